What follows belongs to an exercise in optimizing a design on an open flow for small area; a production flow would make more cautious choices. Function was checked by simulation only, so behaviour that the tests miss may differ from the original. The runs stand in the order in which they began. Some may have run side by side, so a run need not build on the results above it, and the first need not be the original design. Not every run is shown, and edits may drop behaviour that the tests do not exercise. Power figures rest on the tool's default switching activity, not on a simulated workload.

`run.sh`:
```
#!/bin/bash
# synth_recipe.tcl (not shown) runs the flow's synth.tcl, then flattens the netlist and writes it again
# the make line also repeats each setting of config.mk as NAME=value (left out here)
make -C /OpenROAD-flow-scripts/flow DESIGN_CONFIG=/design/flow/config.mk WORK_HOME=/design/flow/orfs CLKGATE_MAP_FILE= SYNTH_SCRIPT=/design/flow/synth_recipe.tcl finish
```
`config.mk`:
```
export PLATFORM = sky130hd
export DESIGN_NAME = profir
export DESIGN_NICKNAME = profir
export VERILOG_FILES = /design/flow/design.v
export SDC_FILE = /design/flow/constraint.sdc
export NUM_CORES = 4
export LEC_CHECK = 0
export CAP_MARGIN = 20
export CORE_MARGIN = 2
export CORE_UTILIZATION = 40
export SLEW_MARGIN = 20
```
`constraint.sdc`:
```
create_clock -name core_clock -period 13.0 [get_ports {clock}]
set_input_delay 2.6000 -clock core_clock [delete_from_list [all_inputs] [get_ports {clock}]]
set_output_delay 2.6000 -clock core_clock [all_outputs]
set_load 0.01 [all_outputs]
```
`design.v`:
```
`timescale 1ns/1ps
module profir(
	input 			clock,
	input 			reset,
	input signed  [15:0] 	datain,
	input			din_enable,
	output         [5:0] 	coeffaddress,
	input signed  [35:0]	coeff0,
	input signed  [35:0]	coeff1,
	input signed  [35:0]	coeff2,
	input signed  [35:0]	coeff3,
	input signed  [35:0]	coeff4,
	input signed  [35:0]	coeff5,
	input signed  [35:0]	coeff6,
	input signed  [35:0]	coeff7,
	output signed [15:0]  dataout0,
	output signed [15:0]  dataout1,
	output signed [15:0]  dataout2,
	output signed [15:0]  dataout3,
	output signed [15:0]  dataout4,
	output signed [15:0]  dataout5,
	output signed [15:0]  dataout6,
	output signed [15:0]  dataout7
);
reg [15:0] ring [0:127];
reg [15:0] newx;
reg [6:0] tapidx;
reg [7:0] nvalid;
reg [6:0] remain;
reg [31:0] acc0, acc1, acc2, acc3, acc4, acc5, acc6, acc7;
wire [6:0] j = tapidx + {6'd0, din_enable};
wire [7:0] nv = nvalid + {7'd0, din_enable};
wire jzero = (j == 7'd0);
wire [15:0] xnew = din_enable ? datain : newx;
wire [15:0] xm = jzero ? xnew : ring[127];
wire active = din_enable | (remain != 7'd0);
wire use_x = active & ({1'b0, j} < nv);
wire signed [15:0] x = use_x ? xm : 16'd0;
wire busy_next = din_enable | (remain > 7'd1);
wire [6:0] jm1 = j - 7'd1;
wire [6:0] jnext = busy_next ? jm1 : j;
assign coeffaddress = jnext[6:1];
wire hi = j[0];
wire signed [17:0] c0 = hi ? coeff0[35:18] : coeff0[17:0];
wire signed [17:0] c1 = hi ? coeff1[35:18] : coeff1[17:0];
wire signed [17:0] c2 = hi ? coeff2[35:18] : coeff2[17:0];
wire signed [17:0] c3 = hi ? coeff3[35:18] : coeff3[17:0];
wire signed [17:0] c4 = hi ? coeff4[35:18] : coeff4[17:0];
wire signed [17:0] c5 = hi ? coeff5[35:18] : coeff5[17:0];
wire signed [17:0] c6 = hi ? coeff6[35:18] : coeff6[17:0];
wire signed [17:0] c7 = hi ? coeff7[35:18] : coeff7[17:0];
wire signed [33:0] p0 = x * c0;
wire signed [33:0] p1 = x * c1;
wire signed [33:0] p2 = x * c2;
wire signed [33:0] p3 = x * c3;
wire signed [33:0] p4 = x * c4;
wire signed [33:0] p5 = x * c5;
wire signed [33:0] p6 = x * c6;
wire signed [33:0] p7 = x * c7;
wire keep = ~din_enable;
integer i;
always @(posedge clock)
begin
	for (i = 127; i > 0; i = i - 1)
		ring[i] <= ring[i-1];
	ring[0] <= xm;
	if (din_enable)
		newx <= datain;
	acc0 <= (keep ? acc0 : 32'd0) + p0[31:0];
	acc1 <= (keep ? acc1 : 32'd0) + p1[31:0];
	acc2 <= (keep ? acc2 : 32'd0) + p2[31:0];
	acc3 <= (keep ? acc3 : 32'd0) + p3[31:0];
	acc4 <= (keep ? acc4 : 32'd0) + p4[31:0];
	acc5 <= (keep ? acc5 : 32'd0) + p5[31:0];
	acc6 <= (keep ? acc6 : 32'd0) + p6[31:0];
	acc7 <= (keep ? acc7 : 32'd0) + p7[31:0];
	if (reset) begin
		tapidx <= 7'd64;
		nvalid <= 8'd0;
		remain <= 7'd0;
	end else begin
		tapidx <= jm1;
		if (din_enable) begin
			if (!nvalid[7])
				nvalid <= nvalid + 8'd1;
			remain <= 7'd127;
		end else if (remain != 7'd0)
			remain <= remain - 7'd1;
	end
end
assign dataout0 = acc0[31:16];
assign dataout1 = acc1[31:16];
assign dataout2 = acc2[31:16];
assign dataout3 = acc3[31:16];
assign dataout4 = acc4[31:16];
assign dataout5 = acc5[31:16];
assign dataout6 = acc6[31:16];
assign dataout7 = acc7[31:16];
endmodule
```
==> impl_metrics.toml, run 1 <==
[run_status]
run_status = "complete, no violations"

[power]
ir_drop_uv = 157.0
powerDensity_nw_per_um2 = 105.8
p_int_w = 0.01232
switching_power_w = 0.004605
clock_power_share_pct = 40.0
static_leakage_nw = 77.91
switching_share_pct = 27.20
power_frac_seq_pct = 44.8
share_comb_of_total_power_pct = 15.2

[setup_path]
crit_buf_inv = 8
crit_path_slowest_cell = "fa_1"
max_stage_delay_ps = 520
crit_cells = 35
arrival_ps = 12120
critical_path.startpoint = "din_enable"
worst_path_dominant_cell_family = "adder cells"
worstReg2RegStart = "tapidx[0]"
required_ps = 13780
worstSetupEndpointType = "flop"
worstSetupStartpointType = "input pin"
path_max_fanout = 44
ff2ff_path_depth = 34
worst-setup-path-type = "input pin to flop"

[final_layout]
most_common_cell_after_layout_fill_and_taps_aside = "inv_1"
final_util_pct = 45.39
final-instance-count-excl-fill = 18556
stdcell_area_um2 = 160000
syn2layout_area_growth_pct = 13.10
fin_nets = 17153
layout.cells.most_common_list = "2794 x inv_1, 2448 x fa_1, 2342 x dfxtp_1, 1320 x nor2_1, 1172 x nand2_1"
drive_above_1_share_pct = 6.248

[sta]
period_minus_slack_ps = 11340
final.setup.tns_ps = 0
final.setup_skew_ps = 116.5
setup_violations = 0
worst-slew-pin-transition_ps = 1148
slew_viol_final = 0
layout_worst_path_cycle_share_pct = 87.23
setup_repair_after_global_routing_missed_its_margin = "no"
setup_ws_ps = 1660
fmaxAchievable_mhz = 88.18
report.final.hold_viol_count = 0
timing.max_slew.rel_slack_pct = 21.26

[die]
floorplan.rows = 218
io_pins = 441
die-area_um2 = 358400
die_height_um = 598.7
floorplan.initialDensity_pct = 40.14
die_w_um = 598.7
core_region_area_um2 = 352400

[hold_path]
launch_instance_of_the_worst_min_delay_path = "ring[49][15]"
hold_class = "flop to flop"
hold_depth = 0

[drt]
route.detailed.vias_per_inst = 4.698
detail_route.first_pass.iterations = 6
post_drt_wl_per_cell_um = 19.79
detail-route-antenna-nets = 0
routed-via-count = 87167
first_iter_violations = 5311
drc = 0
route.final.wire_length_mm = 367.2

[placement]
dpl.hpwl_mm = 287.9
placed_cells_incl_taps = 18105
detailed_place.area_um2 = 152100
port-buffer-count = 440
dp_worst_setup_slack_ps = 795.9
gpl_wtd_cong = 0.8845

[cts]
cts_buffers = 231
cts.htree.levels = 4
cts-root-buf = "clkbuf_16"
clkSinkCount = 2342
clkTransAtPathRegs_ps = 60
tritoncts_clock_tree = "done"
cts_resized = 0
ctsHoldBuffers = 0
cts_max_path_buffers = 4
clk-insertion-delay-late_ps = 960
post-cts-setup-buffer-count = 0

[yosys]
yosysTopAreaCellShare_pct = 34.65
ys_warn_count = 2
syn_inst = 13119
synth-edff-count = 0
ys.flop_type = "dfxtp_1"
ys_seq_elements = 2342
synth.area.top_cells = "fa_1 35%, dfxtp_1 33%, inv_1 7.4%, ha_1 7.0%, nor2_1 3.5%"
synth_area_leader_cell = "fa_1"
seq_area_frac_synth_pct = 33.15
yosysUniqueCellTypes = 72
async_reset_ff_share_pct = 0
syn_area_per_cell_um2 = 10.78
synth.cell_area_um2 = 141400

[grt]
antenna_found_initial = 56
grt_pass1_vias = 93608
grt_remaining_overflow = 0
globalRouteTotalUtil_pct = 21.02
grt_first_pass_wirelength_mm = 566.8
grt_start_max_net_pins = 106

[job]
max_cap_viol_count = 0
## cell usage after synthesis (56+ instances only)
cell / number
buf_4: 129
nor2_1: 1320
a21o_1: 92
nand2_1: 1188
fa_1: 2448
xnor2_1: 285
o21ai_0: 101
mux2_2: 111
xor2_1: 78
inv_1: 2795
nor2b_1: 288
mux2_1: 56
ha_1: 790
clkbuf_1: 250
a21oi_1: 182
dfxtp_1: 2342
mux2i_1: 146
## path summary, 6_finish.rpt
check	to	slack, ps
max	acc0[30]	1660
min	ring[50][15]	260
max reg2reg	acc0[30]	3190
min reg2reg	ring[50][15]	260
## registers in the layout, indices dropped and copies added (netlist names)
register and cells:
acc3 32, acc7 32, remain 7, acc5 32, acc2 32, nvalid 8, acc0 32, ring 2048
acc1 32, tapidx 7, acc4 32, acc6 32, newx 16
## layout make-up
type                       instances  area [µm²]
fill                           33137      192400
timing repair buffer             721        6807
inverter                        2795       10490
clock inverter                   104        1219
clock buffer                     317        6545
tap                             4730        5918
multi-input combinational       7517       82030
antenna                           30       75.07
sequential                      2342       46890
## layer usage
layer  wire (µm)  vias to the layer above  part of all wire, %  GRT usage (%)
li1            -                    39531                    -              -
met1      154500                    44086                   42          27.54
met2      168200                     2770                   46          34.04
met3       25370                      758                  6.9          3.883
met4       19020                       22                  5.2          9.151
met5         108                        -                0.029              0
## per-stage QoR
stage	total power, W	hold WS, ps
after floorplan	0.009231	309.6
after global placement	0.01032	309.6
after detailed placement	0.01033	312.1
after CTS	0.01719	256.4
after global routing	0.01770	254.3
final	0.01693	262.8
## power groups by stage
| stage | Clock (W) | Sequential, W | Combinational [W] |
|---|---|---|---|
| 2_1_floorplan | 0 | 0.00768 | 0.00155 |
| 3_3_place_gp | 0 | 0.00775 | 0.00257 |
| 3_5_place_dp | 0 | 0.00775 | 0.00258 |
| 4_1_cts | 0.00700 | 0.00760 | 0.00260 |
| 5_1_grt | 0.00728 | 0.00762 | 0.00281 |
| 6_report | 0.00677 | 0.00759 | 0.00257 |
## worst register-to-register path: cells and delay by family, from the launching register on
| kind | cells | cell delay (ps) |
|---|---|---|
| adders and majority gates | 10 | 3760 |
| AOI/OAI and AO/OA | 10 | 3050 |
| buffers and inverters | 7 | 1240 |
| xor gates and xnor gates | 2 | 320 |
| DFF | 1 | 350 |
| and+or+nand+nor | 5 | 1040 |
## cells by family after synthesis
group / count (synthesis) / synth area share [%]
adder cells (fa/ha/maj): 3238 / 41.64
multiplexers: 313 / 2.363
buffers and inverters: 3260 / 9.039
AND/OR/NAND/NOR: 3027 / 8.941
AO/OA/AOI/OAI: 576 / 2.626
flip-flops: 2342 / 33.15
XOR/XNOR: 363 / 2.248
==> inputs of run 2 (changes only) <==
--- a/design.v
+++ b/design.v
@@ -43,19 +43,20 @@
 wire hi = j[0];
-wire signed [17:0] c0 = hi ? coeff0[35:18] : coeff0[17:0];
-wire signed [17:0] c1 = hi ? coeff1[35:18] : coeff1[17:0];
-wire signed [17:0] c2 = hi ? coeff2[35:18] : coeff2[17:0];
-wire signed [17:0] c3 = hi ? coeff3[35:18] : coeff3[17:0];
-wire signed [17:0] c4 = hi ? coeff4[35:18] : coeff4[17:0];
-wire signed [17:0] c5 = hi ? coeff5[35:18] : coeff5[17:0];
-wire signed [17:0] c6 = hi ? coeff6[35:18] : coeff6[17:0];
-wire signed [17:0] c7 = hi ? coeff7[35:18] : coeff7[17:0];
-wire signed [33:0] p0 = x * c0;
-wire signed [33:0] p1 = x * c1;
-wire signed [33:0] p2 = x * c2;
-wire signed [33:0] p3 = x * c3;
-wire signed [33:0] p4 = x * c4;
-wire signed [33:0] p5 = x * c5;
-wire signed [33:0] p6 = x * c6;
-wire signed [33:0] p7 = x * c7;
+wire [16:0] xe = {x, 1'b0};
+wire [7:0] one, two, neg;
+genvar g;
+generate for (g = 0; g < 8; g = g + 1) begin : bd
+	assign one[g] = xe[2*g+1] ^ xe[2*g];
+	assign two[g] = (xe[2*g+2] & ~xe[2*g+1] & ~xe[2*g]) | (~xe[2*g+2] & xe[2*g+1] & xe[2*g]);
+	assign neg[g] = xe[2*g+2];
+end endgenerate
 wire keep = ~din_enable;
+wire [31:0] s0, s1, s2, s3, s4, s5, s6, s7;
+profir_mac m0(.one(one), .two(two), .neg(neg), .c(hi ? coeff0[35:18] : coeff0[17:0]), .a(keep ? acc0 : 32'd0), .y(s0));
+profir_mac m1(.one(one), .two(two), .neg(neg), .c(hi ? coeff1[35:18] : coeff1[17:0]), .a(keep ? acc1 : 32'd0), .y(s1));
+profir_mac m2(.one(one), .two(two), .neg(neg), .c(hi ? coeff2[35:18] : coeff2[17:0]), .a(keep ? acc2 : 32'd0), .y(s2));
+profir_mac m3(.one(one), .two(two), .neg(neg), .c(hi ? coeff3[35:18] : coeff3[17:0]), .a(keep ? acc3 : 32'd0), .y(s3));
+profir_mac m4(.one(one), .two(two), .neg(neg), .c(hi ? coeff4[35:18] : coeff4[17:0]), .a(keep ? acc4 : 32'd0), .y(s4));
+profir_mac m5(.one(one), .two(two), .neg(neg), .c(hi ? coeff5[35:18] : coeff5[17:0]), .a(keep ? acc5 : 32'd0), .y(s5));
+profir_mac m6(.one(one), .two(two), .neg(neg), .c(hi ? coeff6[35:18] : coeff6[17:0]), .a(keep ? acc6 : 32'd0), .y(s6));
+profir_mac m7(.one(one), .two(two), .neg(neg), .c(hi ? coeff7[35:18] : coeff7[17:0]), .a(keep ? acc7 : 32'd0), .y(s7));
 integer i;
@@ -68,10 +69,10 @@
 		newx <= datain;
-	acc0 <= (keep ? acc0 : 32'd0) + p0[31:0];
-	acc1 <= (keep ? acc1 : 32'd0) + p1[31:0];
-	acc2 <= (keep ? acc2 : 32'd0) + p2[31:0];
-	acc3 <= (keep ? acc3 : 32'd0) + p3[31:0];
-	acc4 <= (keep ? acc4 : 32'd0) + p4[31:0];
-	acc5 <= (keep ? acc5 : 32'd0) + p5[31:0];
-	acc6 <= (keep ? acc6 : 32'd0) + p6[31:0];
-	acc7 <= (keep ? acc7 : 32'd0) + p7[31:0];
+	acc0 <= s0;
+	acc1 <= s1;
+	acc2 <= s2;
+	acc3 <= s3;
+	acc4 <= s4;
+	acc5 <= s5;
+	acc6 <= s6;
+	acc7 <= s7;
 	if (reset) begin
@@ -99 +100,483 @@
 endmodule
+module profir_mac(
+	input  [7:0]  one,
+	input  [7:0]  two,
+	input  [7:0]  neg,
+	input  [17:0] c,
+	input  [31:0] a,
+	output [31:0] y
+);
+	wire pp0_0 = ((one[0] & c[0]) | (two[0] & 1'b0)) ^ neg[0];
+	wire pp0_1 = ((one[0] & c[1]) | (two[0] & c[0])) ^ neg[0];
+	wire pp0_2 = ((one[0] & c[2]) | (two[0] & c[1])) ^ neg[0];
+	wire pp0_3 = ((one[0] & c[3]) | (two[0] & c[2])) ^ neg[0];
+	wire pp0_4 = ((one[0] & c[4]) | (two[0] & c[3])) ^ neg[0];
+	wire pp0_5 = ((one[0] & c[5]) | (two[0] & c[4])) ^ neg[0];
+	wire pp0_6 = ((one[0] & c[6]) | (two[0] & c[5])) ^ neg[0];
+	wire pp0_7 = ((one[0] & c[7]) | (two[0] & c[6])) ^ neg[0];
+	wire pp0_8 = ((one[0] & c[8]) | (two[0] & c[7])) ^ neg[0];
+	wire pp0_9 = ((one[0] & c[9]) | (two[0] & c[8])) ^ neg[0];
+	wire pp0_10 = ((one[0] & c[10]) | (two[0] & c[9])) ^ neg[0];
+	wire pp0_11 = ((one[0] & c[11]) | (two[0] & c[10])) ^ neg[0];
+	wire pp0_12 = ((one[0] & c[12]) | (two[0] & c[11])) ^ neg[0];
+	wire pp0_13 = ((one[0] & c[13]) | (two[0] & c[12])) ^ neg[0];
+	wire pp0_14 = ((one[0] & c[14]) | (two[0] & c[13])) ^ neg[0];
+	wire pp0_15 = ((one[0] & c[15]) | (two[0] & c[14])) ^ neg[0];
+	wire pp0_16 = ((one[0] & c[16]) | (two[0] & c[15])) ^ neg[0];
+	wire pp0_17 = ((one[0] & c[17]) | (two[0] & c[16])) ^ neg[0];
+	wire s0 = ((one[0] | two[0]) & c[17]) ^ neg[0];
+	wire pp1_0 = ((one[1] & c[0]) | (two[1] & 1'b0)) ^ neg[1];
+	wire pp1_1 = ((one[1] & c[1]) | (two[1] & c[0])) ^ neg[1];
+	wire pp1_2 = ((one[1] & c[2]) | (two[1] & c[1])) ^ neg[1];
+	wire pp1_3 = ((one[1] & c[3]) | (two[1] & c[2])) ^ neg[1];
+	wire pp1_4 = ((one[1] & c[4]) | (two[1] & c[3])) ^ neg[1];
+	wire pp1_5 = ((one[1] & c[5]) | (two[1] & c[4])) ^ neg[1];
+	wire pp1_6 = ((one[1] & c[6]) | (two[1] & c[5])) ^ neg[1];
+	wire pp1_7 = ((one[1] & c[7]) | (two[1] & c[6])) ^ neg[1];
+	wire pp1_8 = ((one[1] & c[8]) | (two[1] & c[7])) ^ neg[1];
+	wire pp1_9 = ((one[1] & c[9]) | (two[1] & c[8])) ^ neg[1];
+	wire pp1_10 = ((one[1] & c[10]) | (two[1] & c[9])) ^ neg[1];
+	wire pp1_11 = ((one[1] & c[11]) | (two[1] & c[10])) ^ neg[1];
+	wire pp1_12 = ((one[1] & c[12]) | (two[1] & c[11])) ^ neg[1];
+	wire pp1_13 = ((one[1] & c[13]) | (two[1] & c[12])) ^ neg[1];
+	wire pp1_14 = ((one[1] & c[14]) | (two[1] & c[13])) ^ neg[1];
+	wire pp1_15 = ((one[1] & c[15]) | (two[1] & c[14])) ^ neg[1];
+	wire pp1_16 = ((one[1] & c[16]) | (two[1] & c[15])) ^ neg[1];
+	wire pp1_17 = ((one[1] & c[17]) | (two[1] & c[16])) ^ neg[1];
+	wire s1 = ((one[1] | two[1]) & c[17]) ^ neg[1];
+	wire pp2_0 = ((one[2] & c[0]) | (two[2] & 1'b0)) ^ neg[2];
+	wire pp2_1 = ((one[2] & c[1]) | (two[2] & c[0])) ^ neg[2];
+	wire pp2_2 = ((one[2] & c[2]) | (two[2] & c[1])) ^ neg[2];
+	wire pp2_3 = ((one[2] & c[3]) | (two[2] & c[2])) ^ neg[2];
+	wire pp2_4 = ((one[2] & c[4]) | (two[2] & c[3])) ^ neg[2];
+	wire pp2_5 = ((one[2] & c[5]) | (two[2] & c[4])) ^ neg[2];
+	wire pp2_6 = ((one[2] & c[6]) | (two[2] & c[5])) ^ neg[2];
+	wire pp2_7 = ((one[2] & c[7]) | (two[2] & c[6])) ^ neg[2];
+	wire pp2_8 = ((one[2] & c[8]) | (two[2] & c[7])) ^ neg[2];
+	wire pp2_9 = ((one[2] & c[9]) | (two[2] & c[8])) ^ neg[2];
+	wire pp2_10 = ((one[2] & c[10]) | (two[2] & c[9])) ^ neg[2];
+	wire pp2_11 = ((one[2] & c[11]) | (two[2] & c[10])) ^ neg[2];
+	wire pp2_12 = ((one[2] & c[12]) | (two[2] & c[11])) ^ neg[2];
+	wire pp2_13 = ((one[2] & c[13]) | (two[2] & c[12])) ^ neg[2];
+	wire pp2_14 = ((one[2] & c[14]) | (two[2] & c[13])) ^ neg[2];
+	wire pp2_15 = ((one[2] & c[15]) | (two[2] & c[14])) ^ neg[2];
+	wire pp2_16 = ((one[2] & c[16]) | (two[2] & c[15])) ^ neg[2];
+	wire pp2_17 = ((one[2] & c[17]) | (two[2] & c[16])) ^ neg[2];
+	wire s2 = ((one[2] | two[2]) & c[17]) ^ neg[2];
+	wire pp3_0 = ((one[3] & c[0]) | (two[3] & 1'b0)) ^ neg[3];
+	wire pp3_1 = ((one[3] & c[1]) | (two[3] & c[0])) ^ neg[3];
+	wire pp3_2 = ((one[3] & c[2]) | (two[3] & c[1])) ^ neg[3];
+	wire pp3_3 = ((one[3] & c[3]) | (two[3] & c[2])) ^ neg[3];
+	wire pp3_4 = ((one[3] & c[4]) | (two[3] & c[3])) ^ neg[3];
+	wire pp3_5 = ((one[3] & c[5]) | (two[3] & c[4])) ^ neg[3];
+	wire pp3_6 = ((one[3] & c[6]) | (two[3] & c[5])) ^ neg[3];
+	wire pp3_7 = ((one[3] & c[7]) | (two[3] & c[6])) ^ neg[3];
+	wire pp3_8 = ((one[3] & c[8]) | (two[3] & c[7])) ^ neg[3];
+	wire pp3_9 = ((one[3] & c[9]) | (two[3] & c[8])) ^ neg[3];
+	wire pp3_10 = ((one[3] & c[10]) | (two[3] & c[9])) ^ neg[3];
+	wire pp3_11 = ((one[3] & c[11]) | (two[3] & c[10])) ^ neg[3];
+	wire pp3_12 = ((one[3] & c[12]) | (two[3] & c[11])) ^ neg[3];
+	wire pp3_13 = ((one[3] & c[13]) | (two[3] & c[12])) ^ neg[3];
+	wire pp3_14 = ((one[3] & c[14]) | (two[3] & c[13])) ^ neg[3];
+	wire pp3_15 = ((one[3] & c[15]) | (two[3] & c[14])) ^ neg[3];
+	wire pp3_16 = ((one[3] & c[16]) | (two[3] & c[15])) ^ neg[3];
+	wire pp3_17 = ((one[3] & c[17]) | (two[3] & c[16])) ^ neg[3];
+	wire s3 = ((one[3] | two[3]) & c[17]) ^ neg[3];
+	wire pp4_0 = ((one[4] & c[0]) | (two[4] & 1'b0)) ^ neg[4];
+	wire pp4_1 = ((one[4] & c[1]) | (two[4] & c[0])) ^ neg[4];
+	wire pp4_2 = ((one[4] & c[2]) | (two[4] & c[1])) ^ neg[4];
+	wire pp4_3 = ((one[4] & c[3]) | (two[4] & c[2])) ^ neg[4];
+	wire pp4_4 = ((one[4] & c[4]) | (two[4] & c[3])) ^ neg[4];
+	wire pp4_5 = ((one[4] & c[5]) | (two[4] & c[4])) ^ neg[4];
+	wire pp4_6 = ((one[4] & c[6]) | (two[4] & c[5])) ^ neg[4];
+	wire pp4_7 = ((one[4] & c[7]) | (two[4] & c[6])) ^ neg[4];
+	wire pp4_8 = ((one[4] & c[8]) | (two[4] & c[7])) ^ neg[4];
+	wire pp4_9 = ((one[4] & c[9]) | (two[4] & c[8])) ^ neg[4];
+	wire pp4_10 = ((one[4] & c[10]) | (two[4] & c[9])) ^ neg[4];
+	wire pp4_11 = ((one[4] & c[11]) | (two[4] & c[10])) ^ neg[4];
+	wire pp4_12 = ((one[4] & c[12]) | (two[4] & c[11])) ^ neg[4];
+	wire pp4_13 = ((one[4] & c[13]) | (two[4] & c[12])) ^ neg[4];
+	wire pp4_14 = ((one[4] & c[14]) | (two[4] & c[13])) ^ neg[4];
+	wire pp4_15 = ((one[4] & c[15]) | (two[4] & c[14])) ^ neg[4];
+	wire pp4_16 = ((one[4] & c[16]) | (two[4] & c[15])) ^ neg[4];
+	wire pp4_17 = ((one[4] & c[17]) | (two[4] & c[16])) ^ neg[4];
+	wire s4 = ((one[4] | two[4]) & c[17]) ^ neg[4];
+	wire pp5_0 = ((one[5] & c[0]) | (two[5] & 1'b0)) ^ neg[5];
+	wire pp5_1 = ((one[5] & c[1]) | (two[5] & c[0])) ^ neg[5];
+	wire pp5_2 = ((one[5] & c[2]) | (two[5] & c[1])) ^ neg[5];
+	wire pp5_3 = ((one[5] & c[3]) | (two[5] & c[2])) ^ neg[5];
+	wire pp5_4 = ((one[5] & c[4]) | (two[5] & c[3])) ^ neg[5];
+	wire pp5_5 = ((one[5] & c[5]) | (two[5] & c[4])) ^ neg[5];
+	wire pp5_6 = ((one[5] & c[6]) | (two[5] & c[5])) ^ neg[5];
+	wire pp5_7 = ((one[5] & c[7]) | (two[5] & c[6])) ^ neg[5];
+	wire pp5_8 = ((one[5] & c[8]) | (two[5] & c[7])) ^ neg[5];
+	wire pp5_9 = ((one[5] & c[9]) | (two[5] & c[8])) ^ neg[5];
+	wire pp5_10 = ((one[5] & c[10]) | (two[5] & c[9])) ^ neg[5];
+	wire pp5_11 = ((one[5] & c[11]) | (two[5] & c[10])) ^ neg[5];
+	wire pp5_12 = ((one[5] & c[12]) | (two[5] & c[11])) ^ neg[5];
+	wire pp5_13 = ((one[5] & c[13]) | (two[5] & c[12])) ^ neg[5];
+	wire pp5_14 = ((one[5] & c[14]) | (two[5] & c[13])) ^ neg[5];
+	wire pp5_15 = ((one[5] & c[15]) | (two[5] & c[14])) ^ neg[5];
+	wire pp5_16 = ((one[5] & c[16]) | (two[5] & c[15])) ^ neg[5];
+	wire pp5_17 = ((one[5] & c[17]) | (two[5] & c[16])) ^ neg[5];
+	wire s5 = ((one[5] | two[5]) & c[17]) ^ neg[5];
+	wire pp6_0 = ((one[6] & c[0]) | (two[6] & 1'b0)) ^ neg[6];
+	wire pp6_1 = ((one[6] & c[1]) | (two[6] & c[0])) ^ neg[6];
+	wire pp6_2 = ((one[6] & c[2]) | (two[6] & c[1])) ^ neg[6];
+	wire pp6_3 = ((one[6] & c[3]) | (two[6] & c[2])) ^ neg[6];
+	wire pp6_4 = ((one[6] & c[4]) | (two[6] & c[3])) ^ neg[6];
+	wire pp6_5 = ((one[6] & c[5]) | (two[6] & c[4])) ^ neg[6];
+	wire pp6_6 = ((one[6] & c[6]) | (two[6] & c[5])) ^ neg[6];
+	wire pp6_7 = ((one[6] & c[7]) | (two[6] & c[6])) ^ neg[6];
+	wire pp6_8 = ((one[6] & c[8]) | (two[6] & c[7])) ^ neg[6];
+	wire pp6_9 = ((one[6] & c[9]) | (two[6] & c[8])) ^ neg[6];
+	wire pp6_10 = ((one[6] & c[10]) | (two[6] & c[9])) ^ neg[6];
+	wire pp6_11 = ((one[6] & c[11]) | (two[6] & c[10])) ^ neg[6];
+	wire pp6_12 = ((one[6] & c[12]) | (two[6] & c[11])) ^ neg[6];
+	wire pp6_13 = ((one[6] & c[13]) | (two[6] & c[12])) ^ neg[6];
+	wire pp6_14 = ((one[6] & c[14]) | (two[6] & c[13])) ^ neg[6];
+	wire pp6_15 = ((one[6] & c[15]) | (two[6] & c[14])) ^ neg[6];
+	wire pp6_16 = ((one[6] & c[16]) | (two[6] & c[15])) ^ neg[6];
+	wire pp6_17 = ((one[6] & c[17]) | (two[6] & c[16])) ^ neg[6];
+	wire s6 = ((one[6] | two[6]) & c[17]) ^ neg[6];
+	wire pp7_0 = ((one[7] & c[0]) | (two[7] & 1'b0)) ^ neg[7];
+	wire pp7_1 = ((one[7] & c[1]) | (two[7] & c[0])) ^ neg[7];
+	wire pp7_2 = ((one[7] & c[2]) | (two[7] & c[1])) ^ neg[7];
+	wire pp7_3 = ((one[7] & c[3]) | (two[7] & c[2])) ^ neg[7];
+	wire pp7_4 = ((one[7] & c[4]) | (two[7] & c[3])) ^ neg[7];
+	wire pp7_5 = ((one[7] & c[5]) | (two[7] & c[4])) ^ neg[7];
+	wire pp7_6 = ((one[7] & c[6]) | (two[7] & c[5])) ^ neg[7];
+	wire pp7_7 = ((one[7] & c[7]) | (two[7] & c[6])) ^ neg[7];
+	wire pp7_8 = ((one[7] & c[8]) | (two[7] & c[7])) ^ neg[7];
+	wire pp7_9 = ((one[7] & c[9]) | (two[7] & c[8])) ^ neg[7];
+	wire pp7_10 = ((one[7] & c[10]) | (two[7] & c[9])) ^ neg[7];
+	wire pp7_11 = ((one[7] & c[11]) | (two[7] & c[10])) ^ neg[7];
+	wire pp7_12 = ((one[7] & c[12]) | (two[7] & c[11])) ^ neg[7];
+	wire pp7_13 = ((one[7] & c[13]) | (two[7] & c[12])) ^ neg[7];
+	wire pp7_14 = ((one[7] & c[14]) | (two[7] & c[13])) ^ neg[7];
+	wire pp7_15 = ((one[7] & c[15]) | (two[7] & c[14])) ^ neg[7];
+	wire pp7_16 = ((one[7] & c[16]) | (two[7] & c[15])) ^ neg[7];
+	wire pp7_17 = ((one[7] & c[17]) | (two[7] & c[16])) ^ neg[7];
+	wire s7 = ((one[7] | two[7]) & c[17]) ^ neg[7];
+	wire t1 = pp0_14 ^ pp1_12;
+	wire t2 = pp0_14 & pp1_12;
+	wire t3 = pp0_15 ^ pp1_13;
+	wire t4 = pp0_15 & pp1_13;
+	wire t5 = pp0_16 ^ pp1_14;
+	wire t6 = pp0_16 & pp1_14;
+	wire t7 = pp0_17 ^ pp1_15;
+	wire t8 = pp0_17 & pp1_15;
+	wire t9 = s0 ^ pp1_16;
+	wire t10 = s0 & pp1_16;
+	wire t11 = s0 ^ pp1_17;
+	wire t12 = s0 & pp1_17;
+	wire t13 = ~s0 ^ ~s1;
+	wire t14 = ~s0 & ~s1;
+	wire t15 = pp0_8 ^ pp1_6;
+	wire t16 = pp0_8 & pp1_6;
+	wire t17 = pp0_9 ^ pp1_7;
+	wire t18 = pp0_9 & pp1_7;
+	wire t19 = pp0_10 ^ pp1_8 ^ pp2_6;
+	wire t20 = (pp0_10 & pp1_8) | (pp0_10 & pp2_6) | (pp1_8 & pp2_6);
+	wire t21 = pp3_4 ^ pp4_2;
+	wire t22 = pp3_4 & pp4_2;
+	wire t23 = pp0_11 ^ pp1_9 ^ pp2_7;
+	wire t24 = (pp0_11 & pp1_9) | (pp0_11 & pp2_7) | (pp1_9 & pp2_7);
+	wire t25 = pp3_5 ^ pp4_3;
+	wire t26 = pp3_5 & pp4_3;
+	wire t27 = pp0_12 ^ pp1_10 ^ pp2_8;
+	wire t28 = (pp0_12 & pp1_10) | (pp0_12 & pp2_8) | (pp1_10 & pp2_8);
+	wire t29 = pp3_6 ^ pp4_4 ^ pp5_2;
+	wire t30 = (pp3_6 & pp4_4) | (pp3_6 & pp5_2) | (pp4_4 & pp5_2);
+	wire t31 = pp6_0 ^ neg[6];
+	wire t32 = pp6_0 & neg[6];
+	wire t33 = pp0_13 ^ pp1_11 ^ pp2_9;
+	wire t34 = (pp0_13 & pp1_11) | (pp0_13 & pp2_9) | (pp1_11 & pp2_9);
+	wire t35 = pp3_7 ^ pp4_5 ^ pp5_3;
+	wire t36 = (pp3_7 & pp4_5) | (pp3_7 & pp5_3) | (pp4_5 & pp5_3);
+	wire t37 = pp6_1 ^ a[13];
+	wire t38 = pp6_1 & a[13];
+	wire t39 = pp2_10 ^ pp3_8 ^ pp4_6;
+	wire t40 = (pp2_10 & pp3_8) | (pp2_10 & pp4_6) | (pp3_8 & pp4_6);
+	wire t41 = pp5_4 ^ pp6_2 ^ pp7_0;
+	wire t42 = (pp5_4 & pp6_2) | (pp5_4 & pp7_0) | (pp6_2 & pp7_0);
+	wire t43 = neg[7] ^ a[14] ^ t1;
+	wire t44 = (neg[7] & a[14]) | (neg[7] & t1) | (a[14] & t1);
+	wire t45 = pp2_11 ^ pp3_9 ^ pp4_7;
+	wire t46 = (pp2_11 & pp3_9) | (pp2_11 & pp4_7) | (pp3_9 & pp4_7);
+	wire t47 = pp5_5 ^ pp6_3 ^ pp7_1;
+	wire t48 = (pp5_5 & pp6_3) | (pp5_5 & pp7_1) | (pp6_3 & pp7_1);
+	wire t49 = a[15] ^ t3 ^ t2;
+	wire t50 = (a[15] & t3) | (a[15] & t2) | (t3 & t2);
+	wire t51 = pp2_12 ^ pp3_10 ^ pp4_8;
+	wire t52 = (pp2_12 & pp3_10) | (pp2_12 & pp4_8) | (pp3_10 & pp4_8);
+	wire t53 = pp5_6 ^ pp6_4 ^ pp7_2;
+	wire t54 = (pp5_6 & pp6_4) | (pp5_6 & pp7_2) | (pp6_4 & pp7_2);
+	wire t55 = a[16] ^ t5 ^ t4;
+	wire t56 = (a[16] & t5) | (a[16] & t4) | (t5 & t4);
+	wire t57 = pp2_13 ^ pp3_11 ^ pp4_9;
+	wire t58 = (pp2_13 & pp3_11) | (pp2_13 & pp4_9) | (pp3_11 & pp4_9);
+	wire t59 = pp5_7 ^ pp6_5 ^ pp7_3;
+	wire t60 = (pp5_7 & pp6_5) | (pp5_7 & pp7_3) | (pp6_5 & pp7_3);
+	wire t61 = a[17] ^ t7 ^ t6;
+	wire t62 = (a[17] & t7) | (a[17] & t6) | (t7 & t6);
+	wire t63 = pp2_14 ^ pp3_12 ^ pp4_10;
+	wire t64 = (pp2_14 & pp3_12) | (pp2_14 & pp4_10) | (pp3_12 & pp4_10);
+	wire t65 = pp5_8 ^ pp6_6 ^ pp7_4;
+	wire t66 = (pp5_8 & pp6_6) | (pp5_8 & pp7_4) | (pp6_6 & pp7_4);
+	wire t67 = a[18] ^ t9 ^ t8;
+	wire t68 = (a[18] & t9) | (a[18] & t8) | (t9 & t8);
+	wire t69 = pp2_15 ^ pp3_13 ^ pp4_11;
+	wire t70 = (pp2_15 & pp3_13) | (pp2_15 & pp4_11) | (pp3_13 & pp4_11);
+	wire t71 = pp5_9 ^ pp6_7 ^ pp7_5;
+	wire t72 = (pp5_9 & pp6_7) | (pp5_9 & pp7_5) | (pp6_7 & pp7_5);
+	wire t73 = a[19] ^ t11 ^ t10;
+	wire t74 = (a[19] & t11) | (a[19] & t10) | (t11 & t10);
+	wire t75 = pp2_16 ^ pp3_14 ^ pp4_12;
+	wire t76 = (pp2_16 & pp3_14) | (pp2_16 & pp4_12) | (pp3_14 & pp4_12);
+	wire t77 = pp5_10 ^ pp6_8 ^ pp7_6;
+	wire t78 = (pp5_10 & pp6_8) | (pp5_10 & pp7_6) | (pp6_8 & pp7_6);
+	wire t79 = a[20] ^ t13 ^ t12;
+	wire t80 = (a[20] & t13) | (a[20] & t12) | (t13 & t12);
+	wire t81 = 1'b1 ^ pp2_17 ^ pp3_15;
+	wire t82 = (1'b1 & pp2_17) | (1'b1 & pp3_15) | (pp2_17 & pp3_15);
+	wire t83 = pp4_13 ^ pp5_11 ^ pp6_9;
+	wire t84 = (pp4_13 & pp5_11) | (pp4_13 & pp6_9) | (pp5_11 & pp6_9);
+	wire t85 = pp7_7 ^ a[21] ^ t14;
+	wire t86 = (pp7_7 & a[21]) | (pp7_7 & t14) | (a[21] & t14);
+	wire t87 = ~s2 ^ pp3_16 ^ pp4_14;
+	wire t88 = (~s2 & pp3_16) | (~s2 & pp4_14) | (pp3_16 & pp4_14);
+	wire t89 = pp5_12 ^ pp6_10 ^ pp7_8;
+	wire t90 = (pp5_12 & pp6_10) | (pp5_12 & pp7_8) | (pp6_10 & pp7_8);
+	wire t91 = 1'b1 ^ pp3_17 ^ pp4_15;
+	wire t92 = (1'b1 & pp3_17) | (1'b1 & pp4_15) | (pp3_17 & pp4_15);
+	wire t93 = pp5_13 ^ pp6_11;
+	wire t94 = pp5_13 & pp6_11;
+	wire t95 = ~s3 ^ pp4_16 ^ pp5_14;
+	wire t96 = (~s3 & pp4_16) | (~s3 & pp5_14) | (pp4_16 & pp5_14);
+	wire t97 = 1'b1 ^ pp4_17;
+	wire t98 = 1'b1 & pp4_17;
+	wire t99 = pp0_4 ^ pp1_2;
+	wire t100 = pp0_4 & pp1_2;
+	wire t101 = pp0_5 ^ pp1_3;
+	wire t102 = pp0_5 & pp1_3;
+	wire t103 = pp0_6 ^ pp1_4 ^ pp2_2;
+	wire t104 = (pp0_6 & pp1_4) | (pp0_6 & pp2_2) | (pp1_4 & pp2_2);
+	wire t105 = pp3_0 ^ neg[3];
+	wire t106 = pp3_0 & neg[3];
+	wire t107 = pp0_7 ^ pp1_5 ^ pp2_3;
+	wire t108 = (pp0_7 & pp1_5) | (pp0_7 & pp2_3) | (pp1_5 & pp2_3);
+	wire t109 = pp3_1 ^ a[7];
+	wire t110 = pp3_1 & a[7];
+	wire t111 = pp2_4 ^ pp3_2 ^ pp4_0;
+	wire t112 = (pp2_4 & pp3_2) | (pp2_4 & pp4_0) | (pp3_2 & pp4_0);
+	wire t113 = neg[4] ^ a[8] ^ t15;
+	wire t114 = (neg[4] & a[8]) | (neg[4] & t15) | (a[8] & t15);
+	wire t115 = pp2_5 ^ pp3_3 ^ pp4_1;
+	wire t116 = (pp2_5 & pp3_3) | (pp2_5 & pp4_1) | (pp3_3 & pp4_1);
+	wire t117 = a[9] ^ t17 ^ t16;
+	wire t118 = (a[9] & t17) | (a[9] & t16) | (t17 & t16);
+	wire t119 = pp5_0 ^ neg[5] ^ a[10];
+	wire t120 = (pp5_0 & neg[5]) | (pp5_0 & a[10]) | (neg[5] & a[10]);
+	wire t121 = t19 ^ t21 ^ t18;
+	wire t122 = (t19 & t21) | (t19 & t18) | (t21 & t18);
+	wire t123 = pp5_1 ^ a[11] ^ t23;
+	wire t124 = (pp5_1 & a[11]) | (pp5_1 & t23) | (a[11] & t23);
+	wire t125 = t25 ^ t20 ^ t22;
+	wire t126 = (t25 & t20) | (t25 & t22) | (t20 & t22);
+	wire t127 = a[12] ^ t27 ^ t29;
+	wire t128 = (a[12] & t27) | (a[12] & t29) | (t27 & t29);
+	wire t129 = t31 ^ t24 ^ t26;
+	wire t130 = (t31 & t24) | (t31 & t26) | (t24 & t26);
+	wire t131 = t33 ^ t35 ^ t37;
+	wire t132 = (t33 & t35) | (t33 & t37) | (t35 & t37);
+	wire t133 = t28 ^ t30 ^ t32;
+	wire t134 = (t28 & t30) | (t28 & t32) | (t30 & t32);
+	wire t135 = t39 ^ t41 ^ t43;
+	wire t136 = (t39 & t41) | (t39 & t43) | (t41 & t43);
+	wire t137 = t34 ^ t36 ^ t38;
+	wire t138 = (t34 & t36) | (t34 & t38) | (t36 & t38);
+	wire t139 = t45 ^ t47 ^ t49;
+	wire t140 = (t45 & t47) | (t45 & t49) | (t47 & t49);
+	wire t141 = t40 ^ t42 ^ t44;
+	wire t142 = (t40 & t42) | (t40 & t44) | (t42 & t44);
+	wire t143 = t51 ^ t53 ^ t55;
+	wire t144 = (t51 & t53) | (t51 & t55) | (t53 & t55);
+	wire t145 = t46 ^ t48 ^ t50;
+	wire t146 = (t46 & t48) | (t46 & t50) | (t48 & t50);
+	wire t147 = t57 ^ t59 ^ t61;
+	wire t148 = (t57 & t59) | (t57 & t61) | (t59 & t61);
+	wire t149 = t52 ^ t54 ^ t56;
+	wire t150 = (t52 & t54) | (t52 & t56) | (t54 & t56);
+	wire t151 = t63 ^ t65 ^ t67;
+	wire t152 = (t63 & t65) | (t63 & t67) | (t65 & t67);
+	wire t153 = t58 ^ t60 ^ t62;
+	wire t154 = (t58 & t60) | (t58 & t62) | (t60 & t62);
+	wire t155 = t69 ^ t71 ^ t73;
+	wire t156 = (t69 & t71) | (t69 & t73) | (t71 & t73);
+	wire t157 = t64 ^ t66 ^ t68;
+	wire t158 = (t64 & t66) | (t64 & t68) | (t66 & t68);
+	wire t159 = t75 ^ t77 ^ t79;
+	wire t160 = (t75 & t77) | (t75 & t79) | (t77 & t79);
+	wire t161 = t70 ^ t72 ^ t74;
+	wire t162 = (t70 & t72) | (t70 & t74) | (t72 & t74);
+	wire t163 = t81 ^ t83 ^ t85;
+	wire t164 = (t81 & t83) | (t81 & t85) | (t83 & t85);
+	wire t165 = t76 ^ t78 ^ t80;
+	wire t166 = (t76 & t78) | (t76 & t80) | (t78 & t80);
+	wire t167 = a[22] ^ t87 ^ t89;
+	wire t168 = (a[22] & t87) | (a[22] & t89) | (t87 & t89);
+	wire t169 = t82 ^ t84 ^ t86;
+	wire t170 = (t82 & t84) | (t82 & t86) | (t84 & t86);
+	wire t171 = pp7_9 ^ a[23] ^ t91;
+	wire t172 = (pp7_9 & a[23]) | (pp7_9 & t91) | (a[23] & t91);
+	wire t173 = t93 ^ t88 ^ t90;
+	wire t174 = (t93 & t88) | (t93 & t90) | (t88 & t90);
+	wire t175 = pp6_12 ^ pp7_10 ^ a[24];
+	wire t176 = (pp6_12 & pp7_10) | (pp6_12 & a[24]) | (pp7_10 & a[24]);
+	wire t177 = t95 ^ t92 ^ t94;
+	wire t178 = (t95 & t92) | (t95 & t94) | (t92 & t94);
+	wire t179 = pp5_15 ^ pp6_13 ^ pp7_11;
+	wire t180 = (pp5_15 & pp6_13) | (pp5_15 & pp7_11) | (pp6_13 & pp7_11);
+	wire t181 = a[25] ^ t97 ^ t96;
+	wire t182 = (a[25] & t97) | (a[25] & t96) | (t97 & t96);
+	wire t183 = ~s4 ^ pp5_16 ^ pp6_14;
+	wire t184 = (~s4 & pp5_16) | (~s4 & pp6_14) | (pp5_16 & pp6_14);
+	wire t185 = pp7_12 ^ a[26] ^ t98;
+	wire t186 = (pp7_12 & a[26]) | (pp7_12 & t98) | (a[26] & t98);
+	wire t187 = 1'b1 ^ pp5_17 ^ pp6_15;
+	wire t188 = (1'b1 & pp5_17) | (1'b1 & pp6_15) | (pp5_17 & pp6_15);
+	wire t189 = pp7_13 ^ a[27];
+	wire t190 = pp7_13 & a[27];
+	wire t191 = ~s5 ^ pp6_16 ^ pp7_14;
+	wire t192 = (~s5 & pp6_16) | (~s5 & pp7_14) | (pp6_16 & pp7_14);
+	wire t193 = 1'b1 ^ pp6_17;
+	wire t194 = 1'b1 & pp6_17;
+	wire t195 = pp0_2 ^ pp1_0;
+	wire t196 = pp0_2 & pp1_0;
+	wire t197 = pp0_3 ^ pp1_1;
+	wire t198 = pp0_3 & pp1_1;
+	wire t199 = pp2_0 ^ neg[2] ^ a[4];
+	wire t200 = (pp2_0 & neg[2]) | (pp2_0 & a[4]) | (neg[2] & a[4]);
+	wire t201 = pp2_1 ^ a[5] ^ t101;
+	wire t202 = (pp2_1 & a[5]) | (pp2_1 & t101) | (a[5] & t101);
+	wire t203 = a[6] ^ t103 ^ t105;
+	wire t204 = (a[6] & t103) | (a[6] & t105) | (t103 & t105);
+	wire t205 = t107 ^ t109 ^ t104;
+	wire t206 = (t107 & t109) | (t107 & t104) | (t109 & t104);
+	wire t207 = t111 ^ t113 ^ t108;
+	wire t208 = (t111 & t113) | (t111 & t108) | (t113 & t108);
+	wire t209 = t115 ^ t117 ^ t112;
+	wire t210 = (t115 & t117) | (t115 & t112) | (t117 & t112);
+	wire t211 = t119 ^ t121 ^ t116;
+	wire t212 = (t119 & t121) | (t119 & t116) | (t121 & t116);
+	wire t213 = t123 ^ t125 ^ t120;
+	wire t214 = (t123 & t125) | (t123 & t120) | (t125 & t120);
+	wire t215 = t127 ^ t129 ^ t124;
+	wire t216 = (t127 & t129) | (t127 & t124) | (t129 & t124);
+	wire t217 = t131 ^ t133 ^ t128;
+	wire t218 = (t131 & t133) | (t131 & t128) | (t133 & t128);
+	wire t219 = t135 ^ t137 ^ t132;
+	wire t220 = (t135 & t137) | (t135 & t132) | (t137 & t132);
+	wire t221 = t139 ^ t141 ^ t136;
+	wire t222 = (t139 & t141) | (t139 & t136) | (t141 & t136);
+	wire t223 = t143 ^ t145 ^ t140;
+	wire t224 = (t143 & t145) | (t143 & t140) | (t145 & t140);
+	wire t225 = t147 ^ t149 ^ t144;
+	wire t226 = (t147 & t149) | (t147 & t144) | (t149 & t144);
+	wire t227 = t151 ^ t153 ^ t148;
+	wire t228 = (t151 & t153) | (t151 & t148) | (t153 & t148);
+	wire t229 = t155 ^ t157 ^ t152;
+	wire t230 = (t155 & t157) | (t155 & t152) | (t157 & t152);
+	wire t231 = t159 ^ t161 ^ t156;
+	wire t232 = (t159 & t161) | (t159 & t156) | (t161 & t156);
+	wire t233 = t163 ^ t165 ^ t160;
+	wire t234 = (t163 & t165) | (t163 & t160) | (t165 & t160);
+	wire t235 = t167 ^ t169 ^ t164;
+	wire t236 = (t167 & t169) | (t167 & t164) | (t169 & t164);
+	wire t237 = t171 ^ t173 ^ t168;
+	wire t238 = (t171 & t173) | (t171 & t168) | (t173 & t168);
+	wire t239 = t175 ^ t177 ^ t172;
+	wire t240 = (t175 & t177) | (t175 & t172) | (t177 & t172);
+	wire t241 = t179 ^ t181 ^ t176;
+	wire t242 = (t179 & t181) | (t179 & t176) | (t181 & t176);
+	wire t243 = t183 ^ t185 ^ t180;
+	wire t244 = (t183 & t185) | (t183 & t180) | (t185 & t180);
+	wire t245 = t187 ^ t189 ^ t184;
+	wire t246 = (t187 & t189) | (t187 & t184) | (t189 & t184);
+	wire t247 = a[28] ^ t191 ^ t188;
+	wire t248 = (a[28] & t191) | (a[28] & t188) | (t191 & t188);
+	wire t249 = pp7_15 ^ a[29] ^ t193;
+	wire t250 = (pp7_15 & a[29]) | (pp7_15 & t193) | (a[29] & t193);
+	wire t251 = ~s6 ^ pp7_16 ^ a[30];
+	wire t252 = (~s6 & pp7_16) | (~s6 & a[30]) | (pp7_16 & a[30]);
+	wire t253 = 1'b1 ^ pp7_17;
+	wire t254 = 1'b1 & pp7_17;
+	wire t255 = pp0_0 ^ neg[0];
+	wire t256 = pp0_0 & neg[0];
+	wire t257 = pp0_1 ^ a[1];
+	wire t258 = pp0_1 & a[1];
+	wire t259 = neg[1] ^ a[2] ^ t195;
+	wire t260 = (neg[1] & a[2]) | (neg[1] & t195) | (a[2] & t195);
+	wire t261 = a[3] ^ t197 ^ t196;
+	wire t262 = (a[3] & t197) | (a[3] & t196) | (t197 & t196);
+	wire t263 = t99 ^ t199 ^ t198;
+	wire t264 = (t99 & t199) | (t99 & t198) | (t199 & t198);
+	wire t265 = t100 ^ t201 ^ t200;
+	wire t266 = (t100 & t201) | (t100 & t200) | (t201 & t200);
+	wire t267 = t102 ^ t203 ^ t202;
+	wire t268 = (t102 & t203) | (t102 & t202) | (t203 & t202);
+	wire t269 = t106 ^ t205 ^ t204;
+	wire t270 = (t106 & t205) | (t106 & t204) | (t205 & t204);
+	wire t271 = t110 ^ t207 ^ t206;
+	wire t272 = (t110 & t207) | (t110 & t206) | (t207 & t206);
+	wire t273 = t114 ^ t209 ^ t208;
+	wire t274 = (t114 & t209) | (t114 & t208) | (t209 & t208);
+	wire t275 = t118 ^ t211 ^ t210;
+	wire t276 = (t118 & t211) | (t118 & t210) | (t211 & t210);
+	wire t277 = t122 ^ t213 ^ t212;
+	wire t278 = (t122 & t213) | (t122 & t212) | (t213 & t212);
+	wire t279 = t126 ^ t215 ^ t214;
+	wire t280 = (t126 & t215) | (t126 & t214) | (t215 & t214);
+	wire t281 = t130 ^ t217 ^ t216;
+	wire t282 = (t130 & t217) | (t130 & t216) | (t217 & t216);
+	wire t283 = t134 ^ t219 ^ t218;
+	wire t284 = (t134 & t219) | (t134 & t218) | (t219 & t218);
+	wire t285 = t138 ^ t221 ^ t220;
+	wire t286 = (t138 & t221) | (t138 & t220) | (t221 & t220);
+	wire t287 = t142 ^ t223 ^ t222;
+	wire t288 = (t142 & t223) | (t142 & t222) | (t223 & t222);
+	wire t289 = t146 ^ t225 ^ t224;
+	wire t290 = (t146 & t225) | (t146 & t224) | (t225 & t224);
+	wire t291 = t150 ^ t227 ^ t226;
+	wire t292 = (t150 & t227) | (t150 & t226) | (t227 & t226);
+	wire t293 = t154 ^ t229 ^ t228;
+	wire t294 = (t154 & t229) | (t154 & t228) | (t229 & t228);
+	wire t295 = t158 ^ t231 ^ t230;
+	wire t296 = (t158 & t231) | (t158 & t230) | (t231 & t230);
+	wire t297 = t162 ^ t233 ^ t232;
+	wire t298 = (t162 & t233) | (t162 & t232) | (t233 & t232);
+	wire t299 = t166 ^ t235 ^ t234;
+	wire t300 = (t166 & t235) | (t166 & t234) | (t235 & t234);
+	wire t301 = t170 ^ t237 ^ t236;
+	wire t302 = (t170 & t237) | (t170 & t236) | (t237 & t236);
+	wire t303 = t174 ^ t239 ^ t238;
+	wire t304 = (t174 & t239) | (t174 & t238) | (t239 & t238);
+	wire t305 = t178 ^ t241 ^ t240;
+	wire t306 = (t178 & t241) | (t178 & t240) | (t241 & t240);
+	wire t307 = t182 ^ t243 ^ t242;
+	wire t308 = (t182 & t243) | (t182 & t242) | (t243 & t242);
+	wire t309 = t186 ^ t245 ^ t244;
+	wire t310 = (t186 & t245) | (t186 & t244) | (t245 & t244);
+	wire t311 = t190 ^ t247 ^ t246;
+	wire t312 = (t190 & t247) | (t190 & t246) | (t247 & t246);
+	wire t313 = t192 ^ t249 ^ t248;
+	wire t314 = (t192 & t249) | (t192 & t248) | (t249 & t248);
+	wire t315 = t194 ^ t251 ^ t250;
+	wire t316 = (t194 & t251) | (t194 & t250) | (t251 & t250);
+	wire t317 = a[31] ^ t253 ^ t252;
+	wire t318 = (a[31] & t253) | (a[31] & t252) | (t253 & t252);
+	wire [31:0] ra = {t317, t315, t313, t311, t309, t307, t305, t303, t301, t299, t297, t295, t293, t291, t289, t287, t285, t283, t281, t279, t277, t275, t273, t271, t269, t267, t265, t263, t261, t259, t257, a[0]};
+	wire [31:0] rb = {t316, t314, t312, t310, t308, t306, t304, t302, t300, t298, t296, t294, t292, t290, t288, t286, t284, t282, t280, t278, t276, t274, t272, t270, t268, t266, t264, t262, t260, t258, t256, t255};
+	assign y = ra + rb;
+endmodule
==> impl_metrics.toml, run 2 <==
[setup_path]
max_stage_delay_ps = 670
crit_path_slowest_cell = "mux2i_4"
crit_buf_inv = 6
arrival_ps = 11790
worstSetupEndpointType = "flop"
worstSetupStartpointType = "input pin"
path_max_fanout = 29
worst-setup-path-type = "input pin to flop"
critical-path-top-cell-by-count = "fa_1"
worst_path_dominant_cell_family = "adder cells"
required_ps = 13730

[cts]
cts_buffers = 220
clkTransAtPathRegs_ps = 70
tritoncts_clock_tree = "done"
cts.htree.levels = 4
cts_max_path_buffers = 4
post-cts-setup-buffer-count = 0
clkSinkCount = 2342
cts_resized = 0
ctsHoldBuffers = 0
cts-root-buf = "clkbuf_16"
clk-insertion-delay-late_ps = 940

[drt]
detail-route-antenna-nets = 0
first_iter_violations = 6587
detail_route.first_pass.iterations = 8
route.detailed.vias_per_inst = 5.320
drc = 0
route.final.wire_length_mm = 369.6
routed-via-count = 78976
post_drt_wl_per_cell_um = 24.90

[final_layout]
most_common_cell_after_layout_fill_and_taps_aside = "dfxtp_1"
stdcell_area_um2 = 130900
layout.area.seq_um2 = 46890
drive_above_1_share_pct = 8.425
registers.top_by_ff_count = "ring"
fillers = 26140
multi_input_area_um2 = 59850
largest_reg_flops = 2048
layout.cells.most_common_list = "2342 x dfxtp_1, 1180 x inv_1, 1016 x fa_1, 930 x o22ai_1, 921 x xnor2_1"
syn2layout_area_growth_pct = 14.46
fin_nets = 12671

[grt]
grt_remaining_overflow = 0
globalRouteTotalUtil_pct = 25.19
grt_pass1_vias = 82527
grt_start_max_net_pins = 107
grt_first_pass_wirelength_mm = 549.2
antenna_found_initial = 17

[yosys]
async_reset_ff_share_pct = 0
yosysTopAreaCellShare_pct = 41.01
seq_area_frac_synth_pct = 41.01
synth.cell_area_um2 = 114300
yosys.cell_count.top_type = "dfxtp_1"
synth-edff-count = 0
yosysUniqueCellTypes = 87
syn_area_per_cell_um2 = 10.73
syn_inst = 10654
synth_area_leader_cell = "dfxtp_1"
ys_seq_elements = 2342
ys_warn_count = 2
ys.flop_type = "dfxtp_1"
synth_common_cells = "2342 x dfxtp_1, 1182 x inv_1, 1016 x fa_1, 930 x o22ai_1, 921 x xnor2_1"
synth.area.top_cells = "dfxtp_1 41%, fa_1 18%, xnor2_1 7.1%, o22ai_1 5.1%, ha_1 5.0%"

[sta]
final.setup_skew_ps = 107.3
final.setup.tns_ps = 0
fmaxAchievable_mhz = 90.43
setup_repair_after_global_routing_missed_its_margin = "no"
report.final.hold_viol_count = 0
period_minus_slack_ps = 11060
layout_worst_path_cycle_share_pct = 85.06
timing.max_slew.rel_slack_pct = 12.72
setup_violations = 0
worst-slew-pin-transition_ps = 1273
slew_viol_final = 0

[placement]
gpl_wtd_cong = 0.9424
port-buffer-count = 440
dpl.hpwl_mm = 268.8
detailed_place.area_um2 = 123200

[die]
floorplan.initialDensity_pct = 40.15
die_height_um = 538.6
die-area_um2 = 290100
die_w_um = 538.6
io_pins = 441
floorplan.rows = 196
core_region_area_um2 = 284700

[job]
max_cap_viol_count = 0

[run_status]
run_status = "complete, no violations"

[hold_path]
hold_class = "flop to flop"

[power]
powerDensity_nw_per_um2 = 175.4
ir_drop_uv = 135.8
static_leakage_nw = 55.42
[run 2: kinds of logic after synthesis]
group                      after synthesis  share of synthesized area (%)
DFF                                   2342                          41.01
xor gates and xnor gates              1283                          9.829
buffers and inverters                 1931                          6.998
and+or+nand+nor                       1351                          5.398
AOI/OAI and AO/OA                     1982                          11.25
adders and majority gates             1479                          22.84
muxes                                  286                          2.684
[run 2: area by class of cell]
type | instances | share of cell area [%]
Clock inverter | 111 | 1.127
Multi-Input combinational cell | 6381 | 45.74
Sequential cell | 2342 | 35.83
Tap cell | 3762 | 3.597
Antenna cell | 8 | 0.01530
Clock buffer | 290 | 4.683
Timing Repair Buffer | 758 | 5.575
Inverter | 1192 | 3.435
[run 2: path summary, 6_finish.rpt]
kind / cells past startpoint / from / endpoint / slack, ps
min reg2reg: 0 / ring[121][5] / ring[122][5] / 270
min: 0 / ring[121][5] / ring[122][5] / 270
max: 29 / din_enable / acc6[30] / 1940
max reg2reg: 28 / tapidx[0] / acc6[30] / 3460
[run 2: stage by stage]
| stage | util (%) | std cells | total power, W | hold WS (ps) | worst slack (ps) |
|---|---|---|---|---|---|
| global placement | 43.25 | 14432 | 0.01618 | 309.6 | 1362 |
| floorplan | - | 10654 | 0.01370 | 309.6 | 1431 |
| detailed placement | 43.28 | 14435 | 0.01630 | 312.1 | 1213 |
| finish | 45.96 | 14844 | 0.02296 | 273.7 | 1942 |
| global route | 45.95 | 14837 | 0.02423 | 277.4 | 1550 |
| CTS | 45.95 | 14836 | 0.02305 | 276.5 | 2094 |
[run 2: where the power goes]
part,switching (W),internal (W)
sequential,0.000256,0.00770
clock,0.00281,0.00385
combinational,0.00508,0.00327
[run 2: routing by layer]
metal	vias to the layer above	global-route usage [%]	share of wire, %
met1	39140	33.52	43
met3	923	5.192	7.9
met4	8	14.12	6.3
met2	3516	38.14	43
met5	-	0	0.015
li1	35389	-	-
==> inputs of run 3 (changes only) <==
--- a/config.mk
+++ b/config.mk
@@ -9,3 +9,5 @@
 export CORE_MARGIN = 2
-export CORE_UTILIZATION = 40
+export CORE_UTILIZATION = 70
+export CTS_BUF_LIST = sky130_fd_sc_hd__clkbuf_4 sky130_fd_sc_hd__clkbuf_8
+export PLACE_DENSITY = 0.78
 export SLEW_MARGIN = 20
==> impl_metrics.toml, run 3 <==
[run_status]
run_status = "complete, no violations"

[setup_path]
worstReg2RegStart = "tapidx[0]"
critical_path.startpoint = "din_enable"
crit_path_slowest_cell = "o41ai_1"
arrival_ps = 13150
max_stage_delay_ps = 1050
rrSetupSlack_ps = 2140
timing.rr.end = "acc5[30]"
worstSetupEndpointType = "flop"
ff2ff_path_depth = 29
critical-path-top-cell-by-count = "fa_1"
path_max_fanout = 22
worst-setup-path-type = "input pin to flop"
required_ps = 13940
worstSetupStartpointType = "input pin"

[hold_path]
min_to = "ring[114][6]"
hold_class = "flop to flop"
hold_depth = 0
launch_instance_of_the_worst_min_delay_path = "ring[113][6]"

[final_layout]
syn2layout_area_growth_pct = 12.08
registers.top_by_ff_count = "ring"
layout.area.seq_um2 = 46890
largest_reg_flops = 2048
multi_input_area_um2 = 59800
most_common_cell_after_layout_fill_and_taps_aside = "dfxtp_1"
layout.cells.most_common_list = "2342 x dfxtp_1, 1180 x inv_1, 1016 x fa_1, 930 x o22ai_1, 921 x xnor2_1"
fin_nets = 12752
fillers = 9353
drive_above_1_share_pct = 9.888

[die]
die-area_um2 = 166600
floorplan.rows = 148
io_pins = 441
floorplan.initialDensity_pct = 70.40
die_height_um = 408.1
core_region_area_um2 = 162400
die_w_um = 408.1

[cts]
cts_resized = 0
cts_buffers = 346
clkTransAtPathRegs_ps = 70
ctsHoldBuffers = 0
cts.htree.levels = 5
clkSinkCount = 2342
cts_max_path_buffers = 4
tritoncts_clock_tree = "done"
post-cts-setup-buffer-count = 0
cts-root-buf = "clkbuf_8"
clk-insertion-delay-late_ps = 1100

[job]
max_cap_viol_count = 0

[grt]
grt_pass1_vias = 91425
grt_start_max_net_pins = 99
globalRouteTotalUtil_pct = 45.77
grt_remaining_overflow = 0
grt_first_pass_wirelength_mm = 571.5
antenna_found_initial = 19

[placement]
port-buffer-count = 440
dpl.hpwl_mm = 256.9
gpl_wtd_cong = 1.017

[drt]
detail-route-antenna-nets = 0
routed-via-count = 85817
drc = 0
route.final.wire_length_mm = 381.9
first_iter_violations = 10733
route.detailed.vias_per_inst = 6.399
post_drt_wl_per_cell_um = 28.47
detail_route.first_pass.iterations = 10

[power]
ir_drop_uv = 228.7
static_leakage_nw = 55.33
powerDensity_nw_per_um2 = 180.3

[yosys]
ys_warn_count = 2
ys.flop_type = "dfxtp_1"
synth_common_cells = "2342 x dfxtp_1, 1182 x inv_1, 1016 x fa_1, 930 x o22ai_1, 921 x xnor2_1"
yosysUniqueCellTypes = 87
yosysTopAreaCellShare_pct = 41.01
ys_seq_elements = 2342
synth.cell_area_um2 = 114300
syn_area_per_cell_um2 = 10.73
synth.area.top_cells = "dfxtp_1 41%, fa_1 18%, xnor2_1 7.1%, o22ai_1 5.1%, ha_1 5.0%"
syn_inst = 10654
synth_area_leader_cell = "dfxtp_1"
seq_area_frac_synth_pct = 41.01
synth-edff-count = 0
yosys.cell_count.top_type = "dfxtp_1"
async_reset_ff_share_pct = 0

[sta]
layout_worst_path_cycle_share_pct = 93.94
final.setup_skew_ps = 110.4
period_minus_slack_ps = 12210
report.final.hold_viol_count = 0
timing.max_slew.rel_slack_pct = 11.34
hold-worst-slack_ps = 257.1
setup_repair_after_global_routing_missed_its_margin = "no"
worst-slew-pin-transition_ps = 1293
final.setup.tns_ps = 0
fmaxAchievable_mhz = 81.89
slew_viol_final = 0
setup_violations = 0
run 3: cell counts after synthesis:
Identical to the previous run, type by type.
run 3: power breakdown:
part           switching (W)  internal [W]  total, W  leakage (nW)
clock network        0.00291       0.00359   0.00650          3.92
logic                0.00533       0.00328   0.00862          32.5
registers           0.000283       0.00770   0.00799          18.9
run 3: worst max path at each step:
stage                     slack, ps  endpoint
after detailed placement        660  acc5[30]
final                           790  acc5[30]
after global placement         1000  acc5[30]
after CTS                      1160  acc5[30]
after global routing            720  acc5[30]
after floorplan                1430  acc6[30]
run 3: layout make-up:
class,count,area share (%)
repair buffers,713,5.253
multi-input cells,6381,46.67
diodes,11,0.02148
well taps,2175,2.124
clock inverters,81,0.7470
clock buffers,517,5.089
flip-flops and latches,2342,36.59
inverters,1192,3.508
run 3: layer usage:
metal	share of wire, %	global-route usage (%)	vias up
li1	-	-	35564
met1	35	54.26	41361
met2	44	69.44	6726
met3	13	17.47	2148
met4	8.0	30.38	18
met5	0.030	0	-
run 3: per-stage QoR:
stage / instances / utilization, % / instance area, µm² / total power [W] / setup slack [ps]
after floorplan: 10654 / - / 114300 / 0.01370 / 1431
after global placement: 12802 / 74.25 / 120600 / 0.01578 / 996.1
after detailed placement: 12802 / 74.26 / 120600 / 0.01617 / 657.2
after CTS: 13400 / 78.86 / 128100 / 0.02284 / 1158
after global routing: 13402 / 78.88 / 128100 / 0.02405 / 719.8
final: 13412 / 78.90 / 128100 / 0.02311 / 787.9
run 3: kinds of logic after synthesis:
family | count (synthesis) | share of synthesized area, %
buffers and inverters | 1931 | 6.998
flip-flops | 2342 | 41.01
adder cells (fa/ha/maj) | 1479 | 22.84
AND/OR/NAND/NOR | 1351 | 5.398
multiplexers | 286 | 2.684
XOR/XNOR | 1283 | 9.829
AO/OA/AOI/OAI | 1982 | 11.25
run 3: critical path, delay by kind of cell:
kind / cells / cell delay (ps)
compound gates: 8 / 3300
simple gates: 6 / 1850
mux: 1 / 910
fa+ha+maj: 7 / 2900
xor+xnor: 2 / 320
buf+inv: 6 / 1220
==> inputs of run 4 (changes only) <==
==> design.v (replaced) <==
`timescale 1ns/1ps
module profir(
	input 			clock,
	input 			reset,
	input signed  [15:0] 	datain,
	input			din_enable,
	output         [5:0] 	coeffaddress,
	input signed  [35:0]	coeff0,
	input signed  [35:0]	coeff1,
	input signed  [35:0]	coeff2,
	input signed  [35:0]	coeff3,
	input signed  [35:0]	coeff4,
	input signed  [35:0]	coeff5,
	input signed  [35:0]	coeff6,
	input signed  [35:0]	coeff7,
	output signed [15:0]  dataout0,
	output signed [15:0]  dataout1,
	output signed [15:0]  dataout2,
	output signed [15:0]  dataout3,
	output signed [15:0]  dataout4,
	output signed [15:0]  dataout5,
	output signed [15:0]  dataout6,
	output signed [15:0]  dataout7
);
reg [15:0] ring [0:127];
reg [15:0] newx;
reg [6:0] tapidx;
reg [7:0] nvalid;
reg [6:0] remain;
reg [31:0] acc0, acc1, acc2, acc3, acc4, acc5, acc6, acc7;
wire [6:0] j = tapidx + {6'd0, din_enable};
wire [7:0] nv = nvalid + {7'd0, din_enable};
wire jzero = (j == 7'd0);
wire [15:0] xnew = din_enable ? datain : newx;
wire [15:0] xm = jzero ? xnew : ring[127];
wire active = din_enable | (remain != 7'd0);
wire use_x = active & ({1'b0, j} < nv);
wire [15:0] x = use_x ? xm : 16'd0;
wire busy_next = din_enable | (remain > 7'd1);
wire [6:0] jm1 = j - 7'd1;
wire [6:0] jnext = busy_next ? jm1 : j;
assign coeffaddress = jnext[6:1];
wire hi = j[0];
wire keep = ~din_enable;
wire [17:0] m1 = {{2{x[15]}}, x};
wire [17:0] m2 = {x[15], x, 1'b0};
wire [17:0] m3 = m1 + m2;
wire [31:0] s0, s1, s2, s3, s4, s5, s6, s7;
profir_mac mac0(.x(x), .m1(m1), .m2(m2), .m3(m3), .c(hi ? coeff0[35:18] : coeff0[17:0]), .a(keep ? acc0 : 32'hffffffff), .y(s0));
profir_mac mac1(.x(x), .m1(m1), .m2(m2), .m3(m3), .c(hi ? coeff1[35:18] : coeff1[17:0]), .a(keep ? acc1 : 32'hffffffff), .y(s1));
profir_mac mac2(.x(x), .m1(m1), .m2(m2), .m3(m3), .c(hi ? coeff2[35:18] : coeff2[17:0]), .a(keep ? acc2 : 32'hffffffff), .y(s2));
profir_mac mac3(.x(x), .m1(m1), .m2(m2), .m3(m3), .c(hi ? coeff3[35:18] : coeff3[17:0]), .a(keep ? acc3 : 32'hffffffff), .y(s3));
profir_mac mac4(.x(x), .m1(m1), .m2(m2), .m3(m3), .c(hi ? coeff4[35:18] : coeff4[17:0]), .a(keep ? acc4 : 32'hffffffff), .y(s4));
profir_mac mac5(.x(x), .m1(m1), .m2(m2), .m3(m3), .c(hi ? coeff5[35:18] : coeff5[17:0]), .a(keep ? acc5 : 32'hffffffff), .y(s5));
profir_mac mac6(.x(x), .m1(m1), .m2(m2), .m3(m3), .c(hi ? coeff6[35:18] : coeff6[17:0]), .a(keep ? acc6 : 32'hffffffff), .y(s6));
profir_mac mac7(.x(x), .m1(m1), .m2(m2), .m3(m3), .c(hi ? coeff7[35:18] : coeff7[17:0]), .a(keep ? acc7 : 32'hffffffff), .y(s7));
integer i;
always @(posedge clock)
begin
	for (i = 127; i > 0; i = i - 1)
		ring[i] <= ring[i-1];
	ring[0] <= xm;
	if (din_enable)
		newx <= datain;
	acc0 <= s0;
	acc1 <= s1;
	acc2 <= s2;
	acc3 <= s3;
	acc4 <= s4;
	acc5 <= s5;
	acc6 <= s6;
	acc7 <= s7;
	if (reset) begin
		tapidx <= 7'd64;
		nvalid <= 8'd0;
		remain <= 7'd0;
	end else begin
		tapidx <= jm1;
		if (din_enable) begin
			if (!nvalid[7])
				nvalid <= nvalid + 8'd1;
			remain <= 7'd127;
		end else if (remain != 7'd0)
			remain <= remain - 7'd1;
	end
end
assign dataout0 = ~acc0[31:16];
assign dataout1 = ~acc1[31:16];
assign dataout2 = ~acc2[31:16];
assign dataout3 = ~acc3[31:16];
assign dataout4 = ~acc4[31:16];
assign dataout5 = ~acc5[31:16];
assign dataout6 = ~acc6[31:16];
assign dataout7 = ~acc7[31:16];
endmodule
module profir_mac(
	input  [15:0] x,
	input  [17:0] m1,
	input  [17:0] m2,
	input  [17:0] m3,
	input  [17:0] c,
	input  [31:0] a,
	output [31:0] y
);
	wire e1_0 = ~c[1] & c[0];
	wire e2_0 = c[1] & ~c[0];
	wire e3_0 = c[1] & c[0];
	wire pn0_0;
	profir_pp pp0_0(.e1(e1_0), .e2(e2_0), .e3(e3_0), .a(m1[0]), .b(m2[0]), .c(m3[0]), .y(pn0_0));
	wire pn0_1;
	profir_pp pp0_1(.e1(e1_0), .e2(e2_0), .e3(e3_0), .a(m1[1]), .b(m2[1]), .c(m3[1]), .y(pn0_1));
	wire pn0_2;
	profir_pp pp0_2(.e1(e1_0), .e2(e2_0), .e3(e3_0), .a(m1[2]), .b(m2[2]), .c(m3[2]), .y(pn0_2));
	wire pn0_3;
	profir_pp pp0_3(.e1(e1_0), .e2(e2_0), .e3(e3_0), .a(m1[3]), .b(m2[3]), .c(m3[3]), .y(pn0_3));
	wire pn0_4;
	profir_pp pp0_4(.e1(e1_0), .e2(e2_0), .e3(e3_0), .a(m1[4]), .b(m2[4]), .c(m3[4]), .y(pn0_4));
	wire pn0_5;
	profir_pp pp0_5(.e1(e1_0), .e2(e2_0), .e3(e3_0), .a(m1[5]), .b(m2[5]), .c(m3[5]), .y(pn0_5));
	wire pn0_6;
	profir_pp pp0_6(.e1(e1_0), .e2(e2_0), .e3(e3_0), .a(m1[6]), .b(m2[6]), .c(m3[6]), .y(pn0_6));
	wire pn0_7;
	profir_pp pp0_7(.e1(e1_0), .e2(e2_0), .e3(e3_0), .a(m1[7]), .b(m2[7]), .c(m3[7]), .y(pn0_7));
	wire pn0_8;
	profir_pp pp0_8(.e1(e1_0), .e2(e2_0), .e3(e3_0), .a(m1[8]), .b(m2[8]), .c(m3[8]), .y(pn0_8));
	wire pn0_9;
	profir_pp pp0_9(.e1(e1_0), .e2(e2_0), .e3(e3_0), .a(m1[9]), .b(m2[9]), .c(m3[9]), .y(pn0_9));
	wire pn0_10;
	profir_pp pp0_10(.e1(e1_0), .e2(e2_0), .e3(e3_0), .a(m1[10]), .b(m2[10]), .c(m3[10]), .y(pn0_10));
	wire pn0_11;
	profir_pp pp0_11(.e1(e1_0), .e2(e2_0), .e3(e3_0), .a(m1[11]), .b(m2[11]), .c(m3[11]), .y(pn0_11));
	wire pn0_12;
	profir_pp pp0_12(.e1(e1_0), .e2(e2_0), .e3(e3_0), .a(m1[12]), .b(m2[12]), .c(m3[12]), .y(pn0_12));
	wire pn0_13;
	profir_pp pp0_13(.e1(e1_0), .e2(e2_0), .e3(e3_0), .a(m1[13]), .b(m2[13]), .c(m3[13]), .y(pn0_13));
	wire pn0_14;
	profir_pp pp0_14(.e1(e1_0), .e2(e2_0), .e3(e3_0), .a(m1[14]), .b(m2[14]), .c(m3[14]), .y(pn0_14));
	wire pn0_15;
	profir_pp pp0_15(.e1(e1_0), .e2(e2_0), .e3(e3_0), .a(m1[15]), .b(m2[15]), .c(m3[15]), .y(pn0_15));
	wire pn0_16;
	profir_pp pp0_16(.e1(e1_0), .e2(e2_0), .e3(e3_0), .a(m1[16]), .b(m2[16]), .c(m3[16]), .y(pn0_16));
	wire pn0_17;
	profir_pp pp0_17(.e1(e1_0), .e2(e2_0), .e3(e3_0), .a(m1[17]), .b(m2[17]), .c(m3[17]), .y(pn0_17));
	wire e1_1 = ~c[3] & c[2];
	wire e2_1 = c[3] & ~c[2];
	wire e3_1 = c[3] & c[2];
	wire pn1_0;
	profir_pp pp1_0(.e1(e1_1), .e2(e2_1), .e3(e3_1), .a(m1[0]), .b(m2[0]), .c(m3[0]), .y(pn1_0));
	wire pn1_1;
	profir_pp pp1_1(.e1(e1_1), .e2(e2_1), .e3(e3_1), .a(m1[1]), .b(m2[1]), .c(m3[1]), .y(pn1_1));
	wire pn1_2;
	profir_pp pp1_2(.e1(e1_1), .e2(e2_1), .e3(e3_1), .a(m1[2]), .b(m2[2]), .c(m3[2]), .y(pn1_2));
	wire pn1_3;
	profir_pp pp1_3(.e1(e1_1), .e2(e2_1), .e3(e3_1), .a(m1[3]), .b(m2[3]), .c(m3[3]), .y(pn1_3));
	wire pn1_4;
	profir_pp pp1_4(.e1(e1_1), .e2(e2_1), .e3(e3_1), .a(m1[4]), .b(m2[4]), .c(m3[4]), .y(pn1_4));
	wire pn1_5;
	profir_pp pp1_5(.e1(e1_1), .e2(e2_1), .e3(e3_1), .a(m1[5]), .b(m2[5]), .c(m3[5]), .y(pn1_5));
	wire pn1_6;
	profir_pp pp1_6(.e1(e1_1), .e2(e2_1), .e3(e3_1), .a(m1[6]), .b(m2[6]), .c(m3[6]), .y(pn1_6));
	wire pn1_7;
	profir_pp pp1_7(.e1(e1_1), .e2(e2_1), .e3(e3_1), .a(m1[7]), .b(m2[7]), .c(m3[7]), .y(pn1_7));
	wire pn1_8;
	profir_pp pp1_8(.e1(e1_1), .e2(e2_1), .e3(e3_1), .a(m1[8]), .b(m2[8]), .c(m3[8]), .y(pn1_8));
	wire pn1_9;
	profir_pp pp1_9(.e1(e1_1), .e2(e2_1), .e3(e3_1), .a(m1[9]), .b(m2[9]), .c(m3[9]), .y(pn1_9));
	wire pn1_10;
	profir_pp pp1_10(.e1(e1_1), .e2(e2_1), .e3(e3_1), .a(m1[10]), .b(m2[10]), .c(m3[10]), .y(pn1_10));
	wire pn1_11;
	profir_pp pp1_11(.e1(e1_1), .e2(e2_1), .e3(e3_1), .a(m1[11]), .b(m2[11]), .c(m3[11]), .y(pn1_11));
	wire pn1_12;
	profir_pp pp1_12(.e1(e1_1), .e2(e2_1), .e3(e3_1), .a(m1[12]), .b(m2[12]), .c(m3[12]), .y(pn1_12));
	wire pn1_13;
	profir_pp pp1_13(.e1(e1_1), .e2(e2_1), .e3(e3_1), .a(m1[13]), .b(m2[13]), .c(m3[13]), .y(pn1_13));
	wire pn1_14;
	profir_pp pp1_14(.e1(e1_1), .e2(e2_1), .e3(e3_1), .a(m1[14]), .b(m2[14]), .c(m3[14]), .y(pn1_14));
	wire pn1_15;
	profir_pp pp1_15(.e1(e1_1), .e2(e2_1), .e3(e3_1), .a(m1[15]), .b(m2[15]), .c(m3[15]), .y(pn1_15));
	wire pn1_16;
	profir_pp pp1_16(.e1(e1_1), .e2(e2_1), .e3(e3_1), .a(m1[16]), .b(m2[16]), .c(m3[16]), .y(pn1_16));
	wire pn1_17;
	profir_pp pp1_17(.e1(e1_1), .e2(e2_1), .e3(e3_1), .a(m1[17]), .b(m2[17]), .c(m3[17]), .y(pn1_17));
	wire e1_2 = ~c[5] & c[4];
	wire e2_2 = c[5] & ~c[4];
	wire e3_2 = c[5] & c[4];
	wire pn2_0;
	profir_pp pp2_0(.e1(e1_2), .e2(e2_2), .e3(e3_2), .a(m1[0]), .b(m2[0]), .c(m3[0]), .y(pn2_0));
	wire pn2_1;
	profir_pp pp2_1(.e1(e1_2), .e2(e2_2), .e3(e3_2), .a(m1[1]), .b(m2[1]), .c(m3[1]), .y(pn2_1));
	wire pn2_2;
	profir_pp pp2_2(.e1(e1_2), .e2(e2_2), .e3(e3_2), .a(m1[2]), .b(m2[2]), .c(m3[2]), .y(pn2_2));
	wire pn2_3;
	profir_pp pp2_3(.e1(e1_2), .e2(e2_2), .e3(e3_2), .a(m1[3]), .b(m2[3]), .c(m3[3]), .y(pn2_3));
	wire pn2_4;
	profir_pp pp2_4(.e1(e1_2), .e2(e2_2), .e3(e3_2), .a(m1[4]), .b(m2[4]), .c(m3[4]), .y(pn2_4));
	wire pn2_5;
	profir_pp pp2_5(.e1(e1_2), .e2(e2_2), .e3(e3_2), .a(m1[5]), .b(m2[5]), .c(m3[5]), .y(pn2_5));
	wire pn2_6;
	profir_pp pp2_6(.e1(e1_2), .e2(e2_2), .e3(e3_2), .a(m1[6]), .b(m2[6]), .c(m3[6]), .y(pn2_6));
	wire pn2_7;
	profir_pp pp2_7(.e1(e1_2), .e2(e2_2), .e3(e3_2), .a(m1[7]), .b(m2[7]), .c(m3[7]), .y(pn2_7));
	wire pn2_8;
	profir_pp pp2_8(.e1(e1_2), .e2(e2_2), .e3(e3_2), .a(m1[8]), .b(m2[8]), .c(m3[8]), .y(pn2_8));
	wire pn2_9;
	profir_pp pp2_9(.e1(e1_2), .e2(e2_2), .e3(e3_2), .a(m1[9]), .b(m2[9]), .c(m3[9]), .y(pn2_9));
	wire pn2_10;
	profir_pp pp2_10(.e1(e1_2), .e2(e2_2), .e3(e3_2), .a(m1[10]), .b(m2[10]), .c(m3[10]), .y(pn2_10));
	wire pn2_11;
	profir_pp pp2_11(.e1(e1_2), .e2(e2_2), .e3(e3_2), .a(m1[11]), .b(m2[11]), .c(m3[11]), .y(pn2_11));
	wire pn2_12;
	profir_pp pp2_12(.e1(e1_2), .e2(e2_2), .e3(e3_2), .a(m1[12]), .b(m2[12]), .c(m3[12]), .y(pn2_12));
	wire pn2_13;
	profir_pp pp2_13(.e1(e1_2), .e2(e2_2), .e3(e3_2), .a(m1[13]), .b(m2[13]), .c(m3[13]), .y(pn2_13));
	wire pn2_14;
	profir_pp pp2_14(.e1(e1_2), .e2(e2_2), .e3(e3_2), .a(m1[14]), .b(m2[14]), .c(m3[14]), .y(pn2_14));
	wire pn2_15;
	profir_pp pp2_15(.e1(e1_2), .e2(e2_2), .e3(e3_2), .a(m1[15]), .b(m2[15]), .c(m3[15]), .y(pn2_15));
	wire pn2_16;
	profir_pp pp2_16(.e1(e1_2), .e2(e2_2), .e3(e3_2), .a(m1[16]), .b(m2[16]), .c(m3[16]), .y(pn2_16));
	wire pn2_17;
	profir_pp pp2_17(.e1(e1_2), .e2(e2_2), .e3(e3_2), .a(m1[17]), .b(m2[17]), .c(m3[17]), .y(pn2_17));
	wire e1_3 = ~c[7] & c[6];
	wire e2_3 = c[7] & ~c[6];
	wire e3_3 = c[7] & c[6];
	wire pn3_0;
	profir_pp pp3_0(.e1(e1_3), .e2(e2_3), .e3(e3_3), .a(m1[0]), .b(m2[0]), .c(m3[0]), .y(pn3_0));
	wire pn3_1;
	profir_pp pp3_1(.e1(e1_3), .e2(e2_3), .e3(e3_3), .a(m1[1]), .b(m2[1]), .c(m3[1]), .y(pn3_1));
	wire pn3_2;
	profir_pp pp3_2(.e1(e1_3), .e2(e2_3), .e3(e3_3), .a(m1[2]), .b(m2[2]), .c(m3[2]), .y(pn3_2));
	wire pn3_3;
	profir_pp pp3_3(.e1(e1_3), .e2(e2_3), .e3(e3_3), .a(m1[3]), .b(m2[3]), .c(m3[3]), .y(pn3_3));
	wire pn3_4;
	profir_pp pp3_4(.e1(e1_3), .e2(e2_3), .e3(e3_3), .a(m1[4]), .b(m2[4]), .c(m3[4]), .y(pn3_4));
	wire pn3_5;
	profir_pp pp3_5(.e1(e1_3), .e2(e2_3), .e3(e3_3), .a(m1[5]), .b(m2[5]), .c(m3[5]), .y(pn3_5));
	wire pn3_6;
	profir_pp pp3_6(.e1(e1_3), .e2(e2_3), .e3(e3_3), .a(m1[6]), .b(m2[6]), .c(m3[6]), .y(pn3_6));
	wire pn3_7;
	profir_pp pp3_7(.e1(e1_3), .e2(e2_3), .e3(e3_3), .a(m1[7]), .b(m2[7]), .c(m3[7]), .y(pn3_7));
	wire pn3_8;
	profir_pp pp3_8(.e1(e1_3), .e2(e2_3), .e3(e3_3), .a(m1[8]), .b(m2[8]), .c(m3[8]), .y(pn3_8));
	wire pn3_9;
	profir_pp pp3_9(.e1(e1_3), .e2(e2_3), .e3(e3_3), .a(m1[9]), .b(m2[9]), .c(m3[9]), .y(pn3_9));
	wire pn3_10;
	profir_pp pp3_10(.e1(e1_3), .e2(e2_3), .e3(e3_3), .a(m1[10]), .b(m2[10]), .c(m3[10]), .y(pn3_10));
	wire pn3_11;
	profir_pp pp3_11(.e1(e1_3), .e2(e2_3), .e3(e3_3), .a(m1[11]), .b(m2[11]), .c(m3[11]), .y(pn3_11));
	wire pn3_12;
	profir_pp pp3_12(.e1(e1_3), .e2(e2_3), .e3(e3_3), .a(m1[12]), .b(m2[12]), .c(m3[12]), .y(pn3_12));
	wire pn3_13;
	profir_pp pp3_13(.e1(e1_3), .e2(e2_3), .e3(e3_3), .a(m1[13]), .b(m2[13]), .c(m3[13]), .y(pn3_13));
	wire pn3_14;
	profir_pp pp3_14(.e1(e1_3), .e2(e2_3), .e3(e3_3), .a(m1[14]), .b(m2[14]), .c(m3[14]), .y(pn3_14));
	wire pn3_15;
	profir_pp pp3_15(.e1(e1_3), .e2(e2_3), .e3(e3_3), .a(m1[15]), .b(m2[15]), .c(m3[15]), .y(pn3_15));
	wire pn3_16;
	profir_pp pp3_16(.e1(e1_3), .e2(e2_3), .e3(e3_3), .a(m1[16]), .b(m2[16]), .c(m3[16]), .y(pn3_16));
	wire pn3_17;
	profir_pp pp3_17(.e1(e1_3), .e2(e2_3), .e3(e3_3), .a(m1[17]), .b(m2[17]), .c(m3[17]), .y(pn3_17));
	wire e1_4 = ~c[9] & c[8];
	wire e2_4 = c[9] & ~c[8];
	wire e3_4 = c[9] & c[8];
	wire pn4_0;
	profir_pp pp4_0(.e1(e1_4), .e2(e2_4), .e3(e3_4), .a(m1[0]), .b(m2[0]), .c(m3[0]), .y(pn4_0));
	wire pn4_1;
	profir_pp pp4_1(.e1(e1_4), .e2(e2_4), .e3(e3_4), .a(m1[1]), .b(m2[1]), .c(m3[1]), .y(pn4_1));
	wire pn4_2;
	profir_pp pp4_2(.e1(e1_4), .e2(e2_4), .e3(e3_4), .a(m1[2]), .b(m2[2]), .c(m3[2]), .y(pn4_2));
	wire pn4_3;
	profir_pp pp4_3(.e1(e1_4), .e2(e2_4), .e3(e3_4), .a(m1[3]), .b(m2[3]), .c(m3[3]), .y(pn4_3));
	wire pn4_4;
	profir_pp pp4_4(.e1(e1_4), .e2(e2_4), .e3(e3_4), .a(m1[4]), .b(m2[4]), .c(m3[4]), .y(pn4_4));
	wire pn4_5;
	profir_pp pp4_5(.e1(e1_4), .e2(e2_4), .e3(e3_4), .a(m1[5]), .b(m2[5]), .c(m3[5]), .y(pn4_5));
	wire pn4_6;
	profir_pp pp4_6(.e1(e1_4), .e2(e2_4), .e3(e3_4), .a(m1[6]), .b(m2[6]), .c(m3[6]), .y(pn4_6));
	wire pn4_7;
	profir_pp pp4_7(.e1(e1_4), .e2(e2_4), .e3(e3_4), .a(m1[7]), .b(m2[7]), .c(m3[7]), .y(pn4_7));
	wire pn4_8;
	profir_pp pp4_8(.e1(e1_4), .e2(e2_4), .e3(e3_4), .a(m1[8]), .b(m2[8]), .c(m3[8]), .y(pn4_8));
	wire pn4_9;
	profir_pp pp4_9(.e1(e1_4), .e2(e2_4), .e3(e3_4), .a(m1[9]), .b(m2[9]), .c(m3[9]), .y(pn4_9));
	wire pn4_10;
	profir_pp pp4_10(.e1(e1_4), .e2(e2_4), .e3(e3_4), .a(m1[10]), .b(m2[10]), .c(m3[10]), .y(pn4_10));
	wire pn4_11;
	profir_pp pp4_11(.e1(e1_4), .e2(e2_4), .e3(e3_4), .a(m1[11]), .b(m2[11]), .c(m3[11]), .y(pn4_11));
	wire pn4_12;
	profir_pp pp4_12(.e1(e1_4), .e2(e2_4), .e3(e3_4), .a(m1[12]), .b(m2[12]), .c(m3[12]), .y(pn4_12));
	wire pn4_13;
	profir_pp pp4_13(.e1(e1_4), .e2(e2_4), .e3(e3_4), .a(m1[13]), .b(m2[13]), .c(m3[13]), .y(pn4_13));
	wire pn4_14;
	profir_pp pp4_14(.e1(e1_4), .e2(e2_4), .e3(e3_4), .a(m1[14]), .b(m2[14]), .c(m3[14]), .y(pn4_14));
	wire pn4_15;
	profir_pp pp4_15(.e1(e1_4), .e2(e2_4), .e3(e3_4), .a(m1[15]), .b(m2[15]), .c(m3[15]), .y(pn4_15));
	wire pn4_16;
	profir_pp pp4_16(.e1(e1_4), .e2(e2_4), .e3(e3_4), .a(m1[16]), .b(m2[16]), .c(m3[16]), .y(pn4_16));
	wire pn4_17;
	profir_pp pp4_17(.e1(e1_4), .e2(e2_4), .e3(e3_4), .a(m1[17]), .b(m2[17]), .c(m3[17]), .y(pn4_17));
	wire e1_5 = ~c[11] & c[10];
	wire e2_5 = c[11] & ~c[10];
	wire e3_5 = c[11] & c[10];
	wire pn5_0;
	profir_pp pp5_0(.e1(e1_5), .e2(e2_5), .e3(e3_5), .a(m1[0]), .b(m2[0]), .c(m3[0]), .y(pn5_0));
	wire pn5_1;
	profir_pp pp5_1(.e1(e1_5), .e2(e2_5), .e3(e3_5), .a(m1[1]), .b(m2[1]), .c(m3[1]), .y(pn5_1));
	wire pn5_2;
	profir_pp pp5_2(.e1(e1_5), .e2(e2_5), .e3(e3_5), .a(m1[2]), .b(m2[2]), .c(m3[2]), .y(pn5_2));
	wire pn5_3;
	profir_pp pp5_3(.e1(e1_5), .e2(e2_5), .e3(e3_5), .a(m1[3]), .b(m2[3]), .c(m3[3]), .y(pn5_3));
	wire pn5_4;
	profir_pp pp5_4(.e1(e1_5), .e2(e2_5), .e3(e3_5), .a(m1[4]), .b(m2[4]), .c(m3[4]), .y(pn5_4));
	wire pn5_5;
	profir_pp pp5_5(.e1(e1_5), .e2(e2_5), .e3(e3_5), .a(m1[5]), .b(m2[5]), .c(m3[5]), .y(pn5_5));
	wire pn5_6;
	profir_pp pp5_6(.e1(e1_5), .e2(e2_5), .e3(e3_5), .a(m1[6]), .b(m2[6]), .c(m3[6]), .y(pn5_6));
	wire pn5_7;
	profir_pp pp5_7(.e1(e1_5), .e2(e2_5), .e3(e3_5), .a(m1[7]), .b(m2[7]), .c(m3[7]), .y(pn5_7));
	wire pn5_8;
	profir_pp pp5_8(.e1(e1_5), .e2(e2_5), .e3(e3_5), .a(m1[8]), .b(m2[8]), .c(m3[8]), .y(pn5_8));
	wire pn5_9;
	profir_pp pp5_9(.e1(e1_5), .e2(e2_5), .e3(e3_5), .a(m1[9]), .b(m2[9]), .c(m3[9]), .y(pn5_9));
	wire pn5_10;
	profir_pp pp5_10(.e1(e1_5), .e2(e2_5), .e3(e3_5), .a(m1[10]), .b(m2[10]), .c(m3[10]), .y(pn5_10));
	wire pn5_11;
	profir_pp pp5_11(.e1(e1_5), .e2(e2_5), .e3(e3_5), .a(m1[11]), .b(m2[11]), .c(m3[11]), .y(pn5_11));
	wire pn5_12;
	profir_pp pp5_12(.e1(e1_5), .e2(e2_5), .e3(e3_5), .a(m1[12]), .b(m2[12]), .c(m3[12]), .y(pn5_12));
	wire pn5_13;
	profir_pp pp5_13(.e1(e1_5), .e2(e2_5), .e3(e3_5), .a(m1[13]), .b(m2[13]), .c(m3[13]), .y(pn5_13));
	wire pn5_14;
	profir_pp pp5_14(.e1(e1_5), .e2(e2_5), .e3(e3_5), .a(m1[14]), .b(m2[14]), .c(m3[14]), .y(pn5_14));
	wire pn5_15;
	profir_pp pp5_15(.e1(e1_5), .e2(e2_5), .e3(e3_5), .a(m1[15]), .b(m2[15]), .c(m3[15]), .y(pn5_15));
	wire pn5_16;
	profir_pp pp5_16(.e1(e1_5), .e2(e2_5), .e3(e3_5), .a(m1[16]), .b(m2[16]), .c(m3[16]), .y(pn5_16));
	wire pn5_17;
	profir_pp pp5_17(.e1(e1_5), .e2(e2_5), .e3(e3_5), .a(m1[17]), .b(m2[17]), .c(m3[17]), .y(pn5_17));
	wire e1_6 = ~c[13] & c[12];
	wire e2_6 = c[13] & ~c[12];
	wire e3_6 = c[13] & c[12];
	wire pn6_0;
	profir_pp pp6_0(.e1(e1_6), .e2(e2_6), .e3(e3_6), .a(m1[0]), .b(m2[0]), .c(m3[0]), .y(pn6_0));
	wire pn6_1;
	profir_pp pp6_1(.e1(e1_6), .e2(e2_6), .e3(e3_6), .a(m1[1]), .b(m2[1]), .c(m3[1]), .y(pn6_1));
	wire pn6_2;
	profir_pp pp6_2(.e1(e1_6), .e2(e2_6), .e3(e3_6), .a(m1[2]), .b(m2[2]), .c(m3[2]), .y(pn6_2));
	wire pn6_3;
	profir_pp pp6_3(.e1(e1_6), .e2(e2_6), .e3(e3_6), .a(m1[3]), .b(m2[3]), .c(m3[3]), .y(pn6_3));
	wire pn6_4;
	profir_pp pp6_4(.e1(e1_6), .e2(e2_6), .e3(e3_6), .a(m1[4]), .b(m2[4]), .c(m3[4]), .y(pn6_4));
	wire pn6_5;
	profir_pp pp6_5(.e1(e1_6), .e2(e2_6), .e3(e3_6), .a(m1[5]), .b(m2[5]), .c(m3[5]), .y(pn6_5));
	wire pn6_6;
	profir_pp pp6_6(.e1(e1_6), .e2(e2_6), .e3(e3_6), .a(m1[6]), .b(m2[6]), .c(m3[6]), .y(pn6_6));
	wire pn6_7;
	profir_pp pp6_7(.e1(e1_6), .e2(e2_6), .e3(e3_6), .a(m1[7]), .b(m2[7]), .c(m3[7]), .y(pn6_7));
	wire pn6_8;
	profir_pp pp6_8(.e1(e1_6), .e2(e2_6), .e3(e3_6), .a(m1[8]), .b(m2[8]), .c(m3[8]), .y(pn6_8));
	wire pn6_9;
	profir_pp pp6_9(.e1(e1_6), .e2(e2_6), .e3(e3_6), .a(m1[9]), .b(m2[9]), .c(m3[9]), .y(pn6_9));
	wire pn6_10;
	profir_pp pp6_10(.e1(e1_6), .e2(e2_6), .e3(e3_6), .a(m1[10]), .b(m2[10]), .c(m3[10]), .y(pn6_10));
	wire pn6_11;
	profir_pp pp6_11(.e1(e1_6), .e2(e2_6), .e3(e3_6), .a(m1[11]), .b(m2[11]), .c(m3[11]), .y(pn6_11));
	wire pn6_12;
	profir_pp pp6_12(.e1(e1_6), .e2(e2_6), .e3(e3_6), .a(m1[12]), .b(m2[12]), .c(m3[12]), .y(pn6_12));
	wire pn6_13;
	profir_pp pp6_13(.e1(e1_6), .e2(e2_6), .e3(e3_6), .a(m1[13]), .b(m2[13]), .c(m3[13]), .y(pn6_13));
	wire pn6_14;
	profir_pp pp6_14(.e1(e1_6), .e2(e2_6), .e3(e3_6), .a(m1[14]), .b(m2[14]), .c(m3[14]), .y(pn6_14));
	wire pn6_15;
	profir_pp pp6_15(.e1(e1_6), .e2(e2_6), .e3(e3_6), .a(m1[15]), .b(m2[15]), .c(m3[15]), .y(pn6_15));
	wire pn6_16;
	profir_pp pp6_16(.e1(e1_6), .e2(e2_6), .e3(e3_6), .a(m1[16]), .b(m2[16]), .c(m3[16]), .y(pn6_16));
	wire pn6_17;
	profir_pp pp6_17(.e1(e1_6), .e2(e2_6), .e3(e3_6), .a(m1[17]), .b(m2[17]), .c(m3[17]), .y(pn6_17));
	wire e1_7 = ~c[15] & c[14];
	wire e2_7 = c[15] & ~c[14];
	wire e3_7 = c[15] & c[14];
	wire pn7_0;
	profir_pp pp7_0(.e1(e1_7), .e2(e2_7), .e3(e3_7), .a(m1[0]), .b(m2[0]), .c(m3[0]), .y(pn7_0));
	wire pn7_1;
	profir_pp pp7_1(.e1(e1_7), .e2(e2_7), .e3(e3_7), .a(m1[1]), .b(m2[1]), .c(m3[1]), .y(pn7_1));
	wire pn7_2;
	profir_pp pp7_2(.e1(e1_7), .e2(e2_7), .e3(e3_7), .a(m1[2]), .b(m2[2]), .c(m3[2]), .y(pn7_2));
	wire pn7_3;
	profir_pp pp7_3(.e1(e1_7), .e2(e2_7), .e3(e3_7), .a(m1[3]), .b(m2[3]), .c(m3[3]), .y(pn7_3));
	wire pn7_4;
	profir_pp pp7_4(.e1(e1_7), .e2(e2_7), .e3(e3_7), .a(m1[4]), .b(m2[4]), .c(m3[4]), .y(pn7_4));
	wire pn7_5;
	profir_pp pp7_5(.e1(e1_7), .e2(e2_7), .e3(e3_7), .a(m1[5]), .b(m2[5]), .c(m3[5]), .y(pn7_5));
	wire pn7_6;
	profir_pp pp7_6(.e1(e1_7), .e2(e2_7), .e3(e3_7), .a(m1[6]), .b(m2[6]), .c(m3[6]), .y(pn7_6));
	wire pn7_7;
	profir_pp pp7_7(.e1(e1_7), .e2(e2_7), .e3(e3_7), .a(m1[7]), .b(m2[7]), .c(m3[7]), .y(pn7_7));
	wire pn7_8;
	profir_pp pp7_8(.e1(e1_7), .e2(e2_7), .e3(e3_7), .a(m1[8]), .b(m2[8]), .c(m3[8]), .y(pn7_8));
	wire pn7_9;
	profir_pp pp7_9(.e1(e1_7), .e2(e2_7), .e3(e3_7), .a(m1[9]), .b(m2[9]), .c(m3[9]), .y(pn7_9));
	wire pn7_10;
	profir_pp pp7_10(.e1(e1_7), .e2(e2_7), .e3(e3_7), .a(m1[10]), .b(m2[10]), .c(m3[10]), .y(pn7_10));
	wire pn7_11;
	profir_pp pp7_11(.e1(e1_7), .e2(e2_7), .e3(e3_7), .a(m1[11]), .b(m2[11]), .c(m3[11]), .y(pn7_11));
	wire pn7_12;
	profir_pp pp7_12(.e1(e1_7), .e2(e2_7), .e3(e3_7), .a(m1[12]), .b(m2[12]), .c(m3[12]), .y(pn7_12));
	wire pn7_13;
	profir_pp pp7_13(.e1(e1_7), .e2(e2_7), .e3(e3_7), .a(m1[13]), .b(m2[13]), .c(m3[13]), .y(pn7_13));
	wire pn7_14;
	profir_pp pp7_14(.e1(e1_7), .e2(e2_7), .e3(e3_7), .a(m1[14]), .b(m2[14]), .c(m3[14]), .y(pn7_14));
	wire pn7_15;
	profir_pp pp7_15(.e1(e1_7), .e2(e2_7), .e3(e3_7), .a(m1[15]), .b(m2[15]), .c(m3[15]), .y(pn7_15));
	wire pn7_16;
	profir_pp pp7_16(.e1(e1_7), .e2(e2_7), .e3(e3_7), .a(m1[16]), .b(m2[16]), .c(m3[16]), .y(pn7_16));
	wire pn7_17;
	profir_pp pp7_17(.e1(e1_7), .e2(e2_7), .e3(e3_7), .a(m1[17]), .b(m2[17]), .c(m3[17]), .y(pn7_17));
	wire pn8_0 = ~(((c[16] & x[0]) | (c[17] & ~c[16] & 1'b0)) ^ c[17]);
	wire pn8_1 = ~(((c[16] & x[1]) | (c[17] & ~c[16] & x[0])) ^ c[17]);
	wire pn8_2 = ~(((c[16] & x[2]) | (c[17] & ~c[16] & x[1])) ^ c[17]);
	wire pn8_3 = ~(((c[16] & x[3]) | (c[17] & ~c[16] & x[2])) ^ c[17]);
	wire pn8_4 = ~(((c[16] & x[4]) | (c[17] & ~c[16] & x[3])) ^ c[17]);
	wire pn8_5 = ~(((c[16] & x[5]) | (c[17] & ~c[16] & x[4])) ^ c[17]);
	wire pn8_6 = ~(((c[16] & x[6]) | (c[17] & ~c[16] & x[5])) ^ c[17]);
	wire pn8_7 = ~(((c[16] & x[7]) | (c[17] & ~c[16] & x[6])) ^ c[17]);
	wire pn8_8 = ~(((c[16] & x[8]) | (c[17] & ~c[16] & x[7])) ^ c[17]);
	wire pn8_9 = ~(((c[16] & x[9]) | (c[17] & ~c[16] & x[8])) ^ c[17]);
	wire pn8_10 = ~(((c[16] & x[10]) | (c[17] & ~c[16] & x[9])) ^ c[17]);
	wire pn8_11 = ~(((c[16] & x[11]) | (c[17] & ~c[16] & x[10])) ^ c[17]);
	wire pn8_12 = ~(((c[16] & x[12]) | (c[17] & ~c[16] & x[11])) ^ c[17]);
	wire pn8_13 = ~(((c[16] & x[13]) | (c[17] & ~c[16] & x[12])) ^ c[17]);
	wire pn8_14 = ~(((c[16] & x[14]) | (c[17] & ~c[16] & x[13])) ^ c[17]);
	wire pn8_15 = ~(((c[16] & x[15]) | (c[17] & ~c[16] & x[14])) ^ c[17]);
	wire t1, t2;
	profir_ha ha_t1(.a(pn0_14), .b(pn1_12), .s(t1), .co(t2));
	wire t3, t4;
	profir_ha ha_t3(.a(pn0_15), .b(pn1_13), .s(t3), .co(t4));
	wire t5, t6;
	profir_fa fa_t5(.a(pn0_16), .b(pn1_14), .c(pn2_12), .s(t5), .co(t6));
	wire t7, t8;
	profir_ha ha_t7(.a(pn3_10), .b(pn4_8), .s(t7), .co(t8));
	wire t9, t10;
	profir_fa fa_t9(.a(~pn0_17), .b(pn1_15), .c(pn2_13), .s(t9), .co(t10));
	wire t11, t12;
	profir_fa fa_t11(.a(pn3_11), .b(pn4_9), .c(pn5_7), .s(t11), .co(t12));
	wire t13, t14;
	profir_fa fa_t13(.a(pn1_16), .b(pn2_14), .c(pn3_12), .s(t13), .co(t14));
	wire t15, t16;
	profir_ha ha_t15(.a(pn4_10), .b(pn5_8), .s(t15), .co(t16));
	wire t17, t18;
	profir_fa fa_t17(.a(~pn1_17), .b(pn2_15), .c(pn3_13), .s(t17), .co(t18));
	wire t19, t20;
	profir_ha ha_t19(.a(pn2_16), .b(pn3_14), .s(t19), .co(t20));
	wire t21, t22;
	profir_ha ha_t21(.a(pn0_8), .b(pn1_6), .s(t21), .co(t22));
	wire t23, t24;
	profir_ha ha_t23(.a(pn0_9), .b(pn1_7), .s(t23), .co(t24));
	wire t25, t26;
	profir_fa fa_t25(.a(pn0_10), .b(pn1_8), .c(pn2_6), .s(t25), .co(t26));
	wire t27, t28;
	profir_ha ha_t27(.a(pn3_4), .b(pn4_2), .s(t27), .co(t28));
	wire t29, t30;
	profir_fa fa_t29(.a(pn0_11), .b(pn1_9), .c(pn2_7), .s(t29), .co(t30));
	wire t31, t32;
	profir_ha ha_t31(.a(pn3_5), .b(pn4_3), .s(t31), .co(t32));
	wire t33, t34;
	profir_fa fa_t33(.a(pn0_12), .b(pn1_10), .c(pn2_8), .s(t33), .co(t34));
	wire t35, t36;
	profir_fa fa_t35(.a(pn3_6), .b(pn4_4), .c(pn5_2), .s(t35), .co(t36));
	wire t37, t38;
	profir_ha ha_t37(.a(pn6_0), .b(a[12]), .s(t37), .co(t38));
	wire t39, t40;
	profir_fa fa_t39(.a(pn0_13), .b(pn1_11), .c(pn2_9), .s(t39), .co(t40));
	wire t41, t42;
	profir_fa fa_t41(.a(pn3_7), .b(pn4_5), .c(pn5_3), .s(t41), .co(t42));
	wire t43, t44;
	profir_ha ha_t43(.a(pn6_1), .b(a[13]), .s(t43), .co(t44));
	wire t45, t46;
	profir_fa fa_t45(.a(pn2_10), .b(pn3_8), .c(pn4_6), .s(t45), .co(t46));
	wire t47, t48;
	profir_fa fa_t47(.a(pn5_4), .b(pn6_2), .c(pn7_0), .s(t47), .co(t48));
	wire t49, t50;
	profir_fa fa_t49(.a(a[14]), .b(1'b1), .c(t1), .s(t49), .co(t50));
	wire t51, t52;
	profir_fa fa_t51(.a(pn2_11), .b(pn3_9), .c(pn4_7), .s(t51), .co(t52));
	wire t53, t54;
	profir_fa fa_t53(.a(pn5_5), .b(pn6_3), .c(pn7_1), .s(t53), .co(t54));
	wire t55, t56;
	profir_fa fa_t55(.a(a[15]), .b(t3), .c(t2), .s(t55), .co(t56));
	wire t57, t58;
	profir_fa fa_t57(.a(pn5_6), .b(pn6_4), .c(pn7_2), .s(t57), .co(t58));
	wire t59, t60;
	profir_fa fa_t59(.a(pn8_0), .b(~c[17]), .c(a[16]), .s(t59), .co(t60));
	wire t61, t62;
	profir_fa fa_t61(.a(t5), .b(t7), .c(t4), .s(t61), .co(t62));
	wire t63, t64;
	profir_fa fa_t63(.a(pn6_5), .b(pn7_3), .c(pn8_1), .s(t63), .co(t64));
	wire t65, t66;
	profir_fa fa_t65(.a(a[17]), .b(1'b1), .c(t9), .s(t65), .co(t66));
	wire t67, t68;
	profir_fa fa_t67(.a(t11), .b(t6), .c(t8), .s(t67), .co(t68));
	wire t69, t70;
	profir_fa fa_t69(.a(pn6_6), .b(pn7_4), .c(pn8_2), .s(t69), .co(t70));
	wire t71, t72;
	profir_fa fa_t71(.a(a[18]), .b(1'b1), .c(t13), .s(t71), .co(t72));
	wire t73, t74;
	profir_fa fa_t73(.a(t15), .b(t10), .c(t12), .s(t73), .co(t74));
	wire t75, t76;
	profir_fa fa_t75(.a(pn4_11), .b(pn5_9), .c(pn6_7), .s(t75), .co(t76));
	wire t77, t78;
	profir_fa fa_t77(.a(pn7_5), .b(pn8_3), .c(a[19]), .s(t77), .co(t78));
	wire t79, t80;
	profir_fa fa_t79(.a(t17), .b(t14), .c(t16), .s(t79), .co(t80));
	wire t81, t82;
	profir_fa fa_t81(.a(pn4_12), .b(pn5_10), .c(pn6_8), .s(t81), .co(t82));
	wire t83, t84;
	profir_fa fa_t83(.a(pn7_6), .b(pn8_4), .c(a[20]), .s(t83), .co(t84));
	wire t85, t86;
	profir_fa fa_t85(.a(1'b1), .b(t19), .c(t18), .s(t85), .co(t86));
	wire t87, t88;
	profir_fa fa_t87(.a(~pn2_17), .b(pn3_15), .c(pn4_13), .s(t87), .co(t88));
	wire t89, t90;
	profir_fa fa_t89(.a(pn5_11), .b(pn6_9), .c(pn7_7), .s(t89), .co(t90));
	wire t91, t92;
	profir_fa fa_t91(.a(pn8_5), .b(a[21]), .c(t20), .s(t91), .co(t92));
	wire t93, t94;
	profir_fa fa_t93(.a(pn3_16), .b(pn4_14), .c(pn5_12), .s(t93), .co(t94));
	wire t95, t96;
	profir_fa fa_t95(.a(pn6_10), .b(pn7_8), .c(pn8_6), .s(t95), .co(t96));
	wire t97, t98;
	profir_ha ha_t97(.a(a[22]), .b(1'b1), .s(t97), .co(t98));
	wire t99, t100;
	profir_fa fa_t99(.a(~pn3_17), .b(pn4_15), .c(pn5_13), .s(t99), .co(t100));
	wire t101, t102;
	profir_fa fa_t101(.a(pn6_11), .b(pn7_9), .c(pn8_7), .s(t101), .co(t102));
	wire t103, t104;
	profir_fa fa_t103(.a(pn4_16), .b(pn5_14), .c(pn6_12), .s(t103), .co(t104));
	wire t105, t106;
	profir_ha ha_t105(.a(pn7_10), .b(pn8_8), .s(t105), .co(t106));
	wire t107, t108;
	profir_fa fa_t107(.a(~pn4_17), .b(pn5_15), .c(pn6_13), .s(t107), .co(t108));
	wire t109, t110;
	profir_ha ha_t109(.a(pn5_16), .b(pn6_14), .s(t109), .co(t110));
	wire t111, t112;
	profir_ha ha_t111(.a(pn0_4), .b(pn1_2), .s(t111), .co(t112));
	wire t113, t114;
	profir_ha ha_t113(.a(pn0_5), .b(pn1_3), .s(t113), .co(t114));
	wire t115, t116;
	profir_fa fa_t115(.a(pn0_6), .b(pn1_4), .c(pn2_2), .s(t115), .co(t116));
	wire t117, t118;
	profir_ha ha_t117(.a(pn3_0), .b(a[6]), .s(t117), .co(t118));
	wire t119, t120;
	profir_fa fa_t119(.a(pn0_7), .b(pn1_5), .c(pn2_3), .s(t119), .co(t120));
	wire t121, t122;
	profir_ha ha_t121(.a(pn3_1), .b(a[7]), .s(t121), .co(t122));
	wire t123, t124;
	profir_fa fa_t123(.a(pn2_4), .b(pn3_2), .c(pn4_0), .s(t123), .co(t124));
	wire t125, t126;
	profir_fa fa_t125(.a(a[8]), .b(1'b1), .c(t21), .s(t125), .co(t126));
	wire t127, t128;
	profir_fa fa_t127(.a(pn2_5), .b(pn3_3), .c(pn4_1), .s(t127), .co(t128));
	wire t129, t130;
	profir_fa fa_t129(.a(a[9]), .b(t23), .c(t22), .s(t129), .co(t130));
	wire t131, t132;
	profir_fa fa_t131(.a(pn5_0), .b(a[10]), .c(1'b1), .s(t131), .co(t132));
	wire t133, t134;
	profir_fa fa_t133(.a(t25), .b(t27), .c(t24), .s(t133), .co(t134));
	wire t135, t136;
	profir_fa fa_t135(.a(pn5_1), .b(a[11]), .c(t29), .s(t135), .co(t136));
	wire t137, t138;
	profir_fa fa_t137(.a(t31), .b(t26), .c(t28), .s(t137), .co(t138));
	wire t139, t140;
	profir_fa fa_t139(.a(1'b1), .b(t33), .c(t35), .s(t139), .co(t140));
	wire t141, t142;
	profir_fa fa_t141(.a(t37), .b(t30), .c(t32), .s(t141), .co(t142));
	wire t143, t144;
	profir_fa fa_t143(.a(t39), .b(t41), .c(t43), .s(t143), .co(t144));
	wire t145, t146;
	profir_fa fa_t145(.a(t34), .b(t36), .c(t38), .s(t145), .co(t146));
	wire t147, t148;
	profir_fa fa_t147(.a(t45), .b(t47), .c(t49), .s(t147), .co(t148));
	wire t149, t150;
	profir_fa fa_t149(.a(t40), .b(t42), .c(t44), .s(t149), .co(t150));
	wire t151, t152;
	profir_fa fa_t151(.a(t51), .b(t53), .c(t55), .s(t151), .co(t152));
	wire t153, t154;
	profir_fa fa_t153(.a(t46), .b(t48), .c(t50), .s(t153), .co(t154));
	wire t155, t156;
	profir_fa fa_t155(.a(t57), .b(t59), .c(t61), .s(t155), .co(t156));
	wire t157, t158;
	profir_fa fa_t157(.a(t52), .b(t54), .c(t56), .s(t157), .co(t158));
	wire t159, t160;
	profir_fa fa_t159(.a(t63), .b(t65), .c(t67), .s(t159), .co(t160));
	wire t161, t162;
	profir_fa fa_t161(.a(t58), .b(t60), .c(t62), .s(t161), .co(t162));
	wire t163, t164;
	profir_fa fa_t163(.a(t69), .b(t71), .c(t73), .s(t163), .co(t164));
	wire t165, t166;
	profir_fa fa_t165(.a(t64), .b(t66), .c(t68), .s(t165), .co(t166));
	wire t167, t168;
	profir_fa fa_t167(.a(t75), .b(t77), .c(t79), .s(t167), .co(t168));
	wire t169, t170;
	profir_fa fa_t169(.a(t70), .b(t72), .c(t74), .s(t169), .co(t170));
	wire t171, t172;
	profir_fa fa_t171(.a(t81), .b(t83), .c(t85), .s(t171), .co(t172));
	wire t173, t174;
	profir_fa fa_t173(.a(t76), .b(t78), .c(t80), .s(t173), .co(t174));
	wire t175, t176;
	profir_fa fa_t175(.a(t87), .b(t89), .c(t91), .s(t175), .co(t176));
	wire t177, t178;
	profir_fa fa_t177(.a(t82), .b(t84), .c(t86), .s(t177), .co(t178));
	wire t179, t180;
	profir_fa fa_t179(.a(t93), .b(t95), .c(t97), .s(t179), .co(t180));
	wire t181, t182;
	profir_fa fa_t181(.a(t88), .b(t90), .c(t92), .s(t181), .co(t182));
	wire t183, t184;
	profir_fa fa_t183(.a(a[23]), .b(t99), .c(t101), .s(t183), .co(t184));
	wire t185, t186;
	profir_fa fa_t185(.a(t94), .b(t96), .c(t98), .s(t185), .co(t186));
	wire t187, t188;
	profir_fa fa_t187(.a(a[24]), .b(1'b1), .c(t103), .s(t187), .co(t188));
	wire t189, t190;
	profir_fa fa_t189(.a(t105), .b(t100), .c(t102), .s(t189), .co(t190));
	wire t191, t192;
	profir_fa fa_t191(.a(pn7_11), .b(pn8_9), .c(a[25]), .s(t191), .co(t192));
	wire t193, t194;
	profir_fa fa_t193(.a(t107), .b(t104), .c(t106), .s(t193), .co(t194));
	wire t195, t196;
	profir_fa fa_t195(.a(pn7_12), .b(pn8_10), .c(a[26]), .s(t195), .co(t196));
	wire t197, t198;
	profir_fa fa_t197(.a(1'b1), .b(t109), .c(t108), .s(t197), .co(t198));
	wire t199, t200;
	profir_fa fa_t199(.a(~pn5_17), .b(pn6_15), .c(pn7_13), .s(t199), .co(t200));
	wire t201, t202;
	profir_fa fa_t201(.a(pn8_11), .b(a[27]), .c(t110), .s(t201), .co(t202));
	wire t203, t204;
	profir_fa fa_t203(.a(pn6_16), .b(pn7_14), .c(pn8_12), .s(t203), .co(t204));
	wire t205, t206;
	profir_ha ha_t205(.a(a[28]), .b(1'b1), .s(t205), .co(t206));
	wire t207, t208;
	profir_fa fa_t207(.a(~pn6_17), .b(pn7_15), .c(pn8_13), .s(t207), .co(t208));
	wire t209, t210;
	profir_ha ha_t209(.a(pn7_16), .b(pn8_14), .s(t209), .co(t210));
	wire t211, t212;
	profir_ha ha_t211(.a(pn0_2), .b(pn1_0), .s(t211), .co(t212));
	wire t213, t214;
	profir_ha ha_t213(.a(pn0_3), .b(pn1_1), .s(t213), .co(t214));
	wire t215, t216;
	profir_fa fa_t215(.a(pn2_0), .b(a[4]), .c(1'b1), .s(t215), .co(t216));
	wire t217, t218;
	profir_fa fa_t217(.a(pn2_1), .b(a[5]), .c(t113), .s(t217), .co(t218));
	wire t219, t220;
	profir_fa fa_t219(.a(1'b1), .b(t115), .c(t117), .s(t219), .co(t220));
	wire t221, t222;
	profir_fa fa_t221(.a(t119), .b(t121), .c(t116), .s(t221), .co(t222));
	wire t223, t224;
	profir_fa fa_t223(.a(t123), .b(t125), .c(t120), .s(t223), .co(t224));
	wire t225, t226;
	profir_fa fa_t225(.a(t127), .b(t129), .c(t124), .s(t225), .co(t226));
	wire t227, t228;
	profir_fa fa_t227(.a(t131), .b(t133), .c(t128), .s(t227), .co(t228));
	wire t229, t230;
	profir_fa fa_t229(.a(t135), .b(t137), .c(t132), .s(t229), .co(t230));
	wire t231, t232;
	profir_fa fa_t231(.a(t139), .b(t141), .c(t136), .s(t231), .co(t232));
	wire t233, t234;
	profir_fa fa_t233(.a(t143), .b(t145), .c(t140), .s(t233), .co(t234));
	wire t235, t236;
	profir_fa fa_t235(.a(t147), .b(t149), .c(t144), .s(t235), .co(t236));
	wire t237, t238;
	profir_fa fa_t237(.a(t151), .b(t153), .c(t148), .s(t237), .co(t238));
	wire t239, t240;
	profir_fa fa_t239(.a(t155), .b(t157), .c(t152), .s(t239), .co(t240));
	wire t241, t242;
	profir_fa fa_t241(.a(t159), .b(t161), .c(t156), .s(t241), .co(t242));
	wire t243, t244;
	profir_fa fa_t243(.a(t163), .b(t165), .c(t160), .s(t243), .co(t244));
	wire t245, t246;
	profir_fa fa_t245(.a(t167), .b(t169), .c(t164), .s(t245), .co(t246));
	wire t247, t248;
	profir_fa fa_t247(.a(t171), .b(t173), .c(t168), .s(t247), .co(t248));
	wire t249, t250;
	profir_fa fa_t249(.a(t175), .b(t177), .c(t172), .s(t249), .co(t250));
	wire t251, t252;
	profir_fa fa_t251(.a(t179), .b(t181), .c(t176), .s(t251), .co(t252));
	wire t253, t254;
	profir_fa fa_t253(.a(t183), .b(t185), .c(t180), .s(t253), .co(t254));
	wire t255, t256;
	profir_fa fa_t255(.a(t187), .b(t189), .c(t184), .s(t255), .co(t256));
	wire t257, t258;
	profir_fa fa_t257(.a(t191), .b(t193), .c(t188), .s(t257), .co(t258));
	wire t259, t260;
	profir_fa fa_t259(.a(t195), .b(t197), .c(t192), .s(t259), .co(t260));
	wire t261, t262;
	profir_fa fa_t261(.a(t199), .b(t201), .c(t196), .s(t261), .co(t262));
	wire t263, t264;
	profir_fa fa_t263(.a(t203), .b(t205), .c(t200), .s(t263), .co(t264));
	wire t265, t266;
	profir_fa fa_t265(.a(a[29]), .b(t207), .c(t204), .s(t265), .co(t266));
	wire t267, t268;
	profir_fa fa_t267(.a(a[30]), .b(1'b1), .c(t209), .s(t267), .co(t268));
	wire t269, t270;
	profir_fa fa_t269(.a(~pn7_17), .b(pn8_15), .c(a[31]), .s(t269), .co(t270));
	wire t271, t272;
	profir_ha ha_t271(.a(pn0_0), .b(a[0]), .s(t271), .co(t272));
	wire t273, t274;
	profir_ha ha_t273(.a(pn0_1), .b(a[1]), .s(t273), .co(t274));
	wire t275, t276;
	profir_fa fa_t275(.a(a[2]), .b(1'b1), .c(t211), .s(t275), .co(t276));
	wire t277, t278;
	profir_fa fa_t277(.a(a[3]), .b(t213), .c(t212), .s(t277), .co(t278));
	wire t279, t280;
	profir_fa fa_t279(.a(t111), .b(t215), .c(t214), .s(t279), .co(t280));
	wire t281, t282;
	profir_fa fa_t281(.a(t112), .b(t217), .c(t216), .s(t281), .co(t282));
	wire t283, t284;
	profir_fa fa_t283(.a(t114), .b(t219), .c(t218), .s(t283), .co(t284));
	wire t285, t286;
	profir_fa fa_t285(.a(t118), .b(t221), .c(t220), .s(t285), .co(t286));
	wire t287, t288;
	profir_fa fa_t287(.a(t122), .b(t223), .c(t222), .s(t287), .co(t288));
	wire t289, t290;
	profir_fa fa_t289(.a(t126), .b(t225), .c(t224), .s(t289), .co(t290));
	wire t291, t292;
	profir_fa fa_t291(.a(t130), .b(t227), .c(t226), .s(t291), .co(t292));
	wire t293, t294;
	profir_fa fa_t293(.a(t134), .b(t229), .c(t228), .s(t293), .co(t294));
	wire t295, t296;
	profir_fa fa_t295(.a(t138), .b(t231), .c(t230), .s(t295), .co(t296));
	wire t297, t298;
	profir_fa fa_t297(.a(t142), .b(t233), .c(t232), .s(t297), .co(t298));
	wire t299, t300;
	profir_fa fa_t299(.a(t146), .b(t235), .c(t234), .s(t299), .co(t300));
	wire t301, t302;
	profir_fa fa_t301(.a(t150), .b(t237), .c(t236), .s(t301), .co(t302));
	wire t303, t304;
	profir_fa fa_t303(.a(t154), .b(t239), .c(t238), .s(t303), .co(t304));
	wire t305, t306;
	profir_fa fa_t305(.a(t158), .b(t241), .c(t240), .s(t305), .co(t306));
	wire t307, t308;
	profir_fa fa_t307(.a(t162), .b(t243), .c(t242), .s(t307), .co(t308));
	wire t309, t310;
	profir_fa fa_t309(.a(t166), .b(t245), .c(t244), .s(t309), .co(t310));
	wire t311, t312;
	profir_fa fa_t311(.a(t170), .b(t247), .c(t246), .s(t311), .co(t312));
	wire t313, t314;
	profir_fa fa_t313(.a(t174), .b(t249), .c(t248), .s(t313), .co(t314));
	wire t315, t316;
	profir_fa fa_t315(.a(t178), .b(t251), .c(t250), .s(t315), .co(t316));
	wire t317, t318;
	profir_fa fa_t317(.a(t182), .b(t253), .c(t252), .s(t317), .co(t318));
	wire t319, t320;
	profir_fa fa_t319(.a(t186), .b(t255), .c(t254), .s(t319), .co(t320));
	wire t321, t322;
	profir_fa fa_t321(.a(t190), .b(t257), .c(t256), .s(t321), .co(t322));
	wire t323, t324;
	profir_fa fa_t323(.a(t194), .b(t259), .c(t258), .s(t323), .co(t324));
	wire t325, t326;
	profir_fa fa_t325(.a(t198), .b(t261), .c(t260), .s(t325), .co(t326));
	wire t327, t328;
	profir_fa fa_t327(.a(t202), .b(t263), .c(t262), .s(t327), .co(t328));
	wire t329, t330;
	profir_fa fa_t329(.a(t206), .b(t265), .c(t264), .s(t329), .co(t330));
	wire t331, t332;
	profir_fa fa_t331(.a(t208), .b(t267), .c(t266), .s(t331), .co(t332));
	wire t333, t334;
	profir_fa fa_t333(.a(t210), .b(t269), .c(t268), .s(t333), .co(t334));
	wire [31:0] ra = {t333, t331, t329, t327, t325, t323, t321, t319, t317, t315, t313, t311, t309, t307, t305, t303, t301, t299, t297, t295, t293, t291, t289, t287, t285, t283, t281, t279, t277, t275, t273, 1'b1};
	wire [31:0] rb = {t332, t330, t328, t326, t324, t322, t320, t318, t316, t314, t312, t310, t308, t306, t304, t302, t300, t298, t296, t294, t292, t290, t288, t286, t284, t282, t280, t278, t276, t274, t272, t271};
	wire [31:0] s0;
	wire [8:0] rc0;
	profir_ha cpa0(.a(ra[0]), .b(rb[0]), .s(s0[0]), .co(rc0[1]));
	profir_fa cpa1(.a(ra[1]), .b(rb[1]), .c(rc0[1]), .s(s0[1]), .co(rc0[2]));
	profir_fa cpa2(.a(ra[2]), .b(rb[2]), .c(rc0[2]), .s(s0[2]), .co(rc0[3]));
	profir_fa cpa3(.a(ra[3]), .b(rb[3]), .c(rc0[3]), .s(s0[3]), .co(rc0[4]));
	profir_fa cpa4(.a(ra[4]), .b(rb[4]), .c(rc0[4]), .s(s0[4]), .co(rc0[5]));
	profir_fa cpa5(.a(ra[5]), .b(rb[5]), .c(rc0[5]), .s(s0[5]), .co(rc0[6]));
	profir_fa cpa6(.a(ra[6]), .b(rb[6]), .c(rc0[6]), .s(s0[6]), .co(rc0[7]));
	profir_fa cpa7(.a(ra[7]), .b(rb[7]), .c(rc0[7]), .s(s0[7]), .co(rc0[8]));
	assign y[7:0] = s0[7:0];
	wire bc0 = rc0[8];
	wire [16:8] rc1;
	profir_ha cpa8(.a(ra[8]), .b(rb[8]), .s(s0[8]), .co(rc1[9]));
	profir_fa cpa9(.a(ra[9]), .b(rb[9]), .c(rc1[9]), .s(s0[9]), .co(rc1[10]));
	profir_fa cpa10(.a(ra[10]), .b(rb[10]), .c(rc1[10]), .s(s0[10]), .co(rc1[11]));
	profir_fa cpa11(.a(ra[11]), .b(rb[11]), .c(rc1[11]), .s(s0[11]), .co(rc1[12]));
	profir_fa cpa12(.a(ra[12]), .b(rb[12]), .c(rc1[12]), .s(s0[12]), .co(rc1[13]));
	profir_fa cpa13(.a(ra[13]), .b(rb[13]), .c(rc1[13]), .s(s0[13]), .co(rc1[14]));
	profir_fa cpa14(.a(ra[14]), .b(rb[14]), .c(rc1[14]), .s(s0[14]), .co(rc1[15]));
	profir_fa cpa15(.a(ra[15]), .b(rb[15]), .c(rc1[15]), .s(s0[15]), .co(rc1[16]));
	wire [16:8] pa1;
	assign pa1[8] = 1'b1;
	assign pa1[9] = pa1[8] & s0[8];
	assign y[8] = s0[8] ^ (bc0 & pa1[8]);
	assign pa1[10] = pa1[9] & s0[9];
	assign y[9] = s0[9] ^ (bc0 & pa1[9]);
	assign pa1[11] = pa1[10] & s0[10];
	assign y[10] = s0[10] ^ (bc0 & pa1[10]);
	assign pa1[12] = pa1[11] & s0[11];
	assign y[11] = s0[11] ^ (bc0 & pa1[11]);
	assign pa1[13] = pa1[12] & s0[12];
	assign y[12] = s0[12] ^ (bc0 & pa1[12]);
	assign pa1[14] = pa1[13] & s0[13];
	assign y[13] = s0[13] ^ (bc0 & pa1[13]);
	assign pa1[15] = pa1[14] & s0[14];
	assign y[14] = s0[14] ^ (bc0 & pa1[14]);
	assign pa1[16] = pa1[15] & s0[15];
	assign y[15] = s0[15] ^ (bc0 & pa1[15]);
	wire bc1 = rc1[16] | (bc0 & pa1[16]);
	wire [24:16] rc2;
	profir_ha cpa16(.a(ra[16]), .b(rb[16]), .s(s0[16]), .co(rc2[17]));
	profir_fa cpa17(.a(ra[17]), .b(rb[17]), .c(rc2[17]), .s(s0[17]), .co(rc2[18]));
	profir_fa cpa18(.a(ra[18]), .b(rb[18]), .c(rc2[18]), .s(s0[18]), .co(rc2[19]));
	profir_fa cpa19(.a(ra[19]), .b(rb[19]), .c(rc2[19]), .s(s0[19]), .co(rc2[20]));
	profir_fa cpa20(.a(ra[20]), .b(rb[20]), .c(rc2[20]), .s(s0[20]), .co(rc2[21]));
	profir_fa cpa21(.a(ra[21]), .b(rb[21]), .c(rc2[21]), .s(s0[21]), .co(rc2[22]));
	profir_fa cpa22(.a(ra[22]), .b(rb[22]), .c(rc2[22]), .s(s0[22]), .co(rc2[23]));
	profir_fa cpa23(.a(ra[23]), .b(rb[23]), .c(rc2[23]), .s(s0[23]), .co(rc2[24]));
	wire [24:16] pa2;
	assign pa2[16] = 1'b1;
	assign pa2[17] = pa2[16] & s0[16];
	assign y[16] = s0[16] ^ (bc1 & pa2[16]);
	assign pa2[18] = pa2[17] & s0[17];
	assign y[17] = s0[17] ^ (bc1 & pa2[17]);
	assign pa2[19] = pa2[18] & s0[18];
	assign y[18] = s0[18] ^ (bc1 & pa2[18]);
	assign pa2[20] = pa2[19] & s0[19];
	assign y[19] = s0[19] ^ (bc1 & pa2[19]);
	assign pa2[21] = pa2[20] & s0[20];
	assign y[20] = s0[20] ^ (bc1 & pa2[20]);
	assign pa2[22] = pa2[21] & s0[21];
	assign y[21] = s0[21] ^ (bc1 & pa2[21]);
	assign pa2[23] = pa2[22] & s0[22];
	assign y[22] = s0[22] ^ (bc1 & pa2[22]);
	assign pa2[24] = pa2[23] & s0[23];
	assign y[23] = s0[23] ^ (bc1 & pa2[23]);
	wire bc2 = rc2[24] | (bc1 & pa2[24]);
	wire [32:24] rc3;
	profir_ha cpa24(.a(ra[24]), .b(rb[24]), .s(s0[24]), .co(rc3[25]));
	profir_fa cpa25(.a(ra[25]), .b(rb[25]), .c(rc3[25]), .s(s0[25]), .co(rc3[26]));
	profir_fa cpa26(.a(ra[26]), .b(rb[26]), .c(rc3[26]), .s(s0[26]), .co(rc3[27]));
	profir_fa cpa27(.a(ra[27]), .b(rb[27]), .c(rc3[27]), .s(s0[27]), .co(rc3[28]));
	profir_fa cpa28(.a(ra[28]), .b(rb[28]), .c(rc3[28]), .s(s0[28]), .co(rc3[29]));
	profir_fa cpa29(.a(ra[29]), .b(rb[29]), .c(rc3[29]), .s(s0[29]), .co(rc3[30]));
	profir_fa cpa30(.a(ra[30]), .b(rb[30]), .c(rc3[30]), .s(s0[30]), .co(rc3[31]));
	profir_fa cpa31(.a(ra[31]), .b(rb[31]), .c(rc3[31]), .s(s0[31]), .co(rc3[32]));
	wire [32:24] pa3;
	assign pa3[24] = 1'b1;
	assign pa3[25] = pa3[24] & s0[24];
	assign y[24] = s0[24] ^ (bc2 & pa3[24]);
	assign pa3[26] = pa3[25] & s0[25];
	assign y[25] = s0[25] ^ (bc2 & pa3[25]);
	assign pa3[27] = pa3[26] & s0[26];
	assign y[26] = s0[26] ^ (bc2 & pa3[26]);
	assign pa3[28] = pa3[27] & s0[27];
	assign y[27] = s0[27] ^ (bc2 & pa3[27]);
	assign pa3[29] = pa3[28] & s0[28];
	assign y[28] = s0[28] ^ (bc2 & pa3[28]);
	assign pa3[30] = pa3[29] & s0[29];
	assign y[29] = s0[29] ^ (bc2 & pa3[29]);
	assign pa3[31] = pa3[30] & s0[30];
	assign y[30] = s0[30] ^ (bc2 & pa3[30]);
	assign pa3[32] = pa3[31] & s0[31];
	assign y[31] = s0[31] ^ (bc2 & pa3[31]);
	wire bc3 = rc3[32] | (bc2 & pa3[32]);
endmodule
module profir_fa(input a, input b, input c, output s, output co);
	assign s = a ^ b ^ c;
	assign co = (a & b) | (a & c) | (b & c);
endmodule
module profir_ha(input a, input b, output s, output co);
	assign s = a ^ b;
	assign co = a & b;
endmodule
module profir_pp(input e1, input e2, input e3, input a, input b, input c, output y);
	assign y = ~((e1 & a) | (e2 & b) | (e3 & c));
endmodule
--- a/config.mk
+++ b/config.mk
@@ -9,5 +9,8 @@
 export CORE_MARGIN = 2
-export CORE_UTILIZATION = 70
-export CTS_BUF_LIST = sky130_fd_sc_hd__clkbuf_4 sky130_fd_sc_hd__clkbuf_8
-export PLACE_DENSITY = 0.78
+export CORE_UTILIZATION = 40
+export CTS_BUF_LIST = sky130_fd_sc_hd__clkbuf_8 sky130_fd_sc_hd__clkbuf_16
+export CTS_CLUSTER_DIAMETER = 80
+export CTS_CLUSTER_SIZE = 30
 export SLEW_MARGIN = 20
+export SYNTH_HIERARCHICAL = 1
+export SYNTH_MINIMUM_KEEP_SIZE = 0
==> impl_metrics.toml, run 4 <==
[run_status]
run_status = "complete, no violations"

[yosys]
synth-edff-count = 0
synth_common_cells = "2342 x dfxtp_1, 1369 x fa_1, 1152 x a222oi_1, 277 x ha_1, 266 x nor2b_1"
yosysTopAreaCellShare_pct = 45.63
synth_area_leader_cell = "dfxtp_1"
seq_area_frac_synth_pct = 45.63
synth.area.top_cells = "dfxtp_1 46%, fa_1 27%, a222oi_1 11%, ha_1 3.4%, mux2_2 1.8%"
syn_area_per_cell_um2 = 14.30
syn_inst = 7187
yosys.cell_count.top_type = "dfxtp_1"
yosysUniqueCellTypes = 55
ys_warn_count = 8
ys_seq_elements = 2342
ys.flop_type = "dfxtp_1"
synth.cell_area_um2 = 102800
async_reset_ff_share_pct = 0

[setup_path]
ff2ff_path_depth = 42
worst-setup-path-type = "input pin to flop"
rrSetupSlack_ps = 1950
crit_path_slowest_cell = "fa_1"
worstReg2RegStart = "tapidx[3]"
required_ps = 13680
timing.rr.end = "acc5[31]"
worstSetupEndpointType = "flop"
max_stage_delay_ps = 540
arrival_ps = 13200
path_max_fanout = 8
worstSetupStartpointType = "input pin"

[final_layout]
registers.top_by_ff_count = "ring"
most_common_cell_after_layout_fill_and_taps_aside = "dfxtp_1"
drive_above_1_share_pct = 14.57
fin_nets = 10171
largest_reg_flops = 2048
syn2layout_area_growth_pct = 16.75
layout.cells.most_common_list = "2342 x dfxtp_1, 1272 x fa_1, 1152 x a222oi_1, 442 x buf_4, 439 x clkdlybuf4s50_1"
final_util_pct = 46.82

[grt]
grt_remaining_overflow = 0
grt_pass1_vias = 72848
grt_start_max_net_pins = 201
antenna_found_initial = 3
grt_first_pass_wirelength_mm = 453.7
globalRouteTotalUtil_pct = 22.52

[sta]
report.final.hold_viol_count = 0
final.setup.tns_ps = 0
timing.max_slew.rel_slack_pct = 24.95
fmaxAchievable_mhz = 79.90
setup_violations = 0
setup_ws_ps = 485.0
hold-worst-slack_ps = 274.1
period_minus_slack_ps = 12520
final.setup_skew_ps = 107.1
slew_viol_final = 0
worst-slew-pin-transition_ps = 1126
layout_worst_path_cycle_share_pct = 96.27

[cts]
tritoncts_clock_tree = "done"
cts_max_path_buffers = 3
ctsHoldBuffers = 0
cts_resized = 0
clkSinkCount = 2342
cts_buffers = 117
clk-insertion-delay-late_ps = 850
clkTransAtPathRegs_ps = 110
post-cts-setup-buffer-count = 0
cts.htree.levels = 3
cts-root-buf = "clkbuf_16"

[hold_path]
hold_depth = 0
hold_class = "flop to flop"
min_to = "ring[75][1]"
launch_instance_of_the_worst_min_delay_path = "ring[74][1]"

[placement]
port-buffer-count = 440
dp_worst_setup_slack_ps = -368.6
gpl_wtd_cong = 0.9279
dpl.hpwl_mm = 197.8

[drt]
first_iter_violations = 14724
drc = 0
route.detailed.vias_per_inst = 5.862
routed-via-count = 68327
detail-route-antenna-nets = 0
post_drt_wl_per_cell_um = 25.42
detail_route.first_pass.iterations = 23
route.final.wire_length_mm = 296.3

[die]
die_height_um = 510.9
floorplan.initialDensity_pct = 40.11
die_w_um = 510.9
floorplan.rows = 186
io_pins = 441
die-area_um2 = 261000
core_region_area_um2 = 256200

[power]
ir_drop_uv = 154.5
static_leakage_nw = 42.04
finalPower_w = 0.02645
powerDensity_nw_per_um2 = 220.5

[job]
max_cap_viol_count = 0
==> run 4: cell count changes after synthesis, moves of 130 or more <==
cell / before / now
ha_1: 453 / 277
nand2_1: 493 / 216
a222oi_1: 0 / 1152
xor2_1: 362 / 110
o22ai_1: 930 / 0
inv_1: 1182 / 229
or2_2: 6 / 136
clkbuf_1: 392 / 90
fa_1: 1016 / 1369
o21ai_0: 217 / 8
nor2_1: 382 / 70
a21oi_1: 265 / 17
mux2i_1: 173 / 1
xnor2_1: 921 / 106
==> run 4: critical path, delay by kind of cell <==
family	cells	cell delay [ps]
xor+xnor	2	270
simple gates	6	630
buf+inv	9	1470
compound gates	8	1810
fa+ha+maj	17	6400
==> run 4: routing by layer <==
layer	up-vias	wire [µm]	GRT usage (%)
met4	2	12710	8.918
met1	33730	113600	29.56
met5	-	14	0
li1	28935	-	-
met3	856	37410	6.682
met2	4804	132600	34.89
==> run 4: power breakdown <==
group          switching (W)  leakage (nW)  total, W  internal [W]
combinational        0.00750          21.1    0.0140       0.00650
sequential          0.000152          19.0   0.00816       0.00801
clock                0.00250          1.91   0.00429       0.00179
==> run 4: cell type report <==
| cell class | count | area, µm² |
|---|---|---|
| inverter | 238 | 898.4 |
| fill | 22497 | 136300 |
| antenna | 3 | 7.507 |
| clock buffer | 117 | 2928 |
| sequential | 2342 | 46890 |
| clock inverter | 53 | 1127 |
| timing repair buffer | 920 | 8493 |
| tap | 3384 | 4234 |
| multi-input combinational | 4599 | 55400 |
==> run 4: cell families after synthesis <==
family | count (synthesis) | synth area share [%]
AOI/OAI and AO/OA | 1467 | 13.59
xor gates and xnor gates | 218 | 1.873
adders and majority gates | 1646 | 30.04
buffers and inverters | 429 | 1.905
DFF | 2342 | 45.63
muxes | 177 | 1.975
other | 9 | 0.03287
and+or+nand+nor | 899 | 4.957
==> run 4: worst max path at each step <==
stage / end / cells past startpoint / start / slack, ps
floorplan: acc0[25] / 35 / din_enable / -3320
global placement: acc6[30] / 42 / din_enable / -240
detailed placement: acc5[31] / 43 / din_enable / -370
CTS: acc5[31] / 43 / din_enable / 420
global route: acc5[31] / 44 / din_enable / -0.02
finish: acc5[31] / 42 / din_enable / 480
==> run 4: stage by stage <==
stage / cells / area, µm²
after floorplan: 7370 / 104200
after global placement: 11483 / 115900
after detailed placement: 11483 / 115900
after CTS: 11653 / 119900
after global routing: 11654 / 120000
final: 11656 / 120000
==> run 4: Yosys stat by module, one instance, submodules excluded <==
module	copies in the design	flip-flops and latches	area, µm²
profir	1	2342	52650
profir_ha	224	0	12.51
profir_fa	1368	0	20.02
profir_pp	1152	0	10.01
profir_mac	8	0	1049
==> inputs of run 5 (changes only) <==
--- a/design.v
+++ b/design.v
@@ -48,10 +48,10 @@
 wire [31:0] s0, s1, s2, s3, s4, s5, s6, s7;
-profir_mac mac0(.x(x), .m1(m1), .m2(m2), .m3(m3), .c(hi ? coeff0[35:18] : coeff0[17:0]), .a(keep ? acc0 : 32'hffffffff), .y(s0));
-profir_mac mac1(.x(x), .m1(m1), .m2(m2), .m3(m3), .c(hi ? coeff1[35:18] : coeff1[17:0]), .a(keep ? acc1 : 32'hffffffff), .y(s1));
-profir_mac mac2(.x(x), .m1(m1), .m2(m2), .m3(m3), .c(hi ? coeff2[35:18] : coeff2[17:0]), .a(keep ? acc2 : 32'hffffffff), .y(s2));
-profir_mac mac3(.x(x), .m1(m1), .m2(m2), .m3(m3), .c(hi ? coeff3[35:18] : coeff3[17:0]), .a(keep ? acc3 : 32'hffffffff), .y(s3));
-profir_mac mac4(.x(x), .m1(m1), .m2(m2), .m3(m3), .c(hi ? coeff4[35:18] : coeff4[17:0]), .a(keep ? acc4 : 32'hffffffff), .y(s4));
-profir_mac mac5(.x(x), .m1(m1), .m2(m2), .m3(m3), .c(hi ? coeff5[35:18] : coeff5[17:0]), .a(keep ? acc5 : 32'hffffffff), .y(s5));
-profir_mac mac6(.x(x), .m1(m1), .m2(m2), .m3(m3), .c(hi ? coeff6[35:18] : coeff6[17:0]), .a(keep ? acc6 : 32'hffffffff), .y(s6));
-profir_mac mac7(.x(x), .m1(m1), .m2(m2), .m3(m3), .c(hi ? coeff7[35:18] : coeff7[17:0]), .a(keep ? acc7 : 32'hffffffff), .y(s7));
+profir_mac mac0(.x(x), .m1(m1), .m2(m2), .m3(m3), .c(hi ? coeff0[35:18] : coeff0[17:0]), .a({~(acc0[31:8] & {24{keep}}), acc0[7:0] | {8{~keep}}}), .y(s0));
+profir_mac mac1(.x(x), .m1(m1), .m2(m2), .m3(m3), .c(hi ? coeff1[35:18] : coeff1[17:0]), .a({~(acc1[31:8] & {24{keep}}), acc1[7:0] | {8{~keep}}}), .y(s1));
+profir_mac mac2(.x(x), .m1(m1), .m2(m2), .m3(m3), .c(hi ? coeff2[35:18] : coeff2[17:0]), .a({~(acc2[31:8] & {24{keep}}), acc2[7:0] | {8{~keep}}}), .y(s2));
+profir_mac mac3(.x(x), .m1(m1), .m2(m2), .m3(m3), .c(hi ? coeff3[35:18] : coeff3[17:0]), .a({~(acc3[31:8] & {24{keep}}), acc3[7:0] | {8{~keep}}}), .y(s3));
+profir_mac mac4(.x(x), .m1(m1), .m2(m2), .m3(m3), .c(hi ? coeff4[35:18] : coeff4[17:0]), .a({~(acc4[31:8] & {24{keep}}), acc4[7:0] | {8{~keep}}}), .y(s4));
+profir_mac mac5(.x(x), .m1(m1), .m2(m2), .m3(m3), .c(hi ? coeff5[35:18] : coeff5[17:0]), .a({~(acc5[31:8] & {24{keep}}), acc5[7:0] | {8{~keep}}}), .y(s5));
+profir_mac mac6(.x(x), .m1(m1), .m2(m2), .m3(m3), .c(hi ? coeff6[35:18] : coeff6[17:0]), .a({~(acc6[31:8] & {24{keep}}), acc6[7:0] | {8{~keep}}}), .y(s6));
+profir_mac mac7(.x(x), .m1(m1), .m2(m2), .m3(m3), .c(hi ? coeff7[35:18] : coeff7[17:0]), .a({~(acc7[31:8] & {24{keep}}), acc7[7:0] | {8{~keep}}}), .y(s7));
 integer i;
@@ -86,10 +86,10 @@
 end
-assign dataout0 = ~acc0[31:16];
-assign dataout1 = ~acc1[31:16];
-assign dataout2 = ~acc2[31:16];
-assign dataout3 = ~acc3[31:16];
-assign dataout4 = ~acc4[31:16];
-assign dataout5 = ~acc5[31:16];
-assign dataout6 = ~acc6[31:16];
-assign dataout7 = ~acc7[31:16];
+assign dataout0 = acc0[31:16];
+assign dataout1 = acc1[31:16];
+assign dataout2 = acc2[31:16];
+assign dataout3 = acc3[31:16];
+assign dataout4 = acc4[31:16];
+assign dataout5 = acc5[31:16];
+assign dataout6 = acc6[31:16];
+assign dataout7 = acc7[31:16];
 endmodule
@@ -792,17 +792,17 @@
 	assign pa1[9] = pa1[8] & s0[8];
-	assign y[8] = s0[8] ^ (bc0 & pa1[8]);
+	assign y[8] = ~(s0[8] ^ (bc0 & pa1[8]));
 	assign pa1[10] = pa1[9] & s0[9];
-	assign y[9] = s0[9] ^ (bc0 & pa1[9]);
+	assign y[9] = ~(s0[9] ^ (bc0 & pa1[9]));
 	assign pa1[11] = pa1[10] & s0[10];
-	assign y[10] = s0[10] ^ (bc0 & pa1[10]);
+	assign y[10] = ~(s0[10] ^ (bc0 & pa1[10]));
 	assign pa1[12] = pa1[11] & s0[11];
-	assign y[11] = s0[11] ^ (bc0 & pa1[11]);
+	assign y[11] = ~(s0[11] ^ (bc0 & pa1[11]));
 	assign pa1[13] = pa1[12] & s0[12];
-	assign y[12] = s0[12] ^ (bc0 & pa1[12]);
+	assign y[12] = ~(s0[12] ^ (bc0 & pa1[12]));
 	assign pa1[14] = pa1[13] & s0[13];
-	assign y[13] = s0[13] ^ (bc0 & pa1[13]);
+	assign y[13] = ~(s0[13] ^ (bc0 & pa1[13]));
 	assign pa1[15] = pa1[14] & s0[14];
-	assign y[14] = s0[14] ^ (bc0 & pa1[14]);
+	assign y[14] = ~(s0[14] ^ (bc0 & pa1[14]));
 	assign pa1[16] = pa1[15] & s0[15];
-	assign y[15] = s0[15] ^ (bc0 & pa1[15]);
+	assign y[15] = ~(s0[15] ^ (bc0 & pa1[15]));
 	wire bc1 = rc1[16] | (bc0 & pa1[16]);
@@ -820,17 +820,17 @@
 	assign pa2[17] = pa2[16] & s0[16];
-	assign y[16] = s0[16] ^ (bc1 & pa2[16]);
+	assign y[16] = ~(s0[16] ^ (bc1 & pa2[16]));
 	assign pa2[18] = pa2[17] & s0[17];
-	assign y[17] = s0[17] ^ (bc1 & pa2[17]);
+	assign y[17] = ~(s0[17] ^ (bc1 & pa2[17]));
 	assign pa2[19] = pa2[18] & s0[18];
-	assign y[18] = s0[18] ^ (bc1 & pa2[18]);
+	assign y[18] = ~(s0[18] ^ (bc1 & pa2[18]));
 	assign pa2[20] = pa2[19] & s0[19];
-	assign y[19] = s0[19] ^ (bc1 & pa2[19]);
+	assign y[19] = ~(s0[19] ^ (bc1 & pa2[19]));
 	assign pa2[21] = pa2[20] & s0[20];
-	assign y[20] = s0[20] ^ (bc1 & pa2[20]);
+	assign y[20] = ~(s0[20] ^ (bc1 & pa2[20]));
 	assign pa2[22] = pa2[21] & s0[21];
-	assign y[21] = s0[21] ^ (bc1 & pa2[21]);
+	assign y[21] = ~(s0[21] ^ (bc1 & pa2[21]));
 	assign pa2[23] = pa2[22] & s0[22];
-	assign y[22] = s0[22] ^ (bc1 & pa2[22]);
+	assign y[22] = ~(s0[22] ^ (bc1 & pa2[22]));
 	assign pa2[24] = pa2[23] & s0[23];
-	assign y[23] = s0[23] ^ (bc1 & pa2[23]);
+	assign y[23] = ~(s0[23] ^ (bc1 & pa2[23]));
 	wire bc2 = rc2[24] | (bc1 & pa2[24]);
@@ -848,17 +848,17 @@
 	assign pa3[25] = pa3[24] & s0[24];
-	assign y[24] = s0[24] ^ (bc2 & pa3[24]);
+	assign y[24] = ~(s0[24] ^ (bc2 & pa3[24]));
 	assign pa3[26] = pa3[25] & s0[25];
-	assign y[25] = s0[25] ^ (bc2 & pa3[25]);
+	assign y[25] = ~(s0[25] ^ (bc2 & pa3[25]));
 	assign pa3[27] = pa3[26] & s0[26];
-	assign y[26] = s0[26] ^ (bc2 & pa3[26]);
+	assign y[26] = ~(s0[26] ^ (bc2 & pa3[26]));
 	assign pa3[28] = pa3[27] & s0[27];
-	assign y[27] = s0[27] ^ (bc2 & pa3[27]);
+	assign y[27] = ~(s0[27] ^ (bc2 & pa3[27]));
 	assign pa3[29] = pa3[28] & s0[28];
-	assign y[28] = s0[28] ^ (bc2 & pa3[28]);
+	assign y[28] = ~(s0[28] ^ (bc2 & pa3[28]));
 	assign pa3[30] = pa3[29] & s0[29];
-	assign y[29] = s0[29] ^ (bc2 & pa3[29]);
+	assign y[29] = ~(s0[29] ^ (bc2 & pa3[29]));
 	assign pa3[31] = pa3[30] & s0[30];
-	assign y[30] = s0[30] ^ (bc2 & pa3[30]);
+	assign y[30] = ~(s0[30] ^ (bc2 & pa3[30]));
 	assign pa3[32] = pa3[31] & s0[31];
-	assign y[31] = s0[31] ^ (bc2 & pa3[31]);
+	assign y[31] = ~(s0[31] ^ (bc2 & pa3[31]));
 	wire bc3 = rc3[32] | (bc2 & pa3[32]);
--- a/config.mk
+++ b/config.mk
@@ -8,2 +8,4 @@
 export CAP_MARGIN = 20
+export CELL_PAD_IN_SITES_DETAIL_PLACEMENT = 1
+export CELL_PAD_IN_SITES_GLOBAL_PLACEMENT = 1
 export CORE_MARGIN = 2
@@ -13,2 +15,3 @@
 export CTS_CLUSTER_SIZE = 30
+export PLACE_DENSITY = 0.5
 export SLEW_MARGIN = 20
==> impl_metrics.toml, run 5 <==
[drt]
post_drt_wl_per_cell_um = 28.67
detail_route.first_pass.iterations = 17
first_iter_violations = 12348
route.final.wire_length_mm = 332.3
drc = 0
route.detailed.vias_per_inst = 5.950
routed-via-count = 68972
detail-route-antenna-nets = 0

[sta]
period_minus_slack_ps = 12640
worst-slew-pin-transition_ps = 1153
report.final.hold_viol_count = 0
layout_worst_path_cycle_share_pct = 97.26
timing.max_slew.rel_slack_pct = 22.81
slew_viol_final = 0
fmaxAchievable_mhz = 79.09
setup_violations = 0
hold-worst-slack_ps = 265.5
final.setup_skew_ps = 107.2
setup_repair_after_global_routing_missed_its_margin = "no"

[cts]
clkSinkCount = 2342
post-cts-setup-buffer-count = 0
clk-insertion-delay-late_ps = 870
cts.htree.levels = 3
cts_max_path_buffers = 3
tritoncts_clock_tree = "done"
clkTransAtPathRegs_ps = 100
cts_resized = 0
ctsHoldBuffers = 0
cts_buffers = 115
cts-root-buf = "clkbuf_16"

[final_layout]
fin_nets = 10099
syn2layout_area_growth_pct = 16.44
largest_reg_flops = 2048
final-instance-count-excl-fill = 11591
registers.top_by_ff_count = "ring"
layout.cells.most_common_list = "2342 x dfxtp_1, 1272 x fa_1, 1152 x a222oi_1, 447 x buf_4, 439 x clkdlybuf4s50_1"
drive_above_1_share_pct = 14.21
final_util_pct = 46.73
stdcell_area_um2 = 119900
most_common_cell_after_layout_fill_and_taps_aside = "dfxtp_1"
fillers = 25493

[die]
die-area_um2 = 261400
floorplan.rows = 186
floorplan.initialDensity_pct = 40.13
die_w_um = 511.3
die_height_um = 511.3
io_pins = 441
core_region_area_um2 = 256500

[run_status]
run_status = "complete, no violations"

[yosys]
async_reset_ff_share_pct = 0
yosys.cell_count.top_type = "dfxtp_1"
synth_common_cells = "2342 x dfxtp_1, 1369 x fa_1, 1152 x a222oi_1, 296 x nand2_1, 277 x ha_1"
syn_inst = 7226
yosysUniqueCellTypes = 54
yosysTopAreaCellShare_pct = 45.55
ys.flop_type = "dfxtp_1"
synth-edff-count = 0
ys_warn_count = 8
synth.cell_area_um2 = 102900
ys_seq_elements = 2342
syn_area_per_cell_um2 = 14.24
synth_area_leader_cell = "dfxtp_1"
synth.area.top_cells = "dfxtp_1 46%, fa_1 27%, a222oi_1 11%, ha_1 3.4%, mux2_2 1.8%"
seq_area_frac_synth_pct = 45.55

[setup_path]
worstSetupStartpointType = "input pin"
worst-setup-path-type = "input pin to flop"
max_stage_delay_ps = 620
arrival_ps = 13390
crit_path_slowest_cell = "a222oi_1"
path_max_fanout = 6
required_ps = 13740
worstSetupEndpointType = "flop"

[grt]
grt_first_pass_wirelength_mm = 497.7
grt_start_max_net_pins = 155
grt_remaining_overflow = 0
antenna_found_initial = 9
globalRouteTotalUtil_pct = 25.15
grt_pass1_vias = 75151

[placement]
port-buffer-count = 440
placed_cells_incl_taps = 11413
dpl.hpwl_mm = 223.5
detailed_place.area_um2 = 115800
gpl_wtd_cong = 0.8792

[job]
max_cap_viol_count = 0

[power]
static_leakage_nw = 41.25
powerDensity_nw_per_um2 = 228.2
ir_drop_uv = 342.0

[hold_path]
hold_class = "flop to flop"
## run 5: through the flow
step           power [W]  setup TNS (ps)  worst slack [ps]
2_1_floorplan    0.01885         -316200             -3236
3_5_place_dp     0.02321          -19470            -512.3
3_3_place_gp     0.02296          -14490            -464.8
6_report         0.02735               0             356.1
5_1_grt          0.02952               0             15.99
4_1_cts          0.02775               0             384.2
## run 5: final cells by class
| class | instances | area (µm²) | area share (%) |
|---|---|---|---|
| Clock buffer | 119 | 2933 | 2.447 |
| Sequential cell | 2342 | 46890 | 39.12 |
| Timing Repair Buffer | 938 | 8791 | 7.335 |
| Inverter | 110 | 420.4 | 0.3508 |
| Clock inverter | 51 | 1106 | 0.9229 |
| Tap cell | 3384 | 4234 | 3.533 |
| Antenna cell | 8 | 20.02 | 0.01670 |
| Multi-Input combinational cell | 4639 | 55460 | 46.28 |
## run 5: kinds of logic (layout without fill, tap and decap cells)
logic type | after synthesis | after routing | synth area share (%)
compound gates | 1515 | 1515 | 13.63
xor+xnor | 218 | 218 | 1.870
fa+ha+maj | 1646 | 1646 | 29.99
buf+inv | 428 | 1218 | 2.328
flops | 2342 | 2342 | 45.55
mux | 177 | 177 | 1.972
other cells | 9 | 200 | 0.03282
simple gates | 891 | 891 | 4.628
## run 5: worst max-delay path, delay by kind of cell
kind / cells / cell delay (ps)
and+or+nand+nor: 5 / 430
AOI/OAI and AO/OA: 11 / 3070
buffers and inverters: 6 / 850
xor gates and xnor gates: 2 / 320
adders and majority gates: 16 / 6090
## run 5: path summary, 6_finish.rpt
kind / startpoint / endpoint / slack [ps] / cells past startpoint
worst max register to register: tapidx[4] / acc1[28] / 1780 / 38
worst min-delay path: ring[94][1] / ring[95][1] / 270 / 0
worst max-delay path: din_enable / acc1[28] / 360 / 40
worst min register to register: ring[94][1] / ring[95][1] / 270 / 0
## run 5: per-module statistics from Yosys, one instance, submodules excluded
module / copies in the design / flops+latches / cells
profir_fa: 1368 / 0 / 1
profir_ha: 224 / 0 / 1
profir: 1 / 2342 / 3210
profir_mac: 8 / 0 / 159
profir_pp: 1152 / 0 / 1
## run 5: report_power, final
group,switching [W],total [W],leakage [nW],internal [W]
registers,0.000355,0.00837,19.0,0.00802
logic,0.00769,0.0146,20.4,0.00695
clock network,0.00247,0.00434,1.92,0.00187
total,0.0105,0.0273,41.2,0.0168
## run 5: per-layer routing
metal / track usage (%) / vias up / share of wire, %
met5: 0.01826 / - / 0.0027
li1: - / 28950 / -
met1: 34.23 / 35636 / 41
met3: 4.721 / 603 / 9.2
met2: 40.02 / 3781 / 46
met4: 9.059 / 2 / 3.6
==> inputs of run 6 (changes only) <==
--- a/design.v
+++ b/design.v
@@ -31,8 +31,9 @@
 wire [6:0] j = tapidx + {6'd0, din_enable};
-wire [7:0] nv = nvalid + {7'd0, din_enable};
-wire jzero = (j == 7'd0);
+wire t127 = (tapidx == 7'd127);
+wire t0 = (tapidx == 7'd0);
+wire jzero = din_enable ? t127 : t0;
 wire [15:0] xnew = din_enable ? datain : newx;
 wire [15:0] xm = jzero ? xnew : ring[127];
-wire active = din_enable | (remain != 7'd0);
-wire use_x = active & ({1'b0, j} < nv);
+wire older = ({1'b0, tapidx} < nvalid);
+wire use_x = din_enable ? (older | t127) : (older & (remain != 7'd0));
 wire [15:0] x = use_x ? xm : 16'd0;
==> flow/run.sh (new file) <==
#!/bin/bash
# The standard layout (standard.sh, which runs the standard synthesis and
# ORFS to the final layout) with two changes to how it is built:
#  - the port buffers that placement inserts are the smallest buffer cell;
#  - clock tree synthesis clusters more registers per leaf buffer and inserts no
#    dummy loads.
# ORFS writes each step's full log under orfs/logs; make's own output goes to
# flow_make.log here.
set -euo pipefail
cd "$(dirname "$0")/.."
export BUFFER_PORTS_ARGS="-buffer_cell sky130_fd_sc_hd__buf_1"
export CTS_ARGS="-sink_clustering_enable -repair_clock_nets -dont_use_dummy_load -sink_clustering_size 30 -sink_clustering_max_diameter 80 -buf_list {sky130_fd_sc_hd__clkbuf_8 sky130_fd_sc_hd__clkbuf_16}"
bash standard.sh > flow_make.log 2>&1
==> standard.sh (new file) <==
#!/bin/bash
# synth_recipe.tcl (not shown) runs the flow's synth.tcl, then flattens the netlist and writes it again
# the make line also repeats each setting of config.mk as NAME=value (left out here)
make -C /OpenROAD-flow-scripts/flow DESIGN_CONFIG=/design/flow/config.mk WORK_HOME=/design/flow/orfs CLKGATE_MAP_FILE= SYNTH_SCRIPT=/design/flow/synth_recipe.tcl "${@:-finish}"
--- a/config.mk
+++ b/config.mk
@@ -12,5 +12,2 @@
 export CORE_UTILIZATION = 40
-export CTS_BUF_LIST = sky130_fd_sc_hd__clkbuf_8 sky130_fd_sc_hd__clkbuf_16
-export CTS_CLUSTER_DIAMETER = 80
-export CTS_CLUSTER_SIZE = 30
 export PLACE_DENSITY = 0.5
removed: run.sh
==> impl_metrics.toml, run 6 <==
[final_layout]
registers.top_by_ff_count = "ring"
largest_reg_flops = 2048
layout.cells.most_common_list = "2342 x dfxtp_1, 1280 x fa_1, 1152 x a222oi_1, 439 x buf_1, 294 x buf_4"
drive_above_1_share_pct = 11.56
most_common_cell_after_layout_fill_and_taps_aside = "dfxtp_1"
fin_nets = 9934
fillers = 25923
final_util_pct = 44.66
syn2layout_area_growth_pct = 11.16

[setup_path]
critical-path-top-cell-by-count = "fa_2"
worst-setup-path-type = "input pin to flop"
critical_path.endpoint = "acc2[29]"
required_ps = 13650
critical_path.startpoint = "din_enable"
crit_path_slowest_cell = "xnor2_4"
worstReg2RegStart = "tapidx[1]"
max_stage_delay_ps = 750
path_max_fanout = 22
worstSetupStartpointType = "input pin"
worstSetupEndpointType = "flop"
arrival_ps = 12950
rrSetupSlack_ps = 1730
ff2ff_path_depth = 34
timing.rr.end = "acc2[29]"

[grt]
grt_first_pass_wirelength_mm = 493.0
globalRouteTotalUtil_pct = 24.90
grt_pass1_vias = 73750
grt_start_max_net_pins = 190
grt_remaining_overflow = 0
antenna_found_initial = 9

[yosys]
yosys-mux-area-fraction_pct = 1.979
ys_seq_elements = 2342
yosys.cell_count.top_type = "dfxtp_1"
synth_common_cells = "2342 x dfxtp_1, 1369 x fa_1, 1152 x a222oi_1, 295 x nand2_1, 275 x ha_1"
synth_xor_area_share_pct = 1.785
ys.flop_type = "dfxtp_1"
synth_simple_gate_area_share_pct = 4.595
synth.area.top_cells = "dfxtp_1 46%, fa_1 27%, a222oi_1 11%, ha_1 3.3%, mux2_2 1.8%"
yosysTopAreaCellShare_pct = 45.50
synth_top_family_by_area = "adder cells"
yosys.area_share.adder_pct = 29.94
syn_area_per_cell_um2 = 14.25
ys_warn_count = 8
seq_area_frac_synth_pct = 45.50
yosysUniqueCellTypes = 66
async_reset_ff_share_pct = 0
synth_area_leader_cell = "dfxtp_1"
synth_compound_gate_area_share_pct = 13.80
syn_inst = 7233
synth.cell_area_um2 = 103000
synth-edff-count = 0

[cts]
tritoncts_clock_tree = "done"
clkSinkCount = 2342
cts_max_path_buffers = 3
ctsHoldBuffers = 0
clkTransAtPathRegs_ps = 100
clk-insertion-delay-late_ps = 870
post-cts-setup-buffer-count = 0
cts-root-buf = "clkbuf_16"
cts.htree.levels = 3
cts_buffers = 119
cts_resized = 0

[placement]
dp_worst_setup_slack_ps = -60.47
port-buffer-count = 440
gpl_wtd_cong = 0.8640
dpl.hpwl_mm = 218.5

[sta]
worst-slew-pin-transition_ps = 1039
layout_worst_path_cycle_share_pct = 94.57
setup_violations = 0
report.final.hold_viol_count = 0
fmaxAchievable_mhz = 81.34
period_minus_slack_ps = 12290
setup_ws_ps = 706.1
slew_viol_final = 0
setup_repair_after_global_routing_missed_its_margin = "no"
final.setup_skew_ps = 161.7
timing.max_slew.rel_slack_pct = 30.76

[drt]
route.final.wire_length_mm = 327.9
post_drt_wl_per_cell_um = 28.83
routed-via-count = 67838
first_iter_violations = 11598
drc = 0
route.detailed.vias_per_inst = 5.965
detail_route.first_pass.iterations = 15
detail-route-antenna-nets = 0

[die]
io_pins = 441
floorplan.initialDensity_pct = 40.18
die_height_um = 511.5
core_region_area_um2 = 256500
floorplan.rows = 186
die-area_um2 = 261700
die_w_um = 511.5

[run_status]
run_status = "complete, no violations"

[power]
powerDensity_nw_per_um2 = 218.8
ir_drop_uv = 177.8
static_leakage_nw = 38.63

[job]
max_cap_viol_count = 0

[hold_path]
hold_class = "flop to flop"
## run 6: final cells by class
class	instances	area (µm²)	share of cell area, %
inverter	112	427.9	0.3736
tap	3384	4234	3.697
sequential	2342	46890	40.94
antenna	8	20.02	0.01748
timing repair buffer	767	4526	3.951
clock buffer	119	2978	2.600
multi-input combinational	4641	55460	48.43
## run 6: per-module statistics from Yosys, one instance, submodules excluded
module / cell area (µm²) / times used
profir_fa: 20.02 / 1368
profir_pp: 10.01 / 1152
profir: 53080 / 1
profir_mac: 1030 / 8
profir_ha: 12.51 / 224
## run 6: through the flow
| step | hold slack (ps) | cells | power (W) | area [µm²] | TNS [ps] |
|---|---|---|---|---|---|
| global placement | 309.5 | 11244 | 0.02121 | 111500 | 0 |
| CTS | 202.5 | 11365 | 0.02541 | 114500 | 0 |
| global route | 213.8 | 11366 | 0.02711 | 114500 | 0 |
| finish | 231.2 | 11373 | 0.02506 | 114500 | 0 |
| detailed placement | 313.2 | 11246 | 0.02148 | 111500 | -439.4 |
| floorplan | 309.6 | 7416 | 0.01839 | 104700 | -271080 |
## run 6: worst min path at each step
stage,cells after the start,slack (ps),startpoint,end
global route,0,210,ring[3][10],ring[4][10]
global placement,0,310,ring[91][13],ring[92][13]
floorplan,0,310,ring[99][0],ring[100][0]
finish,0,230,ring[3][10],ring[4][10]
CTS,0,200,ring[3][10],ring[4][10]
detailed placement,0,310,ring[100][0],ring[101][0]
## run 6: where the power goes
| group | internal (W) | switching, W | total [W] |
|---|---|---|---|
| Clock | 0.00161 | 0.00214 | 0.00375 |
| Sequential | 0.00796 | 0.000348 | 0.00831 |
| Combinational | 0.00571 | 0.00728 | 0.0130 |
## run 6: cell families (layout without fill, tap and decap cells)
logic type | Yosys count | count (layout)
AOI/OAI and AO/OA | 1541 | 1541
xor gates and xnor gates | 210 | 210
adders and majority gates | 1644 | 1644
buffers and inverters | 433 | 998
DFF | 2342 | 2342
muxes | 178 | 178
other | 9 | 200
and+or+nand+nor | 876 | 876
## run 6: worst max-delay path: cells and delay by family
kind / cells / cell delay [ps]
compound gates: 6 / 1250
xor+xnor: 2 / 880
fa+ha+maj: 14 / 5540
buf+inv: 6 / 1200
mux: 1 / 250
simple gates: 6 / 1180
## run 6: metal layers
layer / vias to the layer above / track usage [%] / part of all wire (%)
met5: - / 0.05479 / 0.0079
met3: 483 / 5.256 / 9.8
met4: 4 / 7.143 / 2.5
met2: 3675 / 38.45 / 45
met1: 35034 / 35.24 / 43
li1: 28642 / - / -
==> inputs of run 7 (changes only) <==
--- a/flow/run.sh
+++ b/flow/run.sh
@@ -11,3 +11,3 @@
 export BUFFER_PORTS_ARGS="-buffer_cell sky130_fd_sc_hd__buf_1"
-export CTS_ARGS="-sink_clustering_enable -repair_clock_nets -dont_use_dummy_load -sink_clustering_size 30 -sink_clustering_max_diameter 80 -buf_list {sky130_fd_sc_hd__clkbuf_8 sky130_fd_sc_hd__clkbuf_16}"
+export CTS_ARGS="-sink_clustering_enable -repair_clock_nets -dont_use_dummy_load -sink_clustering_size 20 -sink_clustering_max_diameter 60 -buf_list {sky130_fd_sc_hd__clkbuf_8}"
 bash standard.sh > flow_make.log 2>&1
==> impl_metrics.toml, run 7 <==
[run_status]
run_status = "complete, no violations"

[yosys]
seq_area_frac_synth_pct = 45.50
synth_common_cells = "2342 x dfxtp_1, 1369 x fa_1, 1152 x a222oi_1, 295 x nand2_1, 275 x ha_1"
synth.area.top_cells = "dfxtp_1 46%, fa_1 27%, a222oi_1 11%, ha_1 3.3%, mux2_2 1.8%"
synth_area_leader_cell = "dfxtp_1"
yosysTopAreaCellShare_pct = 45.50
yosys.cell_count.top_type = "dfxtp_1"
async_reset_ff_share_pct = 0
syn_area_per_cell_um2 = 14.25
ys_warn_count = 8
ys_seq_elements = 2342
ys.flop_type = "dfxtp_1"
synth.cell_area_um2 = 103000
synth-edff-count = 0
syn_inst = 7233
yosysUniqueCellTypes = 66

[setup_path]
worstSetupEndpointType = "flop"
required_ps = 13830
crit_path_slowest_cell = "xnor2_4"
max_stage_delay_ps = 740
worst-setup-path-type = "input pin to flop"
arrival_ps = 12930
critical-path-top-cell-by-count = "fa_2"
path_max_fanout = 22
worstSetupStartpointType = "input pin"

[cts]
ctsHoldBuffers = 0
clk-insertion-delay-late_ps = 980
cts_resized = 0
clkSinkCount = 2342
cts-root-buf = "clkbuf_8"
cts_max_path_buffers = 3
post-cts-setup-buffer-count = 0
cts_buffers = 178
tritoncts_clock_tree = "done"
clkTransAtPathRegs_ps = 110
cts.htree.levels = 4

[sta]
slew_viol_final = 0
final.setup_skew_ps = 141.3
worst-slew-pin-transition_ps = 1049
period_minus_slack_ps = 12100
setup_repair_after_global_routing_missed_its_margin = "no"
timing.max_slew.rel_slack_pct = 30.08
report.final.hold_viol_count = 0
final.setup.tns_ps = 0
setup_violations = 0
layout_worst_path_cycle_share_pct = 93.08
fmaxAchievable_mhz = 82.64

[die]
die_w_um = 511.5
core_region_area_um2 = 256500
die_height_um = 511.5
floorplan.rows = 186
floorplan.initialDensity_pct = 40.18
io_pins = 441
die-area_um2 = 261700

[drt]
detail_route.first_pass.iterations = 15
routed-via-count = 68198
first_iter_violations = 11568
post_drt_wl_per_cell_um = 28.70
detail-route-antenna-nets = 0
drc = 0
route.detailed.vias_per_inst = 5.963
route.final.wire_length_mm = 328.3

[power]
switching_share_pct = 39.56
powerDensity_nw_per_um2 = 216.1
static_leakage_nw = 38.44
power_frac_seq_pct = 33.7
finalPower_w = 0.02464
switching_power_w = 0.009749
ir_drop_uv = 165.4
clock_power_share_pct = 13.5
share_comb_of_total_power_pct = 52.8
p_int_w = 0.01489

[final_layout]
layout.cells.most_common_list = "2342 x dfxtp_1, 1280 x fa_1, 1152 x a222oi_1, 439 x buf_1, 294 x buf_4"
most_common_cell_after_layout_fill_and_taps_aside = "dfxtp_1"
fin_nets = 9993
drive_above_1_share_pct = 12.21
registers.top_by_ff_count = "ring"
syn2layout_area_growth_pct = 10.65
largest_reg_flops = 2048

[grt]
globalRouteTotalUtil_pct = 24.97
grt_pass1_vias = 74353
antenna_found_initial = 9
grt_first_pass_wirelength_mm = 493.9
grt_remaining_overflow = 0
grt_start_max_net_pins = 190

[job]
max_cap_viol_count = 0

[hold_path]
hold_class = "flop to flop"

[placement]
dpl.hpwl_mm = 218.5
gpl_wtd_cong = 0.8640
port-buffer-count = 440
==> run 7: path summary, 6_finish.rpt <==
path / start / end / slack (ps) / cells past startpoint
worst min register to register: ring[61][3] / ring[62][3] / 220 / 0
worst max-delay path: din_enable / acc2[29] / 900 / 35
worst max register to register: tapidx[1] / acc2[29] / 1740 / 34
worst min-delay path: ring[61][3] / ring[62][3] / 220 / 0
==> run 7: worst max-delay path: cells and delay by family <==
family,cells,cell delay [ps]
AO/OA/AOI/OAI,6,1250
XOR/XNOR,2,870
adder cells (fa/ha/maj),14,5550
buffers and inverters,6,1200
multiplexers,1,250
AND/OR/NAND/NOR,6,1170
==> run 7: Yosys stat by module, one instance, submodules excluded <==
module | cells inside | times used | area, µm² | flops+latches
profir_ha | 1 | 224 | 12.51 | 0
profir_mac | 159 | 8 | 1030 | 0
profir_fa | 1 | 1368 | 20.02 | 0
profir_pp | 1 | 1152 | 10.01 | 0
profir | 3217 | 1 | 53080 | 2342
==> run 7: area by class of cell <==
type | instances | area, µm²
Clock buffer | 178 | 2450
Sequential cell | 2342 | 46890
Fill cell | 26003 | 142400
Tap cell | 3384 | 4234
Timing Repair Buffer | 767 | 4526
Antenna cell | 12 | 30.03
Inverter | 112 | 427.9
Multi-Input combinational cell | 4641 | 55460
==> run 7: cell families after synthesis <==
group	count (synthesis)	share of synthesized area (%)
and+or+nand+nor	876	4.595
other	9	0.03278
adders and majority gates	1644	29.94
xor gates and xnor gates	210	1.785
buffers and inverters	433	2.367
DFF	2342	45.50
muxes	178	1.979
AOI/OAI and AO/OA	1541	13.80
==> run 7: metrics by stage <==
| step | hold slack, ps | area (µm²) | utilization, % | instances | worst slack (ps) |
|---|---|---|---|---|---|
| 3_3_place_gp | 309.5 | 111500 | 43.47 | 11244 | 98.36 |
| 3_5_place_dp | 313.2 | 111500 | 43.49 | 11246 | -60.47 |
| 5_1_grt | 204.3 | 114000 | 44.45 | 11429 | 561.1 |
| 6_report | 222.1 | 114000 | 44.46 | 11436 | 899.9 |
| 2_1_floorplan | 309.6 | 104700 | - | 7416 | -2955 |
| 4_1_cts | 188.2 | 114000 | 44.45 | 11424 | 955.6 |
==> run 7: routing by layer <==
layer	GRT usage, %	vias up	routed length [µm]
met5	0.05479	-	32
met3	5.843	517	32900
met1	35.09	35170	140800
met4	7.457	4	8567
li1	-	28733	-
met2	38.26	3774	146000
==> run 7: power groups by stage <==
stage	registers, W	clock network [W]	logic, W
6_report	0.00831	0.00333	0.0130
5_1_grt	0.00838	0.00380	0.0145
4_1_cts	0.00832	0.00354	0.0131
3_5_place_dp	0.00847	0	0.0130
3_3_place_gp	0.00847	0	0.0127
2_1_floorplan	0.00826	0	0.0101
==> inputs of run 8 (changes only) <==
--- a/design.v
+++ b/design.v
@@ -433,26 +433,26 @@
 	wire pn8_15 = ~(((c[16] & x[15]) | (c[17] & ~c[16] & x[14])) ^ c[17]);
-	wire t1, t2;
-	profir_ha ha_t1(.a(pn0_14), .b(pn1_12), .s(t1), .co(t2));
+	wire t1 = ~(pn0_0 ^ a[0]);
+	wire t2 = pn0_0 | a[0];
 	wire t3, t4;
-	profir_ha ha_t3(.a(pn0_15), .b(pn1_13), .s(t3), .co(t4));
+	profir_fa fa_t3(.a(pn0_2), .b(pn1_0), .c(a[2]), .s(t3), .co(t4));
 	wire t5, t6;
-	profir_fa fa_t5(.a(pn0_16), .b(pn1_14), .c(pn2_12), .s(t5), .co(t6));
+	profir_fa fa_t5(.a(pn0_3), .b(pn1_1), .c(a[3]), .s(t5), .co(t6));
 	wire t7, t8;
-	profir_ha ha_t7(.a(pn3_10), .b(pn4_8), .s(t7), .co(t8));
+	profir_fa fa_t7(.a(pn0_4), .b(pn1_2), .c(pn2_0), .s(t7), .co(t8));
 	wire t9, t10;
-	profir_fa fa_t9(.a(~pn0_17), .b(pn1_15), .c(pn2_13), .s(t9), .co(t10));
+	profir_fa fa_t9(.a(pn0_5), .b(pn1_3), .c(pn2_1), .s(t9), .co(t10));
 	wire t11, t12;
-	profir_fa fa_t11(.a(pn3_11), .b(pn4_9), .c(pn5_7), .s(t11), .co(t12));
-	wire t13, t14;
-	profir_fa fa_t13(.a(pn1_16), .b(pn2_14), .c(pn3_12), .s(t13), .co(t14));
+	profir_fa fa_t11(.a(pn0_6), .b(pn1_4), .c(pn2_2), .s(t11), .co(t12));
+	wire t13 = ~(pn3_0 ^ a[6]);
+	wire t14 = pn3_0 | a[6];
 	wire t15, t16;
-	profir_ha ha_t15(.a(pn4_10), .b(pn5_8), .s(t15), .co(t16));
+	profir_fa fa_t15(.a(pn0_7), .b(pn1_5), .c(pn2_3), .s(t15), .co(t16));
 	wire t17, t18;
-	profir_fa fa_t17(.a(~pn1_17), .b(pn2_15), .c(pn3_13), .s(t17), .co(t18));
+	profir_fa fa_t17(.a(pn0_8), .b(pn1_6), .c(pn2_4), .s(t17), .co(t18));
 	wire t19, t20;
-	profir_ha ha_t19(.a(pn2_16), .b(pn3_14), .s(t19), .co(t20));
+	profir_fa fa_t19(.a(pn3_2), .b(pn4_0), .c(a[8]), .s(t19), .co(t20));
 	wire t21, t22;
-	profir_ha ha_t21(.a(pn0_8), .b(pn1_6), .s(t21), .co(t22));
+	profir_fa fa_t21(.a(pn0_9), .b(pn1_7), .c(pn2_5), .s(t21), .co(t22));
 	wire t23, t24;
-	profir_ha ha_t23(.a(pn0_9), .b(pn1_7), .s(t23), .co(t24));
+	profir_fa fa_t23(.a(pn3_3), .b(pn4_1), .c(a[9]), .s(t23), .co(t24));
 	wire t25, t26;
@@ -460,3 +460,3 @@
 	wire t27, t28;
-	profir_ha ha_t27(.a(pn3_4), .b(pn4_2), .s(t27), .co(t28));
+	profir_fa fa_t27(.a(pn3_4), .b(pn4_2), .c(pn5_0), .s(t27), .co(t28));
 	wire t29, t30;
@@ -464,3 +464,3 @@
 	wire t31, t32;
-	profir_ha ha_t31(.a(pn3_5), .b(pn4_3), .s(t31), .co(t32));
+	profir_fa fa_t31(.a(pn3_5), .b(pn4_3), .c(pn5_1), .s(t31), .co(t32));
 	wire t33, t34;
@@ -469,4 +469,4 @@
 	profir_fa fa_t35(.a(pn3_6), .b(pn4_4), .c(pn5_2), .s(t35), .co(t36));
-	wire t37, t38;
-	profir_ha ha_t37(.a(pn6_0), .b(a[12]), .s(t37), .co(t38));
+	wire t37 = ~(pn6_0 ^ a[12]);
+	wire t38 = pn6_0 | a[12];
 	wire t39, t40;
@@ -476,33 +476,33 @@
 	wire t43, t44;
-	profir_ha ha_t43(.a(pn6_1), .b(a[13]), .s(t43), .co(t44));
+	profir_fa fa_t43(.a(pn0_14), .b(pn1_12), .c(pn2_10), .s(t43), .co(t44));
 	wire t45, t46;
-	profir_fa fa_t45(.a(pn2_10), .b(pn3_8), .c(pn4_6), .s(t45), .co(t46));
+	profir_fa fa_t45(.a(pn3_8), .b(pn4_6), .c(pn5_4), .s(t45), .co(t46));
 	wire t47, t48;
-	profir_fa fa_t47(.a(pn5_4), .b(pn6_2), .c(pn7_0), .s(t47), .co(t48));
+	profir_fa fa_t47(.a(pn6_2), .b(pn7_0), .c(a[14]), .s(t47), .co(t48));
 	wire t49, t50;
-	profir_fa fa_t49(.a(a[14]), .b(1'b1), .c(t1), .s(t49), .co(t50));
+	profir_fa fa_t49(.a(pn0_15), .b(pn1_13), .c(pn2_11), .s(t49), .co(t50));
 	wire t51, t52;
-	profir_fa fa_t51(.a(pn2_11), .b(pn3_9), .c(pn4_7), .s(t51), .co(t52));
+	profir_fa fa_t51(.a(pn3_9), .b(pn4_7), .c(pn5_5), .s(t51), .co(t52));
 	wire t53, t54;
-	profir_fa fa_t53(.a(pn5_5), .b(pn6_3), .c(pn7_1), .s(t53), .co(t54));
+	profir_fa fa_t53(.a(pn6_3), .b(pn7_1), .c(a[15]), .s(t53), .co(t54));
 	wire t55, t56;
-	profir_fa fa_t55(.a(a[15]), .b(t3), .c(t2), .s(t55), .co(t56));
+	profir_fa fa_t55(.a(pn0_16), .b(pn1_14), .c(pn2_12), .s(t55), .co(t56));
 	wire t57, t58;
-	profir_fa fa_t57(.a(pn5_6), .b(pn6_4), .c(pn7_2), .s(t57), .co(t58));
+	profir_fa fa_t57(.a(pn3_10), .b(pn4_8), .c(pn5_6), .s(t57), .co(t58));
 	wire t59, t60;
-	profir_fa fa_t59(.a(pn8_0), .b(~c[17]), .c(a[16]), .s(t59), .co(t60));
+	profir_fa fa_t59(.a(pn6_4), .b(pn7_2), .c(pn8_0), .s(t59), .co(t60));
 	wire t61, t62;
-	profir_fa fa_t61(.a(t5), .b(t7), .c(t4), .s(t61), .co(t62));
+	profir_fa fa_t61(.a(~pn0_17), .b(pn1_15), .c(pn2_13), .s(t61), .co(t62));
 	wire t63, t64;
-	profir_fa fa_t63(.a(pn6_5), .b(pn7_3), .c(pn8_1), .s(t63), .co(t64));
+	profir_fa fa_t63(.a(pn3_11), .b(pn4_9), .c(pn5_7), .s(t63), .co(t64));
 	wire t65, t66;
-	profir_fa fa_t65(.a(a[17]), .b(1'b1), .c(t9), .s(t65), .co(t66));
+	profir_fa fa_t65(.a(pn6_5), .b(pn7_3), .c(pn8_1), .s(t65), .co(t66));
 	wire t67, t68;
-	profir_fa fa_t67(.a(t11), .b(t6), .c(t8), .s(t67), .co(t68));
+	profir_fa fa_t67(.a(pn1_16), .b(pn2_14), .c(pn3_12), .s(t67), .co(t68));
 	wire t69, t70;
-	profir_fa fa_t69(.a(pn6_6), .b(pn7_4), .c(pn8_2), .s(t69), .co(t70));
+	profir_fa fa_t69(.a(pn4_10), .b(pn5_8), .c(pn6_6), .s(t69), .co(t70));
 	wire t71, t72;
-	profir_fa fa_t71(.a(a[18]), .b(1'b1), .c(t13), .s(t71), .co(t72));
+	profir_fa fa_t71(.a(pn7_4), .b(pn8_2), .c(a[18]), .s(t71), .co(t72));
 	wire t73, t74;
-	profir_fa fa_t73(.a(t15), .b(t10), .c(t12), .s(t73), .co(t74));
+	profir_fa fa_t73(.a(~pn1_17), .b(pn2_15), .c(pn3_13), .s(t73), .co(t74));
 	wire t75, t76;
@@ -512,280 +512,278 @@
 	wire t79, t80;
-	profir_fa fa_t79(.a(t17), .b(t14), .c(t16), .s(t79), .co(t80));
+	profir_fa fa_t79(.a(pn2_16), .b(pn3_14), .c(pn4_12), .s(t79), .co(t80));
 	wire t81, t82;
-	profir_fa fa_t81(.a(pn4_12), .b(pn5_10), .c(pn6_8), .s(t81), .co(t82));
-	wire t83, t84;
-	profir_fa fa_t83(.a(pn7_6), .b(pn8_4), .c(a[20]), .s(t83), .co(t84));
+	profir_fa fa_t81(.a(pn5_10), .b(pn6_8), .c(pn7_6), .s(t81), .co(t82));
+	wire t83 = ~(pn8_4 ^ a[20]);
+	wire t84 = pn8_4 | a[20];
 	wire t85, t86;
-	profir_fa fa_t85(.a(1'b1), .b(t19), .c(t18), .s(t85), .co(t86));
+	profir_fa fa_t85(.a(~pn2_17), .b(pn3_15), .c(pn4_13), .s(t85), .co(t86));
 	wire t87, t88;
-	profir_fa fa_t87(.a(~pn2_17), .b(pn3_15), .c(pn4_13), .s(t87), .co(t88));
+	profir_fa fa_t87(.a(pn5_11), .b(pn6_9), .c(pn7_7), .s(t87), .co(t88));
 	wire t89, t90;
-	profir_fa fa_t89(.a(pn5_11), .b(pn6_9), .c(pn7_7), .s(t89), .co(t90));
+	profir_fa fa_t89(.a(pn3_16), .b(pn4_14), .c(pn5_12), .s(t89), .co(t90));
 	wire t91, t92;
-	profir_fa fa_t91(.a(pn8_5), .b(a[21]), .c(t20), .s(t91), .co(t92));
+	profir_fa fa_t91(.a(pn6_10), .b(pn7_8), .c(pn8_6), .s(t91), .co(t92));
 	wire t93, t94;
-	profir_fa fa_t93(.a(pn3_16), .b(pn4_14), .c(pn5_12), .s(t93), .co(t94));
+	profir_fa fa_t93(.a(~pn3_17), .b(pn4_15), .c(pn5_13), .s(t93), .co(t94));
 	wire t95, t96;
-	profir_fa fa_t95(.a(pn6_10), .b(pn7_8), .c(pn8_6), .s(t95), .co(t96));
+	profir_fa fa_t95(.a(pn6_11), .b(pn7_9), .c(pn8_7), .s(t95), .co(t96));
 	wire t97, t98;
-	profir_ha ha_t97(.a(a[22]), .b(1'b1), .s(t97), .co(t98));
+	profir_fa fa_t97(.a(pn4_16), .b(pn5_14), .c(pn6_12), .s(t97), .co(t98));
 	wire t99, t100;
-	profir_fa fa_t99(.a(~pn3_17), .b(pn4_15), .c(pn5_13), .s(t99), .co(t100));
+	profir_fa fa_t99(.a(pn7_10), .b(pn8_8), .c(a[24]), .s(t99), .co(t100));
 	wire t101, t102;
-	profir_fa fa_t101(.a(pn6_11), .b(pn7_9), .c(pn8_7), .s(t101), .co(t102));
+	profir_fa fa_t101(.a(~pn4_17), .b(pn5_15), .c(pn6_13), .s(t101), .co(t102));
 	wire t103, t104;
-	profir_fa fa_t103(.a(pn4_16), .b(pn5_14), .c(pn6_12), .s(t103), .co(t104));
+	profir_fa fa_t103(.a(pn7_11), .b(pn8_9), .c(a[25]), .s(t103), .co(t104));
 	wire t105, t106;
-	profir_ha ha_t105(.a(pn7_10), .b(pn8_8), .s(t105), .co(t106));
-	wire t107, t108;
-	profir_fa fa_t107(.a(~pn4_17), .b(pn5_15), .c(pn6_13), .s(t107), .co(t108));
+	profir_fa fa_t105(.a(pn5_16), .b(pn6_14), .c(pn7_12), .s(t105), .co(t106));
+	wire t107 = ~(pn8_10 ^ a[26]);
+	wire t108 = pn8_10 | a[26];
 	wire t109, t110;
-	profir_ha ha_t109(.a(pn5_16), .b(pn6_14), .s(t109), .co(t110));
+	profir_fa fa_t109(.a(~pn5_17), .b(pn6_15), .c(pn7_13), .s(t109), .co(t110));
 	wire t111, t112;
-	profir_ha ha_t111(.a(pn0_4), .b(pn1_2), .s(t111), .co(t112));
+	profir_fa fa_t111(.a(pn6_16), .b(pn7_14), .c(pn8_12), .s(t111), .co(t112));
 	wire t113, t114;
-	profir_ha ha_t113(.a(pn0_5), .b(pn1_3), .s(t113), .co(t114));
+	profir_fa fa_t113(.a(~pn6_17), .b(pn7_15), .c(pn8_13), .s(t113), .co(t114));
 	wire t115, t116;
-	profir_fa fa_t115(.a(pn0_6), .b(pn1_4), .c(pn2_2), .s(t115), .co(t116));
+	profir_fa fa_t115(.a(pn7_16), .b(pn8_14), .c(a[30]), .s(t115), .co(t116));
 	wire t117, t118;
-	profir_ha ha_t117(.a(pn3_0), .b(a[6]), .s(t117), .co(t118));
+	profir_fa fa_t117(.a(~pn7_17), .b(pn8_15), .c(a[31]), .s(t117), .co(t118));
 	wire t119, t120;
-	profir_fa fa_t119(.a(pn0_7), .b(pn1_5), .c(pn2_3), .s(t119), .co(t120));
-	wire t121, t122;
-	profir_ha ha_t121(.a(pn3_1), .b(a[7]), .s(t121), .co(t122));
+	profir_fa fa_t119(.a(pn0_1), .b(a[1]), .c(t2), .s(t119), .co(t120));
+	wire t121 = ~(t7 ^ a[4]);
+	wire t122 = t7 | a[4];
 	wire t123, t124;
-	profir_fa fa_t123(.a(pn2_4), .b(pn3_2), .c(pn4_0), .s(t123), .co(t124));
+	profir_fa fa_t123(.a(t9), .b(a[5]), .c(t8), .s(t123), .co(t124));
 	wire t125, t126;
-	profir_fa fa_t125(.a(a[8]), .b(1'b1), .c(t21), .s(t125), .co(t126));
+	profir_fa fa_t125(.a(t11), .b(t13), .c(t10), .s(t125), .co(t126));
 	wire t127, t128;
-	profir_fa fa_t127(.a(pn2_5), .b(pn3_3), .c(pn4_1), .s(t127), .co(t128));
-	wire t129, t130;
-	profir_fa fa_t129(.a(a[9]), .b(t23), .c(t22), .s(t129), .co(t130));
+	profir_fa fa_t127(.a(t15), .b(pn3_1), .c(a[7]), .s(t127), .co(t128));
+	wire t129 = ~(t17 ^ t19);
+	wire t130 = t17 | t19;
 	wire t131, t132;
-	profir_fa fa_t131(.a(pn5_0), .b(a[10]), .c(1'b1), .s(t131), .co(t132));
+	profir_fa fa_t131(.a(t21), .b(t23), .c(t18), .s(t131), .co(t132));
 	wire t133, t134;
-	profir_fa fa_t133(.a(t25), .b(t27), .c(t24), .s(t133), .co(t134));
-	wire t135, t136;
-	profir_fa fa_t135(.a(pn5_1), .b(a[11]), .c(t29), .s(t135), .co(t136));
+	profir_fa fa_t133(.a(t25), .b(t27), .c(a[10]), .s(t133), .co(t134));
+	wire t135 = ~(t22 ^ t24);
+	wire t136 = t22 | t24;
 	wire t137, t138;
-	profir_fa fa_t137(.a(t31), .b(t26), .c(t28), .s(t137), .co(t138));
+	profir_fa fa_t137(.a(t29), .b(t31), .c(a[11]), .s(t137), .co(t138));
 	wire t139, t140;
-	profir_fa fa_t139(.a(1'b1), .b(t33), .c(t35), .s(t139), .co(t140));
+	profir_fa fa_t139(.a(t33), .b(t35), .c(t37), .s(t139), .co(t140));
 	wire t141, t142;
-	profir_fa fa_t141(.a(t37), .b(t30), .c(t32), .s(t141), .co(t142));
+	profir_fa fa_t141(.a(t39), .b(t41), .c(pn6_1), .s(t141), .co(t142));
 	wire t143, t144;
-	profir_fa fa_t143(.a(t39), .b(t41), .c(t43), .s(t143), .co(t144));
+	profir_fa fa_t143(.a(a[13]), .b(t34), .c(t36), .s(t143), .co(t144));
 	wire t145, t146;
-	profir_fa fa_t145(.a(t34), .b(t36), .c(t38), .s(t145), .co(t146));
-	wire t147, t148;
-	profir_fa fa_t147(.a(t45), .b(t47), .c(t49), .s(t147), .co(t148));
+	profir_fa fa_t145(.a(t43), .b(t45), .c(t47), .s(t145), .co(t146));
+	wire t147 = ~(t40 ^ t42);
+	wire t148 = t40 | t42;
 	wire t149, t150;
-	profir_fa fa_t149(.a(t40), .b(t42), .c(t44), .s(t149), .co(t150));
+	profir_fa fa_t149(.a(t49), .b(t51), .c(t53), .s(t149), .co(t150));
 	wire t151, t152;
-	profir_fa fa_t151(.a(t51), .b(t53), .c(t55), .s(t151), .co(t152));
+	profir_fa fa_t151(.a(t44), .b(t46), .c(t48), .s(t151), .co(t152));
 	wire t153, t154;
-	profir_fa fa_t153(.a(t46), .b(t48), .c(t50), .s(t153), .co(t154));
+	profir_fa fa_t153(.a(t55), .b(t57), .c(t59), .s(t153), .co(t154));
 	wire t155, t156;
-	profir_fa fa_t155(.a(t57), .b(t59), .c(t61), .s(t155), .co(t156));
+	profir_fa fa_t155(.a(~c[17]), .b(a[16]), .c(t50), .s(t155), .co(t156));
 	wire t157, t158;
-	profir_fa fa_t157(.a(t52), .b(t54), .c(t56), .s(t157), .co(t158));
-	wire t159, t160;
-	profir_fa fa_t159(.a(t63), .b(t65), .c(t67), .s(t159), .co(t160));
+	profir_fa fa_t157(.a(t61), .b(t63), .c(t65), .s(t157), .co(t158));
+	wire t159 = ~(a[17] ^ t56);
+	wire t160 = a[17] | t56;
 	wire t161, t162;
-	profir_fa fa_t161(.a(t58), .b(t60), .c(t62), .s(t161), .co(t162));
-	wire t163, t164;
-	profir_fa fa_t163(.a(t69), .b(t71), .c(t73), .s(t163), .co(t164));
+	profir_fa fa_t161(.a(t67), .b(t69), .c(t71), .s(t161), .co(t162));
+	wire t163 = ~(t62 ^ t64);
+	wire t164 = t62 | t64;
 	wire t165, t166;
-	profir_fa fa_t165(.a(t64), .b(t66), .c(t68), .s(t165), .co(t166));
+	profir_fa fa_t165(.a(t73), .b(t75), .c(t77), .s(t165), .co(t166));
 	wire t167, t168;
-	profir_fa fa_t167(.a(t75), .b(t77), .c(t79), .s(t167), .co(t168));
+	profir_fa fa_t167(.a(t68), .b(t70), .c(t72), .s(t167), .co(t168));
 	wire t169, t170;
-	profir_fa fa_t169(.a(t70), .b(t72), .c(t74), .s(t169), .co(t170));
+	profir_fa fa_t169(.a(t79), .b(t81), .c(t83), .s(t169), .co(t170));
 	wire t171, t172;
-	profir_fa fa_t171(.a(t81), .b(t83), .c(t85), .s(t171), .co(t172));
+	profir_fa fa_t171(.a(t74), .b(t76), .c(t78), .s(t171), .co(t172));
 	wire t173, t174;
-	profir_fa fa_t173(.a(t76), .b(t78), .c(t80), .s(t173), .co(t174));
+	profir_fa fa_t173(.a(t85), .b(t87), .c(pn8_5), .s(t173), .co(t174));
 	wire t175, t176;
-	profir_fa fa_t175(.a(t87), .b(t89), .c(t91), .s(t175), .co(t176));
+	profir_fa fa_t175(.a(a[21]), .b(t80), .c(t82), .s(t175), .co(t176));
 	wire t177, t178;
-	profir_fa fa_t177(.a(t82), .b(t84), .c(t86), .s(t177), .co(t178));
-	wire t179, t180;
-	profir_fa fa_t179(.a(t93), .b(t95), .c(t97), .s(t179), .co(t180));
+	profir_fa fa_t177(.a(t89), .b(t91), .c(a[22]), .s(t177), .co(t178));
+	wire t179 = ~(t86 ^ t88);
+	wire t180 = t86 | t88;
 	wire t181, t182;
-	profir_fa fa_t181(.a(t88), .b(t90), .c(t92), .s(t181), .co(t182));
-	wire t183, t184;
-	profir_fa fa_t183(.a(a[23]), .b(t99), .c(t101), .s(t183), .co(t184));
+	profir_fa fa_t181(.a(t93), .b(t95), .c(a[23]), .s(t181), .co(t182));
+	wire t183 = ~(t97 ^ t99);
+	wire t184 = t97 | t99;
 	wire t185, t186;
-	profir_fa fa_t185(.a(t94), .b(t96), .c(t98), .s(t185), .co(t186));
+	profir_fa fa_t185(.a(t101), .b(t103), .c(t98), .s(t185), .co(t186));
 	wire t187, t188;
-	profir_fa fa_t187(.a(a[24]), .b(1'b1), .c(t103), .s(t187), .co(t188));
+	profir_fa fa_t187(.a(t105), .b(t107), .c(t102), .s(t187), .co(t188));
 	wire t189, t190;
-	profir_fa fa_t189(.a(t105), .b(t100), .c(t102), .s(t189), .co(t190));
-	wire t191, t192;
-	profir_fa fa_t191(.a(pn7_11), .b(pn8_9), .c(a[25]), .s(t191), .co(t192));
+	profir_fa fa_t189(.a(t109), .b(pn8_11), .c(a[27]), .s(t189), .co(t190));
+	wire t191 = ~(t111 ^ a[28]);
+	wire t192 = t111 | a[28];
 	wire t193, t194;
-	profir_fa fa_t193(.a(t107), .b(t104), .c(t106), .s(t193), .co(t194));
-	wire t195, t196;
-	profir_fa fa_t195(.a(pn7_12), .b(pn8_10), .c(a[26]), .s(t195), .co(t196));
-	wire t197, t198;
-	profir_fa fa_t197(.a(1'b1), .b(t109), .c(t108), .s(t197), .co(t198));
+	profir_fa fa_t193(.a(t113), .b(a[29]), .c(t112), .s(t193), .co(t194));
+	wire t195 = ~(t115 ^ t114);
+	wire t196 = t115 | t114;
+	wire t197 = ~(t3 ^ t120);
+	wire t198 = t3 | t120;
 	wire t199, t200;
-	profir_fa fa_t199(.a(~pn5_17), .b(pn6_15), .c(pn7_13), .s(t199), .co(t200));
+	profir_fa fa_t199(.a(t127), .b(t12), .c(t14), .s(t199), .co(t200));
 	wire t201, t202;
-	profir_fa fa_t201(.a(pn8_11), .b(a[27]), .c(t110), .s(t201), .co(t202));
+	profir_fa fa_t201(.a(t129), .b(t16), .c(t128), .s(t201), .co(t202));
 	wire t203, t204;
-	profir_fa fa_t203(.a(pn6_16), .b(pn7_14), .c(pn8_12), .s(t203), .co(t204));
+	profir_fa fa_t203(.a(t131), .b(t20), .c(t130), .s(t203), .co(t204));
 	wire t205, t206;
-	profir_ha ha_t205(.a(a[28]), .b(1'b1), .s(t205), .co(t206));
+	profir_fa fa_t205(.a(t133), .b(t135), .c(t132), .s(t205), .co(t206));
 	wire t207, t208;
-	profir_fa fa_t207(.a(~pn6_17), .b(pn7_15), .c(pn8_13), .s(t207), .co(t208));
+	profir_fa fa_t207(.a(t137), .b(t26), .c(t28), .s(t207), .co(t208));
 	wire t209, t210;
-	profir_ha ha_t209(.a(pn7_16), .b(pn8_14), .s(t209), .co(t210));
+	profir_fa fa_t209(.a(t139), .b(t30), .c(t32), .s(t209), .co(t210));
 	wire t211, t212;
-	profir_ha ha_t211(.a(pn0_2), .b(pn1_0), .s(t211), .co(t212));
+	profir_fa fa_t211(.a(t141), .b(t143), .c(t38), .s(t211), .co(t212));
 	wire t213, t214;
-	profir_ha ha_t213(.a(pn0_3), .b(pn1_1), .s(t213), .co(t214));
+	profir_fa fa_t213(.a(t145), .b(t147), .c(t142), .s(t213), .co(t214));
 	wire t215, t216;
-	profir_fa fa_t215(.a(pn2_0), .b(a[4]), .c(1'b1), .s(t215), .co(t216));
+	profir_fa fa_t215(.a(t149), .b(t151), .c(t146), .s(t215), .co(t216));
 	wire t217, t218;
-	profir_fa fa_t217(.a(pn2_1), .b(a[5]), .c(t113), .s(t217), .co(t218));
+	profir_fa fa_t217(.a(t153), .b(t155), .c(t52), .s(t217), .co(t218));
 	wire t219, t220;
-	profir_fa fa_t219(.a(1'b1), .b(t115), .c(t117), .s(t219), .co(t220));
+	profir_fa fa_t219(.a(t54), .b(t150), .c(t152), .s(t219), .co(t220));
 	wire t221, t222;
-	profir_fa fa_t221(.a(t119), .b(t121), .c(t116), .s(t221), .co(t222));
+	profir_fa fa_t221(.a(t157), .b(t159), .c(t58), .s(t221), .co(t222));
 	wire t223, t224;
-	profir_fa fa_t223(.a(t123), .b(t125), .c(t120), .s(t223), .co(t224));
+	profir_fa fa_t223(.a(t60), .b(t154), .c(t156), .s(t223), .co(t224));
 	wire t225, t226;
-	profir_fa fa_t225(.a(t127), .b(t129), .c(t124), .s(t225), .co(t226));
+	profir_fa fa_t225(.a(t161), .b(t163), .c(t66), .s(t225), .co(t226));
 	wire t227, t228;
-	profir_fa fa_t227(.a(t131), .b(t133), .c(t128), .s(t227), .co(t228));
+	profir_fa fa_t227(.a(t165), .b(t167), .c(t162), .s(t227), .co(t228));
 	wire t229, t230;
-	profir_fa fa_t229(.a(t135), .b(t137), .c(t132), .s(t229), .co(t230));
+	profir_fa fa_t229(.a(t169), .b(t171), .c(t166), .s(t229), .co(t230));
 	wire t231, t232;
-	profir_fa fa_t231(.a(t139), .b(t141), .c(t136), .s(t231), .co(t232));
+	profir_fa fa_t231(.a(t173), .b(t175), .c(t84), .s(t231), .co(t232));
 	wire t233, t234;
-	profir_fa fa_t233(.a(t143), .b(t145), .c(t140), .s(t233), .co(t234));
+	profir_fa fa_t233(.a(t177), .b(t179), .c(t174), .s(t233), .co(t234));
 	wire t235, t236;
-	profir_fa fa_t235(.a(t147), .b(t149), .c(t144), .s(t235), .co(t236));
+	profir_fa fa_t235(.a(t181), .b(t90), .c(t92), .s(t235), .co(t236));
 	wire t237, t238;
-	profir_fa fa_t237(.a(t151), .b(t153), .c(t148), .s(t237), .co(t238));
+	profir_fa fa_t237(.a(t183), .b(t94), .c(t96), .s(t237), .co(t238));
 	wire t239, t240;
-	profir_fa fa_t239(.a(t155), .b(t157), .c(t152), .s(t239), .co(t240));
+	profir_fa fa_t239(.a(t185), .b(t100), .c(t184), .s(t239), .co(t240));
 	wire t241, t242;
-	profir_fa fa_t241(.a(t159), .b(t161), .c(t156), .s(t241), .co(t242));
+	profir_fa fa_t241(.a(t187), .b(t104), .c(t186), .s(t241), .co(t242));
 	wire t243, t244;
-	profir_fa fa_t243(.a(t163), .b(t165), .c(t160), .s(t243), .co(t244));
+	profir_fa fa_t243(.a(t189), .b(t106), .c(t108), .s(t243), .co(t244));
 	wire t245, t246;
-	profir_fa fa_t245(.a(t167), .b(t169), .c(t164), .s(t245), .co(t246));
+	profir_fa fa_t245(.a(t191), .b(t110), .c(t190), .s(t245), .co(t246));
 	wire t247, t248;
-	profir_fa fa_t247(.a(t171), .b(t173), .c(t168), .s(t247), .co(t248));
+	profir_fa fa_t247(.a(t117), .b(t116), .c(t196), .s(t247), .co(t248));
 	wire t249, t250;
-	profir_fa fa_t249(.a(t175), .b(t177), .c(t172), .s(t249), .co(t250));
+	profir_fa fa_t249(.a(t5), .b(t4), .c(t198), .s(t249), .co(t250));
 	wire t251, t252;
-	profir_fa fa_t251(.a(t179), .b(t181), .c(t176), .s(t251), .co(t252));
+	profir_fa fa_t251(.a(t207), .b(t134), .c(t136), .s(t251), .co(t252));
 	wire t253, t254;
-	profir_fa fa_t253(.a(t183), .b(t185), .c(t180), .s(t253), .co(t254));
+	profir_fa fa_t253(.a(t209), .b(t138), .c(t208), .s(t253), .co(t254));
 	wire t255, t256;
-	profir_fa fa_t255(.a(t187), .b(t189), .c(t184), .s(t255), .co(t256));
+	profir_fa fa_t255(.a(t211), .b(t140), .c(t210), .s(t255), .co(t256));
 	wire t257, t258;
-	profir_fa fa_t257(.a(t191), .b(t193), .c(t188), .s(t257), .co(t258));
+	profir_fa fa_t257(.a(t213), .b(t144), .c(t212), .s(t257), .co(t258));
 	wire t259, t260;
-	profir_fa fa_t259(.a(t195), .b(t197), .c(t192), .s(t259), .co(t260));
+	profir_fa fa_t259(.a(t215), .b(t148), .c(t214), .s(t259), .co(t260));
 	wire t261, t262;
-	profir_fa fa_t261(.a(t199), .b(t201), .c(t196), .s(t261), .co(t262));
+	profir_fa fa_t261(.a(t217), .b(t219), .c(t216), .s(t261), .co(t262));
 	wire t263, t264;
-	profir_fa fa_t263(.a(t203), .b(t205), .c(t200), .s(t263), .co(t264));
+	profir_fa fa_t263(.a(t221), .b(t223), .c(t218), .s(t263), .co(t264));
 	wire t265, t266;
-	profir_fa fa_t265(.a(a[29]), .b(t207), .c(t204), .s(t265), .co(t266));
+	profir_fa fa_t265(.a(t225), .b(t158), .c(t160), .s(t265), .co(t266));
 	wire t267, t268;
-	profir_fa fa_t267(.a(a[30]), .b(1'b1), .c(t209), .s(t267), .co(t268));
+	profir_fa fa_t267(.a(t227), .b(t164), .c(t226), .s(t267), .co(t268));
 	wire t269, t270;
-	profir_fa fa_t269(.a(~pn7_17), .b(pn8_15), .c(a[31]), .s(t269), .co(t270));
+	profir_fa fa_t269(.a(t229), .b(t168), .c(t228), .s(t269), .co(t270));
 	wire t271, t272;
-	profir_ha ha_t271(.a(pn0_0), .b(a[0]), .s(t271), .co(t272));
+	profir_fa fa_t271(.a(t231), .b(t170), .c(t172), .s(t271), .co(t272));
 	wire t273, t274;
-	profir_ha ha_t273(.a(pn0_1), .b(a[1]), .s(t273), .co(t274));
+	profir_fa fa_t273(.a(t233), .b(t176), .c(t232), .s(t273), .co(t274));
 	wire t275, t276;
-	profir_fa fa_t275(.a(a[2]), .b(1'b1), .c(t211), .s(t275), .co(t276));
+	profir_fa fa_t275(.a(t235), .b(t178), .c(t180), .s(t275), .co(t276));
 	wire t277, t278;
-	profir_fa fa_t277(.a(a[3]), .b(t213), .c(t212), .s(t277), .co(t278));
+	profir_fa fa_t277(.a(t237), .b(t182), .c(t236), .s(t277), .co(t278));
 	wire t279, t280;
-	profir_fa fa_t279(.a(t111), .b(t215), .c(t214), .s(t279), .co(t280));
+	profir_fa fa_t279(.a(t243), .b(t188), .c(t242), .s(t279), .co(t280));
 	wire t281, t282;
-	profir_fa fa_t281(.a(t112), .b(t217), .c(t216), .s(t281), .co(t282));
+	profir_fa fa_t281(.a(t193), .b(t192), .c(t246), .s(t281), .co(t282));
 	wire t283, t284;
-	profir_fa fa_t283(.a(t114), .b(t219), .c(t218), .s(t283), .co(t284));
+	profir_fa fa_t283(.a(t121), .b(t6), .c(t250), .s(t283), .co(t284));
 	wire t285, t286;
-	profir_fa fa_t285(.a(t118), .b(t221), .c(t220), .s(t285), .co(t286));
+	profir_fa fa_t285(.a(t263), .b(t220), .c(t262), .s(t285), .co(t286));
 	wire t287, t288;
-	profir_fa fa_t287(.a(t122), .b(t223), .c(t222), .s(t287), .co(t288));
+	profir_fa fa_t287(.a(t265), .b(t222), .c(t224), .s(t287), .co(t288));
 	wire t289, t290;
-	profir_fa fa_t289(.a(t126), .b(t225), .c(t224), .s(t289), .co(t290));
+	profir_fa fa_t289(.a(t271), .b(t230), .c(t270), .s(t289), .co(t290));
 	wire t291, t292;
-	profir_fa fa_t291(.a(t130), .b(t227), .c(t226), .s(t291), .co(t292));
+	profir_fa fa_t291(.a(t275), .b(t234), .c(t274), .s(t291), .co(t292));
 	wire t293, t294;
-	profir_fa fa_t293(.a(t134), .b(t229), .c(t228), .s(t293), .co(t294));
+	profir_fa fa_t293(.a(t239), .b(t238), .c(t278), .s(t293), .co(t294));
 	wire t295, t296;
-	profir_fa fa_t295(.a(t138), .b(t231), .c(t230), .s(t295), .co(t296));
+	profir_fa fa_t295(.a(t245), .b(t244), .c(t280), .s(t295), .co(t296));
 	wire t297, t298;
-	profir_fa fa_t297(.a(t142), .b(t233), .c(t232), .s(t297), .co(t298));
+	profir_fa fa_t297(.a(t195), .b(t194), .c(t282), .s(t297), .co(t298));
 	wire t299, t300;
-	profir_fa fa_t299(.a(t146), .b(t235), .c(t234), .s(t299), .co(t300));
+	profir_fa fa_t299(.a(t123), .b(t122), .c(t284), .s(t299), .co(t300));
 	wire t301, t302;
-	profir_fa fa_t301(.a(t150), .b(t237), .c(t236), .s(t301), .co(t302));
+	profir_fa fa_t301(.a(t287), .b(t264), .c(t286), .s(t301), .co(t302));
 	wire t303, t304;
-	profir_fa fa_t303(.a(t154), .b(t239), .c(t238), .s(t303), .co(t304));
+	profir_fa fa_t303(.a(t267), .b(t266), .c(t288), .s(t303), .co(t304));
 	wire t305, t306;
-	profir_fa fa_t305(.a(t158), .b(t241), .c(t240), .s(t305), .co(t306));
+	profir_fa fa_t305(.a(t273), .b(t272), .c(t290), .s(t305), .co(t306));
 	wire t307, t308;
-	profir_fa fa_t307(.a(t162), .b(t243), .c(t242), .s(t307), .co(t308));
+	profir_fa fa_t307(.a(t277), .b(t276), .c(t292), .s(t307), .co(t308));
 	wire t309, t310;
-	profir_fa fa_t309(.a(t166), .b(t245), .c(t244), .s(t309), .co(t310));
+	profir_fa fa_t309(.a(t241), .b(t240), .c(t294), .s(t309), .co(t310));
 	wire t311, t312;
-	profir_fa fa_t311(.a(t170), .b(t247), .c(t246), .s(t311), .co(t312));
+	profir_fa fa_t311(.a(t125), .b(t124), .c(t300), .s(t311), .co(t312));
 	wire t313, t314;
-	profir_fa fa_t313(.a(t174), .b(t249), .c(t248), .s(t313), .co(t314));
+	profir_fa fa_t313(.a(t269), .b(t268), .c(t304), .s(t313), .co(t314));
 	wire t315, t316;
-	profir_fa fa_t315(.a(t178), .b(t251), .c(t250), .s(t315), .co(t316));
+	profir_fa fa_t315(.a(t199), .b(t126), .c(t312), .s(t315), .co(t316));
 	wire t317, t318;
-	profir_fa fa_t317(.a(t182), .b(t253), .c(t252), .s(t317), .co(t318));
+	profir_fa fa_t317(.a(t201), .b(t200), .c(t316), .s(t317), .co(t318));
 	wire t319, t320;
-	profir_fa fa_t319(.a(t186), .b(t255), .c(t254), .s(t319), .co(t320));
+	profir_fa fa_t319(.a(t203), .b(t202), .c(t318), .s(t319), .co(t320));
 	wire t321, t322;
-	profir_fa fa_t321(.a(t190), .b(t257), .c(t256), .s(t321), .co(t322));
+	profir_fa fa_t321(.a(t205), .b(t204), .c(t320), .s(t321), .co(t322));
 	wire t323, t324;
-	profir_fa fa_t323(.a(t194), .b(t259), .c(t258), .s(t323), .co(t324));
+	profir_fa fa_t323(.a(t251), .b(t206), .c(t322), .s(t323), .co(t324));
 	wire t325, t326;
-	profir_fa fa_t325(.a(t198), .b(t261), .c(t260), .s(t325), .co(t326));
+	profir_fa fa_t325(.a(t253), .b(t252), .c(t324), .s(t325), .co(t326));
 	wire t327, t328;
-	profir_fa fa_t327(.a(t202), .b(t263), .c(t262), .s(t327), .co(t328));
+	profir_fa fa_t327(.a(t255), .b(t254), .c(t326), .s(t327), .co(t328));
 	wire t329, t330;
-	profir_fa fa_t329(.a(t206), .b(t265), .c(t264), .s(t329), .co(t330));
+	profir_fa fa_t329(.a(t257), .b(t256), .c(t328), .s(t329), .co(t330));
 	wire t331, t332;
-	profir_fa fa_t331(.a(t208), .b(t267), .c(t266), .s(t331), .co(t332));
+	profir_fa fa_t331(.a(t259), .b(t258), .c(t330), .s(t331), .co(t332));
 	wire t333, t334;
-	profir_fa fa_t333(.a(t210), .b(t269), .c(t268), .s(t333), .co(t334));
-	wire [31:0] ra = {t333, t331, t329, t327, t325, t323, t321, t319, t317, t315, t313, t311, t309, t307, t305, t303, t301, t299, t297, t295, t293, t291, t289, t287, t285, t283, t281, t279, t277, t275, t273, 1'b1};
-	wire [31:0] rb = {t332, t330, t328, t326, t324, t322, t320, t318, t316, t314, t312, t310, t308, t306, t304, t302, t300, t298, t296, t294, t292, t290, t288, t286, t284, t282, t280, t278, t276, t274, t272, t271};
+	profir_fa fa_t333(.a(t261), .b(t260), .c(t332), .s(t333), .co(t334));
+	wire [31:0] ra = {t247, t297, t281, t295, t279, t309, t293, t307, t291, t305, t289, t313, t303, t301, t285, t333, t331, t329, t327, t325, t323, t321, t319, t317, t315, t311, t299, t283, t249, t197, t119, t1};
+	wire [31:0] rb = {t298, 1'b0, t296, 1'b0, t310, 1'b0, t308, 1'b0, t306, 1'b0, t314, 1'b0, t302, 1'b0, t334, 1'b0, 1'b0, 1'b0, 1'b0, 1'b0, 1'b0, 1'b0, 1'b0, 1'b0, 1'b0, 1'b0, 1'b0, 1'b0, 1'b0, 1'b0, 1'b0, 1'b0};
 	wire [31:0] s0;
-	wire [8:0] rc0;
-	profir_ha cpa0(.a(ra[0]), .b(rb[0]), .s(s0[0]), .co(rc0[1]));
-	profir_fa cpa1(.a(ra[1]), .b(rb[1]), .c(rc0[1]), .s(s0[1]), .co(rc0[2]));
-	profir_fa cpa2(.a(ra[2]), .b(rb[2]), .c(rc0[2]), .s(s0[2]), .co(rc0[3]));
-	profir_fa cpa3(.a(ra[3]), .b(rb[3]), .c(rc0[3]), .s(s0[3]), .co(rc0[4]));
-	profir_fa cpa4(.a(ra[4]), .b(rb[4]), .c(rc0[4]), .s(s0[4]), .co(rc0[5]));
-	profir_fa cpa5(.a(ra[5]), .b(rb[5]), .c(rc0[5]), .s(s0[5]), .co(rc0[6]));
-	profir_fa cpa6(.a(ra[6]), .b(rb[6]), .c(rc0[6]), .s(s0[6]), .co(rc0[7]));
-	profir_fa cpa7(.a(ra[7]), .b(rb[7]), .c(rc0[7]), .s(s0[7]), .co(rc0[8]));
+	assign s0[0] = t1;
+	assign s0[1] = t119;
+	assign s0[2] = t197;
+	assign s0[3] = t249;
+	assign s0[4] = t283;
+	assign s0[5] = t299;
+	assign s0[6] = t311;
+	assign s0[7] = t315;
 	assign y[7:0] = s0[7:0];
-	wire bc0 = rc0[8];
-	wire [16:8] rc1;
-	profir_ha cpa8(.a(ra[8]), .b(rb[8]), .s(s0[8]), .co(rc1[9]));
-	profir_fa cpa9(.a(ra[9]), .b(rb[9]), .c(rc1[9]), .s(s0[9]), .co(rc1[10]));
-	profir_fa cpa10(.a(ra[10]), .b(rb[10]), .c(rc1[10]), .s(s0[10]), .co(rc1[11]));
-	profir_fa cpa11(.a(ra[11]), .b(rb[11]), .c(rc1[11]), .s(s0[11]), .co(rc1[12]));
-	profir_fa cpa12(.a(ra[12]), .b(rb[12]), .c(rc1[12]), .s(s0[12]), .co(rc1[13]));
-	profir_fa cpa13(.a(ra[13]), .b(rb[13]), .c(rc1[13]), .s(s0[13]), .co(rc1[14]));
-	profir_fa cpa14(.a(ra[14]), .b(rb[14]), .c(rc1[14]), .s(s0[14]), .co(rc1[15]));
-	profir_fa cpa15(.a(ra[15]), .b(rb[15]), .c(rc1[15]), .s(s0[15]), .co(rc1[16]));
+	wire bc0 = 1'b0;
+	assign s0[8] = t317;
+	assign s0[9] = t319;
+	assign s0[10] = t321;
+	assign s0[11] = t323;
+	assign s0[12] = t325;
+	assign s0[13] = t327;
+	assign s0[14] = t329;
+	assign s0[15] = t331;
 	wire [16:8] pa1;
@@ -808,12 +806,21 @@
 	assign y[15] = ~(s0[15] ^ (bc0 & pa1[15]));
-	wire bc1 = rc1[16] | (bc0 & pa1[16]);
-	wire [24:16] rc2;
-	profir_ha cpa16(.a(ra[16]), .b(rb[16]), .s(s0[16]), .co(rc2[17]));
-	profir_fa cpa17(.a(ra[17]), .b(rb[17]), .c(rc2[17]), .s(s0[17]), .co(rc2[18]));
-	profir_fa cpa18(.a(ra[18]), .b(rb[18]), .c(rc2[18]), .s(s0[18]), .co(rc2[19]));
-	profir_fa cpa19(.a(ra[19]), .b(rb[19]), .c(rc2[19]), .s(s0[19]), .co(rc2[20]));
-	profir_fa cpa20(.a(ra[20]), .b(rb[20]), .c(rc2[20]), .s(s0[20]), .co(rc2[21]));
-	profir_fa cpa21(.a(ra[21]), .b(rb[21]), .c(rc2[21]), .s(s0[21]), .co(rc2[22]));
-	profir_fa cpa22(.a(ra[22]), .b(rb[22]), .c(rc2[22]), .s(s0[22]), .co(rc2[23]));
-	profir_fa cpa23(.a(ra[23]), .b(rb[23]), .c(rc2[23]), .s(s0[23]), .co(rc2[24]));
+	wire bc1 = 1'b0 | (bc0 & pa1[16]);
+	assign s0[16] = t333;
+	wire rc2_18;
+	profir_ha cpa17(.a(t285), .b(t334), .s(s0[17]), .co(rc2_18));
+	wire rc2_19;
+	profir_ha cpa18(.a(t301), .b(rc2_18), .s(s0[18]), .co(rc2_19));
+	wire t335, rc2_20;
+	profir_fa fa_t335(.a(t303), .b(t302), .c(rc2_19), .s(t335), .co(rc2_20));
+	assign s0[19] = t335;
+	wire rc2_21;
+	profir_ha cpa20(.a(t313), .b(rc2_20), .s(s0[20]), .co(rc2_21));
+	wire t336, rc2_22;
+	profir_fa fa_t336(.a(t289), .b(t314), .c(rc2_21), .s(t336), .co(rc2_22));
+	assign s0[21] = t336;
+	wire rc2_23;
+	profir_ha cpa22(.a(t305), .b(rc2_22), .s(s0[22]), .co(rc2_23));
+	wire t337, rc2_24;
+	profir_fa fa_t337(.a(t291), .b(t306), .c(rc2_23), .s(t337), .co(rc2_24));
+	assign s0[23] = t337;
 	wire [24:16] pa2;
@@ -836,12 +843,21 @@
 	assign y[23] = ~(s0[23] ^ (bc1 & pa2[23]));
-	wire bc2 = rc2[24] | (bc1 & pa2[24]);
-	wire [32:24] rc3;
-	profir_ha cpa24(.a(ra[24]), .b(rb[24]), .s(s0[24]), .co(rc3[25]));
-	profir_fa cpa25(.a(ra[25]), .b(rb[25]), .c(rc3[25]), .s(s0[25]), .co(rc3[26]));
-	profir_fa cpa26(.a(ra[26]), .b(rb[26]), .c(rc3[26]), .s(s0[26]), .co(rc3[27]));
-	profir_fa cpa27(.a(ra[27]), .b(rb[27]), .c(rc3[27]), .s(s0[27]), .co(rc3[28]));
-	profir_fa cpa28(.a(ra[28]), .b(rb[28]), .c(rc3[28]), .s(s0[28]), .co(rc3[29]));
-	profir_fa cpa29(.a(ra[29]), .b(rb[29]), .c(rc3[29]), .s(s0[29]), .co(rc3[30]));
-	profir_fa cpa30(.a(ra[30]), .b(rb[30]), .c(rc3[30]), .s(s0[30]), .co(rc3[31]));
-	profir_fa cpa31(.a(ra[31]), .b(rb[31]), .c(rc3[31]), .s(s0[31]), .co(rc3[32]));
+	wire bc2 = rc2_24 | (bc1 & pa2[24]);
+	assign s0[24] = t307;
+	wire rc3_26;
+	profir_ha cpa25(.a(t293), .b(t308), .s(s0[25]), .co(rc3_26));
+	wire rc3_27;
+	profir_ha cpa26(.a(t309), .b(rc3_26), .s(s0[26]), .co(rc3_27));
+	wire t338, rc3_28;
+	profir_fa fa_t338(.a(t279), .b(t310), .c(rc3_27), .s(t338), .co(rc3_28));
+	assign s0[27] = t338;
+	wire rc3_29;
+	profir_ha cpa28(.a(t295), .b(rc3_28), .s(s0[28]), .co(rc3_29));
+	wire t339, rc3_30;
+	profir_fa fa_t339(.a(t281), .b(t296), .c(rc3_29), .s(t339), .co(rc3_30));
+	assign s0[29] = t339;
+	wire rc3_31;
+	profir_ha cpa30(.a(t297), .b(rc3_30), .s(s0[30]), .co(rc3_31));
+	wire t340, rc3_32;
+	profir_fa fa_t340(.a(t247), .b(t298), .c(rc3_31), .s(t340), .co(rc3_32));
+	assign s0[31] = t340;
 	wire [32:24] pa3;
@@ -864,3 +880,3 @@
 	assign y[31] = ~(s0[31] ^ (bc2 & pa3[31]));
-	wire bc3 = rc3[32] | (bc2 & pa3[32]);
+	wire bc3 = rc3_32 | (bc2 & pa3[32]);
 endmodule
--- a/flow/run.sh
+++ b/flow/run.sh
@@ -11,3 +11,3 @@
 export BUFFER_PORTS_ARGS="-buffer_cell sky130_fd_sc_hd__buf_1"
-export CTS_ARGS="-sink_clustering_enable -repair_clock_nets -dont_use_dummy_load -sink_clustering_size 20 -sink_clustering_max_diameter 60 -buf_list {sky130_fd_sc_hd__clkbuf_8}"
+export CTS_ARGS="-sink_clustering_enable -repair_clock_nets -dont_use_dummy_load -sink_clustering_size 30 -sink_clustering_max_diameter 80 -buf_list {sky130_fd_sc_hd__clkbuf_8 sky130_fd_sc_hd__clkbuf_16}"
 bash standard.sh > flow_make.log 2>&1
==> impl_metrics.toml, run 8 <==
[final_layout]
layout.cells.most_common_list = "2342 x dfxtp_1, 1152 x a222oi_1, 1120 x fa_1, 714 x inv_1, 528 x buf_4"
syn2layout_area_growth_pct = 13.13
largest_reg_flops = 2048
registers.top_by_ff_count = "ring"
fin_nets = 10067
fillers = 25490
final-instance-count-excl-fill = 11611
most_common_cell_after_layout_fill_and_taps_aside = "dfxtp_1"
drive_above_1_share_pct = 14.23

[sta]
worst-slew-pin-transition_ps = 1080
timing.max_slew.rel_slack_pct = 28.00
layout_worst_path_cycle_share_pct = 97.93
period_minus_slack_ps = 12730
final.setup_skew_ps = 113.5
slew_viol_final = 0
setup_violations = 0
setup_repair_after_global_routing_missed_its_margin = "no"
report.final.hold_viol_count = 0
fmaxAchievable_mhz = 78.55
setup_ws_ps = 268.7

[cts]
clkSinkCount = 2342
cts_buffers = 132
clk-insertion-delay-late_ps = 790
tritoncts_clock_tree = "done"
cts_max_path_buffers = 3
cts-root-buf = "clkbuf_16"
cts.htree.levels = 4
clkTransAtPathRegs_ps = 100

[setup_path]
worstSetupStartpointType = "input pin"
arrival_ps = 13420
worstSetupEndpointType = "flop"
max_stage_delay_ps = 930
path_max_fanout = 93
crit_path_slowest_cell = "a222oi_1"
ff2ff_path_depth = 41
timing.rr.end = "acc5[31]"
rrSetupSlack_ps = 1400
critical-path-top-cell-by-count = "fa_2"
required_ps = 13690
worstReg2RegStart = "tapidx[2]"
worst-setup-path-type = "input pin to flop"

[drt]
dr_wl_met3_mm = 27.09
route.layer.met1.wl_mm = 126.9
topRoutingLayerUsed = "met5"
detail_route.first_pass.iterations = 17
detail-route-antenna-nets = 0
routed-via-count = 66901
first_iter_violations = 11207
drc = 0
route.detailed.vias_per_inst = 5.762
dr_wl_met2_mm = 148.6
route.final.wire_length_mm = 311.6
post_drt_wl_per_cell_um = 26.84

[yosys]
synth_area_leader_cell = "dfxtp_1"
syn_area_per_cell_um2 = 13.60
async_reset_ff_share_pct = 0
synth.cell_area_um2 = 100400
synth-edff-count = 0
yosysUniqueCellTypes = 66
synth_common_cells = "2342 x dfxtp_1, 1257 x fa_1, 1152 x a222oi_1, 718 x inv_1, 252 x nand2_1"
ys_warn_count = 8
syn_inst = 7381
ys_seq_elements = 2342
yosysTopAreaCellShare_pct = 46.70
synth.area.top_cells = "dfxtp_1 47%, fa_1 25%, a222oi_1 11%, ha_1 2.8%, inv_1 2.7%"
yosys.cell_count.top_type = "dfxtp_1"
ys.flop_type = "dfxtp_1"
seq_area_frac_synth_pct = 46.70

[placement]
placed_cells_incl_taps = 11476
dpl.hpwl_mm = 220.7
port-buffer-count = 440
gpl_wtd_cong = 0.8815
dp_worst_setup_slack_ps = -550.7

[grt]
grt_first_pass_wirelength_mm = 471.2
grt_remaining_overflow = 0
antenna_found_initial = 17
grt_start_max_net_pins = 141
globalRouteTotalUtil_pct = 24.23
grt_pass1_vias = 72499

[power]
ir_drop_uv = 219.3
powerDensity_nw_per_um2 = 197.7
static_leakage_nw = 39.77

[die]
die-area_um2 = 255000
floorplan.initialDensity_pct = 40.30
die_w_um = 505
floorplan.rows = 183
die_height_um = 505
io_pins = 441
core_region_area_um2 = 249100

[hold_path]
min_to = "ring[77][9]"
hold_class = "flop to flop"
launch_instance_of_the_worst_min_delay_path = "ring[76][9]"
hold_depth = 0

[run_status]
run_status = "complete, no violations"

[job]
max_cap_viol_count = 0
run 8: cell count changes in the layout (fill, tap and decap cells not counted), sizes merged, moves of 31 or more:
cell    before   now
nand2      296   253
ha         275   222
conb       192    64
fa        1369  1257
xnor2      129    50
nor2b      253   222
inv        112   726
buf        766  1008
clkbuf     179   133
run 8: where the power goes:
group	leakage, nW	internal (W)	total [W]	switching [W]
clock	1.63	0.00180	0.00398	0.00218
sequential	18.9	0.00785	0.00815	0.000304
combinational	19.2	0.00454	0.0103	0.00579
total	39.8	0.0142	0.0225	0.00828
run 8: cell type report:
type,instances,area [µm²],area share (%)
antenna,2,5.005,0.004406
clock buffer,132,3303,2.908
inverter,729,2755,2.426
multi-input combinational,4067,50030,44.04
sequential,2342,46890,41.28
tap,3330,4167,3.668
timing repair buffer,1009,6440,5.670
run 8: per-module statistics from Yosys, one instance, submodules excluded:
module      cells inside  cell area (µm²)
profir_pp              1            10.01
profir_fa              1            20.02
profir_mac           207             1225
profir_ha              1            12.51
profir              3253            53120
run 8: worst max-delay path by stage:
stage                    end  depth (start not counted)        from
finish              acc1[31]                         37  din_enable
detailed placement  acc7[31]                         42  din_enable
global route        acc6[31]                         39  din_enable
global placement    acc3[31]                         42  din_enable
floorplan           acc1[31]                         43  din_enable
CTS                 acc6[31]                         42  din_enable
run 8: logic make-up after synthesis:
kind of cell	count (synthesis)	synth area share, %
flops	2342	46.70
other cells	1	0.003735
xor+xnor	105	0.9160
buf+inv	1035	4.853
fa+ha+maj	1480	27.84
simple gates	792	4.231
mux	176	1.991
compound gates	1450	13.47
run 8: critical path, delay by kind of cell:
kind | cells | cell delay (ps)
adder cells (fa/ha/maj) | 23 | 7550
multiplexers | 2 | 620
AO/OA/AOI/OAI | 1 | 930
buffers and inverters | 7 | 980
XOR/XNOR | 1 | 150
AND/OR/NAND/NOR | 3 | 540
run 8: what timing repair did:
item,in CTS,in global routing
buffers inserted,0,1
endpoints found under the setup margin,0,10
resized for setup,0,4
hold buffers,0,0
run 8: per-stage QoR:
step / power [W] / hold WS (ps) / util, % / area [µm²] / setup TNS, ps
global placement: 0.01850 / 309.5 / 44.25 / 110200 / -17770
finish: 0.02246 / 218.2 / 45.59 / 113600 / 0
detailed placement: 0.01880 / 313.2 / 44.25 / 110200 / -27630
floorplan: 0.01575 / 309.6 / - / 101700 / -261110
CTS: 0.02293 / 220.1 / 45.58 / 113500 / 0
global route: 0.02439 / 215.5 / 45.59 / 113600 / 0
run 8: metal layers:
layer / up-vias / global-route usage (%)
li1: 28607 / -
met1: 34284 / 32.21
met2: 3462 / 40.01
met3: 542 / 4.687
met4: 6 / 7.219
met5: - / 0
==> inputs of run 9 (changes only) <==
--- a/design.v
+++ b/design.v
@@ -108,4 +108,3 @@
 	wire e3_0 = c[1] & c[0];
-	wire pn0_0;
-	profir_pp pp0_0(.e1(e1_0), .e2(e2_0), .e3(e3_0), .a(m1[0]), .b(m2[0]), .c(m3[0]), .y(pn0_0));
+	wire pn0_0 = ~(c[0] & m1[0]);
 	wire pn0_1;
@@ -147,4 +146,3 @@
 	wire e3_1 = c[3] & c[2];
-	wire pn1_0;
-	profir_pp pp1_0(.e1(e1_1), .e2(e2_1), .e3(e3_1), .a(m1[0]), .b(m2[0]), .c(m3[0]), .y(pn1_0));
+	wire pn1_0 = ~(c[2] & m1[0]);
 	wire pn1_1;
@@ -186,4 +184,3 @@
 	wire e3_2 = c[5] & c[4];
-	wire pn2_0;
-	profir_pp pp2_0(.e1(e1_2), .e2(e2_2), .e3(e3_2), .a(m1[0]), .b(m2[0]), .c(m3[0]), .y(pn2_0));
+	wire pn2_0 = ~(c[4] & m1[0]);
 	wire pn2_1;
@@ -225,4 +222,3 @@
 	wire e3_3 = c[7] & c[6];
-	wire pn3_0;
-	profir_pp pp3_0(.e1(e1_3), .e2(e2_3), .e3(e3_3), .a(m1[0]), .b(m2[0]), .c(m3[0]), .y(pn3_0));
+	wire pn3_0 = ~(c[6] & m1[0]);
 	wire pn3_1;
@@ -264,4 +260,3 @@
 	wire e3_4 = c[9] & c[8];
-	wire pn4_0;
-	profir_pp pp4_0(.e1(e1_4), .e2(e2_4), .e3(e3_4), .a(m1[0]), .b(m2[0]), .c(m3[0]), .y(pn4_0));
+	wire pn4_0 = ~(c[8] & m1[0]);
 	wire pn4_1;
@@ -303,4 +298,3 @@
 	wire e3_5 = c[11] & c[10];
-	wire pn5_0;
-	profir_pp pp5_0(.e1(e1_5), .e2(e2_5), .e3(e3_5), .a(m1[0]), .b(m2[0]), .c(m3[0]), .y(pn5_0));
+	wire pn5_0 = ~(c[10] & m1[0]);
 	wire pn5_1;
@@ -342,4 +336,3 @@
 	wire e3_6 = c[13] & c[12];
-	wire pn6_0;
-	profir_pp pp6_0(.e1(e1_6), .e2(e2_6), .e3(e3_6), .a(m1[0]), .b(m2[0]), .c(m3[0]), .y(pn6_0));
+	wire pn6_0 = ~(c[12] & m1[0]);
 	wire pn6_1;
@@ -381,4 +374,3 @@
 	wire e3_7 = c[15] & c[14];
-	wire pn7_0;
-	profir_pp pp7_0(.e1(e1_7), .e2(e2_7), .e3(e3_7), .a(m1[0]), .b(m2[0]), .c(m3[0]), .y(pn7_0));
+	wire pn7_0 = ~(c[14] & m1[0]);
 	wire pn7_1;
--- a/flow/run.sh
+++ b/flow/run.sh
@@ -11,3 +11,3 @@
 export BUFFER_PORTS_ARGS="-buffer_cell sky130_fd_sc_hd__buf_1"
-export CTS_ARGS="-sink_clustering_enable -repair_clock_nets -dont_use_dummy_load -sink_clustering_size 30 -sink_clustering_max_diameter 80 -buf_list {sky130_fd_sc_hd__clkbuf_8 sky130_fd_sc_hd__clkbuf_16}"
+export CTS_ARGS="-sink_clustering_enable -repair_clock_nets -dont_use_dummy_load -sink_clustering_size 20 -sink_clustering_max_diameter 60 -buf_list {sky130_fd_sc_hd__clkbuf_8}"
 bash standard.sh > flow_make.log 2>&1
==> impl_metrics.toml, run 9 <==
[run_status]
run_status = "complete, no violations"

[yosys]
syn_inst = 7356
ys_warn_count = 8
syn_area_per_cell_um2 = 13.59
synth.cell_area_um2 = 100000

[final_layout]
layout.cells.most_common_list = "2342 x dfxtp_1, 1152 x fa_1, 1088 x a222oi_1, 689 x inv_1, 502 x buf_4"
syn2layout_area_growth_pct = 11.76
drive_above_1_share_pct = 14.15
most_common_cell_after_layout_fill_and_taps_aside = "dfxtp_1"
stdcell_area_um2 = 111800
largest_reg_flops = 2048
final-instance-count-excl-fill = 11543
fin_nets = 9993
final_util_pct = 44.94
registers.top_by_ff_count = "ring"

[cts]
cts_buffers = 173
cts_max_path_buffers = 3
clkTransAtPathRegs_ps = 110
cts-root-buf = "clkbuf_8"
cts.htree.levels = 4
clk-insertion-delay-late_ps = 970
tritoncts_clock_tree = "done"
clkSinkCount = 2342

[power]
powerDensity_nw_per_um2 = 192.9
static_leakage_nw = 38.57
ir_drop_uv = 177.4

[setup_path]
worstSetupStartpointType = "input pin"
arrival_ps = 13540
critical-path-top-cell-by-count = "fa_2"
worst_path_dominant_cell_family = "adder cells"
crit_path_slowest_cell = "fa_2"
max_stage_delay_ps = 580
worst-setup-path-type = "input pin to flop"
crit_buf_inv = 7
worstSetupEndpointType = "flop"
path_max_fanout = 5
required_ps = 13840

[sta]
setup_repair_after_global_routing_missed_its_margin = "no"
slew_viol_final = 0
report.final.hold_viol_count = 0
worst-slew-pin-transition_ps = 1012
final.setup.tns_ps = 0
hold-worst-slack_ps = 247.9
timing.max_slew.rel_slack_pct = 32.21
setup_violations = 0
fmaxAchievable_mhz = 78.71
layout_worst_path_cycle_share_pct = 97.72
period_minus_slack_ps = 12700
final.setup_skew_ps = 125.6

[job]
max_cap_viol_count = 0

[die]
die_height_um = 504.0
die-area_um2 = 254000
die_w_um = 504.0
io_pins = 441
core_region_area_um2 = 248700
floorplan.initialDensity_pct = 40.21
floorplan.rows = 183

[grt]
grt_start_max_net_pins = 154
grt_remaining_overflow = 0
grt_first_pass_wirelength_mm = 468.9
globalRouteTotalUtil_pct = 24.27
grt_pass1_vias = 71168
antenna_found_initial = 10

[placement]
port-buffer-count = 440
dpl.hpwl_mm = 216.1
gpl_wtd_cong = 0.8587
detailed_place.area_um2 = 109300
placed_cells_incl_taps = 11361

[drt]
route.final.wire_length_mm = 311.0
post_drt_wl_per_cell_um = 26.94
routed-via-count = 66112
first_iter_violations = 11448
drc = 0
detail_route.first_pass.iterations = 15
detail-route-antenna-nets = 0
route.detailed.vias_per_inst = 5.727

[hold_path]
hold_class = "flop to flop"
run 9: final cells by class:
cell class,instances,area [µm²]
fillers,25486,136900
multi-input cells,4003,49410
flip-flops and latches,2342,46890
repair buffers,982,6225
well taps,3330,4167
inverters,705,2665
clock buffers,173,2381
diodes,8,20.02
run 9: report_power, final:
group / switching (W) / internal (W) / total [W]
sequential: 0.000290 / 0.00781 / 0.00810
combinational: 0.00575 / 0.00441 / 0.0102
clock: 0.00212 / 0.00118 / 0.00330
total: 0.00816 / 0.0134 / 0.0216
run 9: metal layers:
layer,vias to the layer above,GRT usage (%),part of all wire (%)
li1,28265,-,-
met1,33834,33.47,42
met2,3462,38.36,46
met3,549,4.594,8.7
met4,2,8.087,3.3
met5,-,0,0.0051
run 9: repair_timing:
item,in CTS,in global routing
endpoints found under the hold margin,0,0
hold buffers,0,0
setup endpoints to repair,0,8
buffers inserted,0,1
gates resized for setup,0,0
run 9: worst reg2reg max path: cells and delay by family (launching register included):
family          cells  cell delay [ps]
fa+ha+maj          26             8640
compound gates      5              980
buf+inv             7              880
simple gates        3              610
flops               1              530
xor+xnor            1              150
run 9: stage by stage:
step | setup WS [ps] | power (W)
floorplan | -2281 | 0.01559
global placement | -641.8 | 0.01829
detailed placement | -761.4 | 0.01855
CTS | 262.6 | 0.02201
global route | 3.714 | 0.02359
finish | 295.8 | 0.02156
run 9: path summary, 6_finish.rpt:
path	start	endpoint	slack (ps)	depth (start not counted)
max	din_enable	acc5[30]	300	41
max reg2reg	tapidx[2]	acc5[30]	1130	42
min reg2reg	ring[85][1]	ring[86][1]	250	0
min	ring[85][1]	ring[86][1]	250	0
==> inputs of run 10 (changes only) <==
--- a/design.v
+++ b/design.v
@@ -33,2 +33,3 @@
 wire t0 = (tapidx == 7'd0);
+wire busy = (remain != 7'd0);
 wire jzero = din_enable ? t127 : t0;
@@ -37,3 +38,3 @@
 wire older = ({1'b0, tapidx} < nvalid);
-wire use_x = din_enable ? (older | t127) : (older & (remain != 7'd0));
+wire use_x = din_enable ? (older | t127) : (older & busy);
 wire [15:0] x = use_x ? xm : 16'd0;
@@ -43,3 +44,3 @@
 assign coeffaddress = jnext[6:1];
-wire hi = j[0];
+wire hi = tapidx[0] ^ ~busy;
 wire keep = ~din_enable;
==> impl_metrics.toml, run 10 <==
[yosys]
syn_inst = 7329
syn_area_per_cell_um2 = 13.63
ys_warn_count = 8
synth.cell_area_um2 = 99900

[grt]
grt_pass1_vias = 71603
grt_start_max_net_pins = 194
antenna_found_initial = 23
globalRouteTotalUtil_pct = 24.84
grt_remaining_overflow = 0
grt_first_pass_wirelength_mm = 476.8

[run_status]
run_status = "complete, no violations"

[final_layout]
final-instance-count-excl-fill = 11437
registers.top_by_ff_count = "ring"
most_common_cell_after_layout_fill_and_taps_aside = "dfxtp_1"
syn2layout_area_growth_pct = 11.20
fin_nets = 9878
layout.cells.most_common_list = "2342 x dfxtp_1, 1152 x fa_1, 1088 x a222oi_1, 690 x inv_1, 439 x buf_1"
drive_above_1_share_pct = 13.44
largest_reg_flops = 2048

[placement]
placed_cells_incl_taps = 11241
gpl_wtd_cong = 0.8581
dp_worst_setup_slack_ps = -877.8
dpl.hpwl_mm = 217.9
port-buffer-count = 440

[hold_path]
hold_depth = 0
hold_class = "flop to flop"

[cts]
cts.htree.levels = 4
clkTransAtPathRegs_ps = 110
clkSinkCount = 2342
tritoncts_clock_tree = "done"
cts_max_path_buffers = 3
cts_buffers = 173
clk-insertion-delay-late_ps = 1000
cts-root-buf = "clkbuf_8"
ctsHoldBuffers = 0

[job]
max_cap_viol_count = 0

[setup_path]
critical_path.startpoint = "din_enable"
worst-setup-path-type = "input pin to flop"
required_ps = 13830
critical-path-top-cell-by-count = "fa_2"
rrSetupSlack_ps = 1040
crit_path_slowest_cell = "xnor2_4"
timing.rr.end = "acc2[30]"
arrival_ps = 13540
max_stage_delay_ps = 540
worstSetupEndpointType = "flop"
path_max_fanout = 23
critical_path.endpoint = "acc2[30]"
ff2ff_path_depth = 37
worstSetupStartpointType = "input pin"
worstReg2RegStart = "tapidx[5]"

[die]
die_height_um = 503.7
die-area_um2 = 253800
floorplan.initialDensity_pct = 40.21
io_pins = 441
floorplan.rows = 183
core_region_area_um2 = 248400
die_w_um = 503.7

[sta]
fmaxAchievable_mhz = 78.68
timing.max_slew.rel_slack_pct = 22.92
setup_ws_ps = 290.6
slew_viol_final = 0
layout_worst_path_cycle_share_pct = 97.76
report.final.hold_viol_count = 0
setup_violations = 0
worst-slew-pin-transition_ps = 1153
period_minus_slack_ps = 12710
hold-worst-slack_ps = 202.1
final.setup_skew_ps = 157.5

[drt]
routed-via-count = 66257
detail_route.first_pass.iterations = 14
drc = 0
post_drt_wl_per_cell_um = 27.76
route.detailed.vias_per_inst = 5.793
route.final.wire_length_mm = 317.5
detail-route-antenna-nets = 0
first_iter_violations = 11579

[power]
static_leakage_nw = 38.08
powerDensity_nw_per_um2 = 161.6
ir_drop_uv = 166.6
finalPower_w = 0.01795
-- run 10: cell types whose count changed in the layout (fill, tap and decap cells not counted), sizes merged, moves of 4 or more --
cell	delta
diode	+9
o311ai	+5
buf	-94
o21ai	-6
o211ai	-4
a21oi	-9
nor3	-4
nand3	+5
-- run 10: through the flow --
stage | TNS (ps) | cell area (µm²) | utilization, %
floorplan | -224090 | 100900 | -
global placement | -45650 | 108500 | 43.68
detailed placement | -53180 | 108500 | 43.69
CTS | 0 | 110900 | 44.65
global route | -0.4903 | 111100 | 44.71
finish | 0 | 111100 | 44.71
-- run 10: power by group --
group	switching [W]	internal, W	leakage (nW)
logic	0.00389	0.00279	17.9
clock network	0.00212	0.00118	1.24
registers	0.000289	0.00768	18.9
-- run 10: worst min path at each step --
stage / from / endpoint
floorplan: ring[99][0] / ring[100][0]
global placement: ring[78][15] / ring[79][15]
detailed placement: ring[100][12] / ring[101][12]
CTS: ring[5][14] / ring[6][14]
global route: ring[5][14] / ring[6][14]
finish: ring[5][14] / ring[6][14]
-- run 10: critical path: cells and delay by family --
kind | cells | cell delay, ps
XOR/XNOR | 2 | 720
buffers and inverters | 6 | 1150
multiplexers | 2 | 650
AND/OR/NAND/NOR | 4 | 730
AO/OA/AOI/OAI | 7 | 1470
adder cells (fa/ha/maj) | 18 | 6210
-- run 10: metal layers --
layer  wire [µm]  share of wire, %  track usage (%)  vias to the layer above
met5           0                 0                0                        -
met4       10500               3.3            8.568                        0
met3       29610               9.3            5.174                      618
met2      144400                45            38.81                     3690
met1      133000                42            34.23                    33955
li1            -                 -                -                    27994
-- run 10: layout make-up --
cell class / instances / area, µm²
fill: 25450 / 137400
tap: 3330 / 4167
timing repair buffer: 888 / 5539
sequential: 2342 / 46890
inverter: 704 / 2658
multi-input combinational: 3983 / 49410
clock buffer: 173 / 2381
antenna: 17 / 42.54
-- run 10: repair_timing --
| action | 4_1_cts | 5_1_grt |
|---|---|---|
| buffers inserted | 0 | 6 |
| endpoints found under the hold margin | 0 | 0 |
| setup endpoints to repair | 0 | 62 |
| gates resized for setup | 0 | 11 |
==> inputs of run 11 (changes only) <==
--- a/design.v
+++ b/design.v
@@ -38,4 +38,7 @@
 wire older = ({1'b0, tapidx} < nvalid);
-wire use_x = din_enable ? (older | t127) : (older & busy);
-wire [15:0] x = use_x ? xm : 16'd0;
+wire sj = busy ? t0 : t127;
+wire [15:0] sxm = sj ? (busy ? newx : datain) : ring[127];
+wire s_use = busy ? older : (older | t127);
+wire [15:0] x = s_use ? sxm : 16'd0;
+wire act = busy | din_enable;
 wire busy_next = din_enable | (remain > 7'd1);
@@ -50,10 +53,10 @@
 wire [31:0] s0, s1, s2, s3, s4, s5, s6, s7;
-profir_mac mac0(.x(x), .m1(m1), .m2(m2), .m3(m3), .c(hi ? coeff0[35:18] : coeff0[17:0]), .a({~(acc0[31:8] & {24{keep}}), acc0[7:0] | {8{~keep}}}), .y(s0));
-profir_mac mac1(.x(x), .m1(m1), .m2(m2), .m3(m3), .c(hi ? coeff1[35:18] : coeff1[17:0]), .a({~(acc1[31:8] & {24{keep}}), acc1[7:0] | {8{~keep}}}), .y(s1));
-profir_mac mac2(.x(x), .m1(m1), .m2(m2), .m3(m3), .c(hi ? coeff2[35:18] : coeff2[17:0]), .a({~(acc2[31:8] & {24{keep}}), acc2[7:0] | {8{~keep}}}), .y(s2));
-profir_mac mac3(.x(x), .m1(m1), .m2(m2), .m3(m3), .c(hi ? coeff3[35:18] : coeff3[17:0]), .a({~(acc3[31:8] & {24{keep}}), acc3[7:0] | {8{~keep}}}), .y(s3));
-profir_mac mac4(.x(x), .m1(m1), .m2(m2), .m3(m3), .c(hi ? coeff4[35:18] : coeff4[17:0]), .a({~(acc4[31:8] & {24{keep}}), acc4[7:0] | {8{~keep}}}), .y(s4));
-profir_mac mac5(.x(x), .m1(m1), .m2(m2), .m3(m3), .c(hi ? coeff5[35:18] : coeff5[17:0]), .a({~(acc5[31:8] & {24{keep}}), acc5[7:0] | {8{~keep}}}), .y(s5));
-profir_mac mac6(.x(x), .m1(m1), .m2(m2), .m3(m3), .c(hi ? coeff6[35:18] : coeff6[17:0]), .a({~(acc6[31:8] & {24{keep}}), acc6[7:0] | {8{~keep}}}), .y(s6));
-profir_mac mac7(.x(x), .m1(m1), .m2(m2), .m3(m3), .c(hi ? coeff7[35:18] : coeff7[17:0]), .a({~(acc7[31:8] & {24{keep}}), acc7[7:0] | {8{~keep}}}), .y(s7));
+profir_mac mac0(.x(x), .m1(m1), .m2(m2), .m3(m3), .cr(hi ? coeff0[35:18] : coeff0[17:0]), .a({~(acc0[31:8] & {24{keep}}), acc0[7:0] | {8{~keep}}}), .act(act), .y(s0));
+profir_mac mac1(.x(x), .m1(m1), .m2(m2), .m3(m3), .cr(hi ? coeff1[35:18] : coeff1[17:0]), .a({~(acc1[31:8] & {24{keep}}), acc1[7:0] | {8{~keep}}}), .act(act), .y(s1));
+profir_mac mac2(.x(x), .m1(m1), .m2(m2), .m3(m3), .cr(hi ? coeff2[35:18] : coeff2[17:0]), .a({~(acc2[31:8] & {24{keep}}), acc2[7:0] | {8{~keep}}}), .act(act), .y(s2));
+profir_mac mac3(.x(x), .m1(m1), .m2(m2), .m3(m3), .cr(hi ? coeff3[35:18] : coeff3[17:0]), .a({~(acc3[31:8] & {24{keep}}), acc3[7:0] | {8{~keep}}}), .act(act), .y(s3));
+profir_mac mac4(.x(x), .m1(m1), .m2(m2), .m3(m3), .cr(hi ? coeff4[35:18] : coeff4[17:0]), .a({~(acc4[31:8] & {24{keep}}), acc4[7:0] | {8{~keep}}}), .act(act), .y(s4));
+profir_mac mac5(.x(x), .m1(m1), .m2(m2), .m3(m3), .cr(hi ? coeff5[35:18] : coeff5[17:0]), .a({~(acc5[31:8] & {24{keep}}), acc5[7:0] | {8{~keep}}}), .act(act), .y(s5));
+profir_mac mac6(.x(x), .m1(m1), .m2(m2), .m3(m3), .cr(hi ? coeff6[35:18] : coeff6[17:0]), .a({~(acc6[31:8] & {24{keep}}), acc6[7:0] | {8{~keep}}}), .act(act), .y(s6));
+profir_mac mac7(.x(x), .m1(m1), .m2(m2), .m3(m3), .cr(hi ? coeff7[35:18] : coeff7[17:0]), .a({~(acc7[31:8] & {24{keep}}), acc7[7:0] | {8{~keep}}}), .act(act), .y(s7));
 integer i;
@@ -102,6 +105,8 @@
 	input  [17:0] m3,
-	input  [17:0] c,
+	input  [17:0] cr,
 	input  [31:0] a,
+	input         act,
 	output [31:0] y
 );
+	wire [17:0] c = cr & {18{act}};
 	wire e1_0 = ~c[1] & c[0];
==> impl_metrics.toml, run 11 <==
[sta]
setup_repair_after_global_routing_missed_its_margin = "no"
report.final.hold_viol_count = 0
final.setup.tns_ps = 0
layout_worst_path_cycle_share_pct = 95.28
final.setup_skew_ps = 135.4
slew_viol_final = 0
setup_violations = 0
timing.max_slew.rel_slack_pct = 28.80
fmaxAchievable_mhz = 80.73
period_minus_slack_ps = 12390
hold-worst-slack_ps = 244.9
worst-slew-pin-transition_ps = 1068

[power]
ir_drop_uv = 156.9
clock_power_share_pct = 15.6
switching_share_pct = 38.15
static_leakage_nw = 38.97
p_int_w = 0.01321
share_comb_of_total_power_pct = 46.2
powerDensity_nw_per_um2 = 191.3
power_frac_seq_pct = 38.2
finalPower_w = 0.02135
switching_power_w = 0.008144

[setup_path]
required_ps = 13760
worstSetupStartpointType = "flop"
path_max_fanout = 18
crit_path_slowest_cell = "mux2_4"
worst-setup-path-type = "flop to flop"
arrival_ps = 13150
critical_path.startpoint = "remain[0]"
max_stage_delay_ps = 570
worstSetupEndpointType = "flop"
rrSetupSlack_ps = 610
timing.rr.end = "acc7[29]"
ff2ff_path_depth = 41
critical-path-top-cell-by-count = "fa_2"
critical_path.endpoint = "acc7[29]"
worstReg2RegStart = "remain[0]"

[hold_path]
launch_instance_of_the_worst_min_delay_path = "ring[58][7]"
hold_class = "flop to flop"

[final_layout]
largest_reg_flops = 2048
fillers = 25863
fin_nets = 10074
layout.cells.most_common_list = "2342 x dfxtp_1, 1137 x fa_1, 1088 x a222oi_1, 684 x inv_1, 515 x nand2_1"
drive_above_1_share_pct = 12.24
registers.top_by_ff_count = "ring"
syn2layout_area_growth_pct = 10.24
most_common_cell_after_layout_fill_and_taps_aside = "dfxtp_1"

[die]
core_region_area_um2 = 251600
io_pins = 441
floorplan.rows = 184
die_height_um = 507.1
die-area_um2 = 257200
die_w_um = 507.1
floorplan.initialDensity_pct = 40.24

[yosys]
synth.cell_area_um2 = 101200
syn_inst = 7631
ys_warn_count = 8
syn_area_per_cell_um2 = 13.27

[drt]
first_iter_violations = 11211
route.final.wire_length_mm = 325.7
detail_route.first_pass.iterations = 17
post_drt_wl_per_cell_um = 27.99
detail-route-antenna-nets = 0
route.detailed.vias_per_inst = 5.784
routed-via-count = 67322
drc = 0

[run_status]
run_status = "complete, no violations"

[cts]
cts_resized = 0
clk-insertion-delay-late_ps = 1000
tritoncts_clock_tree = "done"
clkTransAtPathRegs_ps = 110
cts.htree.levels = 4
cts_buffers = 176
cts_max_path_buffers = 3
cts-root-buf = "clkbuf_8"
clkSinkCount = 2342

[grt]
grt_start_max_net_pins = 199
antenna_found_initial = 18
grt_remaining_overflow = 0
grt_pass1_vias = 72815
grt_first_pass_wirelength_mm = 485.8
globalRouteTotalUtil_pct = 25.15

[placement]
gpl_wtd_cong = 0.8759
port-buffer-count = 440
dpl.hpwl_mm = 218.8

[job]
max_cap_viol_count = 0
[run 11: worst min path at each step]
stage | end | slack, ps | cells past startpoint
detailed placement | ring[100][2] | 310 | 0
global route | ring[59][7] | 210 | 0
floorplan | ring[100][0] | 310 | 0
global placement | ring[101][14] | 310 | 0
finish | ring[59][7] | 240 | 0
CTS | ring[59][7] | 230 | 0
[run 11: repair_timing]
action | 4_1_cts | 5_1_grt
hold buffers | 0 | 0
endpoints found under the setup margin | 0 | 15
buffers inserted | 0 | 8
[run 11: cell type report]
cell class	count	area, µm²	area share (%)
tap	3348	4189	3.753
multi-input combinational	4255	50360	45.12
sequential	2342	46890	42.01
clock buffer	176	2422	2.170
timing repair buffer	824	5142	4.607
inverter	688	2600	2.329
antenna	6	15.01	0.01345
[run 11: power by group through the flow]
| stage | sequential [W] | combinational, W | clock, W |
|---|---|---|---|
| 6_report | 0.00815 | 0.00987 | 0.00333 |
| 5_1_grt | 0.00821 | 0.0113 | 0.00380 |
| 4_1_cts | 0.00817 | 0.0101 | 0.00354 |
| 3_5_place_dp | 0.00832 | 0.00997 | 0 |
| 3_3_place_gp | 0.00833 | 0.00975 | 0 |
| 2_1_floorplan | 0.00814 | 0.00739 | 0 |
[run 11: critical path: cells and delay by family, from the launching register on]
kind                     cells  cell delay, ps
buffers and inverters        3             300
AO/OA/AOI/OAI                7            1590
flip-flops                   1             360
multiplexers                 2             840
AND/OR/NAND/NOR              8            1960
XOR/XNOR                     1             160
adder cells (fa/ha/maj)     20            6990
[run 11: per-layer routing]
layer  part of all wire, %  track usage [%]  vias up
met2                    47            40.74     3425
met5                     0                0        -
li1                      -                -    28590
met1                    42            33.93    34733
met3                   8.7            5.157      574
met4                   2.9            7.583        0
[run 11: stage by stage]
stage | setup slack [ps] | utilization, % | area (µm²) | instances
floorplan | -4377 | - | 102000 | 7631
global placement | -242.2 | 43.34 | 109100 | 11448
detailed placement | -408.4 | 43.34 | 109100 | 11448
CTS | 369.1 | 44.30 | 111500 | 11624
global route | 73.66 | 44.35 | 111600 | 11636
finish | 613.2 | 44.36 | 111600 | 11639

## static timing again, ports no longer ideal
Ports are ideal in the flow. The routed layouts listed here were re-timed in OpenROAD.
Step 1 assumes that a clkbuf_16 drives the clock port and a buf_2 every other input.
Step 2 adds t to the input delays and takes it off the output delays; t is the mean of the earliest and latest rising clock arrival at the registers after step 1. Input paths then give back, and output paths get back, about the clock's delay inside the block.
Three values: ideal ports, drivers, drivers and shift; two values: the first two.
| run | t, ns | slack for setup (ns) | worst data-port slew with drivers (ns) | cell pins on the clock port's net |
|---|---|---|---|---|
| run 1 | 1.000 | 1.660 / 1.712 / 0.712 | 0.22 | 1 |
| run 2 | 0.973 | 1.942 / 2.006 / 1.034 | 0.13 | 1 |
| run 3 | 1.135 | 0.788 / 0.842 / -0.293 | 0.30 | 1 |
| run 4 | 0.895 | 0.485 / 0.562 / -0.333 | 0.06 | 1 |
| run 5 | 0.915 | 0.356 / 0.422 / -0.494 | 0.07 | 1 |
| run 6 | 0.879 | 0.706 / 0.759 / -0.120 | 0.08 | 1 |
| run 7 | 1.038 | 0.900 / 0.946 / -0.092 | 0.08 | 1 |
| run 8 | 0.837 | 0.269 / 0.252 / -0.585 | 0.14 | 1 |
| run 9 | 1.025 | 0.296 / 0.327 / -0.698 | 0.11 | 1 |
| run 10 | 1.040 | 0.291 / 0.295 / -0.746 | 0.16 | 1 |
| run 11 | 1.018 | 0.613 / 0.603 / -0.415 | 0.16 | 1 |
With both steps, setup timing fails in 9 of these runs, where it was met with ideal ports. For run 3, which loses most, drivers alone change the setup slack by +0.054 ns; drivers and shift together by -1.081 ns.
